Context: an optimization exercise on an open-source flow, tuned for small area. The choices shown serve that exercise and are no tape-out recipe. Where RTL was checked, it was by simulation tests only, not by an equivalence proof against the original. The runs stand in the order in which they began. Some may have run side by side, so a run need not build on the results above it, and the first need not be the original design. Some runs may be left out. An edit can pass the tests and still lose a function that they never use. For runs 4 to 6, 19 and 21, only the layout was checked, not whether the RTL still works. Power figures rest on the tool's default switching activity, not on a simulated workload. No driver is modelled on the clock port, so clocking that relies on it looks cheaper here than on a real chip.

**flow/design.v**
```verilog
module router_fifo #(localparam W=9,D=16,A=4)
                      (input clock,resetn,soft_reset,write_enb,read_enb,lfd_state,
			                  input [W-2:0]data_in,
                                output full,empty,
			                           	output reg[W-2:0]data_out);
reg [W-1:0]mem[0:D-1];
reg [A:0]wp,rp;
integer i;
reg [W-3:0]count;
reg tlfd;
always@(posedge clock)begin
	if(!resetn)
		tlfd<=0;
	else
		tlfd<=lfd_state;
end
always@(posedge clock)
begin
	if(!resetn)
	begin
		for(i=0;i<D;i=i+1)begin
			mem[i]<=0;
			end
		wp<=0;
	end
	else if(soft_reset)
	begin
		for(i=0;i<D;i=i+1)begin
			mem[i]<=0;
			end
		wp<=0;
	end
	else if(write_enb && !full)
	begin
			if(wp[4])
			wp<=1'b0;
		else begin
				mem[wp]<={tlfd,data_in};
			wp<=wp+1'b1;
		end
	end
	end
always@(posedge clock)
begin
	if(!resetn)
	begin
		rp<=5'b0;
		data_out<=1'b0;
	end
	else if(soft_reset)
	begin
		rp<=5'b0;
		data_out<= 1'b0;
	end
	else if(count== 7'b0 && data_out!=0)
		data_out<= 1'b0;
	else if(read_enb && !empty)
	begin
			if(rp[4])
			rp<=1'b0;
		else
		begin
	data_out<=mem[rp[3:0]][W-2:0];
		rp<=rp+1'b1;
	end
	end
end
always@(posedge clock)
begin
if(!resetn) count<=7'b0;
else if(soft_reset) count<=7'b0;
else if(read_enb && !empty)begin
	case( mem[rp[3:0]][W-1])
       1'b1 :  count <= mem[rp[3:0]][7:2]+1'b1;
	    1'b0 : if(count!=7'b0) count<=count-1'b1; else count<=count;
	    default : count <= count;
    endcase
end
else
count<=count;
end
assign full=(wp == D && rp == 0);
assign empty=(rp == wp);
endmodule
module router_fsm(input clock,resetn,pkt_valid,parity_done,
                                     input[1:0]data_in,
		                 	input soft_reset_0,soft_reset_1,soft_reset_2,fifo_full,low_pkt_valid,fifo_empty_0,fifo_empty_1,fifo_empty_2,
	                                      output busy,detect_add,ld_state,laf_state,full_state,write_enb_reg,rst_int_reg,lfd_state);
reg [2:0]ste;
reg [2:0]nste;
parameter DECODE_ADDRESS     = 3'b000,        
          LOAD_FIRST_DATA    = 3'b001,        
	  LOAD_DATA          = 3'b010,       
	  FIFO_FULL_STATE    = 3'b011,      
	  LOAD_AFTER_FULL    = 3'b100,     
	  LOAD_PARITY        = 3'b101,    
	  CHECK_PARITY_ERROR = 3'b110,   
	  WAIT_TILL_EMPTY    = 3'b111;  
	  reg[1:0]addr;
	  always@(posedge clock)begin
		  if(!resetn)
			  addr <= 2'b0;
		  else 
			  addr <= data_in;
	  end
	  always@(posedge clock)begin
		  if(!resetn)
			  ste <= DECODE_ADDRESS;
		  else if(soft_reset_0 || soft_reset_1 || soft_reset_2)
			  ste <= DECODE_ADDRESS;
		  else
			  ste <= nste;
	  end
	  always@(*)begin
		  case(ste)
			  DECODE_ADDRESS : if((pkt_valid && (data_in[1:0] == 0) && fifo_empty_0)||
                               (pkt_valid && (data_in[1:0] == 1) && fifo_empty_1)||
					                (pkt_valid && (data_in[1:0] == 2) && fifo_empty_2)) nste = LOAD_FIRST_DATA;
					   else if((pkt_valid && (data_in[1:0] == 0) && !fifo_empty_0)||
                          (pkt_valid && (data_in[1:0] == 1) && !fifo_empty_1)||
					           (pkt_valid && (data_in[1:0] == 2) && !fifo_empty_2)) nste =  WAIT_TILL_EMPTY;  else nste =  DECODE_ADDRESS;
		          LOAD_FIRST_DATA : nste = LOAD_DATA;
		          LOAD_DATA : if(!fifo_full && !pkt_valid) nste =  LOAD_PARITY ; else if(fifo_full) nste = FIFO_FULL_STATE; else nste = LOAD_DATA ;
			  FIFO_FULL_STATE : if(!fifo_full) nste = LOAD_AFTER_FULL ; else nste = FIFO_FULL_STATE;
		          LOAD_AFTER_FULL : if(!parity_done && low_pkt_valid) nste =  LOAD_PARITY; else if(!parity_done && !low_pkt_valid) nste = LOAD_DATA ;
		                            else if(parity_done) nste = DECODE_ADDRESS; else nste = LOAD_AFTER_FULL;
                          LOAD_PARITY : nste = CHECK_PARITY_ERROR;
		          CHECK_PARITY_ERROR : if(fifo_full) nste = FIFO_FULL_STATE; else if(!fifo_full) nste  = DECODE_ADDRESS;else nste = CHECK_PARITY_ERROR;                          
	                  WAIT_TILL_EMPTY : if((fifo_empty_0 && (addr == 0)) || (fifo_empty_1 && (addr == 1)) || (fifo_empty_2 && (addr == 2))) 
		                   nste = LOAD_FIRST_DATA; else nste = WAIT_TILL_EMPTY;
				    default : nste = DECODE_ADDRESS;
		    endcase
	    end
assign detect_add = (ste == DECODE_ADDRESS);
assign ld_state = (ste == LOAD_DATA);
assign laf_state = (ste == LOAD_AFTER_FULL);
assign full_state = (ste == FIFO_FULL_STATE);
assign write_enb_reg = ( ste  == LOAD_DATA || ste == LOAD_PARITY || ste == LOAD_AFTER_FULL);
assign rst_int_reg = (ste == CHECK_PARITY_ERROR);
assign lfd_state = (ste == LOAD_FIRST_DATA);
assign busy = (ste == LOAD_FIRST_DATA || ste == LOAD_PARITY || ste == FIFO_FULL_STATE || ste  == LOAD_AFTER_FULL || ste == WAIT_TILL_EMPTY || ste == CHECK_PARITY_ERROR);
endmodule 
module router_reg(input clock,resetn,pkt_valid,
	input [7:0]data_in,
	input fifo_full,rst_int_reg,detect_add,ld_state,laf_state,full_state,lfd_state,
	output reg parity_done,low_pkt_valid,err,
	output reg [7:0]dout);
reg [7:0] head,ffb,intp,packp; 
always@(posedge clock)begin
	if(!resetn)
		dout<=0;
	else begin
		if(detect_add && pkt_valid && (data_in[1:0] != 3)) dout <= dout;
	        else
		begin
			if(lfd_state) dout<=head;
		        else
			begin
				if(ld_state && (!fifo_full)) dout<=data_in;
				else
				begin
					if(ld_state && fifo_full) dout<=dout;
					else
					begin
						if(laf_state) dout <= ffb; else dout<= dout;
					end
			      end
	        	end
		end
	end
end
always@(posedge clock)begin
	if(!resetn)
		head<=0;
	else
	begin
		if(detect_add && pkt_valid && (data_in[1:0] != 3)) head<= data_in; else head <= head;
	end
end
always@(posedge clock)begin
	if(!resetn)
             intp <= 0;
   else
	begin
		if(detect_add)
			intp <= 0;
		else
		begin
			if(lfd_state)
				intp <= intp ^ head;
			else
			begin
				if(pkt_valid && ld_state && (!full_state))
					intp <= intp ^ data_in;
				else
					intp<=intp;
			end
		end
	end
end
always@(posedge clock)begin
	if(!resetn)
		packp <= 0;
	else
	begin
		if(detect_add)
			packp <= 0;
		else
		begin
			if(ld_state && (!pkt_valid))
				packp <= data_in;
			else
				packp <= packp;
		end
	end
end
always@(posedge clock)begin
	if(!resetn)
		ffb <= 0;
	else
	begin
		if(fifo_full && ld_state)
			ffb <= data_in;
		else
			ffb <= ffb;
	end
end
always@(posedge clock)
begin
	if(!resetn)
		parity_done <= 1'b0;
	  else if(detect_add)
		parity_done <= 1'b0;
		else
	begin
		if((ld_state) && (!fifo_full) && (!pkt_valid) && (laf_state))
			parity_done <= 1'b1;
			else if((laf_state) && (low_pkt_valid) && (!parity_done))
			parity_done <= 1'b1;
		else
			parity_done <= 1'b0;
	end
end
always@(posedge clock)begin
	if(!resetn || rst_int_reg)
		low_pkt_valid <= 0;
	else
	begin
		if(ld_state && (!pkt_valid))
			low_pkt_valid <= 1'b1;
	end
end
always@(posedge clock)begin
	if(!resetn)
		err <= 0;
	else
	begin
		if(rst_int_reg)
		begin
			if(intp != packp)
				err <= 1'b1;
		end
	end
end
endmodule
module router_sync #(parameter N=2)
                    (input detect_add,
			    input [N-1:0]data_in,
			        input write_enb_reg,clock,resetn,read_enb_0,read_enb_1,read_enb_2,empty_0,empty_1,empty_2,
				full_0,full_1,full_2,
				output reg [N:0]write_enb,
				output reg fifo_full,soft_reset_0,soft_reset_1,soft_reset_2,
				output vld_out_0,vld_out_1,vld_out_2);
			reg[N-1:0]add;
			reg[4:0]count_0,count_1,count_2;
			always@(posedge clock)begin
				if(!resetn)
					add <= {N{1'b0}};
				else if(detect_add)
					add <= data_in;
					else
					add<=add;
			end
			always@(*)begin
				if(write_enb_reg)begin
					case(add)
						2'b00 : write_enb = 3'b001;
						2'b01 : write_enb = 3'b010;
						2'b10 : write_enb = 3'b100;
						default : write_enb = 3'b000;
					endcase
				end
				else
					write_enb = 3'b000;
			end
			always@(*)begin
				case(add)
					2'b00 : fifo_full = full_0;
					2'b01 : fifo_full = full_1;
					2'b10 : fifo_full = full_2;
					default : fifo_full = 1'b0;
				endcase
			end
			assign vld_out_0 = ~empty_0;
		   assign vld_out_1 = ~empty_1;
			assign vld_out_2 = ~empty_2;
			always@(posedge clock)begin
				if(!resetn)begin
					count_0 <= 5'b1;
					soft_reset_0 <= 1'b0;
				end
				else if(!vld_out_0)begin
					count_0 <= 5'b1;
					soft_reset_0 <= 5'b0;
				end
				else if(read_enb_0)
	begin
		count_0<=5'b1;
		soft_reset_0<=0;
	end
	else
	begin
		if(count_0==5'd30)
		begin
			count_0<=5'b1;
			soft_reset_0<=1'b1;
		end
		else
		begin
			soft_reset_0<=0;
			count_0<=count_0+1'b1;
		end
	end
			end
			always@(posedge clock)begin
				if(!resetn)begin
					count_1 <= 5'b1;
					soft_reset_1 <= 1'b0;
				end
				else if(!vld_out_1)begin
					count_1 <= 5'b1;
					soft_reset_1 <= 5'b0;
				end
			else if(read_enb_1)
	begin
		count_1<=5'b1;
		soft_reset_1<=0;
	end
	else
	begin
		if(count_1==5'd30)
		begin
			count_1<=5'b1;
			soft_reset_1<=1'b1;
		end
		else
		begin
			soft_reset_1<=0;
			count_1<=count_1+1'b1;
		end
	end
			end
			always@(posedge clock)begin
				if(~resetn)begin
					count_2 <= 5'b1;
					soft_reset_2 <= 1'b0;
				end
				else if(~vld_out_2)begin
					count_2 <= 5'b1;
					soft_reset_2 <= 5'b0;
				end
		else if(read_enb_2)
	begin
		count_2<=5'b1;
		soft_reset_2<=0;
	end
	else
	begin
		if(count_2==5'd30)
		begin
			count_2<=5'b1;
			soft_reset_2<=1'b1;
		end
		else
		begin
			soft_reset_2<=0;
			count_2<=count_2+1'b1;
		end
	end
end
	endmodule
module router_top2 (input clock,resetn,read_enb_0,read_enb_1,read_enb_2,
	input [7:0]data_in,
	input pkt_valid,
	output [7:0]data_out_0,data_out_1,data_out_2,
	output valid_out_0,valid_out_1,valid_out_2,error,busy);
wire [2:0] write_enb1;			
wire [7:0]dt;
wire emt0,emt1,emt2;
router_fsm  rfsm(clock,resetn,pkt_valid,parity_done,data_in[1:0],soft_reset_0,soft_reset_1,soft_reset_2,fifo_full,low_pkt_valid,emt0,emt1,emt2,busy,detect_add,ld_state,laf_state,full_state,write_enb_reg,rst_int_reg,lfd_state);
router_sync  rsync(detect_add,data_in[1:0],write_enb_reg,clock,resetn,read_enb_0,read_enb_1,read_enb_2,emt0,emt1,emt2,
				full_0,full_1,full_2,
			 write_enb1,
				 fifo_full,soft_reset_0,soft_reset_1,soft_reset_2,
				 valid_out_0,valid_out_1,valid_out_2);
router_reg   rr( clock,resetn,pkt_valid,data_in,
	 fifo_full,rst_int_reg,detect_add,ld_state,laf_state,full_state,lfd_state,
	parity_done,low_pkt_valid,error,dt);
router_fifo rf1( clock,resetn,soft_reset_0,write_enb1[0],read_enb_0,lfd_state,dt,full_0,emt0,data_out_0);
router_fifo rf2( clock,resetn,soft_reset_1,write_enb1[1],read_enb_1,lfd_state,dt,full_1,emt1,data_out_1);
router_fifo rf3( clock,resetn,soft_reset_2,write_enb1[2],read_enb_2,lfd_state,dt,full_2,emt2,data_out_2);
endmodule
```
**flow/run.sh**
```bash
#!/bin/bash
# synth_recipe.tcl (not shown) runs the flow's synth.tcl, then flattens the netlist and writes it again
# the make line also repeats each setting of config.mk as NAME=value (left out here)
make -C /OpenROAD-flow-scripts/flow DESIGN_CONFIG=/design/flow/config.mk WORK_HOME=/design/flow/orfs CLKGATE_MAP_FILE= SYNTH_SCRIPT=/design/flow/synth_recipe.tcl finish
```
**flow/config.mk**
```make
export PLATFORM = sky130hd
export DESIGN_NAME = router_top2
export DESIGN_NICKNAME = router_top2
export VERILOG_FILES = /design/flow/design.v
export SDC_FILE = /design/flow/constraint.sdc
export NUM_CORES = 4
export LEC_CHECK = 0
export CAP_MARGIN = 20
export CORE_MARGIN = 2
export CORE_UTILIZATION = 40
export PLACE_DENSITY = 0.6
export SLEW_MARGIN = 20
```
**flow/constraint.sdc**
```tcl
create_clock -name core_clock -period 5.0 [get_ports {clock}]
set_input_delay 1.0000 -clock core_clock [delete_from_list [all_inputs] [get_ports {clock}]]
set_output_delay 1.0000 -clock core_clock [all_outputs]
set_load 0.01 [all_outputs]
```
==> results of run 1 <==
[layer usage]
| metal | track usage (%) | vias up |
|---|---|---|
| li1 | - | 8235 |
| met1 | 26.9 | 8942 |
| met2 | 31.2 | 505 |
| met3 | 3.49 | 98 |
| met4 | 5.57 | 0 |
| met5 | 0 | - |
[synth_stat cells, types with 19 or more instances]
library cell,instances
xnor2_1,21
and3_1,148
nand3_1,60
xor2_1,27
a22oi_1,37
inv_1,39
nor3_1,31
mux2i_1,25
nand2b_1,25
nor2_1,117
clkbuf_1,122
nor2b_1,29
a21oi_1,68
and2_1,295
a31oi_1,19
ha_1,33
edfxtp_1,432
dfxtp_1,156
nand2_1,158
mux4_2,103
o21ai_0,65
[through the flow]
step | instance area (um2) | hold WS, ps
after floorplan | 27700 | 398
after global placement | 29100 | 409
after detailed placement | 29100 | 416
after CTS | 31200 | 429
after global routing | 31200 | 451
final | 31200 | 429
[placed cells by master, fill, tap and decap left out, drive strengths merged, types with 11 or more instances in the layout]
cell type	count
mux4	117
buf	64
o21ai	68
nand3	60
and3	148
inv	41
nor3	39
nand2	158
clkbuf	87
ha	33
a22oi	37
clkinv	28
nor2b	29
mux2i	25
a31oi	20
xor2	27
nor2	118
clkdlybuf4s50	42
and2	295
dfxtp	156
nand2b	25
edfxtp	432
xnor2	21
a21oi	68
nor4	11
[cell type report]
type | instances | area [um2] | share of cell area (%)
clock buffers | 87 | 1850 | 5.93
clock inverters | 34 | 283 | 0.905
inverters | 39 | 146 | 0.469
multi-input cells | 1442 | 10800 | 34.5
flip-flops and latches | 588 | 16100 | 51.5
well taps | 931 | 1160 | 3.73
repair buffers | 106 | 901 | 2.88
[kinds of logic (layout without fill, tap and decap cells)]
family | Yosys count | after routing | share of synthesized area (%)
xor gates and xnor gates | 48 | 48 | 1.52
adders and majority gates | 33 | 33 | 1.49
AOI/OAI and AO/OA | 271 | 271 | 6.23
muxes | 148 | 148 | 10.8
and+or+nand+nor | 942 | 942 | 18.8
DFF | 588 | 588 | 58.1
buffers and inverters | 197 | 266 | 3.03
[where the power goes]
group | total (mW) | switching (mW) | internal [mW]
sequential | 6.09 | 0.486 | 5.60
combinational | 3.79 | 2.35 | 1.45
clock | 4.76 | 1.98 | 2.78
[registers in the layout, summed over array words and instances (netlist names), 8 cells and up, named ones only]
signal and flops:
rf1.data_out 8, rf1.mem 144, rf2.data_out 8, rf2.mem 144, rf3.data_out 8, rf3.mem 144, rr.dout 8, rr.ffb 8
rr.head 8, rr.intp 8, rr.packp 8
[worst reg2reg max path: cells and delay by family, from the launching register on]
| family | cells | cell delay (ps) |
|---|---|---|
| flops | 1 | 590 |
| compound gates | 1 | 300 |
| simple gates | 5 | 2120 |
| buf+inv | 1 | 200 |
[final timing paths]
check	to	from	slack, ps	cells past startpoint
max reg2reg	rf1.mem[2][1]$_SDFFCE_PN0P_	rfsm.ste[1]$_SDFF_PP0_	1460	7
min reg2reg	rsync.count_0[0]$_SDFF_PP1_	rsync.count_0[0]$_SDFF_PP1_	430	1
min	rsync.count_0[0]$_SDFF_PP1_	rsync.count_0[0]$_SDFF_PP1_	430	1
max	valid_out_0	rf1.wp[2]$_SDFFE_PP0N_	1170	5
==> run summary, run 1 <==
status=no timing/DRC/antenna violations; row count=96; fin crit period=3830 ps; DRC Markers=0; total gr overflow=0; cts repair resizes=0; Synthesis Warnings=20; clk sink count=588; CTS max path bufs=3; Async SR Flop Fraction=0%; post-route setup slack=1170 ps; Seq/Total Area, Yosys=58.1%; number of enable flip-flop cells after synthesis=432; final hold viol count=0; Synth top area share=46.8%; placed cell count=3106; Final Setup Violations=0; Power Density=469 nW/um2; die footprint=71400 um2; H-tree depth=3; IO Port Bufs=42; hold_buf cts=0; Final Max Tran Viols=0; global placer's final weighted congestion=slightly above 0.8; relative slew slack=27.0%; Initial Utilization=40.4%; maxcap violations=0; RSZ-0062 raised after global routing=no; CTS tree=yes; setup bufs post-CTS=0; HPWL Detailed=45.3 mm; number of global-route vias before repair=17532; post-route clock period utilization=76.6%; Core Area=68600 um2; Horiz. Die Dim=267 um; largest fanout on the critical path=12; area of the mapped netlist=about 28000 um2; via/cell ratio=5.51; Req. time, crit path=4000 ps; slowest CP cell=dfxtp_1; largest net degree at the start of global routing=49; Worst Path Buf+Inv=2; leakage=11.6 nW; clock buffer count from CTS=66; worst path cell trace=xnor2_1 > nand3_1 > nor2_1 > inv_1 > clkdlybuf4s50_1; Initial DRC Count=1578; I/O Pins=43; Worst Hold Class=reg2reg; CP peak stage delay=720 ps; met1 wire length=30.6 mm; proportion of layout cells with a drive suffix above 1=13.2%; VDD IR max=0.000243 V; Antenna Diode Count=0; Final Core Density=45.5%; GRT Overall Usage=19.4%; max layer used=met4; Synth area leaders=edfxtp_1 (47%), dfxtp_1 (11%), mux4_2 (8.4%), and2_1 (6.7%), and3_1 (3.3%); crit path kind=reg2out; Synth Instances=between 2000 and 2500; Worst-Skew Late Latency=610 ps; root buf cell=clkbuf_16; Final Non-Filler Cells=between 3000 and 4000; FF+latch count, synth=about 590; syn avg cell area=12.4 um2; die height=267 um; clk_skew=26.2 ps; fill count=6053; initial antenna violation count=2; delay-heaviest family, CP=simple AND/OR/NAND/NOR gates; Yosys cell types=74; total via count in the routed design=between 15000 and 20000; CP Capture Type=output pin; Critical Path AT=2830 ps; WL met2=32.1 mm; fmax=around 260 MHz; ys flop type=edfxtp_1; top cell type by total area after synthesis=edfxtp_1; first-pass GRT wire length=105 mm; clock slew at reported path FFs=60 ps; WL/cell=21.2 um; Worst Setup Start Kind=register; Layout area overhead=12.8%; Fin Setup TNS=0 ps; First-pass DRT Iterations=5; total power=roughly 15 mW; Routed met3 length=~4.0 mm; Placement Setup Slack=1090 ps; Total Wirelength=68.5 mm; Final #Nets=2290; Least-Margin Pin Slew=1090 ps; Post-DRT Antenna Nets=0
==> run 2, diff against run 1 <==
==> flow/design.v (replaced) <==
module router_fifo (input clock, resetn, soft_reset, write_enb, read_enb, tlfd,
                    input [7:0] data_in,
                    output full, empty,
                    output reg [7:0] data_out);
reg [8:0] mem [0:15];
reg [4:0] wp, rp;
reg [6:0] count;
wire [8:0] rd = mem[rp[3:0]];
always @(posedge clock)
  if (write_enb && !wp[4])
    mem[wp[3:0]] <= {tlfd, data_in};
always @(posedge clock)
  if (!resetn || soft_reset)
    wp <= 5'd0;
  else if (write_enb && !full)
    wp <= wp[4] ? 5'd0 : wp + 5'd1;
always @(posedge clock)
  if (!resetn || soft_reset) begin
    rp <= 5'd0;
    data_out <= 8'd0;
  end else if (count == 7'd0 && data_out != 8'd0)
    data_out <= 8'd0;
  else if (read_enb && !empty) begin
    if (rp[4])
      rp <= 5'd0;
    else begin
      data_out <= rd[7:0];
      rp <= rp + 5'd1;
    end
  end
always @(posedge clock)
  if (!resetn || soft_reset)
    count <= 7'd0;
  else if (read_enb && !empty) begin
    if (rd[8])
      count <= rd[7:2] + 7'd1;
    else if (count != 7'd0)
      count <= count - 7'd1;
  end
assign full  = (wp == 5'd16 && rp == 5'd0);
assign empty = (rp == wp);
endmodule
module router_fsm (input clock, resetn, pkt_valid, parity_done,
                   input [1:0] data_in,
                   input soft_reset_0, soft_reset_1, soft_reset_2, fifo_full, low_pkt_valid,
                   input fifo_empty_0, fifo_empty_1, fifo_empty_2,
                   output busy, detect_add, ld_state, laf_state, full_state,
                   output write_enb_reg, rst_int_reg, lfd_state);
localparam DECODE_ADDRESS     = 3'b000,
           LOAD_FIRST_DATA    = 3'b001,
           LOAD_DATA          = 3'b010,
           FIFO_FULL_STATE    = 3'b011,
           LOAD_AFTER_FULL    = 3'b100,
           LOAD_PARITY        = 3'b101,
           CHECK_PARITY_ERROR = 3'b110,
           WAIT_TILL_EMPTY    = 3'b111;
reg [2:0] ste, nste;
reg [1:0] addr;    
always @(posedge clock)
  addr <= data_in;
always @(posedge clock)
  if (!resetn || soft_reset_0 || soft_reset_1 || soft_reset_2)
    ste <= DECODE_ADDRESS;
  else
    ste <= nste;
wire dest_empty = (data_in == 2'd0 && fifo_empty_0) || (data_in == 2'd1 && fifo_empty_1) ||
                  (data_in == 2'd2 && fifo_empty_2);
wire addr_empty = (addr == 2'd0 && fifo_empty_0) || (addr == 2'd1 && fifo_empty_1) ||
                  (addr == 2'd2 && fifo_empty_2);
always @(*)
  case (ste)
    DECODE_ADDRESS:     nste = !pkt_valid || data_in == 2'd3 ? DECODE_ADDRESS :
                               dest_empty ? LOAD_FIRST_DATA : WAIT_TILL_EMPTY;
    LOAD_FIRST_DATA:    nste = LOAD_DATA;
    LOAD_DATA:          nste = fifo_full ? FIFO_FULL_STATE : !pkt_valid ? LOAD_PARITY : LOAD_DATA;
    FIFO_FULL_STATE:    nste = fifo_full ? FIFO_FULL_STATE : LOAD_AFTER_FULL;
    LOAD_AFTER_FULL:    nste = parity_done ? DECODE_ADDRESS : low_pkt_valid ? LOAD_PARITY : LOAD_DATA;
    LOAD_PARITY:        nste = CHECK_PARITY_ERROR;
    CHECK_PARITY_ERROR: nste = fifo_full ? FIFO_FULL_STATE : DECODE_ADDRESS;
    default:            nste = addr_empty ? LOAD_FIRST_DATA : WAIT_TILL_EMPTY;
  endcase
assign detect_add    = (ste == DECODE_ADDRESS);
assign ld_state      = (ste == LOAD_DATA);
assign laf_state     = (ste == LOAD_AFTER_FULL);
assign full_state    = (ste == FIFO_FULL_STATE);
assign write_enb_reg = (ste == LOAD_DATA || ste == LOAD_PARITY || ste == LOAD_AFTER_FULL);
assign rst_int_reg   = (ste == CHECK_PARITY_ERROR);
assign lfd_state     = (ste == LOAD_FIRST_DATA);
assign busy          = !(ste == DECODE_ADDRESS || ste == LOAD_DATA);
endmodule
module router_reg (input clock, resetn, pkt_valid,
                   input [7:0] data_in,
                   input fifo_full, rst_int_reg, detect_add, ld_state, laf_state, full_state, lfd_state,
                   output reg parity_done, low_pkt_valid, err,
                   output reg [7:0] dout);
reg [7:0] ffb, intp;
reg perr, pw;
always @(posedge clock)
  if (detect_add || (ld_state && !fifo_full))
    dout <= data_in;
  else if (laf_state)
    dout <= ffb;
always @(posedge clock)
  if (detect_add)
    intp <= data_in;
  else if (pkt_valid && ld_state)
    intp <= intp ^ data_in;
always @(posedge clock)
  if (ld_state && !pkt_valid)
    perr <= (intp != data_in);
always @(posedge clock)
  if (detect_add)
    pw <= 1'b0;
  else if (ld_state && !pkt_valid)
    pw <= 1'b1;
always @(posedge clock)
  if (!resetn)
    ffb <= 8'd0;
  else if (fifo_full && ld_state)
    ffb <= data_in;
always @(posedge clock)
  parity_done <= !detect_add && laf_state && low_pkt_valid && !parity_done;
always @(posedge clock)
  if (!resetn || rst_int_reg)
    low_pkt_valid <= 1'b0;
  else if (ld_state && !pkt_valid)
    low_pkt_valid <= 1'b1;
always @(posedge clock)
  if (!resetn)
    err <= 1'b0;
  else if (rst_int_reg && (pw ? perr : intp != 8'd0))
    err <= 1'b1;
endmodule
module router_sync (input detect_add,
                    input [1:0] data_in,
                    input write_enb_reg, clock, resetn, read_enb_0, read_enb_1, read_enb_2,
                    input empty_0, empty_1, empty_2, full_0, full_1, full_2,
                    output [2:0] write_enb,
                    output fifo_full,
                    output reg soft_reset_0, soft_reset_1, soft_reset_2,
                    output vld_out_0, vld_out_1, vld_out_2);
reg [1:0] add;    
reg [4:0] count_0, count_1, count_2;
always @(posedge clock)
  if (detect_add)
    add <= data_in;
assign write_enb = write_enb_reg ? {add == 2'd2, add == 2'd1, add == 2'd0} : 3'b000;
assign fifo_full = (add == 2'd0 && full_0) || (add == 2'd1 && full_1) || (add == 2'd2 && full_2);
assign vld_out_0 = ~empty_0;
assign vld_out_1 = ~empty_1;
assign vld_out_2 = ~empty_2;
always @(posedge clock) begin
  count_0 <= (!vld_out_0 || read_enb_0 || count_0 == 5'd30) ? 5'd1 : count_0 + 5'd1;
  count_1 <= (!vld_out_1 || read_enb_1 || count_1 == 5'd30) ? 5'd1 : count_1 + 5'd1;
  count_2 <= (!vld_out_2 || read_enb_2 || count_2 == 5'd30) ? 5'd1 : count_2 + 5'd1;
  soft_reset_0 <= resetn && vld_out_0 && !read_enb_0 && count_0 == 5'd30;
  soft_reset_1 <= resetn && vld_out_1 && !read_enb_1 && count_1 == 5'd30;
  soft_reset_2 <= resetn && vld_out_2 && !read_enb_2 && count_2 == 5'd30;
end
endmodule
module router_top2 (input clock, resetn, read_enb_0, read_enb_1, read_enb_2,
                    input [7:0] data_in,
                    input pkt_valid,
                    output [7:0] data_out_0, data_out_1, data_out_2,
                    output valid_out_0, valid_out_1, valid_out_2, error, busy);
wire [2:0] write_enb1;
wire [7:0] dt;
wire emt0, emt1, emt2, full_0, full_1, full_2, fifo_full;
wire soft_reset_0, soft_reset_1, soft_reset_2;
wire parity_done, low_pkt_valid, detect_add, ld_state, laf_state, full_state;
wire write_enb_reg, rst_int_reg, lfd_state;
reg tlfd;
always @(posedge clock)
  tlfd <= lfd_state;
router_fsm rfsm (clock, resetn, pkt_valid, parity_done, data_in[1:0], soft_reset_0, soft_reset_1,
                 soft_reset_2, fifo_full, low_pkt_valid, emt0, emt1, emt2, busy, detect_add,
                 ld_state, laf_state, full_state, write_enb_reg, rst_int_reg, lfd_state);
router_sync rsync (detect_add, data_in[1:0], write_enb_reg, clock, resetn, read_enb_0, read_enb_1,
                   read_enb_2, emt0, emt1, emt2, full_0, full_1, full_2, write_enb1, fifo_full,
                   soft_reset_0, soft_reset_1, soft_reset_2, valid_out_0, valid_out_1, valid_out_2);
router_reg rr (clock, resetn, pkt_valid, data_in, fifo_full, rst_int_reg, detect_add, ld_state,
               laf_state, full_state, lfd_state, parity_done, low_pkt_valid, error, dt);
router_fifo rf1 (clock, resetn, soft_reset_0, write_enb1[0], read_enb_0, tlfd, dt, full_0, emt0, data_out_0);
router_fifo rf2 (clock, resetn, soft_reset_1, write_enb1[1], read_enb_1, tlfd, dt, full_1, emt1, data_out_1);
router_fifo rf3 (clock, resetn, soft_reset_2, write_enb1[2], read_enb_2, tlfd, dt, full_2, emt2, data_out_2);
endmodule
==> run 2 against run 1 <==
Still clean on timing, DRC and antenna; first-iteration DRC count down 26%; cell area is 14% lower; final cell count fell by 27%; clock skew decreased by 6.0 ps; highest routed layer unchanged.
==> run summary, run 2 <==
VDD IR max=0.000273 V; Synth area leaders=edfxtp_1 (58%), mux4_2 (11%), dfxtp_1 (10%), nor2_1 (1.9%), ha_1 (1.8%); syn avg cell area=15.9 um2; Worst Hold Class=reg2reg; CTS max path bufs=3; Synth top area share=57.5%; total via count in the routed design=13151; Horiz. Die Dim=between 200 and 250 um; Core Area=~58000 um2; clock share of power=approximately 38%; Async SR Flop Fraction=0%; GRT Overall Usage=17.3%; Fin Setup TNS=0 ps; global placer's final weighted congestion=0.818; proportion of layout cells with a drive suffix above 1=between 10% and 20%; Worst Path Buf+Inv=2; Seq/Total Area, Yosys=around 70%; fill count=5078; row count=88; RSZ-0062 raised after global routing=no; root buf cell=clkbuf_16; Final Non-Filler Cells=2354; clock slew at reported path FFs=60 ps; clk sink count=574; most frequent cell after synthesis=edfxtp_1; Antenna Diode Count=0; HP Start=rsync.count_0[0]$_SDFF_PP1_; clk_skew=20.2 ps; switching portion of total power=25.0%; largest fanout on the critical path=13; Req. time, crit path=4000 ps; Post-DRT Antenna Nets=0; largest net degree at the start of global routing=just under 50; register share of total power=between 50% and 60%; Initial Utilization=between 40 and 50%; die height=247 um; NetSw=2.82 mW; Worst-Skew Late Latency=610 ps; CTS tree=yes; dpl cell area=between 20000 and 25000 um2; Critical Path AT=2980 ps; setup bufs post-CTS=0; placed cell count=2250; clock buffer count from CTS=57; I/O Pins=between 40 and 50; fin crit period=3980 ps; Total Wirelength=52.0 mm; initial antenna violation count=0; internal power=between 8 and 9 mW; HPWL Detailed=~33 mm; top cell type by total area after synthesis=edfxtp_1; Synthesis Warnings=5; DRC Markers=0; total gr overflow=0; Final Setup Violations=0; die footprint=a little over 60000 um2; status=no timing/DRC/antenna violations; Least-Margin Pin Slew=around 1000 ps; H-tree depth=2; CP peak stage delay=650 ps; fmax=251 MHz; maxcap violations=0; worst path cell trace=xnor2_1 > nand4_1 > nor2_1 > inv_1 > clkdlybuf4s50_1; worst reg2reg startpoint=rfsm.ste[1]$_SDFF_PP0_; hold path cells=1; Reg-to-Reg End=rf3.mem[5][0]$_DFFE_PP_; first-pass GRT wire length=79.2 mm; Yosys cell types=between 70 and 80; area of the mapped netlist=23500 um2; relative slew slack=30.0%; Initial DRC Count=1172; Final Core Density=46.1%; leakage=approximately 8.4 nW; via/cell ratio=approximately 5.6; slowest CP cell=dfxtp_1; number of global-route vias before repair=roughly 13000; Final #Nets=1591; Layout area overhead=13.5%; commonest non-fill, non-tap cell in the layout=edfxtp_1; ys flop type=edfxtp_1; combinational share of power=12.1%; list of most frequent post-synthesis cells=edfxtp_1 (451), dfxtp_1 (123), mux4_2 (120), nor2_1 (120), nand2_1 (82); design area=26700 um2; number of enable flip-flop cells after synthesis=451; Hold EP=rsync.count_0[0]$_SDFF_PP1_; FF+latch count, synth=approximately 570; Worst Setup Start Kind=register; post-route clock period utilization=79.6%; WL/cell=about 22 um; Final Max Tran Viols=0; Synth Instances=1476; commonest cells after routing, fill and taps aside=edfxtp_1 (451), nor2_1 (120), mux4_2 (120), dfxtp_1 (119), nand2_1 (82); First-pass DRT Iterations=5; FF-to-FF path depth=5; delay-heaviest family, CP=simple AND/OR/NAND/NOR gates; IO Port Bufs=42; final hold viol count=0; crit path kind=reg2out; CP Capture Type=output pin; hold_buf cts=0; Power Density=422 nW/um2; cts repair resizes=0; flop2flop setup slack=1680 ps
==> run 2: cell count changes in the layout (fill, tap and decap cells not counted), sizes merged, moves of 9 or more <==
cell and change:
clkbuf -14, edfxtp +19, a31oi -10, nand3 -26, dfxtp -33, and2 -287, o21ai -29, buf -39
nor2b -10, nand2b -9, a22o -9, a21oi -33, nand2 -76, and3 -144
==> run 2: worst register-to-register path, delay by kind of cell, from the launching register on <==
kind / cells / cell delay [ps]
and+or+nand+nor: 4 / 2020
muxes: 1 / 400
DFF: 1 / 500
==> run 2: worst max-delay path by stage <==
stage | start | slack (ps) | cells after the start | to
after floorplan | rfsm.ste[1]$_SDFF_PP0_ | 2230 | 6 | rf3.mem[1][0]$_DFFE_PP_
after global placement | rfsm.ste[1]$_SDFF_PP0_ | 1590 | 5 | rf1.mem[2][5]$_DFFE_PP_
after detailed placement | rfsm.ste[1]$_SDFF_PP0_ | 1690 | 5 | rf1.mem[1][0]$_DFFE_PP_
after CTS | rf1.wp[2]$_SDFFE_PP0P_ | 1040 | 5 | valid_out_0
after global routing | rf1.wp[2]$_SDFFE_PP0P_ | 940 | 5 | valid_out_0
final | rf1.wp[2]$_SDFFE_PP0P_ | 1020 | 5 | valid_out_0
==> run 2: layer usage <==
metal | vias to the layer above | global-route usage [%] | share of wire (%)
met3 | 54 | 3.28 | 5.9
li1 | 5936 | - | -
met1 | 6776 | 24.5 | 45
met2 | 385 | 27.5 | 47
met5 | - | 0 | 0
met4 | 0 | 4.32 | 1.5
==> run 2: power groups by stage <==
| stage | registers (mW) | logic [mW] | clock network [mW] |
|---|---|---|---|
| floorplan | 5.79 | 0.816 | 0 |
| global placement | 5.76 | 1.34 | 0 |
| detailed placement | 5.76 | 1.37 | 0 |
| CTS | 5.66 | 1.38 | 4.34 |
| global route | 5.68 | 1.49 | 4.52 |
| finish | 5.66 | 1.37 | 4.26 |
==> run 2: cells by family (layout without fill, tap and decap cells) <==
logic type	Yosys count	count (layout)	share of synthesized area, %
XOR/XNOR	49	49	1.82
AND/OR/NAND/NOR	377	377	7.90
multiplexers	156	156	13.1
adder cells (fa/ha/maj)	33	33	1.75
AO/OA/AOI/OAI	193	193	5.58
buffers and inverters	94	207	1.86
flip-flops	574	574	68.0
==> run 2: through the flow <==
stage / power [mW] / setup WS (ps) / hold WS, ps
floorplan: 6.61 / 2230 / 398
global placement: 7.10 / 1590 / 410
detailed placement: 7.14 / 1690 / 419
CTS: 11.4 / 1040 / 434
global route: 11.7 / 943 / 461
finish: 11.3 / 1020 / 434
==> run 2: final cells by class <==
class                   count  area [um2]  area share, %
clock buffers              73        1570           5.87
clock inverters            31         292           1.09
multi-input cells         808        7130           26.7
inverters                  36         135          0.506
flip-flops and latches    574       16000           59.9
well taps                 765         957           3.58
repair buffers             67         621           2.32
==> run 3, diff against run 2 <==
--- a/flow/config.mk
+++ b/flow/config.mk
@@ -9,4 +9,7 @@
 export CORE_MARGIN = 2
-export CORE_UTILIZATION = 40
-export PLACE_DENSITY = 0.6
+export CORE_UTILIZATION = 60
+export CTS_BUF_LIST = sky130_fd_sc_hd__clkbuf_16
+export CTS_CLUSTER_DIAMETER = 60
+export CTS_CLUSTER_SIZE = 30
+export PLACE_DENSITY = 0.7
 export SLEW_MARGIN = 20
==> run 3 against run 2 <==
Cell area fell by 3.0%; clock-buffer cell count fell by 34; worst hold slack improved by 1.8 ps; non-clock buffer count did not move; critical path type unchanged; maximum frequency rose by 7.2%; critical path depth fell by 1; critical endpoint unchanged; die area fell by 33%; area after synthesis did not move.
==> run summary, run 3 <==
die height=202 um; Power Density=between 400 and 500 nW/um2; Layout area overhead=10.1%; Final Setup Violations=0; ys flop type=edfxtp_1; die footprint=slightly above 40000 um2; largest fanout on the critical path=15; RSZ-0062 raised after global routing=no; DRC Markers=0; first-pass GRT wire length=76.7 mm; max layer used=met4; setup bufs post-CTS=0; Worst-Skew Late Latency=about 600 ps; Synth area leaders=edfxtp_1 (58%), mux4_2 (11%), dfxtp_1 (10%), nor2_1 (1.9%), ha_1 (1.8%); global placer's final weighted congestion=approximately 0.83; clk sink count=574; Worst Hold Class=reg2reg; total via count in the routed design=13074; HP Start=rsync.count_2[0]$_SDFF_PP1_; clock slew at reported path FFs=~90 ps; leakage=8.19 nW; commonest cells after routing, fill and taps aside=edfxtp_1 (451), mux4_2 (120), nor2_1 (119), dfxtp_1 (119), nand2_1 (82); fin crit period=between 3000 and 4000 ps; final hold viol count=0; met1 wire length=around 22 mm; fmax=269 MHz; Yosys cell types=71; Horiz. Die Dim=202 um; Worst Setup Start Kind=register; Core Area=38600 um2; placed cell count=2002; clk_skew=40.5 ps; WL/cell=~24 um; most frequent cell after synthesis=edfxtp_1; top cell type by total area after synthesis=edfxtp_1; initial antenna violation count=2; area of the mapped netlist=23500 um2; commonest non-fill, non-tap cell in the layout=edfxtp_1; relative slew slack=27.7%; largest net degree at the start of global routing=49; Fin Setup TNS=0 ps; clock buffer count from CTS=37; CTS tree=yes; total power=between 10 and 15 mW; Worst setup startpoint=rf1.rp[4]$_SDFFE_PP0P_; Critical Path AT=2710 ps; total gr overflow=0; Async SR Flop Fraction=0%; cts repair resizes=0; row count=~70; hold_buf cts=0; Total Wirelength=approximately 49 mm; status=no timing/DRC/antenna violations; CTS max path bufs=3; FF+latch count, synth=574; First-pass DRT Iterations=5; Least-Margin Pin Slew=1080 ps; syn avg cell area=15.9 um2; number of enable flip-flop cells after synthesis=451; Routed met3 length=4.11 mm; post-route setup slack=1290 ps; Final Max Tran Viols=0; Synth Instances=1476; CP Capture Type=output pin; Synth top area share=57.5%; post-route clock period utilization=approximately 74%; worst reg2reg startpoint=rfsm.ste[1]$_SDFF_PP0_; HPWL Detailed=31.5 mm; IO Port Bufs=42; number of global-route vias before repair=12962; Initial DRC Count=1188; H-tree depth=2; crit path kind=reg2out; VDD IR max=around 0.00035 V; proportion of layout cells with a drive suffix above 1=15.9%; root buf cell=clkbuf_16; Final Non-Filler Cells=2073; Req. time, crit path=4000 ps; Seq/Total Area, Yosys=between 60% and 70%; Synthesis Warnings=5; via/cell ratio=about 6.3; Placement Setup Slack=1550 ps; GRT Overall Usage=24.9%; maxcap violations=0; list of most frequent post-synthesis cells=edfxtp_1 (451), dfxtp_1 (123), mux4_2 (120), nor2_1 (120), nand2_1 (82); fill count=between 2000 and 3000; WL met2=22.7 mm; Post-DRT Antenna Nets=0; Initial Utilization=60.9%; I/O Pins=43; Final #Nets=between 1500 and 2000
run 3: cell types whose count changed in the layout (fill, tap and decap cells not counted), sizes merged:
cell / delta
bufinv: -2
clkbuf: -34
clkinv: -8
clkinvlp: -5
diode: +2
inv: +13
run 3: per-layer routing:
| metal | up-vias | track usage [%] |
|---|---|---|
| met1 | 6638 | 37.3 |
| met3 | 55 | 5.50 |
| met2 | 495 | 37.8 |
| met5 | - | 0 |
| met4 | 0 | 6.22 |
| li1 | 5886 | - |
run 3: metrics by stage:
stage / utilization, % / cell area, um2 / hold WS, ps
2_1_floorplan: - / 23500 / 398
4_1_cts: 67.0 / 25900 / 435
6_report: 67.0 / 25900 / 435
3_5_place_dp: 63.4 / 24500 / 418
3_3_place_gp: 63.4 / 24500 / 409
5_1_grt: 67.0 / 25900 / 462
run 3: final cells by class:
cell class | instances | area [um2] | share of cell area, %
multi-input cells | 808 | 7130 | 27.5
diodes | 2 | 5.00 | 0.0193
well taps | 518 | 648 | 2.50
clock inverters | 29 | 388 | 1.50
clock buffers | 39 | 976 | 3.77
inverters | 36 | 135 | 0.522
flip-flops and latches | 574 | 16000 | 61.8
repair buffers | 67 | 616 | 2.38
run 3: where the power goes:
part,internal [mW],switching [mW]
logic,0.506,0.824
clock network,1.69,1.77
registers,5.49,0.177
total,7.68,2.77
run 3: kinds of logic after synthesis:
family | Yosys count | share of synthesized area [%]
compound gates | 193 | 5.58
xor+xnor | 49 | 1.82
fa+ha+maj | 33 | 1.75
buf+inv | 94 | 1.86
flops | 574 | 68.0
mux | 156 | 13.1
simple gates | 377 | 7.90
run 3: critical path, cell delays in order (launching register included):
cell             delay, ps
dfxtp_1                680
xor2_1                 570
nor2_1                 240
inv_1                   90
clkdlybuf4s50_1        540
run 3: worst paths after layout:
check,to,slack [ps],depth (start not counted)
worst max-delay path,valid_out_0,1290,4
worst min-delay path,rsync.count_2[0]$_SDFF_PP1_,440,1
worst max register to register,rf3.mem[4][1]$_DFFE_PP_,1810,5
worst min register to register,rsync.count_2[0]$_SDFF_PP1_,440,1
==> run 4, diff against run 3 <==
--- a/flow/design.v
+++ b/flow/design.v
@@ -6,4 +6,10 @@
 reg [4:0] wp, rp;
-reg [6:0] count;
-wire [8:0] rd = mem[rp[3:0]];
+reg [6:0] cnt;    
+reg [8:0] rd;
+integer i;
+always @(*) begin
+  rd = 9'd0;
+  for (i = 0; i < 16; i = i + 1)
+    rd = rd | (mem[i] & {9{rp[3:0] == i}});
+end
 always @(posedge clock)
@@ -20,3 +26,3 @@
     data_out <= 8'd0;
-  end else if (count == 7'd0 && data_out != 8'd0)
+  end else if (cnt == 7'd127 && data_out != 8'd0)
     data_out <= 8'd0;
@@ -32,8 +38,8 @@
   if (!resetn || soft_reset)
-    count <= 7'd0;
+    cnt <= 7'd127;
   else if (read_enb && !empty) begin
     if (rd[8])
-      count <= rd[7:2] + 7'd1;
-    else if (count != 7'd0)
-      count <= count - 7'd1;
+      cnt <= {1'b0, rd[7:2]};
+    else if (cnt != 7'd127)
+      cnt <= cnt - 7'd1;
   end
==> flow/flow/run.sh (new file) <==
#!/bin/bash
set -euo pipefail
CTS="-sink_clustering_enable -repair_clock_nets -dont_use_dummy_load -sink_clustering_size ${CTS_SIZE:-30} -sink_clustering_max_diameter ${CTS_DIAM:-60} -buf_list sky130_fd_sc_hd__clkbuf_16"
bash standard.sh "CTS_ARGS=$CTS" REMOVE_ABC_BUFFERS=1 RECOVER_POWER=100 finish > standard.log 2>&1
==> flow/standard.sh (new file) <==
#!/bin/bash
# synth_recipe.tcl (not shown) runs the flow's synth.tcl, then flattens the netlist and writes it again
# the make line also repeats each setting of config.mk as NAME=value (left out here)
make -C /OpenROAD-flow-scripts/flow DESIGN_CONFIG=/design/flow/config.mk WORK_HOME=/design/flow/orfs CLKGATE_MAP_FILE= SYNTH_SCRIPT=/design/flow/synth_recipe.tcl "${@:-finish}"
--- a/flow/config.mk
+++ b/flow/config.mk
@@ -10,5 +10,2 @@
 export CORE_UTILIZATION = 60
-export CTS_BUF_LIST = sky130_fd_sc_hd__clkbuf_16
-export CTS_CLUSTER_DIAMETER = 60
-export CTS_CLUSTER_SIZE = 30
 export PLACE_DENSITY = 0.7
removed: flow/run.sh
==> run 4 against run 3 <==
The layout now fails its checks (max-capacitance violations, max-slew violations); global-route usage up 2.7 points; largest power group unchanged; power grew 23%; critical path depth up 5; first-iteration DRC count rose by 63%; critical path type is now reg2reg; cell area decreased by 3.7%; clock-buffer cell count decreased by 3; sequential share of layout area up 1.4 points; final cell count up 9.9%; area after synthesis shrank 1.3%.
==> run summary, run 4 <==
CTS max path bufs=3; Core Area=38500 um2; HP Start=rsync.count_2[0]$_SDFF_PP1_; design area=24900 um2; Worst setup startpoint=rf1.rp[0]$_SDFFE_PP0P_; row count=72; Antenna Diode Count=0; Power Density=514 nW/um2; Initial DRC Count=1938; commonest non-fill, non-tap cell in the layout=edfxtp_1; die footprint=slightly above 40000 um2; commonest cells after routing, fill and taps aside=edfxtp_1 (451), nand2_1 (148), nor2_1 (121), dfxtp_1 (111), a21oi_1 (97); placed cell count=2242; I/O Pins=43; leakage=a little over 8 nW; WL/cell=between 20 and 25 um; total gr overflow=0; Horiz. Die Dim=201 um; clock slew at reported path FFs=60 ps; via/cell ratio=6.58; Worst Setup Start Kind=register; Final Max Tran Viols=472; FF+latch count, synth=562; Synthesis Warnings=5; Hold EP=rsync.count_2[0]$_SDFF_PP1_; IO Port Bufs=42; status=failed layout checks; number of global-route vias before repair=approximately 14000; fmax=between 200 and 250 MHz; Final Non-Filler Cells=2279; number of enable flip-flop cells after synthesis=451; most frequent cell after synthesis=edfxtp_1; initial antenna violation count=1; crit path kind=reg2reg; Synth Instances=1749; final hold viol count=0; fill count=2872; largest fanout on the critical path=23; proportion of layout cells with a drive suffix above 1=5.51%; HPWL Detailed=34.6 mm; total via count in the routed design=15004; Worst-Skew Late Latency=560 ps; top cell type by total area after synthesis=edfxtp_1; First-pass DRT Iterations=9; clk_skew=44.5 ps; Worst Hold Class=reg2reg; Synth area leaders=edfxtp_1 (58%), dfxtp_1 (9.6%), a22oi_1 (2.7%), nand2_1 (2.4%), a21oi_1 (2.1%); RSZ-0062 raised after global routing=no; CP Capture Type=register; flop2flop setup slack=910 ps; ys flop type=edfxtp_1; syn avg cell area=13.3 um2; DRC Markers=0; relative slew slack=-87.6%; hold path cells=1; worst reg2reg startpoint=rf1.rp[0]$_SDFFE_PP0P_; Failing Checks=max-capacitance violations, max-slew violations; Fin Setup TNS=0 ps; clock buffer count from CTS=36; list of most frequent post-synthesis cells=edfxtp_1 (451), nand2_1 (148), nor2_1 (121); cts repair resizes=0; VDD IR max=approximately 0.00038 V; die height=201 um; maxcap violations=11; post-route clock period utilization=81.9%; Seq/Total Area, Yosys=67.9%; Req. time, crit path=between 5000 and 6000 ps; Critical Path AT=4550 ps; Post-DRT Antenna Nets=0; WHS=445 ps; Total Wirelength=between 50 and 60 mm; Initial Utilization=60.4%; Final Setup Violations=0; Least-Margin Pin Slew=2810 ps; H-tree depth=2; Final #Nets=1813; global placer's final weighted congestion=approximately 0.8; FF-to-FF path depth=9; Reg-to-Reg End=rf1.cnt[3]$_SDFFE_PP1P_; CTS tree=yes; Layout area overhead=7.34%; Async SR Flop Fraction=0%; root buf cell=clkbuf_16; first-pass GRT wire length=between 80 and 90 mm; dpl cell area=24100 um2; Synth top area share=58.3%; largest net degree at the start of global routing=49; hold_buf cts=0; setup bufs post-CTS=0; clk sink count=562; GRT Overall Usage=27.6%; Yosys cell types=79; area of the mapped netlist=23200 um2; fin crit period=~4100 ps
## run 4: cell types whose count changed after synthesis, sizes merged, moves of 11 or more
cell,before,now
a21oi,35,98
a221oi,1,28
a222oi,0,29
a22o,0,12
a22oi,36,84
a31oi,10,21
buf,32,46
clkbuf,26,64
dfxtp,123,111
mux2i,26,37
mux4,120,6
nand2,82,148
nand3,34,55
## run 4: cells by family after synthesis
group | synth area share (%)
muxes | 3.00
buffers and inverters | 2.70
DFF | 67.9
adders and majority gates | 1.94
xor gates and xnor gates | 1.51
AOI/OAI and AO/OA | 12.7
and+or+nand+nor | 10.3
## run 4: cell type report
class	count	area, um2	area share (%)
inverters	40	150	0.602
clock buffers	36	901	3.61
flip-flops and latches	562	15800	63.2
well taps	518	648	2.60
multi-input cells	1037	6810	27.3
repair buffers	86	664	2.66
## run 4: routing by layer
metal	global-route usage, %	up-vias	part of all wire (%)
li1	-	6730	-
met1	39.9	7488	41
met2	44.8	705	48
met3	3.69	81	8.5
met4	7.33	0	2.4
met5	0	-	0
## run 4: how the worst max path moves through the flow
stage / end / slack, ps
floorplan: rr.ffb[0]$_SDFFE_PN0P_ / 1760
global placement: rf1.cnt[6]$_SDFFE_PP1P_ / 1660
detailed placement: rf1.cnt[6]$_SDFFE_PP1P_ / 1560
CTS: valid_out_1 / 1260
global route: rf1.cnt[3]$_SDFFE_PP1P_ / 570
finish: rf1.cnt[3]$_SDFFE_PP1P_ / 910
## run 4: report_power, final
part           switching [mW]  internal (mW)
Clock                    1.43           1.28
Sequential              0.315           5.86
Combinational            2.64           1.28
Total                    4.39           8.43
## run 4: through the flow
step	worst slack (ps)	util, %	total power, mW
2_1_floorplan	1760	-	8.62
3_3_place_gp	1660	62.7	10.1
3_5_place_dp	1560	62.8	10.2
4_1_cts	1260	65.1	12.9
5_1_grt	573	64.8	13.4
6_report	907	64.8	12.8
## run 4: critical path, stage by stage (launching register included)
cell       delay, ps
dfxtp_1          450
inv_1            110
ha_1             420
buf_4            320
a222oi_1         330
a311oi_1         160
a2111oi_2       1460
a21oi_2          260
and2_0           330
a21oi_1          160
==> run 5, diff against run 4 <==
==> flow/flow/run.sh (replaced) <==
#!/bin/bash
# The standard ORFS flow (standard.sh), with:
#  - synthesis: the standard flow's script, but ABC maps for area (flow/area.abc)
#  - CTS without dummy loads, sink clusters sized for clkbuf_16
#  - ABC's buffers removed at floorplan (the resizer re-buffers where needed)
# Each tool's output goes to the ORFS logs under orfs/logs; make's output to
# standard.log.
set -euo pipefail
HERE=$PWD
export AREA_ABC_DIR=$HERE/flow
cat $HERE/flow/area_hook.tcl $HERE/synth_recipe.tcl > $HERE/area_synth.tcl
CTS="-sink_clustering_enable -repair_clock_nets -dont_use_dummy_load -sink_clustering_size 30 -sink_clustering_max_diameter 60 -buf_list sky130_fd_sc_hd__clkbuf_16"
bash standard.sh SYNTH_SCRIPT=$HERE/area_synth.tcl "CTS_ARGS=$CTS" REMOVE_ABC_BUFFERS=1 finish > standard.log 2>&1
==> flow/flow/area.abc (new file) <==
&get -n
&st
&dch
&nf -R 1000
&st
&dch
&nf -R 1000
&put
==> flow/flow/area_hook.tcl (new file) <==
# Sourced before the standard flow's synthesis script: ABC maps the logic for area with
# area.abc (beside this file) instead of ORFS's speed script. Everything else
# in the synthesis is the standard flow's. Registers are mapped before ABC runs, and ABC
# does not touch them.
set ::area_abc_script [file join $::env(AREA_ABC_DIR) area.abc]
proc abc {args} {
  set i [lsearch -exact $args -script]
  if {$i >= 0} { lset args [expr {$i + 1}] $::area_abc_script }
  puts "area hook: abc $args"
  yosys abc {*}$args
}
==> run 5 against run 4 <==
Now clean on timing, DRC and antenna; critical path depth shrank 5; area after synthesis shrank 6.7%; critical endpoint is now valid_out_1; flip-flop and latch count is the same; setup slack gained 320 ps; sequential share of layout area grew 3.0 points.
==> run summary, run 5 <==
delay-heaviest family, CP=buffers and inverters; total via count in the routed design=13822; Total Wirelength=52.9 mm; CP peak stage delay=590 ps; initial antenna violation count=1; CTS tree=yes; FF-to-FF path depth=9; number of global-route vias before repair=13361; syn avg cell area=14.4 um2; die footprint=37700 um2; root buf cell=clkbuf_16; Critical Path AT=2780 ps; CTS max path bufs=3; WL/cell=25.6 um; register share of total power=59.0%; combinational share of power=13.8%; worst reg2reg startpoint=rf2.rp[0]$_SDFFE_PP0P_; First-pass DRT Iterations=6; simple-gate share of the synthesized area=10.3%; Reg-to-Reg End=rf2.cnt[3]$_SDFFE_PP1P_; I/O Pins=43; CP Capture Type=output pin; status=no timing/DRC/antenna violations; proportion of layout cells with a drive suffix above 1=4.30%; Worst Setup Start Kind=register; Worst-Skew Late Latency=550 ps; switching portion of total power=between 20% and 30%; Synthesis Warnings=5; NetSw=2.59 mW; Synth top area share=62.5%; final hold viol count=0; placed cell count=around 2000; Final Setup Violations=0; number of enable flip-flop cells after synthesis=451; die height=194 um; Layout area overhead=9.73%; first-pass GRT wire length=80.1 mm; setup bufs post-CTS=0; largest net degree at the start of global routing=49; row count=69; FF+latch count, synth=562; ys flop type=edfxtp_1; largest family of logic cells by synthesized area=compound AO/OA/AOI/OAI gates; fmax=265 MHz; Core Area=between 30000 and 40000 um2; commonest cells after routing, fill and taps aside=edfxtp_1 (451), nor2_1 (130), dfxtp_1 (110), nand2_1 (98); clock buffer count from CTS=36; relative slew slack=23.3%; total gr overflow=0; hold_buf cts=0; Synth area leaders=edfxtp_1 (62%), dfxtp_1 (10%), a222oi_1 (3.2%), nor2_1 (2.4%), ha_1 (2.1%); Yosys cell types=47; HPWL Detailed=34.2 mm; Horiz. Die Dim=194 um; Worst Path Buf+Inv=2; area of the mapped netlist=21700 um2; Hold EP=rsync.count_0[0]$_SDFF_PP1_; mux cell area share after synthesis=1.13%; largest fanout on the critical path=10; crit path kind=reg2out; via/cell ratio=6.69; Synth Instances=approximately 1500; RSZ-0062 raised after global routing=no; maxcap violations=0; Initial Utilization=61.0%; Post-DRT Antenna Nets=0; Compound-Gate Fraction of Synth Area=11.6%; adder-cell area share of the yosys netlist=2.08%; Initial DRC Count=2014; XOR/XNOR Fraction of Synth Area=1.54%; internal power=7.30 mW; Final #Nets=between 1500 and 2000; clock share of power=27.2%; Power Density=416 nW/um2; HP Start=rsync.count_0[0]$_SDFF_PP1_; list of most frequent post-synthesis cells=edfxtp_1 (451), nor2_1 (136), dfxtp_1 (111); clock slew at reported path FFs=around 50 ps; slowest CP cell=or3b_1; commonest non-fill, non-tap cell in the layout=edfxtp_1; GRT Overall Usage=between 20% and 30%; Least-Margin Pin Slew=1150 ps; flop2flop setup slack=between 1000 and 1500 ps; Req. time, crit path=approximately 4000 ps; leakage=7.79 nW; Worst Hold Class=reg2reg; fin crit period=about 3800 ps; IO Port Bufs=42; worst path cell trace=clkinv_1 > a2111oi_0 > or3b_1 > clkdlybuf4s50_1; post-route clock period utilization=75.5%; Final Non-Filler Cells=2066; top cell type by total area after synthesis=edfxtp_1; clk sink count=562; clk_skew=43.7 ps; Async SR Flop Fraction=0%; Seq/Total Area, Yosys=slightly above 70%; most frequent cell after synthesis=edfxtp_1; H-tree depth=2; global placer's final weighted congestion=0.866; DRC Markers=0; VDD IR max=0.000414 V; Fin Setup TNS=0 ps; cts repair resizes=0; Final Max Tran Viols=0; hold path cells=1
run 5: cell types whose count changed in the layout (fill, tap and decap cells not counted), moves of 28 or more:
cell             change
nand2_1             -50
dlygate4sd3_1       -33
inv_1               -40
a222oi_1            +40
a22oi_1             -28
a21oi_1             -28
and2_0              +36
clkinv_1            +37
mux2i_1             -34
clkdlybuf4s50_1     +33
run 5: cells by family after synthesis:
group	Yosys count
flops	562
mux	22
buf+inv	37
fa+ha+maj	36
xor+xnor	38
compound gates	347
simple gates	459
run 5: final cells by class:
cell class / instances / area (um2)
Antenna cell: 1 / 2.50
Clock buffer: 36 / 901
Fill cell: 2544 / 11800
Inverter: 37 / 139
Multi-Input combinational cell: 902 / 5800
Sequential cell: 562 / 15800
Tap cell: 461 / 577
Timing Repair Buffer: 67 / 608
run 5: layer usage:
layer | share of wire, % | wire, um | vias up | global-route usage (%)
li1 | - | - | 6160 | -
met5 | 0 | 0 | - | 0
met1 | 43 | 22500 | 6870 | 41.2
met4 | 2.3 | 1230 | 0 | 7.07
met2 | 47 | 24700 | 707 | 44.8
met3 | 8.4 | 4440 | 85 | 3.44
run 5: worst max-delay path by stage:
stage               depth (start not counted)                 endpoint              startpoint  slack (ps)
floorplan                                   9  rf2.cnt[3]$_SDFFE_PP1P_  rf2.rp[0]$_SDFFE_PP0P_        2090
global placement                            9  rf2.cnt[3]$_SDFFE_PP1P_  rf2.rp[0]$_SDFFE_PP0P_        1520
detailed placement                          9  rf2.cnt[3]$_SDFFE_PP1P_  rf2.rp[0]$_SDFFE_PP0P_        1400
CTS                                         4              valid_out_1  rf2.wp[2]$_SDFFE_PP0P_        1210
global route                                9  rf2.cnt[3]$_SDFFE_PP1P_  rf2.rp[0]$_SDFFE_PP0P_         950
finish                                      4              valid_out_1  rf2.wp[2]$_SDFFE_PP0P_        1220
run 5: power by group through the flow:
stage	Clock, mW	Combinational, mW	Sequential, mW
5_1_grt	2.89	1.48	5.87
3_5_place_dp	0	1.35	5.94
6_report	2.69	1.37	5.84
4_1_cts	2.71	1.36	5.84
2_1_floorplan	0	0.626	5.99
3_3_place_gp	0	1.32	5.93
run 5: per-stage QoR:
| stage | hold slack (ps) | power, mW | util [%] | setup WS [ps] | cell area [um2] |
|---|---|---|---|---|---|
| floorplan | 402 | 6.61 | - | 2090 | 21700 |
| global placement | 417 | 7.25 | 64.2 | 1520 | 22900 |
| detailed placement | 422 | 7.29 | 64.3 | 1400 | 22900 |
| CTS | 438 | 9.91 | 66.8 | 1210 | 23800 |
| global route | 455 | 10.2 | 66.9 | 948 | 23800 |
| finish | 433 | 9.90 | 66.9 | 1220 | 23800 |
run 5: worst reg2reg max path, delay by kind of cell, from the launching register on:
kind / cells / cell delay [ps]
AND/OR/NAND/NOR: 3 / 970
adder cells (fa/ha/maj): 1 / 270
flip-flops: 1 / 480
buffers and inverters: 1 / 170
AO/OA/AOI/OAI: 4 / 1710
==> run 6, diff against run 5 <==
--- a/flow/flow/run.sh
+++ b/flow/flow/run.sh
@@ -4,3 +4,2 @@
 #  - CTS without dummy loads, sink clusters sized for clkbuf_16
-#  - ABC's buffers removed at floorplan (the resizer re-buffers where needed)
 # Each tool's output goes to the ORFS logs under orfs/logs; make's output to
@@ -12,2 +11,2 @@
 CTS="-sink_clustering_enable -repair_clock_nets -dont_use_dummy_load -sink_clustering_size 30 -sink_clustering_max_diameter 60 -buf_list sky130_fd_sc_hd__clkbuf_16"
-bash standard.sh SYNTH_SCRIPT=$HERE/area_synth.tcl "CTS_ARGS=$CTS" REMOVE_ABC_BUFFERS=1 finish > standard.log 2>&1
+bash standard.sh SYNTH_SCRIPT=$HERE/area_synth.tcl "CTS_ARGS=$CTS" finish > standard.log 2>&1
==> run 6 against run 5 <==
Critical path depth did not move; still clean on timing, DRC and antenna; first-iteration DRC count did not move; clock skew did not move; largest cell class unchanged; flip-flop and latch count did not move; sequential power barely moved; area after synthesis did not move; clock-buffer cell count did not move; register-to-register slack barely moved; clock power barely moved; final cell count did not move; worst hold slack did not move; wire length did not move.
==> run summary, run 6 <==
status=no timing/DRC/antenna violations; maxcap violations=0; leakage=7.79 nW; Final Max Tran Viols=0; total gr overflow=0; Worst Setup Start Kind=register; GRT Overall Usage=between 20 and 30%; Synth area leaders=edfxtp_1 (62%), dfxtp_1 (10%), a222oi_1 (3.2%), nor2_1 (2.4%), ha_1 (2.1%); die footprint=37700 um2; top cell type by total area after synthesis=edfxtp_1; Async SR Flop Fraction=0%; Final #Nets=1656; RSZ-0062 raised after global routing=no; VDD IR max=0.000414 V; total via count in the routed design=roughly 14000; clock slew at reported path FFs=50 ps; I/O Pins=43; Post-DRT Antenna Nets=0; cts repair resizes=0; Layout area overhead=9.73%; commonest cells after routing, fill and taps aside=edfxtp_1 (451), nor2_1 (130), dfxtp_1 (110), nand2_1 (98); list of most frequent post-synthesis cells=edfxtp_1 (451), nor2_1 (136), dfxtp_1 (111); largest net degree at the start of global routing=49; fmax=roughly 260 MHz; Worst Hold Class=reg2reg; Synthesis Warnings=5; CP peak stage delay=590 ps; ys flop type=edfxtp_1; Initial Utilization=61.0%; CP Capture Type=output pin; Worst-Skew Late Latency=roughly 550 ps; worst path cell trace=clkinv_1 > a2111oi_0 > or3b_1 > clkdlybuf4s50_1; Synth top area share=a little over three fifths; First-pass DRT Iterations=6; Seq/Total Area, Yosys=between 70% and 80%; final hold viol count=0; clock buffer count from CTS=36; Synth Instances=1501; setup bufs post-CTS=0; hold_buf cts=0; die height=roughly 190 um; IO Port Bufs=42; Total Wirelength=52.9 mm; initial antenna violation count=1; Core Area=35600 um2; global placer's final weighted congestion=0.866; Initial DRC Count=2014; Reg area=15800 um2; number of global-route vias before repair=about 13000; clk_skew=43.7 ps; CTS tree=yes; syn avg cell area=14.4 um2; fin crit period=3780 ps; fill count=around 2500; crit path kind=reg2out; first-pass GRT wire length=~80 mm; Critical Path AT=around 2800 ps; most frequent cell after synthesis=edfxtp_1; HP Start=rsync.count_0[0]$_SDFF_PP1_; clk sink count=approximately 560; Reg-to-Reg End=rf2.cnt[3]$_SDFFE_PP1P_; post-route clock period utilization=75.5%; Multi-input gate area=5800 um2; FF-to-FF path depth=9; hold path cells=1; relative slew slack=23.3%; commonest non-fill, non-tap cell in the layout=edfxtp_1; design area=23800 um2; DRC Markers=0; number of enable flip-flop cells after synthesis=between 400 and 500; root buf cell=clkbuf_16; Least-Margin Pin Slew=1150 ps; Hold EP=rsync.count_0[0]$_SDFF_PP1_; largest fanout on the critical path=10; Power Density=roughly 420 nW/um2; Horiz. Die Dim=194 um; flop2flop setup slack=1310 ps; worst reg2reg startpoint=rf2.rp[0]$_SDFFE_PP0P_; area of the mapped netlist=between 20000 and 25000 um2; via/cell ratio=6.69; slowest CP cell=or3b_1; proportion of layout cells with a drive suffix above 1=under 10%; CTS max path bufs=3; FF+latch count, synth=562; dpl cell area=22900 um2; HPWL Detailed=34.2 mm; Fin Setup TNS=0 ps; Final Setup Violations=0; WL/cell=25.6 um; Req. time, crit path=4000 ps; Yosys cell types=47; H-tree depth=2; row count=69
==> run 6: worst max-delay path: cells and delay by family (launching register included) <==
kind	cells	cell delay [ps]
buffers and inverters	2	740
DFF	1	500
AOI/OAI and AO/OA	1	430
and+or+nand+nor	1	590
==> run 6: worst max path at each step <==
stage	start	end	slack, ps
finish	rf2.wp[2]$_SDFFE_PP0P_	valid_out_1	1220
global route	rf2.rp[0]$_SDFFE_PP0P_	rf2.cnt[3]$_SDFFE_PP1P_	950
CTS	rf2.wp[2]$_SDFFE_PP0P_	valid_out_1	1210
detailed placement	rf2.rp[0]$_SDFFE_PP0P_	rf2.cnt[3]$_SDFFE_PP1P_	1400
global placement	rf2.rp[0]$_SDFFE_PP0P_	rf2.cnt[3]$_SDFFE_PP1P_	1520
floorplan	rf2.rp[0]$_SDFFE_PP0P_	rf2.cnt[3]$_SDFFE_PP1P_	2090
==> run 6: routing by layer <==
layer	track usage, %	up-vias	share of wire (%)
li1	-	6160	-
met1	41.2	6870	43
met2	44.8	707	47
met3	3.44	85	8.4
met4	7.07	0	2.3
met5	0	-	0
==> run 6: kinds of logic (layout without fill, tap and decap cells) <==
kind of cell             Yosys count  in the layout  synth area share, %
flip-flops                       562            562                 72.7
AND/OR/NAND/NOR                  459            459                 10.3
AO/OA/AOI/OAI                    347            347                 11.6
XOR/XNOR                          38             38                 1.54
buffers and inverters             37            140                0.641
adder cells (fa/ha/maj)           36             36                 2.08
multiplexers                      22             22                 1.13
other                              0              1                    0
==> run 6: layout make-up <==
class,instances,area share (%)
tap,461,2.42
inverter,37,0.584
clock buffer,36,3.79
antenna,1,0.0105
sequential,562,66.3
timing repair buffer,67,2.56
multi-input combinational,902,24.4
==> run 6: power breakdown <==
| group | internal (mW) | switching [mW] |
|---|---|---|
| clock | 1.28 | 1.41 |
| combinational | 0.434 | 0.932 |
| sequential | 5.59 | 0.254 |
| total | 7.30 | 2.59 |
==> run 6: metrics by stage <==
step	std cells	setup WS, ps	power (mW)	hold slack, ps	utilization (%)
after CTS	2063	1210	9.91	438	66.8
final	2066	1220	9.90	433	66.9
after floorplan	1501	2090	6.61	402	-
after global placement	2027	1520	7.25	417	64.2
after detailed placement	2027	1400	7.29	422	64.3
after global routing	2065	948	10.2	455	66.9
==> run 7, diff against run 6 <==
--- a/flow/design.v
+++ b/flow/design.v
@@ -6,2 +6,7 @@
 reg [4:0] wp, rp;
+function [4:0] step(input [4:0] p);
+  step = p[4] ? 5'b00000 :
+         p[3:0] == 4'b1000 ? 5'b10000 :
+         {1'b0, p[2:0], p[3] ^ p[2] ^ (p[2:0] == 3'b000)};
+endfunction
 reg [6:0] cnt;    
@@ -21,3 +26,3 @@
   else if (write_enb && !full)
-    wp <= wp[4] ? 5'd0 : wp + 5'd1;
+    wp <= step(wp);
 always @(posedge clock)
@@ -29,8 +34,5 @@
   else if (read_enb && !empty) begin
-    if (rp[4])
-      rp <= 5'd0;
-    else begin
+    rp <= step(rp);
+    if (!rp[4])
       data_out <= rd[7:0];
-      rp <= rp + 5'd1;
-    end
   end
@@ -45,3 +47,3 @@
   end
-assign full  = (wp == 5'd16 && rp == 5'd0);
+assign full  = wp[4] && rp == 5'd0;    
 assign empty = (rp == wp);
@@ -149,2 +151,6 @@
 reg [4:0] count_0, count_1, count_2;
+localparam [4:0] C1 = 5'b00001, C30 = 5'b01000;
+function [4:0] lfsr(input [4:0] c);
+  lfsr = {c[3:0], c[4] ^ c[2]};
+endfunction
 always @(posedge clock)
@@ -158,8 +164,8 @@
 always @(posedge clock) begin
-  count_0 <= (!vld_out_0 || read_enb_0 || count_0 == 5'd30) ? 5'd1 : count_0 + 5'd1;
-  count_1 <= (!vld_out_1 || read_enb_1 || count_1 == 5'd30) ? 5'd1 : count_1 + 5'd1;
-  count_2 <= (!vld_out_2 || read_enb_2 || count_2 == 5'd30) ? 5'd1 : count_2 + 5'd1;
-  soft_reset_0 <= resetn && vld_out_0 && !read_enb_0 && count_0 == 5'd30;
-  soft_reset_1 <= resetn && vld_out_1 && !read_enb_1 && count_1 == 5'd30;
-  soft_reset_2 <= resetn && vld_out_2 && !read_enb_2 && count_2 == 5'd30;
+  count_0 <= (!vld_out_0 || read_enb_0 || count_0 == C30) ? C1 : lfsr(count_0);
+  count_1 <= (!vld_out_1 || read_enb_1 || count_1 == C30) ? C1 : lfsr(count_1);
+  count_2 <= (!vld_out_2 || read_enb_2 || count_2 == C30) ? C1 : lfsr(count_2);
+  soft_reset_0 <= resetn && vld_out_0 && !read_enb_0 && count_0 == C30;
+  soft_reset_1 <= resetn && vld_out_1 && !read_enb_1 && count_1 == C30;
+  soft_reset_2 <= resetn && vld_out_2 && !read_enb_2 && count_2 == C30;
 end
--- a/flow/flow/run.sh
+++ b/flow/flow/run.sh
@@ -4,2 +4,4 @@
 #  - CTS without dummy loads, sink clusters sized for clkbuf_16
+#  - port buffers (one per input and output, as standard) of the smallest
+#    buffer cell
 # Each tool's output goes to the ORFS logs under orfs/logs; make's output to
@@ -11,2 +13,2 @@
 CTS="-sink_clustering_enable -repair_clock_nets -dont_use_dummy_load -sink_clustering_size 30 -sink_clustering_max_diameter 60 -buf_list sky130_fd_sc_hd__clkbuf_16"
-bash standard.sh SYNTH_SCRIPT=$HERE/area_synth.tcl "CTS_ARGS=$CTS" finish > standard.log 2>&1
+bash standard.sh SYNTH_SCRIPT=$HERE/area_synth.tcl "CTS_ARGS=$CTS" "BUFFER_PORTS_ARGS=-buffer_cell sky130_fd_sc_hd__buf_2" finish > standard.log 2>&1
==> run 7 against run 6 <==
Clock skew grew 12 ps; power grew 25%; maximum frequency grew 6.0%; flip-flop and latch count is the same; via count shrank 1.7%; global-route usage grew 0.062 points; setup slack gained 210 ps; still clean; worst hold slack gained 24 ps; critical path depth grew 4; final cell count shrank 0.92%.
==> run summary, run 7 <==
FF+latch count, synth=562; CP Capture Type=register; VDD IR max=approximately 0.00049 V; Seq/Total Area, Yosys=73.1%; Worst Setup Start Kind=register; simple-gate share of the synthesized area=10.1%; fmax=281 MHz; area of the mapped netlist=21600 um2; global placer's final weighted congestion=0.908; Critical Path AT=3920 ps; number of enable flip-flop cells after synthesis=451; CTS tree=yes; WL/cell=about 26 um; Initial Utilization=60.8%; Fin Setup TNS=0 ps; Horiz. Die Dim=around 190 um; GRT Overall Usage=28.0%; Final Max Tran Viols=0; XOR/XNOR Fraction of Synth Area=1.62%; Layout area overhead=8.71%; Core Area=35500 um2; Yosys cell types=45; Final Setup Violations=0; clk_skew=55.3 ps; DRC Markers=0; adder-cell area share of the yosys netlist=1.74%; die height=around 190 um; slowest CP cell=o21bai_1; Worst Hold Class=reg2reg; die footprint=37500 um2; first-pass GRT wire length=roughly 80 mm; First-pass DRT Iterations=6; FF-to-FF path depth=8; Total Wirelength=52.6 mm; Worst-Skew Late Latency=560 ps; relative slew slack=22.4%; clock buffer count from CTS=35; hold path cells=1; RSZ-0062 raised after global routing=no; initial antenna violation count=2; I/O Pins=43; syn avg cell area=14.5 um2; clock slew at reported path FFs=80 ps; total via count in the routed design=13588; CTS max path bufs=3; via/cell ratio=6.64; Least-Margin Pin Slew=1160 ps; Synth Instances=1482; Power Density=526 nW/um2; commonest non-fill, non-tap cell in the layout=edfxtp_1; root buf cell=clkbuf_16; hold_buf cts=0; Synth area leaders=edfxtp_1 (63%), dfxtp_1 (10%), a22oi_1 (3.0%), a222oi_1 (2.2%), nor2_1 (2.2%); HPWL Detailed=between 30 and 40 mm; largest family of logic cells by synthesized area=compound AO/OA/AOI/OAI gates; largest fanout on the critical path=14; total gr overflow=0; ys flop type=edfxtp_1; fin crit period=around 3600 ps; post-route clock period utilization=71.2%; commonest cells after routing, fill and taps aside=edfxtp_1 (451), nor2_1 (124), dfxtp_1 (110), nand2_1 (89), a22oi_1 (86); clk sink count=562; proportion of layout cells with a drive suffix above 1=6.81%; row count=69; setup bufs post-CTS=0; IO Port Bufs=42; Post-DRT Antenna Nets=0; number of global-route vias before repair=12928; worst path cell trace=clkinv_1 > ha_1 > and2_0 > a22oi_1 > and4_1 > nand4_1 > o21bai_1 > o21ai_0; Initial DRC Count=1852; Synth top area share=62.8%; list of most frequent post-synthesis cells=edfxtp_1 (451), nor2_1 (126), dfxtp_1 (111); maxcap violations=0; dpl cell area=roughly 23000 um2; Final #Nets=about 1600; final hold viol count=0; largest net degree at the start of global routing=49; leakage=7.66 nW; status=no timing/DRC/antenna violations; design area=roughly 23000 um2; most frequent cell after synthesis=edfxtp_1; CP peak stage delay=880 ps; Synthesis Warnings=5; H-tree depth=2; mux cell area share after synthesis=0.934%; cts repair resizes=0; Async SR Flop Fraction=0%; crit path kind=reg2reg; Req. time, crit path=5360 ps; Compound-Gate Fraction of Synth Area=12.0%; top cell type by total area after synthesis=edfxtp_1
==> run 7: cell count changes after synthesis, moves of 8 or more <==
cell | previous run | this run
a222oi_1 | 69 | 48
a22oi_1 | 56 | 86
and2_0 | 38 | 48
clkinv_1 | 37 | 28
nand2_1 | 98 | 89
nand3_1 | 47 | 28
nand4_1 | 20 | 28
nor2_1 | 136 | 126
nor2b_1 | 22 | 11
nor3_1 | 24 | 39
nor4_1 | 22 | 12
o21ai_0 | 60 | 69
==> run 7: worst paths after layout <==
kind                               startpoint                           to  slack (ps)
setup / recovery       rf2.rp[2]$_SDFFE_PP0P_      rf2.cnt[5]$_SDFFE_PP1P_        1440
hold / removal    rsync.count_0[3]$_SDFF_PP0_  rsync.count_0[4]$_SDFF_PP0_         460
setup reg to reg       rf2.rp[2]$_SDFFE_PP0P_      rf2.cnt[5]$_SDFFE_PP1P_        1440
hold reg to reg   rsync.count_0[3]$_SDFF_PP0_  rsync.count_0[4]$_SDFF_PP0_         460
==> run 7: cell families after synthesis <==
kind of cell / Yosys count
muxes: 18
xor gates and xnor gates: 40
DFF: 562
and+or+nand+nor: 441
buffers and inverters: 28
adders and majority gates: 30
AOI/OAI and AO/OA: 363
==> run 7: metrics by stage <==
stage	setup WS, ps	power [mW]	cells	hold WS (ps)	util, %
after detailed placement	1510	9.75	2010	446	63.5
final	1440	12.3	2047	457	66.0
after global placement	1490	9.66	2009	440	63.5
after global routing	1150	12.9	2047	471	66.0
after CTS	1490	12.3	2045	462	66.0
after floorplan	2240	8.36	1482	416	-
==> run 7: layer usage <==
metal,share of wire [%],global-route usage [%],vias to the layer above
met2,46,43.7,693
met4,2.9,8.68,0
met3,9.2,5.30,91
li1,-,-,6086
met1,41,40.4,6718
met5,0,0,-
==> run 7: worst max-delay path: cells and delay by family, from the launching register on <==
family / cells / cell delay [ps]
adders and majority gates: 1 / 270
buffers and inverters: 1 / 170
AOI/OAI and AO/OA: 3 / 1450
and+or+nand+nor: 3 / 1080
DFF: 1 / 430
==> run 7: power by group <==
| part | switching, mW | internal (mW) |
|---|---|---|
| Clock | 1.40 | 1.25 |
| Combinational | 2.33 | 0.986 |
| Sequential | 0.413 | 5.96 |
| Total | 4.14 | 8.19 |
==> run 7: final cells by class <==
type | instances | area, um2
Antenna cell | 1 | 2.50
Clock buffer | 35 | 876
Fill cell | 2537 | 12000
Inverter | 28 | 105
Multi-Input combinational cell | 892 | 5700
Sequential cell | 562 | 15800
Tap cell | 461 | 577
Timing Repair Buffer | 68 | 405
==> run 8, diff against run 7 <==
--- a/flow/flow/run.sh
+++ b/flow/flow/run.sh
@@ -13,2 +13,2 @@
 CTS="-sink_clustering_enable -repair_clock_nets -dont_use_dummy_load -sink_clustering_size 30 -sink_clustering_max_diameter 60 -buf_list sky130_fd_sc_hd__clkbuf_16"
-bash standard.sh SYNTH_SCRIPT=$HERE/area_synth.tcl "CTS_ARGS=$CTS" "BUFFER_PORTS_ARGS=-buffer_cell sky130_fd_sc_hd__buf_2" finish > standard.log 2>&1
+bash standard.sh SYNTH_SCRIPT=$HERE/area_synth.tcl "CTS_ARGS=$CTS" "BUFFER_PORTS_ARGS=-buffer_cell sky130_fd_sc_hd__buf_1" finish > standard.log 2>&1
==> run 8 against run 7 <==
Die area stayed put; power barely moved; flip-flop and latch count unchanged; area after synthesis unchanged.
==> run summary, run 8 <==
DRC Markers=0; RSZ-0062 raised after global routing=no; post-route clock period utilization=between 70% and 80%; XOR/XNOR Fraction of Synth Area=1.62%; ys flop type=edfxtp_1; CTS max path bufs=3; initial antenna violation count=0; FF+latch count, synth=about 560; number of global-route vias before repair=~13000; final hold viol count=0; slowest CP cell=o21bai_1; Synth area leaders=edfxtp_1 (63%), dfxtp_1 (10%), a22oi_1 (3.0%), a222oi_1 (2.2%), nor2_1 (2.2%); Worst-Skew Late Latency=between 500 and 600 ps; fmax=276 MHz; Total Wirelength=52.6 mm; dpl cell area=22500 um2; Least-Margin Pin Slew=between 1000 and 1500 ps; Yosys cell types=45; relative slew slack=approximately a quarter; proportion of layout cells with a drive suffix above 1=under 10%; most frequent cell after synthesis=edfxtp_1; Req. time, crit path=5380 ps; fin crit period=3630 ps; Synth top area share=62.8%; Multi-input gate area=5700 um2; Synthesis Warnings=5; largest family of logic cells by synthesized area=compound AO/OA/AOI/OAI gates; Final #Nets=1630; total power=12.3 mW; status=no timing/DRC/antenna violations; setup bufs post-CTS=0; number of enable flip-flop cells after synthesis=between 400 and 500; fill count=2540; hold_buf cts=0; simple-gate share of the synthesized area=10.1%; die footprint=37500 um2; list of most frequent post-synthesis cells=edfxtp_1 (451), nor2_1 (126), dfxtp_1 (111); Worst Setup Start Kind=register; crit path kind=reg2reg; clock slew at reported path FFs=about 70 ps; Post-DRT Antenna Nets=0; Final Setup Violations=0; design area=23400 um2; Seq/Total Area, Yosys=73.1%; clk sink count=~560; CP Capture Type=register; Horiz. Die Dim=194 um; Reg area=15800 um2; maxcap violations=0; Initial DRC Count=between 1500 and 2000; commonest non-fill, non-tap cell in the layout=edfxtp_1; clock buffer count from CTS=36; root buf cell=clkbuf_16; mux cell area share after synthesis=less than 1%; Power Density=528 nW/um2; Worst Path Buf+Inv=1; Async SR Flop Fraction=0%; Synth Instances=1482; CTS tree=yes; WL/cell=25.7 um; Final Max Tran Viols=0; GRT Overall Usage=around 28%; top cell type by total area after synthesis=edfxtp_1; row count=a little under 70; area of the mapped netlist=21600 um2; VDD IR max=0.000445 V; First-pass DRT Iterations=6; Fin Setup TNS=0 ps; total gr overflow=0; flop2flop setup slack=1370 ps; commonest cells after routing, fill and taps aside=edfxtp_1 (451), nor2_1 (122), dfxtp_1 (110), nand2_1 (89), a22oi_1 (86); IO Port Bufs=42; syn avg cell area=14.5 um2; Initial Utilization=60.8%; global placer's final weighted congestion=0.924; largest net degree at the start of global routing=49; adder-cell area share of the yosys netlist=between 1.5 and 2%; Antenna Diode Count=0; Core Area=35500 um2; worst path cell trace=clkinv_1 > ha_1 > and2_0 > a22oi_1 > nand4_1 > o21bai_1 > o21ai_0; Layout area overhead=8.48%; Critical Path AT=4000 ps; via/cell ratio=6.57; die height=between 150 and 200 um; clk_skew=51.8 ps; largest fanout on the critical path=14; I/O Pins=43; Compound-Gate Fraction of Synth Area=12.0%; delay-heaviest family, CP=compound AO/OA/AOI/OAI gates; CP peak stage delay=slightly below 900 ps; leakage=7.51 nW; cts repair resizes=0; Worst Hold Class=reg2reg; H-tree depth=2; total via count in the routed design=13438; first-pass GRT wire length=79.2 mm; HPWL Detailed=between 30 and 40 mm
run 8: cell counts after synthesis:
Identical to the previous run, type by type.
run 8: metal layers:
layer | global-route usage (%) | up-vias | wire [um]
li1 | - | 6079 | -
met1 | 40.9 | 6594 | 21600
met2 | 44.6 | 679 | 24600
met3 | 4.57 | 86 | 5170
met4 | 6.81 | 0 | 1250
met5 | 0 | - | 0
run 8: cell families (layout without fill, tap and decap cells):
family | count (synthesis) | after routing
mux | 18 | 18
flops | 562 | 562
compound gates | 363 | 363
xor+xnor | 40 | 40
simple gates | 441 | 441
buf+inv | 28 | 130
fa+ha+maj | 30 | 30
run 8: area by class of cell:
type	count	share of cell area [%]
clock buffers	36	3.85
inverters	28	0.449
multi-input cells	892	24.4
flip-flops and latches	562	67.4
well taps	461	2.47
repair buffers	66	1.43
run 8: metrics by stage:
stage | hold slack (ps) | utilization, % | instances | worst slack, ps
6_report | 461 | 65.9 | 2045 | 1370
3_3_place_gp | 435 | 63.3 | 2007 | 1630
5_1_grt | 486 | 65.9 | 2045 | 1070
2_1_floorplan | 416 | - | 1482 | 2240
4_1_cts | 456 | 65.9 | 2044 | 1510
3_5_place_dp | 447 | 63.3 | 2008 | 1500
run 8: power by group:
part           internal (mW)  total (mW)  leakage (nW)  switching, mW
combinational          0.952        3.32          2.05           2.37
clock                   1.28        2.68         0.444           1.40
sequential              5.96        6.34          5.01          0.380
total                   8.19        12.3          7.51           4.15
run 8: path summary, 6_finish.rpt:
path | endpoint | cells past startpoint | from
worst min-delay path | rsync.count_0[2]$_SDFF_PP0_ | 1 | rsync.count_0[1]$_SDFF_PP0_
worst min register to register | rsync.count_0[2]$_SDFF_PP0_ | 1 | rsync.count_0[1]$_SDFF_PP0_
worst max-delay path | rf2.cnt[5]$_SDFFE_PP1P_ | 7 | rf2.rp[2]$_SDFFE_PP0P_
worst max register to register | rf2.cnt[5]$_SDFFE_PP1P_ | 7 | rf2.rp[2]$_SDFFE_PP0P_
==> run 9, diff against run 8 <==
--- a/flow/flow/run.sh
+++ b/flow/flow/run.sh
@@ -12,3 +12,3 @@
 cat $HERE/flow/area_hook.tcl $HERE/synth_recipe.tcl > $HERE/area_synth.tcl
-CTS="-sink_clustering_enable -repair_clock_nets -dont_use_dummy_load -sink_clustering_size 30 -sink_clustering_max_diameter 60 -buf_list sky130_fd_sc_hd__clkbuf_16"
+CTS="-sink_clustering_enable -repair_clock_nets -dont_use_dummy_load -sink_clustering_size 30 -sink_clustering_max_diameter 100 -buf_list sky130_fd_sc_hd__clkbuf_16"
 bash standard.sh SYNTH_SCRIPT=$HERE/area_synth.tcl "CTS_ARGS=$CTS" "BUFFER_PORTS_ARGS=-buffer_cell sky130_fd_sc_hd__buf_1" finish > standard.log 2>&1
==> run 9 against run 8 <==
Global-route usage decreased by 0.30 points; power decreased by 4.8%; non-clock buffer count unchanged; sequential share of layout area increased by 1.0 points; clock power decreased by 22%; die area unchanged; cell area decreased by 1.5%; largest cell class unchanged; area after synthesis unchanged; register-to-register slack improved by 50 ps; critical path type unchanged.
==> run summary, run 9 <==
status=no timing/DRC/antenna violations; Yosys cell types=45; Placement Setup Slack=1500 ps; Final Max Tran Viols=0; Final Setup Violations=0; fill count=2597; leakage=7.33 nW; mux cell area share after synthesis=0.934%; die footprint=37500 um2; row count=69; I/O Pins=43; CP Capture Type=register; number of global-route vias before repair=12843; largest family of logic cells by synthesized area=compound AO/OA/AOI/OAI gates; Worst Hold Class=reg2reg; die height=roughly 190 um; list of most frequent post-synthesis cells=edfxtp_1 (451), nor2_1 (126), dfxtp_1 (111); Multi-input gate area=5700 um2; Core Area=35500 um2; Initial DRC Count=1904; final hold viol count=0; fin crit period=3580 ps; Async SR Flop Fraction=0%; Seq/Total Area, Yosys=73.1%; total gr overflow=0; clock buffer count from CTS=22; Synth Instances=1482; DRC Markers=0; fmax=between 200 and 300 MHz; Compound-Gate Fraction of Synth Area=12.0%; root buf cell=clkbuf_16; commonest non-fill, non-tap cell in the layout=edfxtp_1; Worst Setup Start Kind=register; Fin Setup TNS=0 ps; IO Port Bufs=42; post-route setup slack=1420 ps; most frequent cell after synthesis=edfxtp_1; adder-cell area share of the yosys netlist=1.74%; FF+latch count, synth=562; CTS tree=yes; Power Density=approximately 510 nW/um2; simple-gate share of the synthesized area=10.1%; Total Wirelength=52.3 mm; syn avg cell area=between 10 and 15 um2; WL/cell=25.8 um; proportion of layout cells with a drive suffix above 1=3.31%; Reg area=15800 um2; First-pass DRT Iterations=8; Post-DRT Antenna Nets=0; placed cell count=between 2000 and 2500; cts repair resizes=0; VDD IR max=0.000384 V; area of the mapped netlist=around 22000 um2; Final #Nets=1616; clk sink count=562; number of enable flip-flop cells after synthesis=451; total via count in the routed design=13375; XOR/XNOR Fraction of Synth Area=between 1.5 and 2%; Final Non-Filler Cells=2031; top cell type by total area after synthesis=edfxtp_1; Least-Margin Pin Slew=1110 ps; Layout area overhead=6.86%; Initial Utilization=around three fifths; via/cell ratio=between 6 and 7; clock slew at reported path FFs=110 ps; hold_buf cts=0; Critical Path AT=3990 ps; post-route clock period utilization=71.6%; total power=~12 mW; Req. time, crit path=5410 ps; GRT Overall Usage=27.7%; largest fanout on the critical path=14; maxcap violations=0; largest net degree at the start of global routing=49; global placer's final weighted congestion=slightly above 0.9; Synthesis Warnings=5; Worst-Skew Late Latency=550 ps; relative slew slack=between 20 and 30%; first-pass GRT wire length=78.9 mm; ys flop type=edfxtp_1; CTS max path bufs=3; Antenna Diode Count=0; HPWL Detailed=33.9 mm; initial antenna violation count=0; setup bufs post-CTS=0; Synth top area share=62.8%; H-tree depth=1; Horiz. Die Dim=194 um; commonest cells after routing, fill and taps aside=edfxtp_1 (451), nor2_1 (122), dfxtp_1 (110), nand2_1 (89), a22oi_1 (86); WHS=471 ps; clk_skew=26.4 ps; Synth area leaders=edfxtp_1 (63%), dfxtp_1 (10%), a22oi_1 (3.0%), a222oi_1 (2.2%), nor2_1 (2.2%); RSZ-0062 raised after global routing=no; crit path kind=reg2reg
[run 9: cell count changes in the layout (fill, tap and decap cells not counted), sizes merged]
cell,previous run,this run
clkbuf,36,22
[run 9: through the flow]
stage / utilization [%] / instance area (um2)
detailed placement: 63.3 / 22500
global route: 64.9 / 23000
finish: 64.9 / 23000
floorplan: - / 21600
CTS: 64.9 / 23000
global placement: 63.3 / 22500
[run 9: layout make-up]
type,count,area share [%]
clock buffers,22,2.39
multi-input cells,892,24.8
inverters,28,0.456
flip-flops and latches,562,68.4
well taps,461,2.50
repair buffers,66,1.46
[run 9: worst paths after layout]
| kind | start | end | slack, ps | cells past startpoint |
|---|---|---|---|---|
| max | rf2.rp[2]$_SDFFE_PP0P_ | rf2.cnt[5]$_SDFFE_PP1P_ | 1420 | 8 |
| min | rsync.count_0[0]$_SDFF_PP1_ | rsync.count_0[1]$_SDFF_PP0_ | 470 | 1 |
| max reg2reg | rf2.rp[2]$_SDFFE_PP0P_ | rf2.cnt[5]$_SDFFE_PP1P_ | 1420 | 8 |
| min reg2reg | rsync.count_0[0]$_SDFF_PP1_ | rsync.count_0[1]$_SDFF_PP0_ | 470 | 1 |
[run 9: routing by layer]
layer | global-route usage, % | part of all wire, %
met3 | 3.29 | 8.8
met5 | 0 | 0
met2 | 45.1 | 47
met4 | 5.12 | 1.8
met1 | 41.1 | 42
[run 9: critical path, cell delays in order, from the launching register on]
cell	delay, ps
dfxtp_1	460
clkinv_1	190
ha_1	290
and2_0	400
a22oi_1	350
and4_1	230
nand4_1	420
o21bai_1	870
o21ai_0	220
[run 9: kinds of logic (layout without fill, tap and decap cells)]
kind of cell    count (synthesis)  after routing
flops                         562            562
compound gates                363            363
buf+inv                        28            116
xor+xnor                       40             40
fa+ha+maj                      30             30
simple gates                  441            441
mux                            18             18
[run 9: power breakdown]
| part | switching [mW] | internal, mW | total (mW) |
|---|---|---|---|
| logic | 2.37 | 0.953 | 3.32 |
| registers | 0.383 | 5.96 | 6.34 |
| clock network | 1.29 | 0.797 | 2.09 |
==> run 10, diff against run 9 <==
--- a/flow/flow/run.sh
+++ b/flow/flow/run.sh
@@ -12,3 +12,3 @@
 cat $HERE/flow/area_hook.tcl $HERE/synth_recipe.tcl > $HERE/area_synth.tcl
-CTS="-sink_clustering_enable -repair_clock_nets -dont_use_dummy_load -sink_clustering_size 30 -sink_clustering_max_diameter 100 -buf_list sky130_fd_sc_hd__clkbuf_16"
+CTS="-sink_clustering_enable -repair_clock_nets -dont_use_dummy_load -sink_clustering_size 30 -sink_clustering_max_diameter 100 -buf_list \"sky130_fd_sc_hd__clkbuf_8 sky130_fd_sc_hd__clkbuf_16\" -sink_clustering_buffer sky130_fd_sc_hd__clkbuf_16 -root_buf sky130_fd_sc_hd__clkbuf_8 -tree_buf sky130_fd_sc_hd__clkbuf_8"
 bash standard.sh SYNTH_SCRIPT=$HERE/area_synth.tcl "CTS_ARGS=$CTS" "BUFFER_PORTS_ARGS=-buffer_cell sky130_fd_sc_hd__buf_1" finish > standard.log 2>&1
==> run 10 against run 9 <==
Synthesized cell count stayed put; the run now fails in clock tree synthesis; area after synthesis stayed put.
==> run summary, run 10 <==
I/O Pins=43; Stopped at=clock tree synthesis; global placer's final weighted congestion=about 0.92; Yosys cell types=45; FF+latch count, synth=562; status=aborted with a tool error; placed cell count=2008; Async SR Flop Fraction=0%; most frequent cell after synthesis=edfxtp_1; IO Port Bufs=42; Synth area leaders=edfxtp_1 (63%), dfxtp_1 (10%), a22oi_1 (3.0%), a222oi_1 (2.2%), nor2_1 (2.2%); dpl cell area=approximately 22000 um2; Synth top area share=62.8%; number of enable flip-flop cells after synthesis=around 450; Placement Setup Slack=1500 ps; die height=194 um; HPWL Detailed=33.9 mm; row count=69; syn avg cell area=14.5 um2; list of most frequent post-synthesis cells=edfxtp_1 (451), nor2_1 (126), dfxtp_1 (111); Synthesis Warnings=5; ys flop type=edfxtp_1; Horiz. Die Dim=just under 200 um; Initial Utilization=60.8%; top cell type by total area after synthesis=edfxtp_1; Synth Instances=around 1500; area of the mapped netlist=around 22000 um2; Error=[ERROR STA-0564] clock_tree_synthesis positional arguments not supported.; Seq/Total Area, Yosys=roughly 73%
## run 10: worst min-delay path by stage
| stage | end | slack (ps) | cells after the start |
|---|---|---|---|
| 2_1_floorplan | rr.parity_done$_DFF_P_ | 420 | 1 |
| 3_3_place_gp | rsync.count_2[4]$_SDFF_PP0_ | 440 | 1 |
| 3_5_place_dp | rr.parity_done$_DFF_P_ | 450 | 1 |
## run 10: logic make-up after synthesis
group | after synthesis | synth area share [%]
AO/OA/AOI/OAI | 363 | 12.0
XOR/XNOR | 40 | 1.62
adder cells (fa/ha/maj) | 30 | 1.74
buffers and inverters | 28 | 0.487
flip-flops | 562 | 73.1
multiplexers | 18 | 0.934
AND/OR/NAND/NOR | 441 | 10.1
## run 10: power by group through the flow
stage	Sequential [mW]	Combinational (mW)	Clock, mW
3_5_place_dp	6.44	3.28	0
3_3_place_gp	6.41	3.20	0
2_1_floorplan	6.58	1.79	0
==> run 11, diff against run 10 <==
--- a/flow/flow/run.sh
+++ b/flow/flow/run.sh
@@ -12,3 +12,3 @@
 cat $HERE/flow/area_hook.tcl $HERE/synth_recipe.tcl > $HERE/area_synth.tcl
-CTS="-sink_clustering_enable -repair_clock_nets -dont_use_dummy_load -sink_clustering_size 30 -sink_clustering_max_diameter 100 -buf_list \"sky130_fd_sc_hd__clkbuf_8 sky130_fd_sc_hd__clkbuf_16\" -sink_clustering_buffer sky130_fd_sc_hd__clkbuf_16 -root_buf sky130_fd_sc_hd__clkbuf_8 -tree_buf sky130_fd_sc_hd__clkbuf_8"
+CTS="-sink_clustering_enable -repair_clock_nets -dont_use_dummy_load -sink_clustering_size 30 -sink_clustering_max_diameter 100 -buf_list {sky130_fd_sc_hd__clkbuf_8 sky130_fd_sc_hd__clkbuf_16} -sink_clustering_buffer sky130_fd_sc_hd__clkbuf_16 -root_buf sky130_fd_sc_hd__clkbuf_8 -tree_buf sky130_fd_sc_hd__clkbuf_8"
 bash standard.sh SYNTH_SCRIPT=$HERE/area_synth.tcl "CTS_ARGS=$CTS" "BUFFER_PORTS_ARGS=-buffer_cell sky130_fd_sc_hd__buf_1" finish > standard.log 2>&1
==> run 11 against run 10 <==
Now clean on timing, DRC and antenna; synthesized cell count stayed put; area after synthesis stayed put.
==> run summary, run 11 <==
status=no timing/DRC/antenna violations; Seq/Total Area, Yosys=approximately 73%; HPWL Detailed=around 34 mm; hold_buf cts=0; Total Wirelength=52.5 mm; largest fanout on the critical path=14; clk sink count=between 500 and 600; setup bufs post-CTS=0; commonest non-fill, non-tap cell in the layout=edfxtp_1; crit path kind=reg2reg; Synth top area share=a little over three fifths; Initial Utilization=60.8%; commonest cells after routing, fill and taps aside=edfxtp_1 (451), nor2_1 (122), dfxtp_1 (110), nand2_1 (89), a22oi_1 (86); clock buffer count from CTS=22; I/O Pins=43; global placer's final weighted congestion=0.924; largest net degree at the start of global routing=about 50; most frequent cell after synthesis=edfxtp_1; Worst Hold Class=reg2reg; ys flop type=edfxtp_1; initial antenna violation count=0; H-tree depth=1; FF+latch count, synth=between 500 and 600; cts repair resizes=0; FF-to-FF path depth=8; total gr overflow=0; Core Area=35500 um2; Synthesis Warnings=5; GRT Overall Usage=about 28%; Synth area leaders=edfxtp_1 (63%), dfxtp_1 (10%), a22oi_1 (3.0%), a222oi_1 (2.2%), nor2_1 (2.2%); Final Max Tran Viols=0; die height=194 um; HP Start=rsync.count_0[0]$_SDFF_PP1_; Yosys cell types=45; total via count in the routed design=around 13000; Layout area overhead=6.70%; Worst Setup Start Kind=register; die footprint=37500 um2; list of most frequent post-synthesis cells=edfxtp_1 (451), nor2_1 (126), dfxtp_1 (111); flop2flop setup slack=1350 ps; number of global-route vias before repair=12834; Power Density=508 nW/um2; Least-Margin Pin Slew=between 1000 and 1500 ps; final hold viol count=0; Fin Setup TNS=0 ps; RSZ-0062 raised after global routing=no; number of enable flip-flop cells after synthesis=451; CTS max path bufs=3; top cell type by total area after synthesis=edfxtp_1; VDD IR max=0.000383 V; clock slew at reported path FFs=110 ps; fmax=roughly 270 MHz; hold path cells=1; Final Setup Violations=0; relative slew slack=26.7%; Final Non-Filler Cells=2031; Req. time, crit path=5500 ps; placed cell count=between 2000 and 2500; first-pass GRT wire length=roughly 80 mm; Initial DRC Count=1827; Final #Nets=between 1500 and 2000; syn avg cell area=approximately 15 um2; root buf cell=clkbuf_8; IO Port Bufs=42; Worst-Skew Late Latency=650 ps; fin crit period=approximately 3700 ps; row count=69; area of the mapped netlist=21600 um2; via/cell ratio=6.63; Worst setup startpoint=rf2.rp[2]$_SDFFE_PP0P_; CP Capture Type=register; total power=~12 mW; worst reg2reg startpoint=rf2.rp[2]$_SDFFE_PP0P_; proportion of layout cells with a drive suffix above 1=under 10%; leakage=7.32 nW; Hold EP=rsync.count_0[1]$_SDFF_PP0_; Async SR Flop Fraction=0%; Antenna Diode Count=0; First-pass DRT Iterations=7; DRC Markers=0; post-route clock period utilization=73.1%; maxcap violations=0; Post-DRT Antenna Nets=0; Reg-to-Reg End=rf2.cnt[5]$_SDFFE_PP1P_; WL/cell=25.8 um; CTS tree=yes; Synth Instances=1482; fill count=2602; Critical Path AT=4160 ps; Horiz. Die Dim=194 um; clk_skew=about 25 ps
[run 11: cell counts after synthesis]
Identical to the previous run, type by type.
[run 11: metrics by stage]
| stage | util [%] | cell area [um2] | setup slack [ps] | hold WS (ps) |
|---|---|---|---|---|
| 2_1_floorplan | - | 21600 | 2240 | 416 |
| 3_3_place_gp | 63.3 | 22500 | 1630 | 435 |
| 3_5_place_dp | 63.3 | 22500 | 1500 | 447 |
| 4_1_cts | 64.8 | 23000 | 1490 | 462 |
| 5_1_grt | 64.8 | 23000 | 1070 | 493 |
| 6_report | 64.8 | 23000 | 1350 | 471 |
[run 11: worst max path at each step]
stage | end | depth (start not counted)
after floorplan | rf3.mem[8][0]$_DFFE_PP_ | 7
after global placement | rf1.mem[0][5]$_DFFE_PP_ | 6
after detailed placement | rf2.cnt[2]$_SDFFE_PP1P_ | 8
after CTS | rf2.cnt[5]$_SDFFE_PP1P_ | 8
after global routing | rf1.cnt[4]$_SDFFE_PP1P_ | 8
final | rf2.cnt[5]$_SDFFE_PP1P_ | 8
[run 11: layout make-up]
type,count,area (um2),share of cell area (%)
inverter,28,105,0.457
multi-input combinational,892,5700,24.8
tap,461,577,2.51
clock buffer,22,517,2.25
timing repair buffer,66,335,1.46
sequential,562,15800,68.5
[run 11: cell families after synthesis]
family / after synthesis / synth area share [%]
XOR/XNOR: 40 / 1.62
adder cells (fa/ha/maj): 30 / 1.74
AO/OA/AOI/OAI: 363 / 12.0
flip-flops: 562 / 73.1
buffers and inverters: 28 / 0.487
multiplexers: 18 / 0.934
AND/OR/NAND/NOR: 441 / 10.1
[run 11: metal layers]
layer	routed length (um)	up-vias	track usage, %
met5	0	-	0
met4	1090	0	5.48
met3	4890	70	3.10
met2	24700	682	45.1
met1	21800	6662	41.2
li1	-	6042	-
[run 11: critical path: stages (launching register included)]
cell,delay [ps]
dfxtp_1,470
clkinv_1,200
ha_1,290
and2_0,410
a22oi_1,360
and4_1,230
nand4_1,440
o21bai_1,870
o21ai_0,220
[run 11: report_power, final]
group | internal, mW | switching [mW] | total, mW | leakage (nW)
logic | 0.953 | 2.37 | 3.32 | 2.05
registers | 5.96 | 0.384 | 6.34 | 5.01
clock network | 0.734 | 1.29 | 2.02 | 0.256
==> run 12, diff against run 11 <==
--- a/flow/design.v
+++ b/flow/design.v
@@ -11,3 +11,4 @@
 endfunction
-reg [6:0] cnt;    
+reg zero;
+reg [5:0] cnt;
 reg [8:0] rd;
@@ -31,3 +32,3 @@
     data_out <= 8'd0;
-  end else if (cnt == 7'd127 && data_out != 8'd0)
+  end else if (zero && data_out != 8'd0)
     data_out <= 8'd0;
@@ -40,8 +41,15 @@
   if (!resetn || soft_reset)
-    cnt <= 7'd127;
+    zero <= 1'b1;
   else if (read_enb && !empty) begin
     if (rd[8])
-      cnt <= {1'b0, rd[7:2]};
-    else if (cnt != 7'd127)
-      cnt <= cnt - 7'd1;
+      zero <= 1'b0;
+    else if (cnt == 6'd0)
+      zero <= 1'b1;
+  end
+always @(posedge clock)
+  if (read_enb && !empty) begin
+    if (rd[8])
+      cnt <= rd[7:2];
+    else
+      cnt <= cnt - 6'd1;
   end
--- a/flow/flow/run.sh
+++ b/flow/flow/run.sh
@@ -12,3 +12,3 @@
 cat $HERE/flow/area_hook.tcl $HERE/synth_recipe.tcl > $HERE/area_synth.tcl
-CTS="-sink_clustering_enable -repair_clock_nets -dont_use_dummy_load -sink_clustering_size 30 -sink_clustering_max_diameter 100 -buf_list {sky130_fd_sc_hd__clkbuf_8 sky130_fd_sc_hd__clkbuf_16} -sink_clustering_buffer sky130_fd_sc_hd__clkbuf_16 -root_buf sky130_fd_sc_hd__clkbuf_8 -tree_buf sky130_fd_sc_hd__clkbuf_8"
+CTS="-sink_clustering_enable -repair_clock_nets -dont_use_dummy_load -sink_clustering_size 30 -sink_clustering_max_diameter 100 -buf_list sky130_fd_sc_hd__clkbuf_16"
 bash standard.sh SYNTH_SCRIPT=$HERE/area_synth.tcl "CTS_ARGS=$CTS" "BUFFER_PORTS_ARGS=-buffer_cell sky130_fd_sc_hd__buf_1" finish > standard.log 2>&1
==> flow/flow/area.abc (replaced) <==
&get -n
&st
&dch
&nf -R 1000
&put
==> run 12 against run 11 <==
Still clean on timing, DRC and antenna; wire length decreased by 9.3%; synthesized cell count decreased by 2.6%; via count decreased by 4.1%; final cell count decreased by 2.4%; power decreased by 7.5%; critical endpoint is now rf1.data_out[1]$_SDFFE_PP0P_.
==> run summary, run 12 <==
status=no timing/DRC/antenna violations; hold_buf cts=0; final hold viol count=0; commonest non-fill, non-tap cell in the layout=edfxtp_1; Antenna Diode Count=0; list of most frequent post-synthesis cells=edfxtp_1 (469), nor2_1 (148), nand2_1 (107); first-pass GRT wire length=72.1 mm; RSZ-0062 raised after global routing=no; Final #Nets=approximately 1600; Worst Setup Start Kind=register; Fin Setup TNS=0 ps; Initial Utilization=60.6%; top cell type by total area after synthesis=edfxtp_1; largest fanout on the critical path=10; initial antenna violation count=0; Synth area leaders=edfxtp_1 (66%), dfxtp_1 (8.7%), a222oi_1 (4.1%), nor2_1 (2.6%), nand2_1 (1.9%); global placer's final weighted congestion=~0.85; row count=around 70; total gr overflow=0; Multi-input gate area=5360 um2; CTS max path bufs=3; Total Wirelength=~48 mm; fill count=2580; fin crit period=3440 ps; commonest cells after routing, fill and taps aside=edfxtp_1 (469), nor2_1 (146), nand2_1 (107), dfxtp_1 (93), a222oi_1 (87); largest net degree at the start of global routing=between 40 and 50; Post-DRT Antenna Nets=0; relative slew slack=33.7%; Reg area=15900 um2; cts repair resizes=0; clock buffer count from CTS=22; Synth Instances=1443; DRC Markers=0; most frequent cell after synthesis=edfxtp_1; proportion of layout cells with a drive suffix above 1=2.83%; maxcap violations=0; Final Setup Violations=0; placed cell count=a little under 2000; Yosys cell types=43; I/O Pins=43; area of the mapped netlist=21400 um2; ys flop type=edfxtp_1; leakage=7.26 nW; Critical Path AT=3870 ps; Final Max Tran Viols=0; post-route clock period utilization=68.9%; flop2flop setup slack=approximately 1600 ps; Layout area overhead=6.65%; clk sink count=about 560; Worst Hold Class=reg2reg; IO Port Bufs=42; number of enable flip-flop cells after synthesis=469; Synth top area share=65.8%; Seq/Total Area, Yosys=74.5%; CP Capture Type=register; Least-Margin Pin Slew=991 ps; Horiz. Die Dim=between 150 and 200 um; root buf cell=clkbuf_16; Core Area=35300 um2; H-tree depth=1; syn avg cell area=14.8 um2; HPWL Detailed=a little over 30 mm; VDD IR max=0.000335 V; die footprint=about 37000 um2; fmax=290 MHz; total via count in the routed design=~13000; Synthesis Warnings=5; number of global-route vias before repair=12197; via/cell ratio=6.50; die height=193 um; Final Non-Filler Cells=1983; First-pass DRT Iterations=9; GRT Overall Usage=between 20 and 30%; setup bufs post-CTS=0; Async SR Flop Fraction=0%; FF+latch count, synth=562; Initial DRC Count=1733; Power Density=474 nW/um2; clock slew at reported path FFs=approximately 110 ps; WL/cell=24.0 um; crit path kind=reg2reg; CTS tree=yes; clk_skew=~40 ps; Worst-Skew Late Latency=~560 ps; Req. time, crit path=5430 ps
## run 12: critical path: stages (launching register included)
cell and delay, ps:
dfxtp_1 480, clkinv_1 160, ha_1 250, and2_0 340, a222oi_1 390, a21boi_0 260
nand3_1 110, a221o_1 280, a221o_1 270, a221o_1 270, a221oi_1 380, a21oi_1 130
## run 12: logic make-up after synthesis
logic type	after synthesis	share of synthesized area [%]
AO/OA/AOI/OAI	317	10.9
XOR/XNOR	34	1.39
adder cells (fa/ha/maj)	30	1.75
buffers and inverters	30	0.526
flip-flops	562	74.5
multiplexers	15	0.784
AND/OR/NAND/NOR	455	10.1
## run 12: routing by layer
| metal | vias up | GRT usage (%) | share of wire [%] |
|---|---|---|---|
| li1 | 5866 | - | - |
| met1 | 6445 | 39.2 | 44 |
| met2 | 542 | 41.4 | 47 |
| met3 | 45 | 2.73 | 7.4 |
| met4 | 0 | 4.46 | 1.6 |
| met5 | - | 0 | 0 |
## run 12: power breakdown
part | switching, mW | internal, mW | leakage [nW]
logic | 1.84 | 0.700 | 1.97
registers | 0.274 | 5.92 | 5.02
clock network | 1.27 | 0.797 | 0.271
## run 12: metrics by stage
| step | hold WS, ps | setup slack [ps] | cell area, um2 | total power [mW] | util [%] |
|---|---|---|---|---|---|
| final | 462 | 1560 | 22800 | 10.8 | 64.6 |
| after global routing | 475 | 1250 | 22800 | 11.3 | 64.6 |
| after global placement | 437 | 1680 | 22200 | 8.72 | 63.0 |
| after floorplan | 415 | 2190 | 21400 | 7.78 | - |
| after CTS | 461 | 1590 | 22800 | 10.8 | 64.6 |
| after detailed placement | 447 | 1630 | 22300 | 8.81 | 63.0 |
## run 12: layout make-up
type,count,share of cell area (%)
flip-flops and latches,562,69.9
inverters,30,0.494
multi-input cells,851,23.5
repair buffers,57,1.18
clock buffers,22,2.41
well taps,461,2.53
## run 12: worst paths after layout
kind              depth (start not counted)                    from                            to
hold / removal                            1  rr.parity_done$_DFF_P_        rr.parity_done$_DFF_P_
setup reg to reg                         11  rf1.rp[2]$_SDFFE_PP0P_  rf1.data_out[1]$_SDFFE_PP0P_
hold reg to reg                           1  rr.parity_done$_DFF_P_        rr.parity_done$_DFF_P_
setup / recovery                         11  rf1.rp[2]$_SDFFE_PP0P_  rf1.data_out[1]$_SDFFE_PP0P_
==> run 13, diff against run 12 <==
==> flow/flow/run.sh (replaced) <==
#!/bin/bash
# The standard ORFS flow (standard.sh), with:
#  - synthesis: the standard flow's script, but ABC maps for area (flow/area.abc), and
#    adders are left to ABC instead of ORFS's half/full-adder cells
#  - CTS without dummy loads, sink clusters of up to 30 on clkbuf_16,
#    clkbuf_8 above them
#  - port buffers (one per input and output, as standard) of the smallest
#    buffer cell
# Each tool's output goes to the ORFS logs under orfs/logs; make's output to
# standard.log.
set -euo pipefail
HERE=$PWD
export AREA_ABC_DIR=$HERE/flow
cat $HERE/flow/area_hook.tcl $HERE/synth_recipe.tcl > $HERE/area_synth.tcl
CTS="-sink_clustering_enable -repair_clock_nets -dont_use_dummy_load -sink_clustering_size 30 -sink_clustering_max_diameter 100 -buf_list {sky130_fd_sc_hd__clkbuf_8 sky130_fd_sc_hd__clkbuf_16} -sink_clustering_buffer sky130_fd_sc_hd__clkbuf_16 -root_buf sky130_fd_sc_hd__clkbuf_8 -tree_buf sky130_fd_sc_hd__clkbuf_8"
bash standard.sh SYNTH_SCRIPT=$HERE/area_synth.tcl ADDER_MAP_FILE= "CTS_ARGS=$CTS" "BUFFER_PORTS_ARGS=-buffer_cell sky130_fd_sc_hd__buf_1" finish > standard.log 2>&1
==> flow/flow/area.abc (replaced) <==
&get -n
&st
&dch
&nf -p -C 32 -F 10 -R 1000
&put
--- a/flow/config.mk
+++ b/flow/config.mk
@@ -9,4 +9,4 @@
 export CORE_MARGIN = 2
-export CORE_UTILIZATION = 60
-export PLACE_DENSITY = 0.7
+export CORE_UTILIZATION = 70
+export PLACE_DENSITY = 0.8
 export SLEW_MARGIN = 20
==> run 13 against run 12 <==
Still clean on timing, DRC and antenna; power fell by 17%; via count barely moved; flip-flop and latch count did not move; critical path type is now reg2out; wire length fell by 4.6%; final cell count fell by 6.4%; maximum frequency fell by 8.9%.
==> run summary, run 13 <==
Layout area overhead=6.97%; Post-DRT Antenna Nets=0; met1 GRT Util=44.6%; top cell type by total area after synthesis=edfxtp_1; I/O Pins=43; internal power=around 6.7 mW; DRC Markers=0; worst path cell trace=xnor2_1 > nand3_1 > nor3_1 > clkinv_1 > buf_1; global placer's final weighted congestion=between 0.8 and 0.9; Antenna Diode Count=0; IO Port Bufs=42; initial antenna violation count=0; placed cell count=1833; maxcap violations=0; post-route clock period utilization=75.6%; Core Area=around 29000 um2; relative slew slack=a little over a quarter; proportion of layout cells with a drive suffix above 1=4.50%; Worst Hold Class=reg2reg; switching portion of total power=a little over a quarter; design area=about 22000 um2; clk sink count=562; commonest cells after routing, fill and taps aside=edfxtp_1 (469), nor2_1 (158), nand2_1 (103), a222oi_1 (93), dfxtp_1 (93); FF+latch count, synth=562; via/cell ratio=between 6 and 7; Reg area=15900 um2; list of most frequent post-synthesis cells=edfxtp_1 (469), nor2_1 (160), nand2_1 (103); commonest non-fill, non-tap cell in the layout=edfxtp_1; die footprint=31200 um2; NetSw=2.36 mW; met3 Usage GRT=3.93%; HPWL Detailed=29.1 mm; leakage=6.93 nW; syn avg cell area=roughly 15 um2; First-pass DRT Iterations=7; VDD IR max=0.000378 V; clock buffer count from CTS=22; Horiz. Die Dim=177 um; area of the mapped netlist=20900 um2; fmax=264 MHz; largest fanout on the critical path=11; Multi-input gate area=4950 um2; Seq/Total Area, Yosys=~76%; Final Max Tran Viols=0; GRT Overall Usage=around 29%; total via count in the routed design=12889; clock share of power=22.1%; grt met2 use=45.5%; Final Setup Violations=0; CP Capture Type=output pin; row count=63; Final #Nets=1482; RSZ-0062 raised after global routing=no; setup bufs post-CTS=0; Initial Utilization=70.8%; clock slew at reported path FFs=approximately 110 ps; Synth top area share=67.5%; Power Density=404 nW/um2; combinational share of power=14.2%; clk_skew=45.2 ps; Worst Setup Start Kind=register; CTS max path bufs=3; Critical Path AT=~2800 ps; Worst-Skew Late Latency=650 ps; slowest CP cell=nor3_1; Fin Setup TNS=0 ps; fill count=1773; Yosys cell types=44; total gr overflow=0; Final Non-Filler Cells=1856; Initial DRC Count=roughly 2200; dpl cell area=21800 um2; most frequent cell after synthesis=edfxtp_1; Req. time, crit path=4000 ps; fin crit period=around 3800 ps; Synth area leaders=edfxtp_1 (67%), dfxtp_1 (8.9%), a222oi_1 (4.5%), nor2_1 (2.9%), a22oi_1 (2.1%); most crowded layer after global routing=met2; final hold viol count=0; Synthesis Warnings=5; WHS=468 ps; number of global-route vias before repair=between 10000 and 15000; cts repair resizes=0; first-pass GRT wire length=69.3 mm; CTS tree=yes; Synth Instances=~1400; ys flop type=edfxtp_1; H-tree depth=1; largest net degree at the start of global routing=49; number of enable flip-flop cells after synthesis=469; CP peak stage delay=750 ps; root buf cell=clkbuf_8; Least-Margin Pin Slew=~1100 ps; WL/cell=24.5 um; hold_buf cts=0; status=no timing/DRC/antenna violations; die height=177 um; register share of total power=63.7%; Total Wirelength=45.5 mm; crit path kind=reg2out; Async SR Flop Fraction=0%
==> run 13: per-layer routing <==
| metal | wire length (um) | vias up |
|---|---|---|
| met5 | 0 | - |
| met3 | 4700 | 88 |
| met4 | 1240 | 0 |
| li1 | - | 5725 |
| met1 | 18300 | 6322 |
| met2 | 21300 | 754 |
==> run 13: cell type report <==
cell class,count,share of cell area (%)
Sequential cell,562,71.4
Multi-Input combinational cell,801,22.2
Clock buffer,22,2.32
Tap cell,390,2.19
Timing Repair Buffer,74,1.76
Inverter,7,0.118
==> run 13: worst max-delay path, delay by kind of cell, from the launching register on <==
family	cells	cell delay (ps)
and+or+nand+nor	2	830
DFF	1	600
buffers and inverters	2	540
xor gates and xnor gates	1	170
==> run 13: cell families after synthesis <==
logic type,count (synthesis),share of synthesized area (%)
AND/OR/NAND/NOR,467,10.6
XOR/XNOR,35,1.47
multiplexers,22,1.15
AO/OA/AOI/OAI,277,10.3
flip-flops,562,76.4
buffers and inverters,7,0.126
==> run 13: per-stage QoR <==
stage / setup WS, ps / utilization (%) / power [mW]
after floorplan: 2240 / - / 6.55
after global placement: 1660 / 73.8 / 7.04
after detailed placement: 1640 / 73.8 / 7.10
after CTS: 1280 / 75.6 / 8.99
after global routing: 1210 / 75.7 / 9.28
final: 1220 / 75.7 / 9.02
==> run 13: power by group through the flow <==
stage	logic [mW]	clock network, mW	registers [mW]
after floorplan	0.575	0	5.97
after global placement	1.21	0	5.83
after detailed placement	1.25	0	5.85
after CTS	1.26	1.99	5.74
after global routing	1.39	2.13	5.77
final	1.28	1.99	5.74
==> run 13: worst paths after layout <==
check | start | end | slack (ps) | depth (start not counted)
hold reg to reg | rr.parity_done$_DFF_P_ | rr.parity_done$_DFF_P_ | 470 | 1
setup / recovery | rf1.rp[2]$_SDFFE_PP0P_ | valid_out_0 | 1220 | 5
hold / removal | rr.parity_done$_DFF_P_ | rr.parity_done$_DFF_P_ | 470 | 1
setup reg to reg | rfsm.ste[2]$_SDFF_PP0_ | rf1.mem[14][6]$_DFFE_PP_ | 1650 | 6
==> run 14, diff against run 13 <==
--- a/flow/config.mk
+++ b/flow/config.mk
@@ -9,4 +9,4 @@
 export CORE_MARGIN = 2
-export CORE_UTILIZATION = 70
-export PLACE_DENSITY = 0.8
+export CORE_UTILIZATION = 60
+export PLACE_DENSITY = 0.7
 export SLEW_MARGIN = 20
==> run 14 against run 13 <==
Still clean; die area up 16%; cell area up 0.50%; setup slack better by 58 ps; clock-buffer cell count unchanged; sequential power about the same; flip-flop and latch count unchanged; power up 0.30%; utilization down 10 points; largest power group unchanged; highest routed layer unchanged.
==> run summary, run 14 <==
status=no timing/DRC/antenna violations; mux cell area share after synthesis=roughly 1.2%; largest fanout on the critical path=11; root buf cell=clkbuf_8; final hold viol count=0; list of most frequent post-synthesis cells=edfxtp_1 (469), nor2_1 (160), nand2_1 (103); switching portion of total power=a little over a quarter; proportion of layout cells with a drive suffix above 1=4.64%; Fin Setup TNS=0 ps; Critical Path AT=2720 ps; die height=190 um; Final Non-Filler Cells=1922; number of global-route vias before repair=11917; Synth Instances=1370; ys flop type=edfxtp_1; Final #Nets=1483; row count=just under 70; die footprint=approximately 36000 um2; DRC Markers=0; Worst setup endpoint=valid_out_0; Layout area overhead=7.50%; WP depth=5; RSZ-0062 raised after global routing=no; Final Max Tran Viols=0; total power=approximately 9 mW; HPWL Detailed=30.3 mm; I/O Pins=43; CTS max path bufs=3; fin crit period=3720 ps; commonest cells after routing, fill and taps aside=edfxtp_1 (469), nor2_1 (159), nand2_1 (103), a222oi_1 (93), dfxtp_1 (93); internal power=between 6 and 7 mW; Worst Hold Class=reg2reg; Final Core Density=65.3%; worst reg2reg startpoint=rfsm.ste[2]$_SDFF_PP0_; worst path cell trace=xnor2_1 > nand3_1 > nor3_1 > clkinv_1 > buf_1; first-pass GRT wire length=71.3 mm; Least-Margin Pin Slew=1130 ps; combinational share of power=14.1%; Power Density=403 nW/um2; Worst-Skew Late Latency=650 ps; Worst Setup Start Kind=register; Synthesis Warnings=5; Post-DRT Antenna Nets=0; NetSw=roughly 2.4 mW; Synth area leaders=edfxtp_1 (67%), dfxtp_1 (8.9%), a222oi_1 (4.5%), nor2_1 (2.9%), a22oi_1 (2.1%); via/cell ratio=around 6.7; simple-gate share of the synthesized area=10.6%; H-tree depth=1; GRT Overall Usage=between 20% and 30%; XOR/XNOR Fraction of Synth Area=approximately 1.5%; Worst Path Buf+Inv=2; clk sink count=562; crit path kind=reg2out; adder-cell area share of the yosys netlist=0%; flop2flop setup slack=between 1500 and 2000 ps; relative slew slack=24.1%; fmax=269 MHz; Seq/Total Area, Yosys=between 70% and 80%; Yosys cell types=between 40 and 50; clock slew at reported path FFs=110 ps; Initial Utilization=60.7%; FF-to-FF path depth=5; post-route clock period utilization=74.5%; placed cell count=1900; commonest non-fill, non-tap cell in the layout=edfxtp_1; Compound-Gate Fraction of Synth Area=10.3%; Final Setup Violations=0; CP peak stage delay=750 ps; clock share of power=22.2%; cts repair resizes=0; Multi-input gate area=4970 um2; register share of total power=63.8%; delay-heaviest family, CP=simple AND/OR/NAND/NOR gates; Async SR Flop Fraction=0%; FF+latch count, synth=about 560; clock buffer count from CTS=22; hold_buf cts=0; slowest CP cell=nor3_1; fill count=2510; Reg area=15900 um2; number of enable flip-flop cells after synthesis=between 400 and 500; syn avg cell area=around 15 um2; total gr overflow=0; Antenna Diode Count=0; First-pass DRT Iterations=9; Synth top area share=67.5%; largest family of logic cells by synthesized area=simple AND/OR/NAND/NOR gates; Worst setup startpoint=rf1.rp[2]$_SDFFE_PP0P_; Reg-to-Reg End=rf2.mem[14][2]$_DFFE_PP_; most frequent cell after synthesis=edfxtp_1; Horiz. Die Dim=approximately 190 um; maxcap violations=0; WL/cell=24.7 um; initial antenna violation count=0; Total Wirelength=47.5 mm; leakage=6.95 nW; CP Capture Type=output pin; setup bufs post-CTS=0; area of the mapped netlist=roughly 21000 um2; clk_skew=27.5 ps; Initial DRC Count=2117; Core Area=34400 um2; VDD IR max=0.000338 V; CTS tree=yes; global placer's final weighted congestion=0.901; IO Port Bufs=42; Req. time, crit path=4000 ps; total via count in the routed design=12856; largest net degree at the start of global routing=49; top cell type by total area after synthesis=edfxtp_1
==> run 14: cell types whose count changed in the layout (fill, tap and decap cells not counted), sizes merged <==
cell,before,now
clkbuf,23,22
buf,73,75
==> run 14: metal layers <==
layer	vias to the layer above	routed length (um)	track usage [%]
met4	0	964	5.66
met5	-	0	0
met3	61	4450	4.05
li1	5731	-	-
met1	6397	19600	38.7
met2	667	22500	41.7
==> run 14: how the worst min path moves through the flow <==
| stage | cells past startpoint | start | to |
|---|---|---|---|
| 6_report | 1 | rsync.count_1[1]$_SDFF_PP0_ | rsync.count_1[2]$_SDFF_PP0_ |
| 5_1_grt | 1 | rsync.count_0[3]$_SDFF_PP0_ | rsync.count_0[4]$_SDFF_PP0_ |
| 4_1_cts | 1 | rsync.count_1[1]$_SDFF_PP0_ | rsync.count_1[2]$_SDFF_PP0_ |
| 3_5_place_dp | 1 | rsync.count_2[0]$_SDFF_PP1_ | rsync.count_2[1]$_SDFF_PP0_ |
| 3_3_place_gp | 1 | rsync.count_2[1]$_SDFF_PP0_ | rsync.count_2[2]$_SDFF_PP0_ |
| 2_1_floorplan | 1 | rr.parity_done$_DFF_P_ | rr.parity_done$_DFF_P_ |
==> run 14: metrics by stage <==
stage	setup WS, ps	cell area [um2]	hold slack, ps
3_5_place_dp	1600	21900	447
6_report	1280	22400	458
4_1_cts	1240	22400	464
2_1_floorplan	2240	20900	422
3_3_place_gp	1670	21900	434
5_1_grt	1090	22400	480
==> run 14: layout make-up <==
cell class              instances  area share, %
clock buffers                  22           2.30
inverters                       7          0.117
multi-input cells             801           22.2
flip-flops and latches        562           71.1
well taps                     455           2.54
repair buffers                 75           1.81
==> run 14: cell families after synthesis <==
family / after synthesis
XOR/XNOR: 35
AO/OA/AOI/OAI: 277
multiplexers: 22
AND/OR/NAND/NOR: 467
buffers and inverters: 7
flip-flops: 562
==> run 14: power by group through the flow <==
stage / clock (mW) / combinational (mW) / sequential, mW
6_report: 2.01 / 1.27 / 5.77
2_1_floorplan: 0 / 0.575 / 5.97
4_1_cts: 2.04 / 1.26 / 5.76
3_3_place_gp: 0 / 1.23 / 5.86
3_5_place_dp: 0 / 1.26 / 5.87
5_1_grt: 2.17 / 1.40 / 5.79
==> run 15, diff against run 14 <==
--- a/flow/config.mk
+++ b/flow/config.mk
@@ -7,6 +7,6 @@
 export LEC_CHECK = 0
-export CAP_MARGIN = 20
+export CAP_MARGIN = 0
 export CORE_MARGIN = 2
-export CORE_UTILIZATION = 60
-export PLACE_DENSITY = 0.7
-export SLEW_MARGIN = 20
+export CORE_UTILIZATION = 70
+export PLACE_DENSITY = 0.8
+export SLEW_MARGIN = 0
==> run 15 against run 14 <==
Still clean on timing, DRC and antenna; critical path type unchanged; clock-buffer cell count unchanged; maximum frequency up 0.35%; non-clock buffer count down 2; setup slack better by 13 ps; final cell count down 3.5%; flip-flop and latch count unchanged.
==> run summary, run 15 <==
most frequent cell after synthesis=edfxtp_1; Final Core Density=75.5%; Layout area overhead=6.73%; ys flop type=edfxtp_1; syn avg cell area=between 15 and 20 um2; VDD IR max=0.000355 V; Worst Hold Class=reg2reg; maxcap violations=0; status=no timing/DRC/antenna violations; final hold viol count=0; Final #Nets=1481; number of enable flip-flop cells after synthesis=469; die footprint=31200 um2; Fin Setup TNS=0 ps; I/O Pins=43; Post-DRT Antenna Nets=0; leakage=6.89 nW; Total Wirelength=45.4 mm; largest fanout on the critical path=11; Req. time, crit path=4000 ps; relative slew slack=between 10% and 20%; clock slew at reported path FFs=110 ps; RSZ-0062 raised after global routing=no; Synth area leaders=edfxtp_1 (67%), dfxtp_1 (8.9%), a222oi_1 (4.5%), nor2_1 (2.9%), a22oi_1 (2.1%); Antenna Diode Count=0; initial antenna violation count=0; fmax=between 200 and 300 MHz; commonest cells after routing, fill and taps aside=edfxtp_1 (469), nor2_1 (160), nand2_1 (103), a222oi_1 (93), dfxtp_1 (93); Seq/Total Area, Yosys=76.4%; Critical Path AT=2710 ps; hold_buf cts=0; Synthesis Warnings=5; Synth top area share=67.5%; Core Area=29500 um2; die height=177 um; area of the mapped netlist=approximately 21000 um2; list of most frequent post-synthesis cells=edfxtp_1 (469), nor2_1 (160), nand2_1 (103); proportion of layout cells with a drive suffix above 1=3.75%; GRT Overall Usage=29.3%; FF+latch count, synth=562; first-pass GRT wire length=69.0 mm; clock buffer count from CTS=22; WL/cell=about 24 um; Power Density=404 nW/um2; Initial DRC Count=2194; fin crit period=between 3000 and 4000 ps; slowest CP cell=nor3_1; Async SR Flop Fraction=0%; total gr overflow=0; row count=between 60 and 70; DRC Markers=0; clk sink count=562; number of global-route vias before repair=12138; Yosys cell types=44; largest net degree at the start of global routing=just under 50; Initial Utilization=70.8%; top cell type by total area after synthesis=edfxtp_1; global placer's final weighted congestion=0.879; Synth Instances=between 1000 and 1500; CTS tree=yes; setup bufs post-CTS=0; crit path kind=reg2out; CP peak stage delay=690 ps; post-route clock period utilization=74.2%; CP Capture Type=output pin; Least-Margin Pin Slew=1280 ps; Worst-Skew Late Latency=between 600 and 700 ps; Final Max Tran Viols=0; Worst Setup Start Kind=register; commonest non-fill, non-tap cell in the layout=edfxtp_1; IO Port Bufs=42; Final Setup Violations=0; HPWL Detailed=29.0 mm; Horiz. Die Dim=177 um; cts repair resizes=0; CTS max path bufs=3; worst path cell trace=xnor2_1 > nand3_1 > nor3_1 > clkinv_1 > buf_1; total via count in the routed design=12951; clk_skew=between 30 and 40 ps; via/cell ratio=6.98; root buf cell=clkbuf_8; H-tree depth=1; First-pass DRT Iterations=10
==> run 15: stage by stage <==
stage          instances  hold slack, ps  area [um2]  setup WS [ps]  power, mW
3_5_place_dp        1832             449       21700           1490       7.10
4_1_cts             1854             467       22300           1310       9.01
2_1_floorplan       1370             422       20900           2240       6.55
6_report            1855             468       22300           1290       9.01
5_1_grt             1855             484       22300           1010       9.29
3_3_place_gp        1832             434       21700           1660       7.04
==> run 15: area by class of cell <==
cell class | instances | area (um2)
clock buffer | 22 | 517
multi-input combinational | 801 | 4910
sequential | 562 | 15900
timing repair buffer | 73 | 388
tap | 390 | 488
inverter | 7 | 26.3
fill | 1792 | 7210
==> run 15: routing by layer <==
metal	share of wire, %	global-route usage, %
met1	41	44.0
met2	47	45.6
met3	9.5	4.19
met4	2.9	8.85
met5	0	0
==> run 15: final timing paths <==
| kind | startpoint | to | slack [ps] | cells after the start |
|---|---|---|---|---|
| worst max-delay path | rf1.rp[2]$_SDFFE_PP0P_ | valid_out_0 | 1290 | 5 |
| worst min-delay path | rsync.count_0[3]$_SDFF_PP0_ | rsync.count_0[4]$_SDFF_PP0_ | 470 | 1 |
| worst max register to register | rfsm.ste[2]$_SDFF_PP0_ | rf1.mem[14][6]$_DFFE_PP_ | 1350 | 5 |
| worst min register to register | rsync.count_0[3]$_SDFF_PP0_ | rsync.count_0[4]$_SDFF_PP0_ | 470 | 1 |
==> run 15: kinds of logic (layout without fill, tap and decap cells) <==
kind of cell	after synthesis	count (layout)	share of synthesized area (%)
flip-flops	562	562	76.4
AO/OA/AOI/OAI	277	277	10.3
AND/OR/NAND/NOR	467	467	10.6
XOR/XNOR	35	35	1.47
multiplexers	22	22	1.15
buffers and inverters	7	102	0.126
==> run 15: critical path: cells and delay by family (launching register included) <==
| kind | cells | cell delay [ps] |
|---|---|---|
| simple gates | 2 | 770 |
| flops | 1 | 610 |
| xor+xnor | 1 | 170 |
| buf+inv | 2 | 520 |
==> run 15: power breakdown <==
group          total, mW  internal [mW]  switching, mW
combinational       1.28          0.324          0.951
clock               1.99          0.734           1.26
sequential          5.74           5.59          0.148
==> run 16, diff against run 15 <==
==> flow/flow/run.sh (replaced) <==
#!/bin/bash
# The standard ORFS flow (standard.sh), with:
#  - synthesis: the standard flow's script, but ABC maps for area (flow/area.abc), and
#    adders are left to ABC instead of ORFS's half/full-adder cells
#  - CTS without dummy loads, sink clusters of up to 33 on clkbuf_16,
#    clkbuf_8 above them
#  - port buffers (one per input and output, as standard) of the smallest
#    buffer cell
# Each tool's output goes to the ORFS logs under orfs/logs; make's output to
# standard.log.
set -euo pipefail
HERE=$PWD
export AREA_ABC_DIR=$HERE/flow
cat $HERE/flow/area_hook.tcl $HERE/synth_recipe.tcl > $HERE/area_synth.tcl
CTS="-sink_clustering_enable -repair_clock_nets -dont_use_dummy_load -sink_clustering_size 33 -sink_clustering_max_diameter 110 -buf_list {sky130_fd_sc_hd__clkbuf_8 sky130_fd_sc_hd__clkbuf_16} -sink_clustering_buffer sky130_fd_sc_hd__clkbuf_16 -root_buf sky130_fd_sc_hd__clkbuf_8 -tree_buf sky130_fd_sc_hd__clkbuf_8"
bash standard.sh SYNTH_SCRIPT=$HERE/area_synth.tcl ADDER_MAP_FILE= "CTS_ARGS=$CTS" "BUFFER_PORTS_ARGS=-buffer_cell sky130_fd_sc_hd__buf_1" finish > standard.log 2>&1
==> flow/flow/area.abc (replaced) <==
&get -n
&st
&dch
&nf -p -C 32 -F 10 -R 1000
&put
mfs2 -a
strash
&get -n
&dch
&nf -p -C 32 -F 10 -R 1000
&put
==> run 16 against run 15 <==
First-iteration DRC count grew 10%; sequential power grew 9.1%; combinational power is 83% higher; critical path depth did not move; die area fell by 0.34%; largest power group unchanged; non-clock buffer count is 1 lower; utilization is 0.39 points lower; clock-buffer cell count shrank 1.
==> run summary, run 16 <==
status=no timing/DRC/antenna violations; DRC Markers=0; H-tree depth=1; IO Port Bufs=42; WL/cell=25.8 um; RSZ-0062 raised after global routing=no; commonest non-fill, non-tap cell in the layout=edfxtp_1; Synthesis Warnings=5; Total Wirelength=47.5 mm; ys flop type=edfxtp_1; Yosys cell types=between 40 and 50; area of the mapped netlist=20800 um2; leakage=6.97 nW; Async SR Flop Fraction=0%; clock buffer count from CTS=21; CTS tree=yes; Antenna Diode Count=0; final hold viol count=0; grt met2 use=50.4%; Synth Instances=1354; total gr overflow=0; maxcap violations=0; total via count in the routed design=~13000; placed cell count=1816; Power Density=477 nW/um2; syn avg cell area=15.4 um2; design area=22200 um2; crit path kind=reg2out; Horiz. Die Dim=about 180 um; global placer's final weighted congestion=0.897; number of enable flip-flop cells after synthesis=469; most crowded layer after global routing=met2; dpl cell area=between 20000 and 25000 um2; fmax=260 MHz; met1 GRT Util=44.5%; Final #Nets=between 1000 and 1500; relative slew slack=around a tenth; FF-to-FF path depth=7; Final Setup Violations=0; FF+latch count, synth=562; clock slew at reported path FFs=120 ps; Hold EP=rsync.count_1[1]$_SDFF_PP0_; VDD IR max=0.000399 V; clk_skew=a little under 100 ps; HPWL Detailed=a little over 30 mm; Seq/Total Area, Yosys=76.7%; top cell type by total area after synthesis=edfxtp_1; number of global-route vias before repair=12340; First-pass DRT Iterations=9; CTS max path bufs=3; hold path cells=1; most frequent cell after synthesis=edfxtp_1; Worst Hold Class=reg2reg; Least-Margin Pin Slew=1350 ps; Core Area=a little under 30000 um2; hold_buf cts=0; proportion of layout cells with a drive suffix above 1=3.52%; Final Max Tran Viols=0; Worst Setup Start Kind=register; largest net degree at the start of global routing=just under 50; commonest cells after routing, fill and taps aside=edfxtp_1 (469), nor2_1 (176), a222oi_1 (98), dfxtp_1 (93), nand2_1 (67); Reg-to-Reg End=rf3.mem[2][0]$_DFFE_PP_; Synth area leaders=edfxtp_1 (68%), dfxtp_1 (9.0%), a222oi_1 (4.7%), nor2_1 (3.2%), a22oi_1 (2.3%); via/cell ratio=between 7 and 8; root buf cell=clkbuf_8; first-pass GRT wire length=between 70 and 80 mm; Synth top area share=about two thirds; Critical Path AT=2840 ps; Post-DRT Antenna Nets=0; I/O Pins=43; Layout area overhead=6.55%; Initial Utilization=70.5%; cts repair resizes=0; initial antenna violation count=0; post-route clock period utilization=76.8%; Final Non-Filler Cells=1837; largest fanout on the critical path=11; die height=around 180 um; fin crit period=3840 ps; flop2flop setup slack=about 1300 ps; Worst-Skew Late Latency=650 ps; met3 Usage GRT=3.70%; list of most frequent post-synthesis cells=edfxtp_1 (469), nor2_1 (176), a222oi_1 (98); fill count=1783; setup bufs post-CTS=0; Fin Setup TNS=0 ps; clk sink count=562; HP Start=rsync.count_1[0]$_SDFF_PP1_; Req. time, crit path=about 4000 ps; row count=between 60 and 70; GRT Overall Usage=30.6%; worst reg2reg startpoint=rfsm.ste[2]$_SDFF_PP0_; die footprint=31100 um2; CP Capture Type=output pin; Initial DRC Count=2420
-- run 16: kinds of logic (layout without fill, tap and decap cells) --
group / Yosys count / after routing / synth area share (%)
DFF: 562 / 562 / 76.7
and+or+nand+nor: 436 / 436 / 9.77
AOI/OAI and AO/OA: 296 / 296 / 11.0
xor gates and xnor gates: 36 / 36 / 1.52
muxes: 18 / 18 / 0.957
buffers and inverters: 6 / 99 / 0.108
-- run 16: layer usage --
layer | wire length, um | vias up | share of wire, %
met5 | 0 | - | 0
li1 | - | 5676 | -
met3 | 4960 | 96 | 10
met4 | 1410 | 0 | 3.0
met2 | 23000 | 858 | 48
met1 | 18100 | 6344 | 38
-- run 16: power breakdown --
group          switching, mW  internal [mW]
Sequential             0.318           5.94
Combinational           1.71          0.636
Clock                   1.26          0.700
Total                   3.28           7.28
-- run 16: worst max path at each step --
stage | end | cells past startpoint | slack [ps] | start
after floorplan | rr.dout[0]$_DFFE_PP_ | 7 | 2070 | rf3.rp[0]$_SDFFE_PP0P_
after global placement | rf3.mem[2][0]$_DFFE_PP_ | 7 | 1590 | rfsm.ste[2]$_SDFF_PP0_
after detailed placement | rf3.mem[2][0]$_DFFE_PP_ | 7 | 1360 | rfsm.ste[2]$_SDFF_PP0_
after CTS | valid_out_0 | 5 | 1290 | rf1.rp[2]$_SDFFE_PP0P_
after global routing | rf1.mem[4][5]$_DFFE_PP_ | 8 | 990 | rfsm.ste[2]$_SDFF_PP0_
final | valid_out_0 | 5 | 1160 | rf1.rp[2]$_SDFFE_PP0P_
-- run 16: area by class of cell --
type	count	area, um2	area share, %
Sequential cell	562	15900	72.0
Multi-Input combinational cell	786	4830	21.8
Clock buffer	21	492	2.22
Tap cell	390	488	2.20
Timing Repair Buffer	72	383	1.73
Inverter	6	22.5	0.102
-- run 16: critical path, stage by stage (launching register included) --
cell	delay, ps
dfxtp_1	570
xnor2_1	180
nand3_1	90
nor3_1	860
clkinv_1	290
buf_1	200
-- run 16: per-stage QoR --
stage | power [mW] | utilization [%] | hold slack (ps) | setup slack [ps]
finish | 10.6 | 75.2 | 458 | 1160
global route | 10.9 | 75.2 | 491 | 991
CTS | 10.5 | 75.2 | 468 | 1290
detailed placement | 8.65 | 73.5 | 446 | 1360
global placement | 8.56 | 73.5 | 436 | 1590
floorplan | 7.62 | - | 421 | 2070
==> run 17, diff against run 16 <==
==> flow/flow/run.sh (replaced) <==
#!/bin/bash
# The standard ORFS flow (standard.sh), with:
#  - synthesis: the standard flow's script, but ABC maps for area (flow/area.abc), and
#    adders are left to ABC instead of ORFS's half/full-adder cells
#  - CTS without dummy loads, sink clusters of up to 30 on clkbuf_16,
#    clkbuf_8 above them
#  - port buffers (one per input and output, as standard) of the smallest
#    buffer cell
# Each tool's output goes to the ORFS logs under orfs/logs; make's output to
# standard.log.
set -euo pipefail
HERE=$PWD
export AREA_ABC_DIR=$HERE/flow
cat $HERE/flow/area_hook.tcl $HERE/synth_recipe.tcl > $HERE/area_synth.tcl
CTS="-sink_clustering_enable -repair_clock_nets -dont_use_dummy_load -sink_clustering_size 30 -sink_clustering_max_diameter 100 -buf_list {sky130_fd_sc_hd__clkbuf_8 sky130_fd_sc_hd__clkbuf_16} -sink_clustering_buffer sky130_fd_sc_hd__clkbuf_16 -root_buf sky130_fd_sc_hd__clkbuf_8 -tree_buf sky130_fd_sc_hd__clkbuf_8"
bash standard.sh SYNTH_SCRIPT=$HERE/area_synth.tcl ADDER_MAP_FILE= "CTS_ARGS=$CTS" "BUFFER_PORTS_ARGS=-buffer_cell sky130_fd_sc_hd__buf_1" finish > standard.log 2>&1
==> run 17 against run 16 <==
Global-route usage grew 0.13 points; sequential share of layout area is 0.081 points lower; power is 0.49% higher; cell area grew 0.11%; still clean on timing, DRC and antenna; largest cell class unchanged; combinational power barely moved.
==> run summary, run 17 <==
HP Start=rsync.count_1[0]$_SDFF_PP1_; first-pass GRT wire length=72.1 mm; total gr overflow=0; Final #Nets=1464; clock slew at reported path FFs=110 ps; Yosys cell types=42; largest net degree at the start of global routing=49; worst path cell trace=xor2_1 > nor3_1 > clkinv_1 > buf_1; final hold viol count=0; syn avg cell area=15.4 um2; Fin Setup TNS=0 ps; global placer's final weighted congestion=0.897; clk sink count=562; most frequent cell after synthesis=edfxtp_1; I/O Pins=43; combinational share of power=22.1%; VDD IR max=0.000420 V; number of enable flip-flop cells after synthesis=469; CP Capture Type=output pin; Async SR Flop Fraction=0%; RSZ-0062 raised after global routing=no; CTS tree=yes; proportion of layout cells with a drive suffix above 1=3.59%; fin crit period=around 3800 ps; Initial DRC Count=between 2000 and 2500; Req. time, crit path=4000 ps; die height=176 um; DRC Markers=0; H-tree depth=1; slowest CP cell=nor3_1; post-route clock period utilization=76.9%; NetSw=3.30 mW; Final Setup Violations=0; CP peak stage delay=940 ps; WHS=448 ps; worst reg2reg startpoint=rfsm.ste[2]$_SDFF_PP0_; switching portion of total power=around 31%; commonest cells after routing, fill and taps aside=edfxtp_1 (469), nor2_1 (176), a222oi_1 (98), dfxtp_1 (93), nand2_1 (67); leakage=~7 nW; IO Port Bufs=between 40 and 50; Core Area=slightly below 30000 um2; clock share of power=between 10% and 20%; GRT Overall Usage=30.8%; Initial Utilization=about 71%; list of most frequent post-synthesis cells=edfxtp_1 (469), nor2_1 (176), a222oi_1 (98); Synthesis Warnings=5; setup bufs post-CTS=0; fmax=260 MHz; Final Max Tran Viols=0; maxcap violations=0; Worst Setup Start Kind=register; ys flop type=edfxtp_1; Synth area leaders=edfxtp_1 (68%), dfxtp_1 (9.0%), a222oi_1 (4.7%), nor2_1 (3.2%), a22oi_1 (2.3%); Worst-Skew Late Latency=640 ps; CTS max path bufs=3; root buf cell=clkbuf_8; Layout area overhead=6.67%; top cell type by total area after synthesis=edfxtp_1; area of the mapped netlist=20800 um2; largest fanout on the critical path=12; First-pass DRT Iterations=6; hold_buf cts=0; Horiz. Die Dim=176 um; Least-Margin Pin Slew=roughly 1300 ps; Worst setup startpoint=rf1.wp[0]$_SDFFE_PP0P_; Total Wirelength=47.6 mm; Power Density=478 nW/um2; Critical Path AT=2850 ps; relative slew slack=12.2%; FF+latch count, synth=between 500 and 600; Synth Instances=1354; register share of total power=59.0%; row count=63; initial antenna violation count=0; Post-DRT Antenna Nets=0; internal power=7.31 mW; clk_skew=slightly below 40 ps; crit path kind=reg2out; die footprint=31100 um2; via/cell ratio=between 6 and 7; HPWL Detailed=30.7 mm; Antenna Diode Count=0; cts repair resizes=0; total via count in the routed design=~13000; status=no timing/DRC/antenna violations; commonest non-fill, non-tap cell in the layout=edfxtp_1; Seq/Total Area, Yosys=76.7%; WL/cell=25.9 um; clock buffer count from CTS=22; number of global-route vias before repair=12406; Worst Hold Class=reg2reg; Synth top area share=67.7%
-- run 17: cell counts after synthesis --
Identical to the previous run, type by type.
-- run 17: power groups by stage --
stage               logic (mW)  clock network (mW)  registers (mW)
floorplan                 1.14                   0            6.48
global placement          2.22                   0            6.34
detailed placement        2.30                   0            6.36
CTS                       2.31                2.02            6.25
global route              2.54                2.17            6.30
finish                    2.35                2.01            6.26
-- run 17: worst max-delay path: cells and delay by family (launching register included) --
| family | cells | cell delay (ps) |
|---|---|---|
| xor gates and xnor gates | 1 | 120 |
| DFF | 1 | 650 |
| and+or+nand+nor | 1 | 940 |
| buffers and inverters | 2 | 500 |
-- run 17: area by class of cell --
cell class | instances | area (um2)
Sequential cell | 562 | 15900
Clock buffer | 22 | 517
Tap cell | 390 | 488
Inverter | 6 | 22.5
Timing Repair Buffer | 72 | 383
Fill cell | 1779 | 7300
Multi-Input combinational cell | 786 | 4830
-- run 17: cells by family (layout without fill, tap and decap cells) --
kind of cell           after synthesis  after routing  synth area share, %
buffers and inverters                6            100                0.108
AND/OR/NAND/NOR                    436            436                 9.77
XOR/XNOR                            36             36                 1.52
multiplexers                        18             18                0.957
AO/OA/AOI/OAI                      296            296                 11.0
flip-flops                         562            562                 76.7
-- run 17: final timing paths --
check	end	slack, ps	depth (start not counted)
worst max register to register	rf2.mem[12][2]$_DFFE_PP_	1350	8
worst min-delay path	rsync.count_1[1]$_SDFF_PP0_	450	1
worst min register to register	rsync.count_1[1]$_SDFF_PP0_	450	1
worst max-delay path	valid_out_0	1150	4
-- run 17: per-layer routing --
| metal | vias up | global-route usage [%] | routed length, um |
|---|---|---|---|
| met2 | 809 | 50.8 | 23200 |
| met3 | 103 | 4.52 | 4800 |
| met1 | 6255 | 44.0 | 18400 |
| met4 | 0 | 7.99 | 1250 |
| li1 | 5675 | - | - |
| met5 | - | 0 | 0 |
-- run 17: stage by stage --
stage	total power, mW	area, um2	instances	util, %	worst slack (ps)
finish	10.6	22200	1838	75.2	1150
global route	11.0	22200	1838	75.2	1020
CTS	10.6	22200	1838	75.2	1300
detailed placement	8.65	21700	1816	73.5	1360
global placement	8.56	21700	1816	73.5	1590
floorplan	7.62	20800	1354	-	2070
==> run 18, diff against run 17 <==
--- a/flow/flow/run.sh
+++ b/flow/flow/run.sh
@@ -6,2 +6,4 @@
 #    clkbuf_8 above them
+#  - the resizer may swap a cell for one of another size footprint (it can
+#    upsize a weak gate instead of adding a buffer)
 #  - port buffers (one per input and output, as standard) of the smallest
@@ -15,2 +17,2 @@
 CTS="-sink_clustering_enable -repair_clock_nets -dont_use_dummy_load -sink_clustering_size 30 -sink_clustering_max_diameter 100 -buf_list {sky130_fd_sc_hd__clkbuf_8 sky130_fd_sc_hd__clkbuf_16} -sink_clustering_buffer sky130_fd_sc_hd__clkbuf_16 -root_buf sky130_fd_sc_hd__clkbuf_8 -tree_buf sky130_fd_sc_hd__clkbuf_8"
-bash standard.sh SYNTH_SCRIPT=$HERE/area_synth.tcl ADDER_MAP_FILE= "CTS_ARGS=$CTS" "BUFFER_PORTS_ARGS=-buffer_cell sky130_fd_sc_hd__buf_1" finish > standard.log 2>&1
+bash standard.sh SYNTH_SCRIPT=$HERE/area_synth.tcl ADDER_MAP_FILE= "CTS_ARGS=$CTS" "BUFFER_PORTS_ARGS=-buffer_cell sky130_fd_sc_hd__buf_1" MATCH_CELL_FOOTPRINT=0 finish > standard.log 2>&1
==> run 18 against run 17 <==
Final cell count stayed put; worst hold slack is the same; setup slack stayed put; clock-buffer cell count did not move; clock skew did not move; sequential share of layout area stayed put; combinational power is essentially flat; flip-flop and latch count is the same; global-route usage unchanged.
==> run summary, run 18 <==
cts repair resizes=0; switching portion of total power=a little under a third; XOR/XNOR Fraction of Synth Area=around 1.5%; FF+latch count, synth=562; Compound-Gate Fraction of Synth Area=11.0%; largest family of logic cells by synthesized area=compound AO/OA/AOI/OAI gates; met3 Usage GRT=4.52%; Async SR Flop Fraction=0%; Req. time, crit path=approximately 4000 ps; number of enable flip-flop cells after synthesis=469; CP Capture Type=output pin; HPWL Detailed=30.7 mm; Initial DRC Count=approximately 2400; status=no timing/DRC/antenna violations; die footprint=31100 um2; Synthesis Warnings=5; first-pass GRT wire length=approximately 72 mm; total gr overflow=0; crit path kind=reg2out; syn avg cell area=between 15 and 20 um2; leakage=6.98 nW; Yosys cell types=42; DRC Markers=0; Least-Margin Pin Slew=1310 ps; First-pass DRT Iterations=6; Worst Hold Class=reg2reg; most crowded layer after global routing=met2; Final Max Tran Viols=0; list of most frequent post-synthesis cells=edfxtp_1 (469), nor2_1 (176), a222oi_1 (98); GRT Overall Usage=between 30% and 40%; largest net degree at the start of global routing=approximately 50; die height=176 um; maxcap violations=0; Horiz. Die Dim=176 um; area of the mapped netlist=a little over 20000 um2; global placer's final weighted congestion=roughly 0.90; hold_buf cts=0; grt met2 use=approximately half; CTS tree=yes; ys flop type=edfxtp_1; via/cell ratio=6.99; Final #Nets=between 1000 and 1500; Initial Utilization=70.5%; mux cell area share after synthesis=0.957%; initial antenna violation count=0; commonest non-fill, non-tap cell in the layout=edfxtp_1; root buf cell=clkbuf_8; setup bufs post-CTS=0; Core Area=approximately 29000 um2; clock slew at reported path FFs=110 ps; Synth top area share=between 60% and 70%; Antenna Diode Count=0; Final Setup Violations=0; IO Port Bufs=42; simple-gate share of the synthesized area=9.77%; most frequent cell after synthesis=edfxtp_1; total via count in the routed design=12842; relative slew slack=between 10% and 20%; clk_skew=38.6 ps; H-tree depth=1; Final Core Density=75.2%; post-route clock period utilization=76.9%; met1 GRT Util=44.0%; VDD IR max=0.000420 V; RSZ-0062 raised after global routing=no; fmax=260 MHz; Synth Instances=1354; Post-DRT Antenna Nets=0; Fin Setup TNS=0 ps; combinational share of power=roughly 22%; clock share of power=18.9%; Worst-Skew Late Latency=640 ps; Worst Setup Start Kind=register; row count=63; Total Wirelength=roughly 48 mm; adder-cell area share of the yosys netlist=0%; Seq/Total Area, Yosys=76.7%; Critical Path AT=2850 ps; I/O Pins=43; clock buffer count from CTS=22; internal power=between 7 and 8 mW; Power Density=around 480 nW/um2; WL/cell=25.9 um; Layout area overhead=6.67%; top cell type by total area after synthesis=edfxtp_1; final hold viol count=0; proportion of layout cells with a drive suffix above 1=about 3.6%; largest fanout on the critical path=12; fin crit period=about 3800 ps; commonest cells after routing, fill and taps aside=edfxtp_1 (469), nor2_1 (176), a222oi_1 (98), dfxtp_1 (93), nand2_1 (67); Synth area leaders=edfxtp_1 (68%), dfxtp_1 (9.0%), a222oi_1 (4.7%), nor2_1 (3.2%), a22oi_1 (2.3%); register share of total power=59.0%; CTS max path bufs=3; number of global-route vias before repair=12406; clk sink count=562; NetSw=3.30 mW
-- run 18: per-stage QoR --
step	power [mW]	hold WS, ps	instance area [um2]	worst slack (ps)	cells
2_1_floorplan	7.62	421	20800	2070	1354
3_3_place_gp	8.56	436	21700	1590	1816
3_5_place_dp	8.65	446	21700	1360	1816
4_1_cts	10.6	455	22200	1300	1838
5_1_grt	11.0	486	22200	1020	1838
6_report	10.6	448	22200	1150	1838
-- run 18: layout make-up --
type | instances | area, um2
clock buffers | 22 | 517
multi-input cells | 786 | 4830
fillers | 1779 | 7300
repair buffers | 72 | 383
inverters | 6 | 22.5
flip-flops and latches | 562 | 15900
well taps | 390 | 488
-- run 18: logic make-up (layout without fill, tap and decap cells) --
kind of cell	Yosys count	after routing
xor gates and xnor gates	36	36
and+or+nand+nor	436	436
muxes	18	18
DFF	562	562
buffers and inverters	6	100
AOI/OAI and AO/OA	296	296
-- run 18: path summary, 6_finish.rpt --
path / from / endpoint / slack (ps) / cells past startpoint
setup / recovery: rf1.wp[0]$_SDFFE_PP0P_ / valid_out_0 / 1150 / 4
hold / removal: rsync.count_1[0]$_SDFF_PP1_ / rsync.count_1[1]$_SDFF_PP0_ / 450 / 1
setup reg to reg: rfsm.ste[2]$_SDFF_PP0_ / rf2.mem[12][2]$_DFFE_PP_ / 1350 / 8
hold reg to reg: rsync.count_1[0]$_SDFF_PP1_ / rsync.count_1[1]$_SDFF_PP0_ / 450 / 1
-- run 18: critical path, cell delays in order, from the launching register on --
cell and delay [ps]:
dfxtp_1 650, xor2_1 120, nor3_1 940, clkinv_1 300
buf_1 200
-- run 18: per-layer routing --
| layer | vias to the layer above | wire, um |
|---|---|---|
| li1 | 5675 | - |
| met1 | 6255 | 18400 |
| met2 | 809 | 23200 |
| met3 | 103 | 4800 |
| met4 | 0 | 1250 |
| met5 | - | 0 |
-- run 18: power by group through the flow --
stage | Combinational, mW | Sequential (mW) | Clock [mW]
after global routing | 2.54 | 6.30 | 2.17
after detailed placement | 2.30 | 6.36 | 0
after floorplan | 1.14 | 6.48 | 0
after global placement | 2.22 | 6.34 | 0
final | 2.35 | 6.26 | 2.01
after CTS | 2.31 | 6.25 | 2.02
==> run 19, diff against run 18 <==
--- a/flow/design.v
+++ b/flow/design.v
@@ -112,3 +112,3 @@
 reg [7:0] ffb, intp;
-reg perr, pw;
+reg perr;
 always @(posedge clock)
@@ -124,9 +124,4 @@
 always @(posedge clock)
-  if (ld_state && !pkt_valid)
+  if (ld_state)
     perr <= (intp != data_in);
-always @(posedge clock)
-  if (detect_add)
-    pw <= 1'b0;
-  else if (ld_state && !pkt_valid)
-    pw <= 1'b1;
 always @(posedge clock)
@@ -146,3 +141,3 @@
     err <= 1'b0;
-  else if (rst_int_reg && (pw ? perr : intp != 8'd0))
+  else if (rst_int_reg && perr)
     err <= 1'b1;
--- a/flow/flow/run.sh
+++ b/flow/flow/run.sh
@@ -6,4 +6,2 @@
 #    clkbuf_8 above them
-#  - the resizer may swap a cell for one of another size footprint (it can
-#    upsize a weak gate instead of adding a buffer)
 #  - port buffers (one per input and output, as standard) of the smallest
@@ -17,2 +15,2 @@
 CTS="-sink_clustering_enable -repair_clock_nets -dont_use_dummy_load -sink_clustering_size 30 -sink_clustering_max_diameter 100 -buf_list {sky130_fd_sc_hd__clkbuf_8 sky130_fd_sc_hd__clkbuf_16} -sink_clustering_buffer sky130_fd_sc_hd__clkbuf_16 -root_buf sky130_fd_sc_hd__clkbuf_8 -tree_buf sky130_fd_sc_hd__clkbuf_8"
-bash standard.sh SYNTH_SCRIPT=$HERE/area_synth.tcl ADDER_MAP_FILE= "CTS_ARGS=$CTS" "BUFFER_PORTS_ARGS=-buffer_cell sky130_fd_sc_hd__buf_1" MATCH_CELL_FOOTPRINT=0 finish > standard.log 2>&1
+bash standard.sh SYNTH_SCRIPT=$HERE/area_synth.tcl ADDER_MAP_FILE= "CTS_ARGS=$CTS" "BUFFER_PORTS_ARGS=-buffer_cell sky130_fd_sc_hd__buf_1" finish > standard.log 2>&1
==> run 19 against run 18 <==
Flip-flop and latch count decreased by 1; maximum frequency shrank 3.6%; via count is 1.5% higher; sequential share of layout area down 0.098 points; wire length is 1.6% higher; sequential power shrank 1%; worst hold slack improved by 6.7 ps.
==> run summary, run 19 <==
status=no timing/DRC/antenna violations; largest net degree at the start of global routing=around 50; GRT Overall Usage=31.4%; relative slew slack=between 10% and 20%; Final #Nets=1465; list of most frequent post-synthesis cells=edfxtp_1 (469), nor2_1 (164), a222oi_1 (98); CTS max path bufs=3; Yosys cell types=41; top cell type by total area after synthesis=edfxtp_1; Seq/Total Area, Yosys=76.7%; Placement Setup Slack=1260 ps; Antenna Diode Count=0; CP Capture Type=register; Async SR Flop Fraction=0%; Least-Margin Pin Slew=1230 ps; FF+latch count, synth=561; syn avg cell area=about 15 um2; largest fanout on the critical path=9; die height=176 um; maxcap violations=0; die footprint=31000 um2; Synthesis Warnings=5; WHS=455 ps; Initial Utilization=70.6%; final hold viol count=0; RSZ-0062 raised after global routing=no; total via count in the routed design=13031; number of global-route vias before repair=approximately 12000; commonest cells after routing, fill and taps aside=edfxtp_1 (469), nor2_1 (164), a222oi_1 (98), dfxtp_1 (92), nand2_1 (73); setup bufs post-CTS=0; Core Area=29400 um2; H-tree depth=1; Initial DRC Count=2585; Synth Instances=1350; Power Density=473 nW/um2; I/O Pins=43; Final Core Density=75.5%; Horiz. Die Dim=176 um; IO Port Bufs=42; Total Wirelength=48.4 mm; Final Setup Violations=0; clk sink count=561; global placer's final weighted congestion=about 0.96; commonest non-fill, non-tap cell in the layout=edfxtp_1; WL/cell=26.3 um; proportion of layout cells with a drive suffix above 1=4.00%; fin crit period=3990 ps; Post-DRT Antenna Nets=0; HPWL Detailed=31.1 mm; Worst-Skew Late Latency=660 ps; leakage=6.92 nW; via/cell ratio=7.09; CTS tree=yes; fill count=1765; total gr overflow=0; Final Max Tran Viols=0; Worst Setup Start Kind=register; area of the mapped netlist=20800 um2; Layout area overhead=6.89%; crit path kind=reg2reg; clock slew at reported path FFs=110 ps; First-pass DRT Iterations=12; row count=63; ys flop type=edfxtp_1; VDD IR max=0.000371 V; DRC Markers=0; Critical Path AT=around 4300 ps; Req. time, crit path=5280 ps; Fin Setup TNS=0 ps; fmax=251 MHz; root buf cell=clkbuf_8; number of enable flip-flop cells after synthesis=469; Worst Hold Class=reg2reg; hold_buf cts=0; clk_skew=38.4 ps; post-route setup slack=about 1000 ps; post-route clock period utilization=79.8%; most frequent cell after synthesis=edfxtp_1; first-pass GRT wire length=72.9 mm; Synth top area share=approximately two thirds; clock buffer count from CTS=22; initial antenna violation count=0; Synth area leaders=edfxtp_1 (68%), dfxtp_1 (8.9%), a222oi_1 (4.7%), nor2_1 (3.0%), a22oi_1 (2.4%); cts repair resizes=0
==> run 19: critical path, stage by stage, from the launching register on <==
cell	delay [ps]
dfxtp_1	430
clkinv_1	160
o21ai_0	810
nand4b_1	410
nor2_1	600
nand3b_1	270
nor3_1	970
==> run 19: area by class of cell <==
type,count,area [um2],share of cell area (%)
Sequential cell,561,15900,71.8
Inverter,10,37.5,0.169
Tap cell,390,488,2.20
Multi-Input combinational cell,779,4800,21.6
Timing Repair Buffer,77,420,1.89
Clock buffer,22,517,2.33
==> run 19: per-stage QoR <==
step           area [um2]  total power, mW  cells
4_1_cts             22200             10.5   1839
3_3_place_gp        21700             8.48   1817
3_5_place_dp        21700             8.57   1817
2_1_floorplan       20800             7.52   1350
5_1_grt             22200             10.9   1839
6_report            22200             10.5   1839
==> run 19: path summary, 6_finish.rpt <==
| kind | start | endpoint | slack [ps] | depth (start not counted) |
|---|---|---|---|---|
| setup reg to reg | rfsm.ste[2]$_SDFF_PP0_ | rf2.mem[4][0]$_DFFE_PP_ | 1010 | 6 |
| hold / removal | rsync.count_1[3]$_SDFF_PP0_ | rsync.count_1[4]$_SDFF_PP0_ | 450 | 1 |
| setup / recovery | rfsm.ste[2]$_SDFF_PP0_ | rf2.mem[4][0]$_DFFE_PP_ | 1010 | 6 |
| hold reg to reg | rsync.count_1[3]$_SDFF_PP0_ | rsync.count_1[4]$_SDFF_PP0_ | 450 | 1 |
==> run 19: cell families after synthesis <==
group | after synthesis | share of synthesized area [%]
DFF | 561 | 76.7
and+or+nand+nor | 431 | 9.78
AOI/OAI and AO/OA | 298 | 11.0
xor gates and xnor gates | 34 | 1.43
muxes | 16 | 0.850
buffers and inverters | 10 | 0.181
==> run 19: metal layers <==
metal | up-vias | wire length, um | global-route usage (%)
li1 | 5670 | - | -
met1 | 6382 | 18600 | 46.0
met2 | 870 | 23200 | 50.1
met3 | 109 | 5230 | 5.15
met4 | 0 | 1380 | 8.54
met5 | - | 0 | 0
==> run 19: report_power, final <==
part           internal [mW]  switching [mW]
clock                  0.734            1.26
combinational          0.607            1.71
sequential              5.91           0.279
==> run 20, diff against run 19 <==
--- a/flow/design.v
+++ b/flow/design.v
@@ -109,3 +109,4 @@
                    input fifo_full, rst_int_reg, detect_add, ld_state, laf_state, full_state, lfd_state,
-                   output reg parity_done, low_pkt_valid, err,
+                   output parity_done,
+                   output reg low_pkt_valid, err,
                    output reg [7:0] dout);
@@ -131,4 +132,3 @@
     ffb <= data_in;
-always @(posedge clock)
-  parity_done <= !detect_add && laf_state && low_pkt_valid && !parity_done;
+assign parity_done = 1'b0;
 always @(posedge clock)
==> run 20 against run 19 <==
Still clean on timing, DRC and antenna; largest power group unchanged; setup slack better by 350 ps; largest cell class unchanged; clock skew up 15 ps; final cell count down 0.44%.
==> run summary, run 20 <==
most frequent cell after synthesis=edfxtp_1; Synthesis Warnings=5; first-pass GRT wire length=71.6 mm; CTS tree=yes; RSZ-0062 raised after global routing=no; Power Density=~420 nW/um2; Post-DRT Antenna Nets=0; row count=a little over 60; maxcap violations=0; area of the mapped netlist=20700 um2; dpl cell area=21700 um2; HPWL Detailed=about 30 mm; number of global-route vias before repair=12402; largest fanout on the critical path=11; root buf cell=clkbuf_8; clk_skew=53.3 ps; total gr overflow=0; global placer's final weighted congestion=0.905; total via count in the routed design=12808; via/cell ratio=7.00; Final Max Tran Viols=0; number of enable flip-flop cells after synthesis=469; CP Capture Type=register; Layout area overhead=7.08%; post-route clock period utilization=between 70% and 80%; final hold viol count=0; Fin Setup TNS=0 ps; Worst-Skew Late Latency=660 ps; Core Area=28900 um2; top cell type by total area after synthesis=edfxtp_1; CTS max path bufs=3; Least-Margin Pin Slew=1350 ps; Final #Nets=around 1500; Async SR Flop Fraction=0%; largest net degree at the start of global routing=slightly below 50; Initial DRC Count=2304; GRT Overall Usage=30.6%; clock slew at reported path FFs=around 110 ps; Synth Instances=1342; H-tree depth=1; Final Setup Violations=0; Seq/Total Area, Yosys=76.8%; leakage=7.01 nW; Synth top area share=68.0%; First-pass DRT Iterations=10; Worst Hold Class=reg2reg; die height=176 um; list of most frequent post-synthesis cells=edfxtp_1 (469), nor2_1 (185), a222oi_1 (98); Initial Utilization=~70%; fin crit period=3640 ps; Antenna Diode Count=0; DRC Markers=0; setup bufs post-CTS=0; I/O Pins=43; hold_buf cts=0; status=no timing/DRC/antenna violations; initial antenna violation count=0; FF+latch count, synth=560; fmax=275 MHz; clk sink count=560; cts repair resizes=0; Critical Path AT=3900 ps; Total Wirelength=46.8 mm; IO Port Bufs=42; clock buffer count from CTS=22; commonest non-fill, non-tap cell in the layout=edfxtp_1; Horiz. Die Dim=176 um; VDD IR max=0.000407 V; proportion of layout cells with a drive suffix above 1=about 4.4%; syn avg cell area=15.4 um2; Req. time, crit path=5260 ps; ys flop type=edfxtp_1; crit path kind=reg2reg; WL/cell=25.5 um; Worst Setup Start Kind=register; commonest cells after routing, fill and taps aside=edfxtp_1 (469), nor2_1 (185), a222oi_1 (98), dfxtp_1 (91), nand2_1 (73); design area=22200 um2; relative slew slack=9.99%; Yosys cell types=43; Synth area leaders=edfxtp_1 (68%), dfxtp_1 (8.8%), a222oi_1 (4.7%), nor2_1 (3.4%), a22oi_1 (2.1%); die footprint=31000 um2
## run 20: cell count changes after synthesis, sizes merged, moves of 4 or more
cell | previous run | this run
a221oi | 4 | 9
a21oi | 28 | 10
a211oi | 13 | 18
o21ai | 54 | 45
nand2b | 34 | 27
or4 | 0 | 4
nor2 | 164 | 185
a22oi | 65 | 57
## run 20: final cells by class
class | instances | area [um2]
timing repair buffer | 83 | 465
sequential | 560 | 15900
inverter | 7 | 26.3
clock buffer | 22 | 517
multi-input combinational | 775 | 4790
fill | 1661 | 6750
tap | 384 | 480
## run 20: worst paths after layout
path                                                   from                           to  slack [ps]  cells after the start
worst max register to register       rf1.rp[0]$_SDFFE_PP0P_         rr.dout[7]$_DFFE_PP_        1360                      7
worst min register to register  rsync.count_2[1]$_SDFF_PP0_  rsync.count_2[2]$_SDFF_PP0_         470                      1
worst max-delay path                 rf1.rp[0]$_SDFFE_PP0P_         rr.dout[7]$_DFFE_PP_        1360                      7
worst min-delay path            rsync.count_2[1]$_SDFF_PP0_  rsync.count_2[2]$_SDFF_PP0_         470                      1
## run 20: kinds of logic (layout without fill, tap and decap cells)
logic type,after synthesis,after routing,share of synthesized area (%)
buffers and inverters,7,112,0.127
and+or+nand+nor,445,445,9.94
AOI/OAI and AO/OA,276,276,10.7
xor gates and xnor gates,36,36,1.52
muxes,18,18,0.960
DFF,560,560,76.8
## run 20: metal layers
layer / part of all wire, % / GRT usage (%) / vias to the layer above
met3: 9.8 / 4.13 / 97
met2: 49 / 50.2 / 771
li1: - / - / 5649
met5: 0 / 0 / -
met4: 2.9 / 8.75 / 0
met1: 38 / 43.9 / 6291
## run 20: metrics by stage
step / cells / total power, mW / utilization (%) / hold WS (ps) / setup WS [ps]
final: 1831 / 9.40 / 76.7 / 470 / 1360
after global routing: 1831 / 9.70 / 76.7 / 488 / 1110
after CTS: 1831 / 9.37 / 76.7 / 469 / 1410
after detailed placement: 1809 / 7.46 / 74.9 / 449 / 1410
after global placement: 1809 / 7.38 / 74.9 / 438 / 1570
after floorplan: 1342 / 6.78 / - / 430 / 1810
## run 20: worst max-delay path, stage by stage, from the launching register on
cell and delay, ps:
dfxtp_1 440, nor4_1 320, buf_4 230, nand3b_1 190, o311ai_0 770, nand2_1 420, nand2_1 400, o21ai_0 500
## run 20: where the power goes
part / internal (mW) / switching [mW] / leakage [nW] / total [mW]
clock network: 0.734 / 1.26 / 0.256 / 2.00
logic: 0.397 / 1.18 / 1.74 / 1.58
registers: 5.66 / 0.162 / 5.01 / 5.82
==> run 21, diff against run 20 <==
--- a/flow/design.v
+++ b/flow/design.v
@@ -161,4 +161,4 @@
     add <= data_in;
-assign write_enb = write_enb_reg ? {add == 2'd2, add == 2'd1, add == 2'd0} : 3'b000;
-assign fifo_full = (add == 2'd0 && full_0) || (add == 2'd1 && full_1) || (add == 2'd2 && full_2);
+assign write_enb = write_enb_reg ? {add[1], add[0], add == 2'd0} : 3'b000;
+assign fifo_full = add[1] ? full_2 : add[0] ? full_1 : full_0;
 assign vld_out_0 = ~empty_0;
==> run 21 against run 20 <==
Still clean on timing, DRC and antenna; via count is 0.62% higher; clock power hardly changed; global-route usage is 0.081 points higher; die area is 0.18% higher; critical path depth is 2 lower; clock-buffer cell count stayed put; setup slack worse by 200 ps; flip-flop and latch count stayed put; wire length is 0.22% lower; area after synthesis is 0.18% higher; final cell count is 1.1% higher; maximum frequency is 5.1% lower; critical path type is now reg2out.
==> run summary, run 21 <==
area of the mapped netlist=20800 um2; First-pass DRT Iterations=7; largest fanout on the critical path=11; Synth top area share=67.9%; delay-heaviest family, CP=simple AND/OR/NAND/NOR gates; FF+latch count, synth=560; final hold viol count=0; largest family of logic cells by synthesized area=compound AO/OA/AOI/OAI gates; HP Start=rsync.count_0[3]$_SDFF_PP0_; post-route clock period utilization=76.6%; hold_buf cts=0; setup bufs post-CTS=0; maxcap violations=0; placed cell count=1828; switching portion of total power=roughly a third; worst reg2reg startpoint=rf1.rp[1]$_SDFFE_PP0P_; Async SR Flop Fraction=0%; Initial DRC Count=~2400; total via count in the routed design=12887; clock slew at reported path FFs=110 ps; Post-DRT Antenna Nets=0; Least-Margin Pin Slew=approximately 1300 ps; CTS max path bufs=3; I/O Pins=43; Worst Hold Class=reg2reg; adder-cell area share of the yosys netlist=0%; top cell type by total area after synthesis=edfxtp_1; Power Density=between 400 and 500 nW/um2; internal power=between 7 and 8 mW; slowest CP cell=nor3_1; leakage=7.02 nW; Compound-Gate Fraction of Synth Area=10.9%; GRT Overall Usage=30.7%; H-tree depth=1; register share of total power=58.5%; worst path cell trace=xnor2_1 > nand3_1 > nor3_1 > clkinv_1 > buf_1; ys flop type=edfxtp_1; RSZ-0062 raised after global routing=no; Reg area=between 15000 and 20000 um2; clk sink count=560; Synth Instances=1358; Req. time, crit path=4000 ps; simple-gate share of the synthesized area=9.86%; syn avg cell area=15.3 um2; mux cell area share after synthesis=0.904%; Horiz. Die Dim=around 180 um; total gr overflow=0; number of global-route vias before repair=approximately 12000; Final Max Tran Viols=0; commonest cells after routing, fill and taps aside=edfxtp_1 (469), nor2_1 (178), a222oi_1 (103), dfxtp_1 (91), nand2_1 (77); Worst Setup Start Kind=register; cts repair resizes=0; Critical Path AT=2830 ps; commonest non-fill, non-tap cell in the layout=edfxtp_1; fmax=between 200 and 300 MHz; Final #Nets=1477; status=no timing/DRC/antenna violations; Worst-Skew Late Latency=650 ps; combinational share of power=between 20% and 30%; Core Area=29400 um2; CTS tree=yes; WL/cell=between 20 and 30 um; Multi-input gate area=4810 um2; crit path kind=reg2out; XOR/XNOR Fraction of Synth Area=1.52%; proportion of layout cells with a drive suffix above 1=4.24%; relative slew slack=13.5%; Synthesis Warnings=5; Fin Setup TNS=0 ps; IO Port Bufs=42; root buf cell=clkbuf_8; list of most frequent post-synthesis cells=edfxtp_1 (469), nor2_1 (178), a222oi_1 (103); VDD IR max=0.000370 V; die height=approximately 180 um; Total Wirelength=46.7 mm; Seq/Total Area, Yosys=76.6%; Final Non-Filler Cells=1851; NetSw=around 3.5 mW; Initial Utilization=70.6%; Final Setup Violations=0; CP Capture Type=output pin; Worst Path Buf+Inv=2; clk_skew=35.9 ps; largest net degree at the start of global routing=49; fin crit period=3830 ps; CP peak stage delay=760 ps; WHS=465 ps; post-route setup slack=1170 ps; first-pass GRT wire length=71.5 mm; most frequent cell after synthesis=edfxtp_1; HPWL Detailed=30.3 mm; clock buffer count from CTS=22; Worst setup startpoint=rf1.wp[0]$_SDFFE_PP0P_; Placement Setup Slack=1330 ps; via/cell ratio=6.96; row count=63; Antenna Diode Count=0; Layout area overhead=7.04%; Yosys cell types=40; clock share of power=between 10% and 20%; Synth area leaders=edfxtp_1 (68%), dfxtp_1 (8.8%), a222oi_1 (5.0%), nor2_1 (3.2%), a22oi_1 (2.1%); fill count=1781; initial antenna violation count=0; die footprint=31000 um2; global placer's final weighted congestion=0.897; number of enable flip-flop cells after synthesis=469; DRC Markers=0
-- run 21: changes by cell type in the layout (fill, tap and decap cells not counted), sizes merged, moves of 4 or more --
cell    previous run  this run
a21oi             10        25
a221oi             9         4
a222oi            98       103
a32oi              9         3
and3               7         2
clkinv             7        11
nand2             73        77
nand2b            27        36
nor2             185       178
nor3              40        49
nor4              12        16
or4                4         0
-- run 21: cell families (layout without fill, tap and decap cells) --
kind of cell | Yosys count | count (layout)
AOI/OAI and AO/OA | 289 | 289
xor gates and xnor gates | 36 | 36
buffers and inverters | 11 | 114
DFF | 560 | 560
muxes | 17 | 17
and+or+nand+nor | 445 | 445
-- run 21: power groups by stage --
stage	Clock, mW	Combinational, mW	Sequential (mW)
floorplan	0	1.37	6.61
global placement	0	2.45	6.49
detailed placement	0	2.54	6.53
CTS	1.99	2.55	6.42
global route	2.13	2.84	6.49
finish	1.99	2.59	6.43
-- run 21: path summary, 6_finish.rpt --
path                                       to  slack [ps]  cells past startpoint
setup / recovery                  valid_out_0        1170                      5
hold / removal    rsync.count_0[4]$_SDFF_PP0_         470                      1
setup reg to reg      rf1.mem[0][7]$_DFFE_PP_        1370                      9
hold reg to reg   rsync.count_0[4]$_SDFF_PP0_         470                      1
-- run 21: cell type report --
type,count,area share (%)
Sequential cell,560,71.6
Inverter,11,0.186
Tap cell,390,2.20
Timing Repair Buffer,81,2.03
Multi-Input combinational cell,787,21.7
Clock buffer,22,2.33
-- run 21: layer usage --
metal	routed length (um)	global-route usage, %	up-vias	part of all wire (%)
met5	0	0	-	0
met4	1240	9.02	0	2.6
met3	4720	4.63	87	10
met2	22500	49.2	801	48
met1	18200	44.7	6291	39
li1	-	-	5708	-
-- run 21: metrics by stage --
stage               cell area, um2  utilization [%]  power, mW
finish                       22200             75.6       11.0
floorplan                    20800                -       7.98
detailed placement           21700             73.8       9.07
CTS                          22200             75.5       11.0
global placement             21700             73.8       8.94
global route                 22200             75.6       11.5
==> run 22, diff against run 21 <==
--- a/flow/design.v
+++ b/flow/design.v
@@ -161,4 +161,4 @@
     add <= data_in;
-assign write_enb = write_enb_reg ? {add[1], add[0], add == 2'd0} : 3'b000;
-assign fifo_full = add[1] ? full_2 : add[0] ? full_1 : full_0;
+assign write_enb = write_enb_reg ? {add == 2'd2, add == 2'd1, add == 2'd0} : 3'b000;
+assign fifo_full = (add == 2'd0 && full_0) || (add == 2'd1 && full_1) || (add == 2'd2 && full_2);
 assign vld_out_0 = ~empty_0;
--- a/flow/flow/run.sh
+++ b/flow/flow/run.sh
@@ -6,2 +6,4 @@
 #    clkbuf_8 above them
+#  - before repair_design, weak gates with 8 or more loads go one size up
+#    (flow/pre_resize.tcl)
 #  - port buffers (one per input and output, as standard) of the smallest
@@ -15,2 +17,2 @@
 CTS="-sink_clustering_enable -repair_clock_nets -dont_use_dummy_load -sink_clustering_size 30 -sink_clustering_max_diameter 100 -buf_list {sky130_fd_sc_hd__clkbuf_8 sky130_fd_sc_hd__clkbuf_16} -sink_clustering_buffer sky130_fd_sc_hd__clkbuf_16 -root_buf sky130_fd_sc_hd__clkbuf_8 -tree_buf sky130_fd_sc_hd__clkbuf_8"
-bash standard.sh SYNTH_SCRIPT=$HERE/area_synth.tcl ADDER_MAP_FILE= "CTS_ARGS=$CTS" "BUFFER_PORTS_ARGS=-buffer_cell sky130_fd_sc_hd__buf_1" finish > standard.log 2>&1
+bash standard.sh SYNTH_SCRIPT=$HERE/area_synth.tcl ADDER_MAP_FILE= "CTS_ARGS=$CTS" "BUFFER_PORTS_ARGS=-buffer_cell sky130_fd_sc_hd__buf_1" PRE_RESIZE_TCL=$HERE/flow/pre_resize.tcl finish > standard.log 2>&1
==> flow/flow/pre_resize.tcl (new file) <==
set n_up 0
foreach inst [get_cells *] {
  set ref [get_property $inst ref_name]
  if {[regexp {^sky130_fd_sc_hd__(nor2|nor3|nor4|nand2|nand3|nand4|nor2b|nor3b|nand2b|and2|and3|and4|or2|or3|or4|inv|a21oi|o21ai|a22oi|o22ai)_1$} $ref -> base]} {
    set out [get_pins -of_objects $inst -filter "direction==output"]
    set net [get_nets -of_objects $out]
    set loads [llength [get_pins -of_objects $net -filter "direction==input"]]
    if {$loads >= 8} {
      replace_cell $inst sky130_fd_sc_hd__${base}_2
      incr n_up
    }
  }
}
puts "pre_resize: upsized $n_up gates"
--- a/flow/config.mk
+++ b/flow/config.mk
@@ -10,2 +10,3 @@
 export CORE_UTILIZATION = 70
+export GPL_TIMING_DRIVEN = 0
 export PLACE_DENSITY = 0.8
==> run 22 against run 21 <==
Sequential power decreased by 6.5%; setup slack worse by 520 ps; clock-buffer cell count unchanged; final cell count decreased by 2.8%; non-clock buffer count fell by 29; combinational power down 43%; register-to-register slack got worse by 720 ps; clock skew fell by 5.6 ps; critical path depth increased by 1; global-route usage is 0.49 points lower; power shrank 14%; critical endpoint is now rr.dout[5]$_DFFE_PP_; highest routed layer unchanged.
==> run summary, run 22 <==
status=no timing/DRC/antenna violations; clk sink count=560; fmax=between 200 and 250 MHz; commonest non-fill, non-tap cell in the layout=edfxtp_1; FF+latch count, synth=560; HPWL Detailed=31.0 mm; final hold viol count=0; Horiz. Die Dim=176 um; RSZ-0062 raised after global routing=no; Worst Setup Start Kind=register; Synthesis Warnings=5; Final Non-Filler Cells=between 1500 and 2000; Core Area=slightly below 30000 um2; Synth top area share=68.0%; fill count=~1700; WL/cell=25.9 um; die footprint=31000 um2; Req. time, crit path=5240 ps; clk_skew=30.3 ps; proportion of layout cells with a drive suffix above 1=10.3%; largest fanout on the critical path=11; syn avg cell area=around 15 um2; Total Wirelength=46.5 mm; IO Port Bufs=42; Yosys cell types=43; Critical Path AT=4600 ps; GRT Overall Usage=30.2%; first-pass GRT wire length=about 71 mm; number of global-route vias before repair=12407; die height=roughly 180 um; most frequent cell after synthesis=edfxtp_1; commonest cells after routing, fill and taps aside=edfxtp_1 (469), nor2_1 (112), a222oi_1 (98), dfxtp_1 (90), nor2_2 (73); WHS=474 ps; root buf cell=clkbuf_8; Post-DRT Antenna Nets=0; Initial Utilization=a little under three quarters; hold_buf cts=0; crit path kind=reg2reg; Power Density=422 nW/um2; Synth area leaders=edfxtp_1 (68%), dfxtp_1 (8.8%), a222oi_1 (4.7%), nor2_1 (3.4%), a22oi_1 (2.1%); DRC Markers=0; CP Capture Type=register; clock slew at reported path FFs=roughly 110 ps; fin crit period=4350 ps; Final Max Tran Viols=0; placed cell count=1778; clock buffer count from CTS=22; total via count in the routed design=12848; CTS max path bufs=3; leakage=a little over 7 nW; H-tree depth=1; relative slew slack=11.8%; Worst-Skew Late Latency=640 ps; Initial DRC Count=2080; Final #Nets=approximately 1400; largest net degree at the start of global routing=49; Worst Hold Class=reg2reg; maxcap violations=0; via/cell ratio=7.14; First-pass DRT Iterations=9; CTS tree=yes; list of most frequent post-synthesis cells=edfxtp_1 (469), nor2_1 (185), a222oi_1 (98); I/O Pins=43; Final Setup Violations=0; Seq/Total Area, Yosys=76.8%; Async SR Flop Fraction=0%; VDD IR max=0.000354 V; post-route clock period utilization=87.1%; cts repair resizes=0; global placer's final weighted congestion=0.851; Synth Instances=1342; Layout area overhead=8.51%; ys flop type=edfxtp_1; row count=62; Least-Margin Pin Slew=between 1000 and 1500 ps; number of enable flip-flop cells after synthesis=469; setup bufs post-CTS=0; initial antenna violation count=0; Antenna Diode Count=0; total gr overflow=0; top cell type by total area after synthesis=edfxtp_1; area of the mapped netlist=20700 um2
run 22: worst max-delay path: stages (launching register included):
cell and delay [ps]:
dfxtp_1 480, nor4_2 990, nand3b_1 390, o311ai_0 940
nand2_2 350, nand2_2 320, o21ai_0 470
run 22: per-layer routing:
layer,track usage (%),share of wire (%),vias to the layer above
met2,49.2,48,745
met1,43.0,39,6399
met5,0,0,-
li1,-,-,5614
met4,9.64,2.8,0
met3,4.44,10,90
run 22: metrics by stage:
| step | power, mW | setup TNS, ps | area, um2 | setup slack [ps] | utilization (%) |
|---|---|---|---|---|---|
| after global placement | 7.32 | -488 | 21400 | -61.1 | 73.8 |
| after detailed placement | 7.58 | 0 | 22000 | 653 | 75.9 |
| after global routing | 9.79 | 0 | 22500 | 254 | 77.7 |
| after CTS | 9.46 | 0 | 22500 | 611 | 77.7 |
| after floorplan | 6.78 | 0 | 20700 | 1810 | - |
| final | 9.48 | 0 | 22500 | 647 | 77.7 |
run 22: kinds of logic (layout without fill, tap and decap cells):
group	count (synthesis)	after routing	share of synthesized area, %
compound gates	276	276	10.7
xor+xnor	36	36	1.52
buf+inv	7	81	0.127
flops	560	560	76.8
mux	18	18	0.960
simple gates	445	445	9.94
run 22: final timing paths:
path | start | to | slack (ps) | depth (start not counted)
max reg2reg | rf1.rp[0]$_SDFFE_PP0P_ | rr.dout[5]$_DFFE_PP_ | 650 | 6
max | rf1.rp[0]$_SDFFE_PP0P_ | rr.dout[5]$_DFFE_PP_ | 650 | 6
min | rsync.count_2[1]$_SDFF_PP0_ | rsync.count_2[2]$_SDFF_PP0_ | 470 | 1
min reg2reg | rsync.count_2[1]$_SDFF_PP0_ | rsync.count_2[2]$_SDFF_PP0_ | 470 | 1
run 22: final cells by class:
class,count,area (um2),area share (%)
Tap cell,384,480,2.14
Clock buffer,22,517,2.30
Inverter,7,26.3,0.117
Multi-Input combinational cell,775,5150,22.9
Sequential cell,560,15900,70.8
Timing Repair Buffer,52,395,1.76
run 22: power by group:
| part | internal, mW | switching (mW) | total [mW] |
|---|---|---|---|
| combinational | 0.486 | 0.997 | 1.48 |
| clock | 0.734 | 1.26 | 1.99 |
| sequential | 5.66 | 0.348 | 6.01 |
==> run 23, diff against run 22 <==
--- a/flow/flow/run.sh
+++ b/flow/flow/run.sh
@@ -6,4 +6,2 @@
 #    clkbuf_8 above them
-#  - before repair_design, weak gates with 8 or more loads go one size up
-#    (flow/pre_resize.tcl)
 #  - port buffers (one per input and output, as standard) of the smallest
@@ -17,2 +15,2 @@
 CTS="-sink_clustering_enable -repair_clock_nets -dont_use_dummy_load -sink_clustering_size 30 -sink_clustering_max_diameter 100 -buf_list {sky130_fd_sc_hd__clkbuf_8 sky130_fd_sc_hd__clkbuf_16} -sink_clustering_buffer sky130_fd_sc_hd__clkbuf_16 -root_buf sky130_fd_sc_hd__clkbuf_8 -tree_buf sky130_fd_sc_hd__clkbuf_8"
-bash standard.sh SYNTH_SCRIPT=$HERE/area_synth.tcl ADDER_MAP_FILE= "CTS_ARGS=$CTS" "BUFFER_PORTS_ARGS=-buffer_cell sky130_fd_sc_hd__buf_1" PRE_RESIZE_TCL=$HERE/flow/pre_resize.tcl finish > standard.log 2>&1
+bash standard.sh SYNTH_SCRIPT=$HERE/area_synth.tcl ADDER_MAP_FILE= "CTS_ARGS=$CTS" "BUFFER_PORTS_ARGS=-buffer_cell sky130_fd_sc_hd__buf_1" finish > standard.log 2>&1
removed: flow/flow/pre_resize.tcl
==> run 23 against run 22 <==
Non-clock buffer count grew 6; sequential power barely moved; clock skew rose by 8.0 ps; sequential share of layout area rose by 0.74 points; still clean on timing, DRC and antenna; worst hold slack lost 0.99 ps; clock power barely moved.
==> run summary, run 23 <==
status=no timing/DRC/antenna violations; Synth area leaders=edfxtp_1 (68%), dfxtp_1 (8.8%), a222oi_1 (4.7%), nor2_1 (3.4%), a22oi_1 (2.1%); FF+latch count, synth=560; Power Density=425 nW/um2; initial antenna violation count=0; die footprint=31000 um2; root buf cell=clkbuf_8; fmax=roughly 250 MHz; Synth Instances=1342; largest net degree at the start of global routing=49; CTS max path bufs=3; Total Wirelength=45.5 mm; proportion of layout cells with a drive suffix above 1=under 10%; CTS tree=yes; commonest cells after routing, fill and taps aside=edfxtp_1 (469), nor2_1 (185), a222oi_1 (98), dfxtp_1 (90), nand2_1 (73); ys flop type=edfxtp_1; list of most frequent post-synthesis cells=edfxtp_1 (469), nor2_1 (185), a222oi_1 (98); most frequent cell after synthesis=edfxtp_1; final hold viol count=0; Async SR Flop Fraction=0%; VDD IR max=0.000352 V; Placement Setup Slack=slightly below 1000 ps; Worst-Skew Late Latency=650 ps; via/cell ratio=7.02; crit path kind=reg2reg; Final #Nets=around 1400; clock slew at reported path FFs=110 ps; First-pass DRT Iterations=8; RSZ-0062 raised after global routing=no; fill count=~1700; Seq/Total Area, Yosys=76.8%; total via count in the routed design=12686; IO Port Bufs=42; clk_skew=38.3 ps; row count=62; fin crit period=roughly 4100 ps; design area=about 22000 um2; Req. time, crit path=about 5200 ps; Worst Hold Class=reg2reg; post-route clock period utilization=81.5%; HPWL Detailed=a little over 30 mm; CP Capture Type=register; Worst Setup Start Kind=register; Synthesis Warnings=5; first-pass GRT wire length=69.0 mm; top cell type by total area after synthesis=edfxtp_1; commonest non-fill, non-tap cell in the layout=edfxtp_1; Final Setup Violations=0; Post-DRT Antenna Nets=0; relative slew slack=7.04%; total gr overflow=0; WHS=between 400 and 500 ps; Critical Path AT=4300 ps; Horiz. Die Dim=176 um; DRC Markers=0; Yosys cell types=43; global placer's final weighted congestion=0.851; clock buffer count from CTS=22; Layout area overhead=7.39%; GRT Overall Usage=29.5%; Initial DRC Count=2166; Final Max Tran Viols=0; cts repair resizes=0; WL/cell=approximately 25 um; leakage=7.00 nW; maxcap violations=0; post-route setup slack=927 ps; area of the mapped netlist=20700 um2; syn avg cell area=15.4 um2; number of global-route vias before repair=12124; Least-Margin Pin Slew=1380 ps; dpl cell area=about 22000 um2; largest fanout on the critical path=11; hold_buf cts=0; setup bufs post-CTS=0; Core Area=28900 um2; H-tree depth=1; clk sink count=560; Synth top area share=68.0%; Initial Utilization=71.6%; die height=176 um; number of enable flip-flop cells after synthesis=469; I/O Pins=43
[run 23: cell count changes in the layout (fill, tap and decap cells not counted), sizes merged]
cell | before | now
buf | 52 | 58
diode | 0 | 1
[run 23: power by group]
| part | switching (mW) | total [mW] | leakage [nW] | internal (mW) |
|---|---|---|---|---|
| Sequential | 0.343 | 6.00 | 5.01 | 5.66 |
| Combinational | 0.982 | 1.47 | 1.74 | 0.490 |
| Clock | 1.25 | 1.98 | 0.256 | 0.733 |
[run 23: worst paths after layout]
path | endpoint | cells after the start | start | slack, ps
max reg2reg | rr.dout[1]$_DFFE_PP_ | 7 | rf1.rp[0]$_SDFFE_PP0P_ | 930
min reg2reg | rsync.count_2[2]$_SDFF_PP0_ | 1 | rsync.count_2[1]$_SDFF_PP0_ | 470
max | rr.dout[1]$_DFFE_PP_ | 7 | rf1.rp[0]$_SDFFE_PP0P_ | 930
min | rsync.count_2[2]$_SDFF_PP0_ | 1 | rsync.count_2[1]$_SDFF_PP0_ | 470
[run 23: cell families (layout without fill, tap and decap cells)]
logic type / after synthesis / after routing / synth area share, %
buf+inv: 7 / 87 / 0.127
simple gates: 445 / 445 / 9.94
xor+xnor: 36 / 36 / 1.52
flops: 560 / 560 / 76.8
mux: 18 / 18 / 0.960
other cells: 0 / 1 / 0
compound gates: 276 / 276 / 10.7
[run 23: final cells by class]
cell class	count	area (um2)	area share, %
well taps	384	480	2.16
clock buffers	22	517	2.32
repair buffers	58	440	1.98
flip-flops and latches	560	15900	71.5
diodes	1	2.50	0.0112
inverters	7	26.3	0.118
multi-input cells	775	4870	21.9
[run 23: critical path: stages (launching register included)]
cell      delay, ps
dfxtp_1         460
nor4_2          460
buf_4           250
nand3b_1        220
o311ai_0        760
nand2_1         470
nand2_1         470
o21ai_0         540
[run 23: through the flow]
| step | total power, mW | setup TNS [ps] | std cells | util, % |
|---|---|---|---|---|
| finish | 9.46 | 0 | 1807 | 76.9 |
| global route | 9.79 | 0 | 1806 | 76.9 |
| CTS | 9.43 | 0 | 1804 | 76.7 |
| detailed placement | 7.55 | 0 | 1782 | 74.9 |
| global placement | 7.32 | -488 | 1768 | 73.8 |
| floorplan | 6.78 | 0 | 1342 | - |
[run 23: layer usage]
| metal | global-route usage, % | vias to the layer above | part of all wire [%] |
|---|---|---|---|
| met5 | 0 | - | 0 |
| met4 | 7.95 | 0 | 2.5 |
| met1 | 43.3 | 6250 | 39 |
| met3 | 3.88 | 77 | 10 |
| li1 | - | 5612 | - |
| met2 | 47.7 | 747 | 48 |
==> run 24, diff against run 23 <==
--- a/flow/config.mk
+++ b/flow/config.mk
@@ -9,5 +9,4 @@
 export CORE_MARGIN = 2
-export CORE_UTILIZATION = 70
-export GPL_TIMING_DRIVEN = 0
-export PLACE_DENSITY = 0.8
+export CORE_UTILIZATION = 80
+export PLACE_DENSITY = 0.9
 export SLEW_MARGIN = 0
==> run 24 against run 23 <==
Critical endpoint is now valid_out_0; clock power about the same; first-iteration DRC count is 37% higher; register-to-register slack improved by 470 ps; highest routed layer unchanged; critical path type is now reg2out; still clean on timing, DRC and antenna; sequential share of layout area up 0.56 points; global-route usage grew 7.8 points; worst hold slack better by 0.63 ps.
==> run summary, run 24 <==
most frequent cell after synthesis=edfxtp_1; number of enable flip-flop cells after synthesis=between 400 and 500; Reg-to-Reg End=rr.dout[2]$_DFFE_PP_; Async SR Flop Fraction=0%; Initial DRC Count=just under 3000; IO Port Bufs=42; maxcap violations=0; clk sink count=560; post-route clock period utilization=75.7%; Final Setup Violations=0; area of the mapped netlist=20700 um2; list of most frequent post-synthesis cells=edfxtp_1 (469), nor2_1 (185), a222oi_1 (98); status=no timing/DRC/antenna violations; FF+latch count, synth=560; number of global-route vias before repair=12879; setup bufs post-CTS=0; Hold EP=rsync.count_2[2]$_SDFF_PP0_; HP Start=rsync.count_2[1]$_SDFF_PP0_; WL/cell=28.2 um; ys flop type=edfxtp_1; leakage=between 6 and 7 nW; Power Density=roughly 430 nW/um2; CTS max path bufs=3; Least-Margin Pin Slew=1400 ps; H-tree depth=1; clock buffer count from CTS=22; clock slew at reported path FFs=110 ps; CP Capture Type=output pin; Final Max Tran Viols=0; Initial Utilization=81.8%; relative slew slack=around 5.9%; first-pass GRT wire length=74.7 mm; Synthesis Warnings=5; hold path cells=1; Worst-Skew Late Latency=about 670 ps; fin crit period=between 3000 and 4000 ps; GRT Overall Usage=between 30% and 40%; Worst Hold Class=reg2reg; Total Wirelength=49.9 mm; Layout area overhead=6.54%; Antenna Diode Count=0; crit path kind=reg2out; flop2flop setup slack=between 1000 and 1500 ps; Synth Instances=1342; via/cell ratio=7.70; initial antenna violation count=0; commonest non-fill, non-tap cell in the layout=edfxtp_1; HPWL Detailed=31.4 mm; cts repair resizes=0; root buf cell=clkbuf_8; First-pass DRT Iterations=9; Synth area leaders=edfxtp_1 (68%), dfxtp_1 (8.8%), a222oi_1 (4.7%), nor2_1 (3.4%), a22oi_1 (2.1%); largest net degree at the start of global routing=a little under 50; total via count in the routed design=13629; VDD IR max=0.000421 V; RSZ-0062 raised after global routing=no; CTS tree=yes; Worst Setup Start Kind=register; FF-to-FF path depth=7; Yosys cell types=43; die height=165 um; I/O Pins=43; worst reg2reg startpoint=rf1.rp[0]$_SDFFE_PP0P_; DRC Markers=0; Fin Setup TNS=0 ps; Final #Nets=around 1500; Horiz. Die Dim=165 um; Core Area=25300 um2; syn avg cell area=15.4 um2; proportion of layout cells with a drive suffix above 1=4.02%; top cell type by total area after synthesis=edfxtp_1; clk_skew=~63 ps; global placer's final weighted congestion=0.926; total gr overflow=0; row count=58; Req. time, crit path=about 4000 ps; final hold viol count=0; die footprint=27200 um2; fmax=around 260 MHz; Critical Path AT=roughly 2800 ps; hold_buf cts=0; Seq/Total Area, Yosys=between 70 and 80%; WHS=around 470 ps; largest fanout on the critical path=12; Post-DRT Antenna Nets=0; commonest cells after routing, fill and taps aside=edfxtp_1 (469), nor2_1 (185), a222oi_1 (98), dfxtp_1 (91), nand2_1 (73); Synth top area share=68.0%
-- run 24: cell types whose count changed in the layout (fill, tap and decap cells not counted) --
cell | before | now
buf_4 | 6 | 35
nor3_1 | 26 | 39
nor3_2 | 14 | 1
buf_16 | 7 | 0
buf_8 | 3 | 0
nor4_1 | 9 | 12
nor4_2 | 3 | 0
dfxtp_1 | 90 | 91
dfxtp_2 | 1 | 0
diode_2 | 1 | 0
-- run 24: cell families (layout without fill, tap and decap cells) --
kind of cell    after synthesis  in the layout  share of synthesized area (%)
buf+inv                       7            106                          0.127
mux                          18             18                          0.960
xor+xnor                     36             36                           1.52
flops                       560            560                           76.8
compound gates              276            276                           10.7
simple gates                445            445                           9.94
-- run 24: how the worst max path moves through the flow --
stage	startpoint	end	cells past startpoint
final	rf1.wp[0]$_SDFFE_PP0P_	valid_out_0	5
after global routing	rf1.rp[0]$_SDFFE_PP0P_	rr.dout[5]$_DFFE_PP_	7
after CTS	rf1.wp[0]$_SDFFE_PP0P_	valid_out_0	5
after detailed placement	rf1.rp[0]$_SDFFE_PP0P_	rr.dout[3]$_DFFE_PP_	7
after global placement	rf1.rp[0]$_SDFFE_PP0P_	rr.dout[5]$_DFFE_PP_	7
after floorplan	rf1.rp[0]$_SDFFE_PP0P_	rr.dout[0]$_DFFE_PP_	6
-- run 24: area by class of cell --
class / count / area (um2)
well taps: 330 / 413
multi-input cells: 775 / 4790
inverters: 7 / 26.3
repair buffers: 77 / 420
clock buffers: 22 / 517
flip-flops and latches: 560 / 15900
fillers: 1044 / 3260
-- run 24: worst max-delay path, stage by stage (launching register included) --
cell and delay (ps):
dfxtp_1 630, xnor2_1 180, nand3_1 100, nor3_1 760
clkinv_1 220, buf_1 220
-- run 24: metrics by stage --
stage | instance area [um2] | setup slack (ps) | utilization, % | total power [mW] | cells
finish | 22100 | 1220 | 87.1 | 9.44 | 1771
floorplan | 20700 | 1810 | - | 6.78 | 1342
global placement | 21600 | 1750 | 85.1 | 7.35 | 1749
global route | 22100 | 1060 | 87.1 | 9.68 | 1771
detailed placement | 21600 | 1580 | 85.1 | 7.46 | 1749
CTS | 22100 | 1310 | 87.1 | 9.35 | 1771
-- run 24: where the power goes --
group          leakage, nW  internal [mW]  total [mW]  switching (mW)
registers             5.01           5.66        5.86           0.197
logic                 1.71          0.391        1.60            1.20
clock network        0.256          0.734        1.99            1.25
total                 6.97           6.79        9.44            2.66
-- run 24: per-layer routing --
layer | track usage [%] | wire length (um) | part of all wire (%)
met4 | 13.7 | 2060 | 4.1
met1 | 52.1 | 16900 | 34
met5 | 0 | 0 | 0
met2 | 60.7 | 23900 | 48
met3 | 6.43 | 7100 | 14
==> run 25, diff against run 24 <==
--- a/flow/config.mk
+++ b/flow/config.mk
@@ -9,4 +9,4 @@
 export CORE_MARGIN = 2
-export CORE_UTILIZATION = 80
-export PLACE_DENSITY = 0.9
+export CORE_UTILIZATION = 75
+export PLACE_DENSITY = 0.85
 export SLEW_MARGIN = 0
==> run 25 against run 24 <==
Still clean; utilization decreased by 5.3 points; worst hold slack improved by 11 ps; critical path depth unchanged; final cell count rose by 0.79%; first-iteration DRC count decreased by 20%; sequential share of layout area fell by 0.12 points; largest power group unchanged.
==> run summary, run 25 <==
most crowded layer after global routing=met2; IO Port Bufs=42; Worst-Skew Late Latency=650 ps; HPWL Detailed=30.5 mm; crit path kind=reg2out; number of global-route vias before repair=12733; cts repair resizes=0; CTS max path bufs=3; Total Wirelength=around 48 mm; Least-Margin Pin Slew=1260 ps; Final #Nets=1460; Placement Setup Slack=1540 ps; hold_buf cts=0; fmax=259 MHz; Yosys cell types=43; total gr overflow=0; clk_skew=about 32 ps; commonest non-fill, non-tap cell in the layout=edfxtp_1; GRT Overall Usage=about 33%; Async SR Flop Fraction=0%; Initial DRC Count=approximately 2400; final hold viol count=0; VDD IR max=between 0.0005 and 0.0006 V; largest net degree at the start of global routing=49; via/cell ratio=7.33; internal power=6.79 mW; commonest cells after routing, fill and taps aside=edfxtp_1 (469), nor2_1 (185), a222oi_1 (98), dfxtp_1 (91), nand2_1 (73); First-pass DRT Iterations=9; area of the mapped netlist=20700 um2; total via count in the routed design=13078; clock share of power=21.1%; list of most frequent post-synthesis cells=edfxtp_1 (469), nor2_1 (185), a222oi_1 (98); NetSw=2.61 mW; fin crit period=~3900 ps; register share of total power=between 60 and 70%; WHS=484 ps; die footprint=29000 um2; Post-DRT Antenna Nets=0; DRC Markers=0; Core Area=27000 um2; global placer's final weighted congestion=0.900; post-route clock period utilization=77.3%; CP Capture Type=output pin; met1 GRT Util=between 40% and 50%; syn avg cell area=15.4 um2; root buf cell=clkbuf_8; Final Setup Violations=0; top cell type by total area after synthesis=edfxtp_1; Synth area leaders=edfxtp_1 (68%), dfxtp_1 (8.8%), a222oi_1 (4.7%), nor2_1 (3.4%), a22oi_1 (2.1%); total power=9.39 mW; largest fanout on the critical path=12; slowest CP cell=nor3_1; combinational share of power=17.1%; Worst Setup Start Kind=register; worst path cell trace=xnor2_1 > nand3_1 > nor3_1 > clkinv_1 > buf_1; number of enable flip-flop cells after synthesis=469; Horiz. Die Dim=170 um; Synthesis Warnings=5; ys flop type=edfxtp_1; proportion of layout cells with a drive suffix above 1=about 4.2%; Worst Hold Class=reg2reg; Final Non-Filler Cells=1785; Req. time, crit path=4000 ps; Initial Utilization=between 70% and 80%; Critical Path AT=2860 ps; relative slew slack=15.4%; Synth top area share=68.0%; FF+latch count, synth=560; Power Density=425 nW/um2; switching portion of total power=27.7%; post-route setup slack=approximately 1100 ps; Fin Setup TNS=0 ps; first-pass GRT wire length=71.8 mm; Antenna Diode Count=0; Seq/Total Area, Yosys=about three quarters; met3 Usage GRT=5.51%; setup bufs post-CTS=0; CP peak stage delay=810 ps; WL/cell=26.7 um; Layout area overhead=6.72%; row count=60; placed cell count=approximately 1800; Synth Instances=about 1300; grt met2 use=53.5%; initial antenna violation count=0; Final Max Tran Viols=0; most frequent cell after synthesis=edfxtp_1; leakage=6.99 nW; clk sink count=560; RSZ-0062 raised after global routing=no; I/O Pins=43; CTS tree=yes; fill count=1400; clock buffer count from CTS=22; H-tree depth=1; clock slew at reported path FFs=110 ps; maxcap violations=0; status=no timing/DRC/antenna violations; die height=about 170 um
[run 25: cell types whose count changed in the layout (fill, tap and decap cells not counted), sizes merged]
cell | before | now
buf | 77 | 78
clkbuf | 22 | 24
[run 25: routing by layer]
| metal | up-vias | routed length [um] | part of all wire (%) |
|---|---|---|---|
| li1 | 5645 | - | - |
| met5 | - | 0 | 0 |
| met2 | 945 | 22700 | 48 |
| met1 | 6345 | 17600 | 37 |
| met4 | 0 | 1830 | 3.8 |
| met3 | 143 | 5570 | 12 |
[run 25: cells by family after synthesis]
kind of cell,synth area share [%]
XOR/XNOR,1.52
buffers and inverters,0.127
flip-flops,76.8
AO/OA/AOI/OAI,10.7
AND/OR/NAND/NOR,9.94
multiplexers,0.960
[run 25: worst paths after layout]
path                                     from                          end  slack [ps]  cells past startpoint
setup / recovery       rf1.wp[1]$_SDFFE_PP0P_                  valid_out_0        1140                      5
hold / removal    rsync.count_0[0]$_SDFF_PP1_  rsync.count_0[1]$_SDFF_PP0_         480                      1
setup reg to reg       rf1.rp[0]$_SDFFE_PP0P_         rr.dout[0]$_DFFE_PP_        1440                      7
hold reg to reg   rsync.count_0[0]$_SDFF_PP1_  rsync.count_0[1]$_SDFF_PP0_         480                      1
[run 25: power by group through the flow]
stage,Combinational (mW),Clock (mW),Sequential [mW]
3_5_place_dp,1.55,0,5.90
3_3_place_gp,1.48,0,5.88
2_1_floorplan,0.702,0,6.08
4_1_cts,1.56,1.98,5.80
5_1_grt,1.72,2.12,5.82
6_report,1.61,1.98,5.80
[run 25: stage by stage]
stage          utilization [%]  cell area [um2]
2_1_floorplan                -            20700
6_report                  81.8            22100
3_3_place_gp              79.8            21600
3_5_place_dp              79.8            21600
5_1_grt                   81.8            22100
4_1_cts                   81.7            22100
[run 25: cell type report]
class	count	area (um2)	area share [%]
Sequential cell	560	15900	71.9
Tap cell	341	427	1.93
Timing Repair Buffer	80	443	2.00
Inverter	7	26.3	0.119
Multi-Input combinational cell	775	4790	21.7
Clock buffer	22	517	2.34
[run 25: critical path, delay by kind of cell, from the launching register on]
kind	cells	cell delay (ps)
xor+xnor	1	180
buf+inv	2	510
flops	1	610
simple gates	2	930
==> run 26, diff against run 25 <==
--- a/flow/flow/run.sh
+++ b/flow/flow/run.sh
@@ -6,2 +6,4 @@
 #    clkbuf_8 above them
+#  - before global placement, the gates driving memory row write enables go
+#    one size up (flow/pre_gpl.tcl)
 #  - port buffers (one per input and output, as standard) of the smallest
@@ -15,2 +17,2 @@
 CTS="-sink_clustering_enable -repair_clock_nets -dont_use_dummy_load -sink_clustering_size 30 -sink_clustering_max_diameter 100 -buf_list {sky130_fd_sc_hd__clkbuf_8 sky130_fd_sc_hd__clkbuf_16} -sink_clustering_buffer sky130_fd_sc_hd__clkbuf_16 -root_buf sky130_fd_sc_hd__clkbuf_8 -tree_buf sky130_fd_sc_hd__clkbuf_8"
-bash standard.sh SYNTH_SCRIPT=$HERE/area_synth.tcl ADDER_MAP_FILE= "CTS_ARGS=$CTS" "BUFFER_PORTS_ARGS=-buffer_cell sky130_fd_sc_hd__buf_1" finish > standard.log 2>&1
+bash standard.sh SYNTH_SCRIPT=$HERE/area_synth.tcl ADDER_MAP_FILE= "CTS_ARGS=$CTS" "BUFFER_PORTS_ARGS=-buffer_cell sky130_fd_sc_hd__buf_1" PRE_GLOBAL_PLACE_TCL=$HERE/flow/pre_gpl.tcl finish > standard.log 2>&1
==> flow/flow/pre_gpl.tcl (new file) <==
set n_up 0
foreach inst [get_cells *] {
  set ref [get_property $inst ref_name]
  if {![regexp {^sky130_fd_sc_hd__([a-z0-9]+)_1$} $ref -> base]} { continue }
  if {[string match "*df*" $base]} { continue }
  set up [get_lib_cells -quiet */sky130_fd_sc_hd__${base}_2]
  if {[llength $up] == 0} { continue }
  set out [get_pins -of_objects $inst -filter "direction==output"]
  if {[llength $out] != 1} { continue }
  set net [get_nets -of_objects $out]
  set de 0
  foreach p [get_pins -of_objects $net -filter "direction==input"] {
    if {[get_property $p lib_pin_name] eq "DE"} { incr de }
  }
  if {$de >= 8} {
    replace_cell $inst sky130_fd_sc_hd__${base}_2
    incr n_up
  }
}
puts "pre_gpl: upsized $n_up row-enable gates"
--- a/flow/config.mk
+++ b/flow/config.mk
@@ -9,4 +9,4 @@
 export CORE_MARGIN = 2
-export CORE_UTILIZATION = 75
-export PLACE_DENSITY = 0.85
+export CORE_UTILIZATION = 80
+export PLACE_DENSITY = 0.9
 export SLEW_MARGIN = 0
==> run 26 against run 25 <==
Critical path depth did not move; largest power group unchanged; wire length rose by 2.4%; sequential share of layout area fell by 0.11 points; critical path type unchanged.
==> run summary, run 26 <==
Critical Path AT=2740 ps; Placement Setup Slack=1600 ps; WHS=442 ps; cts repair resizes=0; commonest cells after routing, fill and taps aside=edfxtp_1 (469), nor2_1 (149), a222oi_1 (98), dfxtp_1 (91), nand2_1 (73); Worst-Skew Late Latency=660 ps; Reg area=15900 um2; global placer's final weighted congestion=0.874; IO Port Bufs=42; Post-DRT Antenna Nets=0; grt met2 use=60.3%; Initial Utilization=approximately four fifths; setup bufs post-CTS=0; total power=9.39 mW; Synthesis Warnings=5; status=no timing/DRC/antenna violations; HPWL Detailed=31.1 mm; relative slew slack=under 10%; Final #Nets=1447; fmax=between 200 and 300 MHz; Reg-to-Reg End=rr.dout[5]$_DFFE_PP_; Antenna Diode Count=0; First-pass DRT Iterations=9; Final Max Tran Viols=0; CP Capture Type=output pin; die height=between 150 and 200 um; slowest CP cell=nor3_1; CTS tree=yes; post-route setup slack=1260 ps; crit path kind=reg2out; CP peak stage delay=~710 ps; FF+latch count, synth=560; RSZ-0062 raised after global routing=no; Hold EP=rsync.count_1[1]$_SDFF_PP0_; Seq/Total Area, Yosys=approximately three quarters; Initial DRC Count=2746; root buf cell=clkbuf_8; maxcap violations=0; Final Setup Violations=0; clock buffer count from CTS=22; fin crit period=about 3700 ps; Least-Margin Pin Slew=approximately 1300 ps; initial antenna violation count=0; clk_skew=45.5 ps; CTS max path bufs=3; Async SR Flop Fraction=0%; Req. time, crit path=about 4000 ps; clk sink count=560; Yosys cell types=43; Total Wirelength=48.8 mm; die footprint=approximately 27000 um2; most crowded layer after global routing=met2; WL/cell=27.7 um; area of the mapped netlist=between 20000 and 25000 um2; commonest non-fill, non-tap cell in the layout=edfxtp_1; H-tree depth=1; ys flop type=edfxtp_1; Final Non-Filler Cells=1761; largest net degree at the start of global routing=just under 50; Layout area overhead=6.89%; row count=58; fill count=1038; FF-to-FF path depth=6; first-pass GRT wire length=between 70 and 80 mm; number of enable flip-flop cells after synthesis=469; HP Start=rsync.count_1[0]$_SDFF_PP1_; hold path cells=1; Horiz. Die Dim=165 um; flop2flop setup slack=1430 ps; top cell type by total area after synthesis=edfxtp_1; total via count in the routed design=13356; Core Area=25300 um2; list of most frequent post-synthesis cells=edfxtp_1 (469), nor2_1 (185), a222oi_1 (98); met3 Usage GRT=5.25%; largest fanout on the critical path=12; Power Density=424 nW/um2; Synth top area share=about two thirds; Fin Setup TNS=0 ps; via/cell ratio=around 7.6; clock slew at reported path FFs=110 ps; total gr overflow=0; hold_buf cts=0; most frequent cell after synthesis=edfxtp_1; Worst Setup Start Kind=register; Synth area leaders=edfxtp_1 (68%), dfxtp_1 (8.8%), a222oi_1 (4.7%), nor2_1 (3.4%), a22oi_1 (2.1%); Worst Hold Class=reg2reg; leakage=6.97 nW; final hold viol count=0; VDD IR max=0.000444 V; worst reg2reg startpoint=rf1.rp[0]$_SDFFE_PP0P_; post-route clock period utilization=around three quarters; Multi-input gate area=a little under 5000 um2; DRC Markers=0; proportion of layout cells with a drive suffix above 1=6.71%; worst path cell trace=xnor2_1 > nand3_1 > nor3_1 > clkinv_1 > buf_1; number of global-route vias before repair=12531; GRT Overall Usage=36.3%; I/O Pins=43; Synth Instances=1342; placed cell count=1739; syn avg cell area=15.4 um2; met1 GRT Util=50.6%
## run 26: through the flow
step                util (%)  instance area (um2)
floorplan                  -                20700
global placement        85.4                21600
detailed placement      85.4                21600
CTS                     87.4                22100
global route            87.4                22100
finish                  87.4                22100
## run 26: logic make-up (layout without fill, tap and decap cells)
family                 after synthesis  in the layout  synth area share, %
buffers and inverters                7             96                0.127
AO/OA/AOI/OAI                      276            276                 10.7
multiplexers                        18             18                0.960
XOR/XNOR                            36             36                 1.52
AND/OR/NAND/NOR                    445            445                 9.94
flip-flops                         560            560                 76.8
## run 26: layer usage
metal	wire length, um	share of wire, %	vias to the layer above
li1	-	-	5625
met1	16800	34	6320
met2	23700	49	1232
met3	6400	13	179
met4	1930	4.0	0
met5	0	0	-
## run 26: area by class of cell
cell class | instances | area share [%]
clock buffer | 22 | 2.33
inverter | 7 | 0.119
multi-input combinational | 775 | 22.3
sequential | 560 | 71.8
tap | 330 | 1.86
timing repair buffer | 67 | 1.56
## run 26: report_power, final
group | switching, mW | internal [mW]
Combinational | 1.21 | 0.386
Clock | 1.25 | 0.733
Sequential | 0.144 | 5.66
## run 26: how the worst max path moves through the flow
stage | from | end | slack (ps) | depth (start not counted)
after global placement | rf1.rp[0]$_SDFFE_PP0P_ | rr.dout[5]$_DFFE_PP_ | 1790 | 6
after CTS | rf1.wp[1]$_SDFFE_PP0P_ | valid_out_0 | 1280 | 5
final | rf1.wp[1]$_SDFFE_PP0P_ | valid_out_0 | 1260 | 5
after global routing | rf1.wp[0]$_SDFFE_PP0P_ | valid_out_0 | 1120 | 5
after detailed placement | rf1.rp[0]$_SDFFE_PP0P_ | rr.dout[5]$_DFFE_PP_ | 1600 | 6
after floorplan | rf1.rp[0]$_SDFFE_PP0P_ | rr.dout[0]$_DFFE_PP_ | 1810 | 6
## run 26: critical path: cells and delay by family (launching register included)
kind	cells	cell delay (ps)
flip-flops	1	640
buffers and inverters	2	440
AND/OR/NAND/NOR	2	810
XOR/XNOR	1	190
==> run 27, diff against run 26 <==
==> flow/flow/run.sh (replaced) <==
#!/bin/bash
# The standard ORFS flow (standard.sh), with:
#  - synthesis: the standard flow's script, but ABC maps for area (flow/area.abc), and
#    adders are left to ABC instead of ORFS's half/full-adder cells
#  - CTS without dummy loads, sink clusters of up to 33 on clkbuf_16,
#    clkbuf_8 above them
#  - port buffers (one per input and output, as standard) of the smallest
#    buffer cell
# Each tool's output goes to the ORFS logs under orfs/logs; make's output to
# standard.log.
set -euo pipefail
HERE=$PWD
export AREA_ABC_DIR=$HERE/flow
cat $HERE/flow/area_hook.tcl $HERE/synth_recipe.tcl > $HERE/area_synth.tcl
CTS="-sink_clustering_enable -repair_clock_nets -dont_use_dummy_load -sink_clustering_size 33 -sink_clustering_max_diameter 90 -buf_list {sky130_fd_sc_hd__clkbuf_8 sky130_fd_sc_hd__clkbuf_16} -sink_clustering_buffer sky130_fd_sc_hd__clkbuf_16 -root_buf sky130_fd_sc_hd__clkbuf_8 -tree_buf sky130_fd_sc_hd__clkbuf_8"
bash standard.sh SYNTH_SCRIPT=$HERE/area_synth.tcl ADDER_MAP_FILE= "CTS_ARGS=$CTS" "BUFFER_PORTS_ARGS=-buffer_cell sky130_fd_sc_hd__buf_1" finish > standard.log 2>&1
removed: flow/flow/pre_gpl.tcl
==> run 27 against run 26 <==
Power shrank 0.50%; sequential share of layout area grew 0.40 points; maximum frequency shrank 0.12%; cell area shrank 0.55%; clock skew shrank 13 ps; register-to-register slack lost 70 ps.
==> run summary, run 27 <==
Async SR Flop Fraction=0%; Layout area overhead=6.30%; flop2flop setup slack=1360 ps; placed cell count=1749; VDD IR max=0.000514 V; total gr overflow=0; area of the mapped netlist=20700 um2; final hold viol count=0; row count=58; adder-cell area share of the yosys netlist=0%; setup bufs post-CTS=0; I/O Pins=43; Power Density=424 nW/um2; die height=165 um; FF-to-FF path depth=7; simple-gate share of the synthesized area=9.94%; Synth Instances=1342; RSZ-0062 raised after global routing=no; proportion of layout cells with a drive suffix above 1=3.89%; status=no timing/DRC/antenna violations; Least-Margin Pin Slew=1350 ps; syn avg cell area=15.4 um2; top cell type by total area after synthesis=edfxtp_1; CP peak stage delay=760 ps; fmax=between 200 and 300 MHz; WL met2=24.0 mm; maxcap violations=0; WL/cell=28.0 um; Post-DRT Antenna Nets=0; largest fanout on the critical path=12; leakage=6.95 nW; Horiz. Die Dim=165 um; ys flop type=edfxtp_1; First-pass DRT Iterations=10; Reg-to-Reg End=rf1.mem[12][1]$_DFFE_PP_; Worst-Skew Late Latency=between 600 and 700 ps; global placer's final weighted congestion=0.926; initial antenna violation count=1; Synthesis Warnings=5; total via count in the routed design=~14000; Routed met3 length=6.96 mm; Final Max Tran Viols=0; H-tree depth=1; number of global-route vias before repair=12885; clock slew at reported path FFs=120 ps; commonest non-fill, non-tap cell in the layout=edfxtp_1; delay-heaviest family, CP=simple AND/OR/NAND/NOR gates; largest family of logic cells by synthesized area=compound AO/OA/AOI/OAI gates; most frequent cell after synthesis=edfxtp_1; max layer used=met5; hold_buf cts=0; list of most frequent post-synthesis cells=edfxtp_1 (469), nor2_1 (185), a222oi_1 (98); clk_skew=32.4 ps; CTS max path bufs=3; worst reg2reg startpoint=rf1.rp[1]$_SDFFE_PP0P_; Worst setup startpoint=rf1.wp[0]$_SDFFE_PP0P_; clock buffer count from CTS=20; Final Non-Filler Cells=1769; root buf cell=clkbuf_8; commonest cells after routing, fill and taps aside=edfxtp_1 (469), nor2_1 (185), a222oi_1 (98), dfxtp_1 (91), nand2_1 (73); Worst Hold Class=reg2reg; Compound-Gate Fraction of Synth Area=10.7%; Total Wirelength=about 50 mm; XOR/XNOR Fraction of Synth Area=1.52%; Core Area=25300 um2; HPWL Detailed=31.4 mm; worst path cell trace=xnor2_1 > nand3_1 > nor3_1 > clkinv_1 > buf_1; first-pass GRT wire length=74.6 mm; relative slew slack=a little under a tenth; met1 wire length=16.8 mm; mux cell area share after synthesis=less than 1%; CTS tree=yes; Req. time, crit path=4000 ps; slowest CP cell=nor3_1; Synth area leaders=edfxtp_1 (68%), dfxtp_1 (8.8%), a222oi_1 (4.7%), nor2_1 (3.4%), a22oi_1 (2.1%); Seq/Total Area, Yosys=76.8%; crit path kind=reg2out; Final Setup Violations=0; total power=9.34 mW; Worst setup endpoint=valid_out_0; WP depth=5; largest net degree at the start of global routing=49; post-route clock period utilization=74.8%; clk sink count=560; fill count=1048; Worst Setup Start Kind=register; FF+latch count, synth=560; GRT Overall Usage=between 30% and 40%; Initial DRC Count=between 2000 and 3000; number of enable flip-flop cells after synthesis=around 470; Fin Setup TNS=0 ps; Worst Path Buf+Inv=2; Synth top area share=between 60 and 70%; via/cell ratio=around 7.7; fin crit period=3740 ps; Antenna Diode Count=0; die footprint=27200 um2; CP Capture Type=output pin; HP Start=rsync.count_2[1]$_SDFF_PP0_; Initial Utilization=about four fifths; DRC Markers=0; IO Port Bufs=42; hold path cells=1; cts repair resizes=0; Yosys cell types=43; Critical Path AT=2740 ps; Final #Nets=1455
-- run 27: cell counts after synthesis --
Identical to the previous run, type by type.
-- run 27: cell type report --
| cell class | count | area, um2 | share of cell area [%] |
|---|---|---|---|
| multi-input combinational | 775 | 4790 | 21.8 |
| sequential | 560 | 15900 | 72.2 |
| tap | 330 | 413 | 1.88 |
| timing repair buffer | 77 | 420 | 1.91 |
| inverter | 7 | 26.3 | 0.119 |
| clock buffer | 20 | 467 | 2.12 |
-- run 27: layer usage --
metal	vias up	global-route usage, %
li1	5646	-
met1	6442	52.2
met2	1305	61.0
met3	160	6.63
met4	2	13.0
met5	-	0
-- run 27: report_power, final --
group          internal [mW]  total [mW]  switching (mW)
registers               5.66        5.86           0.195
logic                  0.391        1.58            1.18
clock network          0.668        1.91            1.24
total                   6.72        9.34            2.62
-- run 27: per-stage QoR --
stage / worst slack, ps / hold WS [ps] / util (%) / cell area [um2]
finish: 1260 / 476 / 86.9 / 22000
global route: 1080 / 489 / 86.9 / 22000
CTS: 1330 / 479 / 86.9 / 22000
detailed placement: 1580 / 449 / 85.1 / 21600
global placement: 1750 / 439 / 85.1 / 21600
floorplan: 1810 / 430 / - / 20700
-- run 27: kinds of logic after synthesis --
family	after synthesis
buffers and inverters	7
AND/OR/NAND/NOR	445
AO/OA/AOI/OAI	276
XOR/XNOR	36
flip-flops	560
multiplexers	18
-- run 27: worst register-to-register path, cell delays in order, from the launching register on --
cell      delay [ps]
dfxtp_1          590
nor4_1           120
buf_4            210
nand3b_1         200
nand3_1          320
nor2_1           520
nand3_1          240
nor3_1          1070
-- run 27: worst min-delay path by stage --
stage,end
CTS,rsync.count_2[2]$_SDFF_PP0_
global route,rsync.count_2[2]$_SDFF_PP0_
finish,rsync.count_2[2]$_SDFF_PP0_
global placement,rsync.count_2[2]$_SDFF_PP0_
detailed placement,rsync.count_2[2]$_SDFF_PP0_
floorplan,rf2.zero$_SDFFE_PP1P_
==> run 28, diff against run 27 <==
==> flow/flow/run.sh (replaced) <==
#!/bin/bash
# The standard ORFS flow (standard.sh), with:
#  - synthesis: the standard flow's script, but ABC maps for area (flow/area.abc), and
#    adders are left to ABC instead of ORFS's half/full-adder cells
#  - CTS without dummy loads, sink clusters of up to 34 on clkbuf_16,
#    clkbuf_8 above them
#  - port buffers (one per input and output, as standard) of the smallest
#    buffer cell
# Each tool's output goes to the ORFS logs under orfs/logs; make's output to
# standard.log.
set -euo pipefail
HERE=$PWD
export AREA_ABC_DIR=$HERE/flow
cat $HERE/flow/area_hook.tcl $HERE/synth_recipe.tcl > $HERE/area_synth.tcl
CTS="-sink_clustering_enable -repair_clock_nets -dont_use_dummy_load -sink_clustering_size 34 -sink_clustering_max_diameter 80 -buf_list {sky130_fd_sc_hd__clkbuf_8 sky130_fd_sc_hd__clkbuf_16} -sink_clustering_buffer sky130_fd_sc_hd__clkbuf_16 -root_buf sky130_fd_sc_hd__clkbuf_8 -tree_buf sky130_fd_sc_hd__clkbuf_8"
bash standard.sh SYNTH_SCRIPT=$HERE/area_synth.tcl ADDER_MAP_FILE= "CTS_ARGS=$CTS" "BUFFER_PORTS_ARGS=-buffer_cell sky130_fd_sc_hd__buf_1" finish > standard.log 2>&1
==> run 28 against run 27 <==
Combinational power is essentially flat; non-clock buffer count unchanged; utilization unchanged; critical path type unchanged; clock power about the same.
==> run summary, run 28 <==
setup bufs post-CTS=0; First-pass DRT Iterations=7; register share of total power=62.8%; RSZ-0062 raised after global routing=no; slowest CP cell=nor3_1; number of enable flip-flop cells after synthesis=~470; relative slew slack=11.0%; post-route clock period utilization=between 70% and 80%; clk sink count=560; Req. time, crit path=4000 ps; Async SR Flop Fraction=0%; Final Setup Violations=0; proportion of layout cells with a drive suffix above 1=around 3.9%; Yosys cell types=43; CTS max path bufs=3; maxcap violations=0; list of most frequent post-synthesis cells=edfxtp_1 (469), nor2_1 (185), a222oi_1 (98); status=no timing/DRC/antenna violations; max layer used=met5; Layout area overhead=6.30%; hold_buf cts=0; Placement Setup Slack=around 1600 ps; Post-DRT Antenna Nets=0; crit path kind=reg2out; initial antenna violation count=1; WL met2=23.9 mm; clock slew at reported path FFs=120 ps; Least-Margin Pin Slew=1330 ps; first-pass GRT wire length=73.8 mm; area of the mapped netlist=20700 um2; worst path cell trace=xnor2_1 > nand3_1 > nor3_1 > clkinv_1 > buf_1; VDD IR max=0.000420 V; Antenna Diode Count=0; Synth top area share=68.0%; Final Max Tran Viols=0; IO Port Bufs=between 40 and 50; fin crit period=3760 ps; root buf cell=clkbuf_8; CTS tree=yes; Initial DRC Count=3106; Worst-Skew Late Latency=around 660 ps; global placer's final weighted congestion=0.926; WL/cell=27.8 um; NetSw=2.60 mW; Routed met3 length=6.58 mm; Seq/Total Area, Yosys=around 77%; Horiz. Die Dim=165 um; clock buffer count from CTS=20; leakage=6.95 nW; Core Area=around 25000 um2; number of global-route vias before repair=12605; Final Core Density=86.9%; switching portion of total power=27.9%; die footprint=about 27000 um2; CP peak stage delay=between 800 and 900 ps; Synth area leaders=edfxtp_1 (68%), dfxtp_1 (8.8%), a222oi_1 (4.7%), nor2_1 (3.4%), a22oi_1 (2.1%); Power Density=423 nW/um2; total gr overflow=0; Final #Nets=approximately 1500; commonest non-fill, non-tap cell in the layout=edfxtp_1; H-tree depth=1; row count=58; clock share of power=20.3%; met1 wire length=17.0 mm; top cell type by total area after synthesis=edfxtp_1; total via count in the routed design=13514; ys flop type=edfxtp_1; Worst Hold Class=reg2reg; commonest cells after routing, fill and taps aside=edfxtp_1 (469), nor2_1 (185), a222oi_1 (98), dfxtp_1 (91), nand2_1 (73); GRT Overall Usage=36.9%; post-route setup slack=1240 ps; HPWL Detailed=31.4 mm; Worst Setup Start Kind=register; Initial Utilization=between 80% and 90%; clk_skew=64.1 ps; die height=165 um; final hold viol count=0; I/O Pins=43; Total Wirelength=49.3 mm; Critical Path AT=2760 ps; DRC Markers=0; fmax=266 MHz; Fin Setup TNS=0 ps; via/cell ratio=7.64; Synth Instances=1342; Synthesis Warnings=5; syn avg cell area=15.4 um2; largest fanout on the critical path=11; internal power=a little under 7 mW; FF+latch count, synth=560; largest net degree at the start of global routing=49; cts repair resizes=0; CP Capture Type=output pin; most frequent cell after synthesis=edfxtp_1; combinational share of power=16.9%
## run 28: metrics by stage
step | total power, mW | hold WS (ps) | cell area [um2] | cells
2_1_floorplan | 6.78 | 430 | 20700 | 1342
3_3_place_gp | 7.35 | 439 | 21600 | 1749
3_5_place_dp | 7.46 | 449 | 21600 | 1749
6_report | 9.32 | 477 | 22000 | 1769
4_1_cts | 9.23 | 479 | 22000 | 1769
5_1_grt | 9.56 | 490 | 22000 | 1769
## run 28: area by class of cell
class,count,area [um2]
repair buffers,77,420
inverters,7,26.3
multi-input cells,775,4790
well taps,330,413
flip-flops and latches,560,15900
clock buffers,20,467
fillers,1066,3310
## run 28: logic make-up after synthesis
group,synth area share [%]
flip-flops,76.8
AND/OR/NAND/NOR,9.94
XOR/XNOR,1.52
buffers and inverters,0.127
AO/OA/AOI/OAI,10.7
multiplexers,0.960
## run 28: final timing paths
kind                                    start                          end  slack, ps  depth (start not counted)
setup / recovery       rf3.rp[2]$_SDFFE_PP0P_                  valid_out_2       1240                          5
hold / removal    rsync.count_2[1]$_SDFF_PP0_  rsync.count_2[2]$_SDFF_PP0_        480                          1
setup reg to reg       rf1.rp[0]$_SDFFE_PP0P_         rr.dout[2]$_DFFE_PP_       1380                          7
hold reg to reg   rsync.count_2[1]$_SDFF_PP0_  rsync.count_2[2]$_SDFF_PP0_        480                          1
## run 28: worst max-delay path: cells and delay by family (launching register included)
family | cells | cell delay, ps
flops | 1 | 630
buf+inv | 2 | 400
simple gates | 2 | 940
xor+xnor | 1 | 170
## run 28: power groups by stage
stage	Clock, mW	Combinational, mW	Sequential [mW]
finish	1.90	1.57	5.86
global route	2.01	1.68	5.88
CTS	1.86	1.52	5.85
detailed placement	0	1.51	5.95
global placement	0	1.42	5.93
floorplan	0	0.702	6.08
## run 28: layer usage
| metal | up-vias | track usage [%] |
|---|---|---|
| li1 | 5629 | - |
| met1 | 6506 | 52.7 |
| met2 | 1221 | 60.8 |
| met3 | 156 | 5.30 |
| met4 | 2 | 11.3 |
| met5 | - | 0 |

[port drivers added, routing unchanged]
In the flow no input, the clock included, has a driving cell. The finished layouts below were timed again as built, in two steps. Step 1 sets driving cells, clkbuf_16 on the clock port and buf_2 on the other inputs (assumed; they add their load-dependent delay and slew). Step 2, shift: input delay + t, output delay - t, t = (earliest + latest rising clock arrival at the registers) / 2. This alone moves slack from input paths to output paths. a / b / c = no drivers / after step 1 / after step 2; a / b = the first two.
run | shift t [ns] | setup slack, ns | clock arrival spread, ns | worst data-port slew with drivers (ns)
run 1 | 0.663 | 1.169 / 1.104 / 1.063 | 0.027 / 0.027 | 0.03
run 2 | 0.657 | 1.019 / 0.962 / 1.620 | 0.023 / 0.023 | 0.08
run 3 | 0.635 | 1.285 / 1.233 / 1.500 | 0.040 / 0.040 | 0.04
run 4 | 0.592 | 0.907 / 0.907 / 0.854 | 0.053 / 0.054 | 0.03
run 5 | 0.583 | 1.225 / 1.172 / 1.308 | 0.049 / 0.048 | 0.07
run 6 | 0.583 | 1.225 / 1.172 / 1.308 | 0.049 / 0.048 | 0.07
run 7 | 0.593 | 1.438 / 1.438 / 1.438 | 0.061 / 0.061 | 0.08
run 8 | 0.582 | 1.373 / 1.373 / 1.373 | 0.052 / 0.052 | 0.04
run 9 | 0.595 | 1.422 / 1.422 / 1.422 | 0.032 / 0.032 | 0.04
run 11 | 0.692 | 1.346 / 1.346 / 1.346 | 0.031 / 0.031 | 0.04
run 12 | 0.595 | 1.556 / 1.556 / 1.556 | 0.044 / 0.044 | 0.03
run 13 | 0.678 | 1.218 / 1.172 / 1.648 | 0.048 / 0.048 | 0.03
run 14 | 0.685 | 1.276 / 1.224 / 1.614 | 0.032 / 0.031 | 0.03
run 15 | 0.677 | 1.289 / 1.241 / 1.346 | 0.040 / 0.040 | 0.03
run 16 | 0.650 | 1.160 / 1.113 / 1.315 | 0.098 / 0.098 | 0.03
run 17 | 0.670 | 1.155 / 1.108 / 1.348 | 0.039 / 0.040 | 0.03
run 18 | 0.670 | 1.155 / 1.108 / 1.348 | 0.039 / 0.040 | 0.03
run 19 | 0.690 | 1.010 / 1.010 / 1.010 | 0.038 / 0.039 | 0.04
run 20 | 0.683 | 1.364 / 1.364 / 1.364 | 0.053 / 0.054 | 0.03
run 21 | 0.683 | 1.168 / 1.121 / 1.374 | 0.037 / 0.038 | 0.04
run 22 | 0.674 | 0.647 / 0.647 / 0.647 | 0.033 / 0.033 | 0.03
run 23 | 0.680 | 0.927 / 0.927 / 0.927 | 0.040 / 0.040 | 0.03
run 24 | 0.681 | 1.215 / 1.169 / 1.401 | 0.067 / 0.067 | 0.03
run 25 | 0.678 | 1.136 / 1.088 / 1.444 | 0.032 / 0.032 | 0.04
run 26 | 0.689 | 1.264 / 1.214 / 1.427 | 0.046 / 0.047 | 0.03
run 27 | 0.673 | 1.260 / 1.212 / 1.360 | 0.032 / 0.032 | 0.03
run 28 | 0.676 | 1.242 / 1.195 / 1.379 | 0.064 / 0.065 | 0.03
The setup slack of run 1, which loses most, moves by -0.065 ns with the drivers and by -0.106 ns with both steps.
